What follows belongs to an exercise in optimizing a design on an open flow for small area and a short achievable clock period; a production flow would make more cautious choices.
Function was checked by simulation only, so behaviour that the tests miss may differ from the original.
The runs stand in the order in which they began. Some may have run side by side, so a run need not build on the results above it, and the first need not be the original design.
Not every run is shown, and edits may drop behaviour that the tests do not exercise.

==> design/flow/design.v <==
module TGR#(
    parameter    PLATFORM = "xilinx"
)(
input			clk,
input			rst_n,
input           test_stop,
input           lau_update_finish,
(*mark_debug="TRUE"*)input	 [11:0] in_tgr_pkt_len,
(*mark_debug="TRUE"*)input         in_tgr_slot_shift, 
(*mark_debug="TRUE"*)input	 [15:0] in_tgr_tb_size,        
(*mark_debug="TRUE"*)input   [15:0] in_tgr_tb_rate,        
input	        in_tgr_selected,    
output	reg     out_tgr_req
);
wire [15:0] pkt_len;
assign pkt_len = {4'b0,in_tgr_pkt_len+12'd4};
(*mark_debug="TRUE"*)reg  [15:0] RT;         
(*mark_debug="TRUE"*)reg  [15:0] CT;         
always@(posedge clk or negedge rst_n) begin
    if(rst_n == 1'b0) begin
        CT <= 16'd0;	
    end
    else begin
		if(in_tgr_selected == 1'b1)begin
		    CT <= pkt_len;
		end
		else begin
		    CT <= 16'd0;
		end
    end
end 
(*mark_debug="TRUE"*)reg [3:0] tb_state;
localparam INIT_S = 4'd0,
           TB_UPDATA_S = 4'd1;
reg slot_shift_slave;
always@(negedge clk or negedge rst_n) begin
    if(rst_n == 1'b0) begin
        RT <= 16'd0;
        slot_shift_slave <= 1'b0;
        tb_state <= INIT_S;
    end
	else begin
	    case(tb_state)
	        INIT_S:begin
	            if(lau_update_finish == 1'b1)begin
	                RT <= in_tgr_tb_rate;
	                tb_state <= TB_UPDATA_S;
	            end
	            else begin
	                RT <= 16'd0;
	                tb_state <= INIT_S;
	            end   
	        end
	        TB_UPDATA_S:begin
	           if(test_stop == 1'b0)begin
	               tb_state <= TB_UPDATA_S;
	               if(slot_shift_slave != in_tgr_slot_shift) begin
	                   slot_shift_slave <= in_tgr_slot_shift;
	                   if(RT + in_tgr_tb_rate - CT <= in_tgr_tb_size)begin
	                       RT <= RT + in_tgr_tb_rate - CT;
	                   end
	                   else begin
	                       RT <= in_tgr_tb_size;
	                   end
	                end
	                else begin
	                    RT <= RT - CT;
	                end
                end
                else begin
                    RT <= 16'd0;
                    tb_state <= INIT_S;
                end
            end
            default:begin
                tb_state <= INIT_S;
            end
            endcase
        end
end
always@(posedge clk or negedge rst_n) begin
    if(rst_n == 1'b0) begin
        out_tgr_req <= 1'b0;
    end
    else begin
	    if(RT >= pkt_len)begin
		    out_tgr_req <= 1'b1;
		end
		else begin
		    out_tgr_req <= 1'b0;
		end
    end     
end        
endmodule
module GCM#(
    parameter    PLATFORM = "xilinx"
)(
input			clk,
input			rst_n,
input           lau_update_finish,
input	        in_gcm_test_start,       
input	        test_stop,       
(*mark_debug="TRUE"*)input     [3:0]  slot_shift_cnt, 
input              gcl_ram_rd,
input	        in_gcm_req_1,    
input	        in_gcm_req_2, 
input	        in_gcm_req_3, 
input	        in_gcm_req_4,
input	        in_gcm_req_5, 
input	        in_gcm_req_6, 
input	        in_gcm_req_7, 
input	        in_gcm_req_8,   
output	reg             out_gcm_gcl_rd,   
output	reg      [4:0]  out_gcm_gcl_addr,    
(*mark_debug="TRUE"*)input	 [127:0]in_gcm_gc,
(*mark_debug="TRUE"*)output	reg      [7:0]  out_gcm_valid
);
(*mark_debug="TRUE"*)wire [7:0] req;
assign req = {in_gcm_req_8,in_gcm_req_7,in_gcm_req_6,in_gcm_req_5,in_gcm_req_4,in_gcm_req_3,in_gcm_req_2,in_gcm_req_1};
(*mark_debug="TRUE"*)reg [3:0] gcm_state; 
localparam INIT_S = 4'd0,
           IDLE_S = 4'd1,
           WAIT1_S = 4'd2,
		   WAIT2_S = 4'd3,
		   READ_S = 4'd4,
		   SLOT_FINISH_S = 4'd5;
always@(posedge clk or negedge rst_n) begin
    if(rst_n == 1'b0) begin
        out_gcm_gcl_rd <= 1'b0;  
		out_gcm_gcl_addr <= 5'd0;
		gcm_state <= INIT_S;
    end
    else begin
	    case(gcm_state)
	        INIT_S:begin
			    if(lau_update_finish == 1'b1)begin 
			        out_gcm_gcl_rd <= 1'b1;
				    gcm_state <= WAIT1_S; 
				end
				else begin
				    out_gcm_gcl_rd <= 1'b0;
				    gcm_state <= INIT_S; 
				end
			end
            IDLE_S:begin
			    if(test_stop == 1'b0)begin
			        if(gcl_ram_rd == 1'b1)begin
					    out_gcm_gcl_rd <= 1'b1;  
				        gcm_state <= WAIT1_S;    
				    end
				    else begin
					    out_gcm_gcl_rd <= 1'b0;
				        gcm_state <= IDLE_S; 
				    end
				end
				else begin
				    out_gcm_gcl_rd <= 1'b0;
				    out_gcm_gcl_addr <= 5'd0;
				    gcm_state <= INIT_S; 
				end
			end
            WAIT1_S:begin
			    gcm_state <= WAIT2_S;    
		    end
            WAIT2_S:begin
			    gcm_state <= READ_S;    
		    end
			READ_S:begin
			    out_gcm_gcl_rd <= 1'b0;
			    out_gcm_gcl_addr <= out_gcm_gcl_addr + 5'd1;
			    gcm_state <= IDLE_S;    
		    end
	    endcase
    end     
end 
always@(posedge clk or negedge rst_n) begin
    if(rst_n == 1'b0) begin
        out_gcm_valid <= 8'b0;  
    end
    else begin
	    if(in_gcm_test_start == 1'b0)begin
		    out_gcm_valid <= 8'b0;
		end
		else begin
	        case(slot_shift_cnt) 
                4'b0000: out_gcm_valid <= in_gcm_gc[7:0]     & req;
                4'b0001: out_gcm_valid <= in_gcm_gc[15:8]    & req;	
                4'b0010: out_gcm_valid <= in_gcm_gc[23:16]   & req;	
                4'b0011: out_gcm_valid <= in_gcm_gc[31:24]   & req;	
                4'b0100: out_gcm_valid <= in_gcm_gc[39:32]   & req;	
                4'b0101: out_gcm_valid <= in_gcm_gc[47:40]   & req;	
                4'b0110: out_gcm_valid <= in_gcm_gc[55:48]   & req;	
                4'b0111: out_gcm_valid <= in_gcm_gc[63:56]   & req;	
                4'b1000: out_gcm_valid <= in_gcm_gc[71:64]   & req;	
                4'b1001: out_gcm_valid <= in_gcm_gc[79:72]   & req;	
                4'b1010: out_gcm_valid <= in_gcm_gc[87:80]   & req;	
                4'b1011: out_gcm_valid <= in_gcm_gc[95:88]   & req;	
                4'b1100: out_gcm_valid <= in_gcm_gc[103:96]  & req;	
                4'b1101: out_gcm_valid <= in_gcm_gc[111:104] & req;	
                4'b1110: out_gcm_valid <= in_gcm_gc[119:112] & req;	
                4'b1111: out_gcm_valid <= in_gcm_gc[127:120] & req;
                default: out_gcm_valid <= 8'b0;	
            endcase
        end		
    end     
end       
endmodule
module TSM#(
    parameter    PLATFORM = "xilinx"
)(
input	   clk,
input      rst_n,
input      [7:0] in_tsm_valid,
(*mark_debug="TRUE"*)input    in_tsm_outport_free,
input    in_tsm_test_start,
(*mark_debug="TRUE"*)input     [7:0] in_tsm_fifo_usedw,  
(*mark_debug="TRUE"*)output	reg [7:0]  out_tsm_selected
);
(*mark_debug="TRUE"*)reg [1:0] tsm_state;
reg       init_flag;   
localparam IDLE_S = 2'd0,
           UDO_FIFO_FREE_S = 2'd1,
           PRIORITY_SCHEDULE_S = 2'd2;
always@(posedge clk or negedge rst_n) begin
    if(rst_n == 1'b0) begin
        out_tsm_selected <= 8'b0; 
		init_flag <= 1'b1;
		tsm_state <= IDLE_S;
    end
    else begin
	    case(tsm_state)
            IDLE_S:begin
			    if(init_flag || in_tsm_outport_free)begin
				    tsm_state <= UDO_FIFO_FREE_S;    
				end
				else begin
				    tsm_state <= IDLE_S; 
				end
			end
			UDO_FIFO_FREE_S:begin
	            if(in_tsm_fifo_usedw <= 8'd5)begin
		            tsm_state <= PRIORITY_SCHEDULE_S; 
		        end
		        else begin			
			        tsm_state <= UDO_FIFO_FREE_S; 
			    end
			end
            PRIORITY_SCHEDULE_S:begin
			    if(|out_tsm_selected)begin
				    out_tsm_selected <= 8'b0;
					init_flag <= 1'b0;
					tsm_state <= IDLE_S;
                end					
                else begin
				    tsm_state <= PRIORITY_SCHEDULE_S;	
	                casex(in_tsm_valid)
		                8'bxxxx_xxx1:out_tsm_selected <= 8'b0000_0001;
		                8'bxxxx_xx10:out_tsm_selected <= 8'b0000_0010;
                        8'bxxxx_x100:out_tsm_selected <= 8'b0000_0100;
                        8'bxxxx_1000:out_tsm_selected <= 8'b0000_1000;
			            8'bxxx1_0000:out_tsm_selected <= 8'b0001_0000;
			            8'bxx10_0000:out_tsm_selected <= 8'b0010_0000;
			            8'bx100_0000:out_tsm_selected <= 8'b0100_0000;
			            8'b1000_0000:out_tsm_selected <= 8'b1000_0000;
		                default:out_tsm_selected <= 8'b0;
		            endcase                 				
				end
		    end
	    endcase
    end     
end 
endmodule 
module DRM#(
    parameter    PLATFORM = "xilinx"
)(
input			clk,
input			rst_n,
input           in_drm_addr_shift,
input    [7:0]  in_drm_selected,
output	reg         out_drm_pkt_hdr_rd,
output	reg  [5:0]  out_drm_pkt_hdr_addr,
input	     [127:0]in_drm_pkt_hdr,
output	reg  [127:0]out_drm_pkt_hdr,
output	reg         out_drm_pkt_hdr_wr
);
(*mark_debug="TRUE"*)reg [2:0] drm_state;
localparam IDLE_S = 3'd0,
           WAIT1_S = 3'd1,
		   WAIT2_S = 3'd2,
		   READ_DATA1_S = 3'd3,
           READ_DATA2_S = 3'd4,
		   READ_DATA3_S = 3'd5,
		   READ_DATA4_S = 3'd6;
always@(posedge clk or negedge rst_n) begin
    if(rst_n == 1'b0) begin
        out_drm_pkt_hdr_rd <= 1'b0;
		out_drm_pkt_hdr_addr <= 6'd0;
		out_drm_pkt_hdr <= 128'b0;
		out_drm_pkt_hdr_wr <= 1'b0;
		drm_state <= IDLE_S;
    end
    else begin
	    case(drm_state)
            IDLE_S:begin
		        out_drm_pkt_hdr <= 128'b0;
		        out_drm_pkt_hdr_wr <= 1'b0;
			    if(in_drm_selected != 8'd0)begin
				    drm_state <= WAIT1_S; 
                    out_drm_pkt_hdr_rd <= 1'b1;
		            case(in_drm_selected)
		                8'b0000_0001:out_drm_pkt_hdr_addr <= {in_drm_addr_shift,5'd0};
		                8'b0000_0010:out_drm_pkt_hdr_addr <= {in_drm_addr_shift,5'd4};
                        8'b0000_0100:out_drm_pkt_hdr_addr <= {in_drm_addr_shift,5'd8};
                        8'b0000_1000:out_drm_pkt_hdr_addr <= {in_drm_addr_shift,5'd12};
		                8'b0001_0000:out_drm_pkt_hdr_addr <= {in_drm_addr_shift,5'd16};
		                8'b0010_0000:out_drm_pkt_hdr_addr <= {in_drm_addr_shift,5'd20};
		                8'b0100_0000:out_drm_pkt_hdr_addr <= {in_drm_addr_shift,5'd24};
		                8'b1000_0000:out_drm_pkt_hdr_addr <= {in_drm_addr_shift,5'd28};					
		                default:out_drm_pkt_hdr_addr <= 6'd0;	
		            endcase 					  
				end
				else begin
                    out_drm_pkt_hdr_rd <= 1'b0;
		            out_drm_pkt_hdr_addr <= 6'd0;
				    drm_state <= IDLE_S; 
				end
			end
			WAIT1_S:begin
			    out_drm_pkt_hdr_addr <= out_drm_pkt_hdr_addr + 6'd1;
		        drm_state <= WAIT2_S;
		    end
			WAIT2_S:begin
			    out_drm_pkt_hdr_addr <= out_drm_pkt_hdr_addr + 6'd1;
		        drm_state <= READ_DATA1_S;
		    end
            READ_DATA1_S:begin
		        out_drm_pkt_hdr <= in_drm_pkt_hdr;
		        out_drm_pkt_hdr_wr <= 1'b1;			
			    out_drm_pkt_hdr_addr <= out_drm_pkt_hdr_addr + 6'd1;
		        drm_state <= READ_DATA2_S;
			end
            READ_DATA2_S:begin		        		        
		        out_drm_pkt_hdr <= in_drm_pkt_hdr;
		        out_drm_pkt_hdr_wr <= 1'b1;			
	            out_drm_pkt_hdr_addr <= out_drm_pkt_hdr_addr + 6'd1;
		        drm_state <= READ_DATA3_S;
			end
            READ_DATA3_S:begin
                out_drm_pkt_hdr_rd <= 1'b0;
		        out_drm_pkt_hdr_addr <= 6'd0;
		        out_drm_pkt_hdr <= in_drm_pkt_hdr;
		        out_drm_pkt_hdr_wr <= 1'b1;			
		        drm_state <= READ_DATA4_S;
			end
            READ_DATA4_S:begin
		        out_drm_pkt_hdr <= in_drm_pkt_hdr;
		        out_drm_pkt_hdr_wr <= 1'b1;			
		        drm_state <= IDLE_S;
			end
	    endcase
    end     
end 
endmodule 
module PHE#(
    parameter    PLATFORM = "xilinx"
)(
input		clk,
input		rst_n,
input       cnt_rst,
input    in_phe_test_start,
input    [47:0] timestamp,
input    [3:0]  slot_shift_cnt, 
(*mark_debug="TRUE"*)input    [8:0]  slot_ID,
input    [11:0] in_phe_pkt_1_len,
input    [11:0] in_phe_pkt_2_len,
input    [11:0] in_phe_pkt_3_len,
input    [11:0] in_phe_pkt_4_len,
input    [11:0] in_phe_pkt_5_len,
input    [11:0] in_phe_pkt_6_len,
input    [11:0] in_phe_pkt_7_len,
input    [11:0] in_phe_pkt_8_len,
output	reg  [31:0] out_phe_pkt_1_cnt,
output	reg  [31:0] out_phe_pkt_2_cnt,
output	reg  [31:0] out_phe_pkt_3_cnt,
output	reg  [31:0] out_phe_pkt_4_cnt,
output	reg  [31:0] out_phe_pkt_5_cnt,
output	reg  [31:0] out_phe_pkt_6_cnt,
output	reg  [31:0] out_phe_pkt_7_cnt,
output	reg  [31:0] out_phe_pkt_8_cnt,
input   [7:0]  in_phe_selected,
input    [127:0]in_phe_pkt_hdr,
input           in_phe_pkt_hdr_wr,
output	reg  [133:0]out_phe_data,
output	reg         out_phe_data_wr,
output	reg         out_phe_data_valid,
output	reg         out_phe_data_valid_wr
);
reg [127:0] reg_ph_data_1;
reg reg_ph_data_1_wr;
reg [127:0] reg_ph_data_2;
reg reg_ph_data_2_wr;
always@(posedge clk or negedge rst_n) begin
    if(rst_n == 1'b0) begin
        reg_ph_data_1 <= 128'b0;
		reg_ph_data_1_wr <= 1'b0;
        reg_ph_data_2 <= 128'b0;
		reg_ph_data_2_wr <= 1'b0;
    end
    else begin
        reg_ph_data_1 <= in_phe_pkt_hdr;
		reg_ph_data_1_wr <= in_phe_pkt_hdr_wr;
        reg_ph_data_2 <= reg_ph_data_1;
		reg_ph_data_2_wr <= reg_ph_data_1_wr;
	end
end
reg [11:0] reg_selected_pkt_len;
reg [31:0] reg_selected_pkt_seq;
always@(posedge clk or negedge rst_n) begin
    if(rst_n == 1'b0) begin
        reg_selected_pkt_len <= 12'b0;
        reg_selected_pkt_seq <= 32'd0;
        out_phe_pkt_1_cnt <= 32'd0; 
        out_phe_pkt_2_cnt <= 32'd0; 
        out_phe_pkt_3_cnt <= 32'd0; 
        out_phe_pkt_4_cnt <= 32'd0; 
        out_phe_pkt_5_cnt <= 32'd0; 
        out_phe_pkt_6_cnt <= 32'd0; 
        out_phe_pkt_7_cnt <= 32'd0; 
        out_phe_pkt_8_cnt <= 32'd0; 
    end
	else begin
	    if(cnt_rst == 1'b0)begin
		    case(in_phe_selected)
		        8'b0000_0001:begin
		            reg_selected_pkt_len <= in_phe_pkt_1_len;
		            out_phe_pkt_1_cnt <= out_phe_pkt_1_cnt + 32'd1; 
		            reg_selected_pkt_seq <= out_phe_pkt_1_cnt + 32'd1; 
		        end
		        8'b0000_0010:begin 
		            reg_selected_pkt_len <= in_phe_pkt_2_len;
		            out_phe_pkt_2_cnt <= out_phe_pkt_2_cnt + 32'd1; 
		            reg_selected_pkt_seq <= out_phe_pkt_2_cnt + 32'd1; 
		        end
                8'b0000_0100:begin 
                    reg_selected_pkt_len <= in_phe_pkt_3_len;
                    out_phe_pkt_3_cnt <= out_phe_pkt_3_cnt + 32'd1; 
                    reg_selected_pkt_seq <= out_phe_pkt_3_cnt + 32'd1; 
                end
                8'b0000_1000:begin 
                    reg_selected_pkt_len <= in_phe_pkt_4_len;
                    out_phe_pkt_4_cnt <= out_phe_pkt_4_cnt + 32'd1;
                    reg_selected_pkt_seq <= out_phe_pkt_4_cnt + 32'd1;  
                end
		        8'b0001_0000:begin 
		            reg_selected_pkt_len <= in_phe_pkt_5_len;
		            out_phe_pkt_5_cnt <= out_phe_pkt_5_cnt + 32'd1; 
		            reg_selected_pkt_seq <= out_phe_pkt_5_cnt + 32'd1; 
		        end
		        8'b0010_0000:begin 
		            reg_selected_pkt_len <= in_phe_pkt_6_len;
		            out_phe_pkt_6_cnt <= out_phe_pkt_6_cnt + 32'd1; 
		            reg_selected_pkt_seq <= out_phe_pkt_6_cnt + 32'd1; 
		        end
		        8'b0100_0000:begin 
		            reg_selected_pkt_len <= in_phe_pkt_7_len;
		            out_phe_pkt_7_cnt <= out_phe_pkt_7_cnt + 32'd1;
		            reg_selected_pkt_seq <= out_phe_pkt_7_cnt + 32'd1; 
		        end 
		        8'b1000_0000:begin 
		            reg_selected_pkt_len <= in_phe_pkt_8_len;
		            out_phe_pkt_8_cnt <= out_phe_pkt_8_cnt + 32'd1; 
		            reg_selected_pkt_seq <= out_phe_pkt_8_cnt + 32'd1; 
		        end	
		        default:begin
		            reg_selected_pkt_len <= reg_selected_pkt_len;
		            out_phe_pkt_1_cnt <= out_phe_pkt_1_cnt;
		            out_phe_pkt_2_cnt <= out_phe_pkt_2_cnt;
		            out_phe_pkt_3_cnt <= out_phe_pkt_3_cnt;
		            out_phe_pkt_4_cnt <= out_phe_pkt_4_cnt;
		            out_phe_pkt_5_cnt <= out_phe_pkt_5_cnt;
		            out_phe_pkt_6_cnt <= out_phe_pkt_6_cnt;
		            out_phe_pkt_7_cnt <= out_phe_pkt_7_cnt;
		            out_phe_pkt_8_cnt <= out_phe_pkt_8_cnt;
		            reg_selected_pkt_seq <= reg_selected_pkt_seq; 
		        end	
		    endcase
		end
		else begin
            reg_selected_pkt_len <= 12'b0;
            reg_selected_pkt_seq <= 32'd0;
            out_phe_pkt_1_cnt <= 32'd0; 
            out_phe_pkt_2_cnt <= 32'd0; 
            out_phe_pkt_3_cnt <= 32'd0; 
            out_phe_pkt_4_cnt <= 32'd0; 
            out_phe_pkt_5_cnt <= 32'd0; 
            out_phe_pkt_6_cnt <= 32'd0; 
            out_phe_pkt_7_cnt <= 32'd0; 
            out_phe_pkt_8_cnt <= 32'd0; 	
		end
	end
end
reg [11:0] reg_remain_pkt_len;
(*mark_debug="TRUE"*)reg [2:0] phe_state;
localparam IDLE_S = 3'd0,
           GENERATE_MD1_S = 3'd1,
		   MODIFY_DATA1_S = 3'd2,
		   MODIFY_DATA2_S = 3'd3,
           MODIFY_DATA3_S = 3'd4,
		   MODIFY_DATA4_S = 3'd5,
		   ADD_SEQ_S = 3'd6,
		   PKT_EXTENSION_S = 3'd7;
always@(posedge clk or negedge rst_n) begin
    if(rst_n == 1'b0) begin
        out_phe_data <= 134'b0;
		out_phe_data_wr <= 1'b0;
		out_phe_data_valid <= 1'b0;
		out_phe_data_valid_wr <= 1'b0;
		reg_remain_pkt_len <= 12'd0;
		phe_state <= IDLE_S;
    end
    else begin
	    case(phe_state)
            IDLE_S:begin
		        out_phe_data_valid <= 1'b0;
		        out_phe_data_valid_wr <= 1'b0;
				reg_remain_pkt_len <= reg_selected_pkt_len;
			    if(in_phe_pkt_hdr_wr == 1'b1)begin
				    out_phe_data <= {2'b01,4'd0,20'd0,reg_selected_pkt_len + 12'd32,96'd0};
				    out_phe_data_wr <= 1'b1;
				    phe_state <= GENERATE_MD1_S;   
				end
				else begin
                    out_phe_data <= 134'b0;
		            out_phe_data_wr <= 1'b0;
				    phe_state <= IDLE_S; 
				end
			end
			GENERATE_MD1_S:begin
				out_phe_data <= {2'b11,4'd0,128'd0};
				out_phe_data_wr <= 1'b1;
				phe_state <= MODIFY_DATA1_S;  
		    end
			MODIFY_DATA1_S:begin
				out_phe_data <= {2'b11,4'd0,reg_ph_data_2};
				out_phe_data_wr <= 1'b1;
				reg_remain_pkt_len <= reg_remain_pkt_len - 12'd16;
				phe_state <= MODIFY_DATA2_S; 
		    end
			MODIFY_DATA2_S:begin
				out_phe_data <= {2'b11,4'd0,reg_ph_data_2};
				out_phe_data_wr <= 1'b1;
				reg_remain_pkt_len <= reg_remain_pkt_len - 12'd16;
				phe_state <= MODIFY_DATA3_S; 
		    end
			MODIFY_DATA3_S:begin
				out_phe_data <= {2'b11,4'd0,reg_ph_data_2};
				out_phe_data_wr <= 1'b1;
				reg_remain_pkt_len <= reg_remain_pkt_len - 12'd16;
				phe_state <= MODIFY_DATA4_S; 
		    end
			MODIFY_DATA4_S:begin
				out_phe_data_wr <= 1'b1;
			    if(reg_remain_pkt_len <= 12'd16)begin
				    out_phe_data[133:48] <= {2'b10,4'd0 - reg_remain_pkt_len[3:0],reg_ph_data_2[127:48]};
				    out_phe_data[47:0] <= timestamp;          
					out_phe_data_valid <= 1'b1;
		            out_phe_data_valid_wr <= 1'b1;					
				    phe_state <= IDLE_S; 
				end
				else begin
					out_phe_data[133:48] <= {2'b11,4'd0,reg_ph_data_2[127:48]};
				    out_phe_data[47:0] <= timestamp;          
					reg_remain_pkt_len <= reg_remain_pkt_len - 12'd16;
				    phe_state <= ADD_SEQ_S; 				
				end
		    end
		    ADD_SEQ_S:begin
		        if(reg_remain_pkt_len <= 12'd16)begin
				    out_phe_data <= {2'b10,4'd0 - reg_remain_pkt_len[3:0],reg_selected_pkt_seq,76'd0,slot_shift_cnt,7'b0,slot_ID};
				    out_phe_data_wr <= 1'b1;
					out_phe_data_valid <= 1'b1;
		            out_phe_data_valid_wr <= 1'b1;
		            phe_state <= IDLE_S;
				end
				else begin
				    out_phe_data <= {2'b11,4'd0,reg_selected_pkt_seq,76'd0,slot_shift_cnt,7'b0,slot_ID};
				    out_phe_data_wr <= 1'b1;
                    reg_remain_pkt_len <= reg_remain_pkt_len - 12'd16;  
		            phe_state <= PKT_EXTENSION_S;				    
				end		    
		    end
            PKT_EXTENSION_S:begin
		        if(reg_remain_pkt_len <= 12'd16)begin
				    out_phe_data <= {2'b10,4'd0 - reg_remain_pkt_len[3:0],128'b0};
				    out_phe_data_wr <= 1'b1;
					out_phe_data_valid <= 1'b1;
		            out_phe_data_valid_wr <= 1'b1;
		            phe_state <= IDLE_S;
				end
				else begin
				    out_phe_data <= {2'b11,4'd0,128'd0};
				    out_phe_data_wr <= 1'b1;
                    reg_remain_pkt_len <= reg_remain_pkt_len - 12'd16;  
		            phe_state <= PKT_EXTENSION_S;				    
				end
			end
	    endcase
    end     
end 
endmodule 
module PGM#(
    parameter    PLATFORM = "xilinx"
)(
input			clk,
input			rst_n,
input           cnt_rst,
input           lau_update_finish,
input     [47:0] timestamp,
input            in_pgm_addr_shift,
input            in_pgm_slot_shift, 
input	         in_pgm_test_start,       
input            test_stop, 
input     [11:0] in_pgm_pkt_1_len,
input     [11:0] in_pgm_pkt_2_len,
input     [11:0] in_pgm_pkt_3_len,
input     [11:0] in_pgm_pkt_4_len,
input     [11:0] in_pgm_pkt_5_len,
input     [11:0] in_pgm_pkt_6_len,
input     [11:0] in_pgm_pkt_7_len,
input     [11:0] in_pgm_pkt_8_len,
input	  [15:0] in_pgm_tb_1_size, 
input     [15:0] in_pgm_tb_1_rate,
input	  [15:0] in_pgm_tb_2_size, 
input     [15:0] in_pgm_tb_2_rate,
input	  [15:0] in_pgm_tb_3_size, 
input     [15:0] in_pgm_tb_3_rate,
input	  [15:0] in_pgm_tb_4_size, 
input     [15:0] in_pgm_tb_4_rate,
input	  [15:0] in_pgm_tb_5_size, 
input     [15:0] in_pgm_tb_5_rate,
input	  [15:0] in_pgm_tb_6_size, 
input     [15:0] in_pgm_tb_6_rate,
input	  [15:0] in_pgm_tb_7_size, 
input     [15:0] in_pgm_tb_7_rate,
input	  [15:0] in_pgm_tb_8_size, 
input     [15:0] in_pgm_tb_8_rate,
input            gcl_ram_rd,
input     [3:0]  slot_shift_cnt, 
input     [8:0]  slot_ID,
output     [31:0] out_pgm_pkt_1_cnt,
output     [31:0] out_pgm_pkt_2_cnt,
output     [31:0] out_pgm_pkt_3_cnt,
output     [31:0] out_pgm_pkt_4_cnt,
output     [31:0] out_pgm_pkt_5_cnt,
output     [31:0] out_pgm_pkt_6_cnt,
output     [31:0] out_pgm_pkt_7_cnt,
output     [31:0] out_pgm_pkt_8_cnt,
input     [7:0]  in_pgm_fifo_usedw, 
output           out_pgm_gcl_rd,   
output    [4:0]  out_pgm_gcl_addr,    
input	  [127:0]in_pgm_gc,         
output	         out_pgm_pkt_hdr_rd,
output	  [5:0]  out_pgm_pkt_hdr_addr,
input	  [127:0]in_pgm_pkt_hdr,
(*mark_debug="TRUE"*)output	   [133:0]out_pgm_data,
(*mark_debug="TRUE"*)output	          out_pgm_data_wr,
(*mark_debug="TRUE"*)output	          out_pgm_data_valid,
(*mark_debug="TRUE"*)output	          out_pgm_data_valid_wr
);
wire [7:0]	tsm_selected;  
wire        tgr2gcm_req_1;
wire        tgr2gcm_req_2;
wire        tgr2gcm_req_3;
wire        tgr2gcm_req_4;
wire        tgr2gcm_req_5;
wire        tgr2gcm_req_6;
wire        tgr2gcm_req_7;
wire        tgr2gcm_req_8;
wire [7:0]  gcm2tsm_valid;
wire [127:0]drm2phe_pkt_hdr;
wire        drm2phe_pkt_hdr_wr;
TGR TGR_1_inst(
.clk(clk),
.rst_n(rst_n), 
.test_stop(test_stop),
.lau_update_finish(lau_update_finish),
.in_tgr_pkt_len(in_pgm_pkt_1_len),
.in_tgr_slot_shift(in_pgm_slot_shift),
.in_tgr_tb_size(in_pgm_tb_1_size),
.in_tgr_tb_rate(in_pgm_tb_1_rate),   
.in_tgr_selected(tsm_selected[0]),
.out_tgr_req(tgr2gcm_req_1)
);
TGR TGR_2_inst(
.clk(clk),
.rst_n(rst_n), 
.test_stop(test_stop),
.lau_update_finish(lau_update_finish),
.in_tgr_pkt_len(in_pgm_pkt_2_len),
.in_tgr_slot_shift(in_pgm_slot_shift),
.in_tgr_tb_size(in_pgm_tb_2_size),
.in_tgr_tb_rate(in_pgm_tb_2_rate),   
.in_tgr_selected(tsm_selected[1]),
.out_tgr_req(tgr2gcm_req_2)
);
TGR TGR_3_inst(
.clk(clk),
.rst_n(rst_n), 
.test_stop(test_stop),
.lau_update_finish(lau_update_finish),
.in_tgr_pkt_len(in_pgm_pkt_3_len),
.in_tgr_slot_shift(in_pgm_slot_shift),
.in_tgr_tb_size(in_pgm_tb_3_size),
.in_tgr_tb_rate(in_pgm_tb_3_rate),   
.in_tgr_selected(tsm_selected[2]),
.out_tgr_req(tgr2gcm_req_3)
);
TGR TGR_4_inst(
.clk(clk),
.rst_n(rst_n), 
.test_stop(test_stop),
.lau_update_finish(lau_update_finish),
.in_tgr_pkt_len(in_pgm_pkt_4_len),
.in_tgr_slot_shift(in_pgm_slot_shift),
.in_tgr_tb_size(in_pgm_tb_4_size),
.in_tgr_tb_rate(in_pgm_tb_4_rate),   
.in_tgr_selected(tsm_selected[3]),
.out_tgr_req(tgr2gcm_req_4)
);
TGR TGR_5_inst(
.clk(clk),
.rst_n(rst_n), 
.test_stop(test_stop),
.lau_update_finish(lau_update_finish),
.in_tgr_pkt_len(in_pgm_pkt_5_len),
.in_tgr_slot_shift(in_pgm_slot_shift),
.in_tgr_tb_size(in_pgm_tb_5_size),
.in_tgr_tb_rate(in_pgm_tb_5_rate),   
.in_tgr_selected(tsm_selected[4]),
.out_tgr_req(tgr2gcm_req_5)
);
TGR TGR_6_inst(
.clk(clk),
.rst_n(rst_n), 
.test_stop(test_stop),
.lau_update_finish(lau_update_finish),
.in_tgr_pkt_len(in_pgm_pkt_6_len),
.in_tgr_slot_shift(in_pgm_slot_shift),
.in_tgr_tb_size(in_pgm_tb_6_size),
.in_tgr_tb_rate(in_pgm_tb_6_rate),   
.in_tgr_selected(tsm_selected[5]),
.out_tgr_req(tgr2gcm_req_6)
);
TGR TGR_7_inst(
.clk(clk),
.rst_n(rst_n), 
.test_stop(test_stop),
.lau_update_finish(lau_update_finish),
.in_tgr_pkt_len(in_pgm_pkt_7_len),
.in_tgr_slot_shift(in_pgm_slot_shift),
.in_tgr_tb_size(in_pgm_tb_7_size),
.in_tgr_tb_rate(in_pgm_tb_7_rate),   
.in_tgr_selected(tsm_selected[6]),
.out_tgr_req(tgr2gcm_req_7)
);
TGR TGR_8_inst(
.clk(clk),
.rst_n(rst_n), 
.test_stop(test_stop),
.lau_update_finish(lau_update_finish),
.in_tgr_pkt_len(in_pgm_pkt_8_len),
.in_tgr_slot_shift(in_pgm_slot_shift),
.in_tgr_tb_size(in_pgm_tb_8_size),
.in_tgr_tb_rate(in_pgm_tb_8_rate),   
.in_tgr_selected(tsm_selected[7]),
.out_tgr_req(tgr2gcm_req_8)
);
GCM GCM_inst(
.clk(clk),
.rst_n(rst_n),
.lau_update_finish(lau_update_finish),
.test_stop(test_stop),  
.in_gcm_test_start(in_pgm_test_start),  
.slot_shift_cnt(slot_shift_cnt),
.gcl_ram_rd(gcl_ram_rd),
.in_gcm_req_1(tgr2gcm_req_1),
.in_gcm_req_2(tgr2gcm_req_2),  
.in_gcm_req_3(tgr2gcm_req_3),
.in_gcm_req_4(tgr2gcm_req_4),
.in_gcm_req_5(tgr2gcm_req_5),
.in_gcm_req_6(tgr2gcm_req_6),
.in_gcm_req_7(tgr2gcm_req_7),
.in_gcm_req_8(tgr2gcm_req_8),
.out_gcm_gcl_rd(out_pgm_gcl_rd),
.out_gcm_gcl_addr(out_pgm_gcl_addr),
.in_gcm_gc(in_pgm_gc),
.out_gcm_valid(gcm2tsm_valid)
);
TSM TSM_inst(
.clk(clk),
.rst_n(rst_n),
.in_tsm_test_start(in_pgm_test_start),
.in_tsm_valid(gcm2tsm_valid),
.in_tsm_outport_free(out_pgm_data_valid),       
.in_tsm_fifo_usedw(in_pgm_fifo_usedw),
.out_tsm_selected(tsm_selected)
);
DRM DRM_inst(
.clk(clk),
.rst_n(rst_n),
.in_drm_addr_shift(in_pgm_addr_shift),
.in_drm_selected(tsm_selected),  
.out_drm_pkt_hdr_rd(out_pgm_pkt_hdr_rd),
.out_drm_pkt_hdr_addr(out_pgm_pkt_hdr_addr),
.in_drm_pkt_hdr(in_pgm_pkt_hdr),     
.out_drm_pkt_hdr(drm2phe_pkt_hdr),
.out_drm_pkt_hdr_wr(drm2phe_pkt_hdr_wr)
);
PHE PHE_inst(
.clk(clk),
.rst_n(rst_n),
.cnt_rst(cnt_rst),
.in_phe_test_start(in_pgm_test_start),
.timestamp(timestamp),
.slot_shift_cnt(slot_shift_cnt),
.slot_ID(slot_ID),
.in_phe_pkt_1_len(in_pgm_pkt_1_len),
.in_phe_pkt_2_len(in_pgm_pkt_2_len),
.in_phe_pkt_3_len(in_pgm_pkt_3_len),
.in_phe_pkt_4_len(in_pgm_pkt_4_len),
.in_phe_pkt_5_len(in_pgm_pkt_5_len),
.in_phe_pkt_6_len(in_pgm_pkt_6_len),
.in_phe_pkt_7_len(in_pgm_pkt_7_len),
.in_phe_pkt_8_len(in_pgm_pkt_8_len),
.out_phe_pkt_1_cnt(out_pgm_pkt_1_cnt),
.out_phe_pkt_2_cnt(out_pgm_pkt_2_cnt),
.out_phe_pkt_3_cnt(out_pgm_pkt_3_cnt),
.out_phe_pkt_4_cnt(out_pgm_pkt_4_cnt),
.out_phe_pkt_5_cnt(out_pgm_pkt_5_cnt),
.out_phe_pkt_6_cnt(out_pgm_pkt_6_cnt),
.out_phe_pkt_7_cnt(out_pgm_pkt_7_cnt),
.out_phe_pkt_8_cnt(out_pgm_pkt_8_cnt),
.in_phe_selected(tsm_selected),
.in_phe_pkt_hdr(drm2phe_pkt_hdr),
.in_phe_pkt_hdr_wr(drm2phe_pkt_hdr_wr),
.out_phe_data(out_pgm_data),
.out_phe_data_wr(out_pgm_data_wr),
.out_phe_data_valid(out_pgm_data_valid),
.out_phe_data_valid_wr(out_pgm_data_valid_wr)
);
endmodule
==> design/flow/run.sh <==
#!/bin/bash
# synth_recipe.tcl (not shown) runs the flow's synth.tcl, then flattens the netlist and writes it again
# the make line also repeats each setting of config.mk as NAME=value (left out here)
make -C /OpenROAD-flow-scripts/flow DESIGN_CONFIG=/design/flow/config.mk WORK_HOME=/design/flow/orfs CLKGATE_MAP_FILE= SYNTH_SCRIPT=/design/flow/synth_recipe.tcl finish
==> design/flow/config.mk <==
export PLATFORM = sky130hd
export DESIGN_NAME = PGM
export DESIGN_NICKNAME = PGM
export VERILOG_FILES = /design/flow/design.v
export SDC_FILE = /design/flow/constraint.sdc
export NUM_CORES = 4
export LEC_CHECK = 0
export CAP_MARGIN = 20
export CORE_MARGIN = 2
export CORE_UTILIZATION = 40
export SLEW_MARGIN = 20
==> design/flow/constraint.sdc <==
create_clock -name core_clock -period 18.0 [get_ports {clk}]
set_input_delay 3.6000 -clock core_clock [delete_from_list [all_inputs] [get_ports {clk}]]
set_output_delay 3.6000 -clock core_clock [all_outputs]
set_load 0.01 [all_outputs]
==> results of run 1 <==
cells in the mapped netlist, types with 14 or more instances:
cell                         n
sky130_fd_sc_hd__a22oi_1    59
sky130_fd_sc_hd__a21oi_1   402
sky130_fd_sc_hd__fa_1      104
sky130_fd_sc_hd__o221ai_1   18
sky130_fd_sc_hd__o211ai_1   81
sky130_fd_sc_hd__o31ai_1    19
sky130_fd_sc_hd__a221oi_1   56
sky130_fd_sc_hd__or3_1     104
sky130_fd_sc_hd__a21o_1    118
sky130_fd_sc_hd__and4_1     26
sky130_fd_sc_hd__o21a_1     34
sky130_fd_sc_hd__and2_1     47
sky130_fd_sc_hd__nor2b_1    61
sky130_fd_sc_hd__o21bai_1   26
sky130_fd_sc_hd__nor4_1     28
sky130_fd_sc_hd__inv_1     786
sky130_fd_sc_hd__buf_2      47
sky130_fd_sc_hd__a31oi_1    85
sky130_fd_sc_hd__ha_1      493
sky130_fd_sc_hd__nor2_1    610
sky130_fd_sc_hd__mux2_2     19
sky130_fd_sc_hd__o21ai_0   332
sky130_fd_sc_hd__a32o_1     20
sky130_fd_sc_hd__or2_2      24
sky130_fd_sc_hd__o22ai_1    68
sky130_fd_sc_hd__dfrtp_1   977
sky130_fd_sc_hd__nand4_1   113
sky130_fd_sc_hd__a211o_1    20
sky130_fd_sc_hd__dfrtn_1   144
sky130_fd_sc_hd__nand2b_1   35
sky130_fd_sc_hd__and3_1    149
sky130_fd_sc_hd__nand2_1   608
sky130_fd_sc_hd__a22o_1    196
sky130_fd_sc_hd__nand3_1   272
sky130_fd_sc_hd__xnor2_1   367
sky130_fd_sc_hd__buf_1      14
sky130_fd_sc_hd__xor2_1    326
sky130_fd_sc_hd__mux2i_1    77
sky130_fd_sc_hd__nor3_1    132
sky130_fd_sc_hd__clkbuf_1  241
sky130_fd_sc_hd__a211oi_1   60
flip-flops by register name (all words and copies together), names as in the netlist, 32 cells and up:
signal                         flops
PHE_inst.out_phe_data            134
DRM_inst.out_drm_pkt_hdr         128
PHE_inst.reg_ph_data_1           128
PHE_inst.reg_ph_data_2           128
PHE_inst.out_phe_pkt_1_cnt        32
PHE_inst.out_phe_pkt_2_cnt        32
PHE_inst.out_phe_pkt_3_cnt        32
PHE_inst.out_phe_pkt_4_cnt        32
PHE_inst.out_phe_pkt_5_cnt        32
PHE_inst.out_phe_pkt_6_cnt        32
PHE_inst.out_phe_pkt_7_cnt        32
PHE_inst.out_phe_pkt_8_cnt        32
PHE_inst.reg_selected_pkt_seq     32
worst min path at each step:
stage                     depth (start not counted)  slack [ns]                          end                         from
after floorplan                                   0        0.33    PHE_inst.reg_ph_data_2[0]    PHE_inst.reg_ph_data_1[0]
final                                             0        0.34   PHE_inst.reg_ph_data_2[53]   PHE_inst.reg_ph_data_1[53]
after CTS                                         0        0.34   PHE_inst.reg_ph_data_2[51]   PHE_inst.reg_ph_data_1[51]
after detailed placement                          0        0.33  PHE_inst.reg_ph_data_2[106]  PHE_inst.reg_ph_data_1[106]
after global routing                              0        0.35   PHE_inst.reg_ph_data_2[81]   PHE_inst.reg_ph_data_1[81]
after global placement                            0        0.33   PHE_inst.reg_ph_data_2[62]   PHE_inst.reg_ph_data_1[62]
routing by layer:
metal	track usage, %	wire (microns)
met2	54.36	144300
met4	20.75	20700
met1	39.66	117600
met3	6.580	19700
met5	0	93
cell families (layout without fill, tap and decap cells):
kind of cell    after synthesis  in the layout  synth area share, %
fa+ha+maj                   597            597                11.77
other cells                   0             48                    0
mux                          97             97                1.436
xor+xnor                    693            693                8.656
buf+inv                    1095           2280                5.958
simple gates               2269           2269                15.59
compound gates             1728           1728                16.55
flops                      1122           1122                40.04
area by class of cell:
type                            count  area, sq um
Antenna cell                       48        120.1
Clock buffer                      198         4018
Clock inverter                     51        918.4
Fill cell                       16180        84850
Inverter                          788         2958
Multi-Input combinational cell   5384        38000
Sequential cell                  1122        28080
Tap cell                         2325         2909
Timing Repair Buffer             1243        12160
worst max-delay path, stage by stage:
cell                              delay, ns
sky130_fd_sc_hd__clkdlybuf4s50_1       0.66
sky130_fd_sc_hd__inv_1                 0.12
sky130_fd_sc_hd__fa_1                  0.54
sky130_fd_sc_hd__inv_1                 0.04
sky130_fd_sc_hd__ha_1                  0.29
sky130_fd_sc_hd__a211o_1               0.34
sky130_fd_sc_hd__a2111oi_4             0.35
sky130_fd_sc_hd__nor3_1                0.18
sky130_fd_sc_hd__o311ai_1              0.33
sky130_fd_sc_hd__a21boi_1              0.17
sky130_fd_sc_hd__or3_1                 0.35
sky130_fd_sc_hd__and2_1                0.17
sky130_fd_sc_hd__ha_1                  0.28
sky130_fd_sc_hd__nand4_1               0.16
sky130_fd_sc_hd__nor4_2                0.36
sky130_fd_sc_hd__nor3_1                0.09
sky130_fd_sc_hd__o31ai_1               0.11
sky130_fd_sc_hd__o21a_1                0.23
sky130_fd_sc_hd__buf_12                0.17
sky130_fd_sc_hd__mux2i_1               0.20
sky130_fd_sc_hd__nand2_1               0.07
sky130_fd_sc_hd__a32o_1                0.28
metrics by stage:
step | cells | utilization, %
2_1_floorplan | 7601 | -
3_3_place_gp | 10860 | 48.30
3_5_place_dp | 10860 | 48.30
4_1_cts | 11110 | 51.14
5_1_grt | 11150 | 51.23
6_report | 11160 | 51.24
what timing repair did:
| item | CTS | global route |
|---|---|---|
| hold endpoints to repair | 0 | 0 |
| endpoints found under the setup margin | 0 | 16 |
| gates resized for setup | 0 | 4 |
| setup buffers | 0 | 0 |
==> implementation parameters, run 1 <==
Parameter                              Value

Synth
  Most used flip-flop cell after synthesis    sky130_fd_sc_hd__dfrtp_1
  Yosys synthesis warning count    5
  Proportion of synthesized chip area in sequential cells    40.04%
  Largest cells by area after synthesis    sky130_fd_sc_hd__dfrtp_1 (35%), sky130_fd_sc_hd__ha_1 (8.8%), sky130_fd_sc_hd__dfrtn_1 (5.1%)
  Nets in the synthesized netlist    8884
  Yosys top cell by area    sky130_fd_sc_hd__dfrtp_1
  Flip-flop and latch count after synthesis    1122
  Cells after Synth    7601
  Netlist area before placement    around 70000 sq um
  Mean post-synth cell area    about 9.2 sq um
  Share of the synthesized area in the top cell type    a little over a third
  Post-synthesis async set-or-reset flop share    between 90% and 100%
  Number of distinct library cell variants in the gate-level netlist after synthesis    96
  EDFF count, synth    0

Timing
  Accumulated negative setup slack    0 ns
  Relative slew slack    between 10% and 20%
  Count of endpoints failing setup in the final report    0
  Worst Slack Setup Final    0.4221 ns
  Max-slew violations    0
  Unrepaired setup endpoints after global routing    no
  Hold slack    between 0.3 and 0.4 ns
  Worst-Margin Slew    1.204 ns
  Clock tree skew after final layout    0.1075 ns
  Number of hold-slack violations in the final timing report    0

Detailed routing
  Total wirelength of the detailed-routed design    302400 microns
  1st-pass router iterations    6
  Number of violations reported at the end of detailed-routing iteration 0    between 5000 and 6000
  Avg WL per Cell    27.10 microns
  Remaining design rule violation count    0
  Antenna Nets Post-Route    0
  Via density per instance    5.620
  Vias post-DR    62710

Clock tree
  Clock insertion delay at the later pin of the skew report    approximately 0.80 ns
  Number of CTS-inserted buffers    roughly 140
  Clk pin slew, worst setup/hold paths    0.06 ns
  H-Tree Depth    4
  CTS root buffer    sky130_fd_sc_hd__clkbuf_16
  Post-CTS Hold Buffers    0
  Buffer depth of the longest clock path    3
  CTS tree    yes
  Sinks on Clock Net    1122

Placed design
  Global placer's final weighted congestion    1.088
  Placed Area    84050 sq um
  Placed wire-length estimate    239200 microns
  Dpl ws    -0.5468 ns
  Number of port buffers    1090

Floorplanning
  Chip Width    422.7 microns
  Boundary Pins    approximately 1100
  Starting utilization of the core area    40.30%
  Standard-cell row count    roughly 150
  Placeable core region    174000 sq um
  Die Y    between 400 and 500 microns
  Die area    178700 sq um

Job
  Max_cap viols    0

Global routing
  Maximum number of pins on one net before global-route repair    192
  GRT Util Overall    33.07%
  Wire length of the first global-routing pass    432100 microns
  Vias in the first global route    between 60000 and 70000
  Global-route congestion overflow total    0
  Antenna violations before repair    73

Critical path
  Endpoint of the worst setup timing path    TGR_4_inst.RT[0]
  Type of origin of the critical path    input pin
  Worst reg2reg startpoint    TGR_4_inst.CT[1]
  Startpoint-to-endpoint class of the critical path    in -> reg
  R2R setup slack    3.46 ns
  Setup crit end kind    register
  Arrival time of data at the critical path endpoint    9.12 ns
  Required time of the critical path    9.54 ns
  R2R Path End    TGR_4_inst.RT[0]
  R2R cell count    20
  Peak fanout along the critical path    19
  Worst setup path startpoint    in_pgm_tb_4_rate[2]

Worst hold path
  Class of the tightest hold or removal check    reg -> reg

Layout
  Commonest cells after routing, fill and taps aside    sky130_fd_sc_hd__clkdlybuf4s50_1 (1082), sky130_fd_sc_hd__dfrtp_1 (977), sky130_fd_sc_hd__inv_1 (786), sky130_fd_sc_hd__nand2_1 (608), sky130_fd_sc_hd__nor2_1 (604)
  Final instance area    approximately 89000 sq um
  Area grow syn2layout    27.16%
  Layout cell share with drive strength beyond 1    5.611%
  Layout net count    9957
  Leading cell type in the layout, fill and taps excluded    sky130_fd_sc_hd__clkdlybuf4s50_1

Outcome
  Result of the run    finished clean
Power of run 1 is not shown: the default activity estimate is doubtful for this run.
==> inputs of run 2 (changes only) <==
==> design/flow/design.v (replaced) <==
module PGM#(
    parameter    PLATFORM = "xilinx"
)(
input			clk,
input			rst_n,
input           cnt_rst,
input           lau_update_finish,
input     [47:0] timestamp,
input            in_pgm_addr_shift,
input            in_pgm_slot_shift, 
input	         in_pgm_test_start,       
input            test_stop, 
input     [11:0] in_pgm_pkt_1_len,
input     [11:0] in_pgm_pkt_2_len,
input     [11:0] in_pgm_pkt_3_len,
input     [11:0] in_pgm_pkt_4_len,
input     [11:0] in_pgm_pkt_5_len,
input     [11:0] in_pgm_pkt_6_len,
input     [11:0] in_pgm_pkt_7_len,
input     [11:0] in_pgm_pkt_8_len,
input	  [15:0] in_pgm_tb_1_size, 
input     [15:0] in_pgm_tb_1_rate,
input	  [15:0] in_pgm_tb_2_size, 
input     [15:0] in_pgm_tb_2_rate,
input	  [15:0] in_pgm_tb_3_size, 
input     [15:0] in_pgm_tb_3_rate,
input	  [15:0] in_pgm_tb_4_size, 
input     [15:0] in_pgm_tb_4_rate,
input	  [15:0] in_pgm_tb_5_size, 
input     [15:0] in_pgm_tb_5_rate,
input	  [15:0] in_pgm_tb_6_size, 
input     [15:0] in_pgm_tb_6_rate,
input	  [15:0] in_pgm_tb_7_size, 
input     [15:0] in_pgm_tb_7_rate,
input	  [15:0] in_pgm_tb_8_size, 
input     [15:0] in_pgm_tb_8_rate,
input            gcl_ram_rd,
input     [3:0]  slot_shift_cnt, 
input     [8:0]  slot_ID,
output     [31:0] out_pgm_pkt_1_cnt,
output     [31:0] out_pgm_pkt_2_cnt,
output     [31:0] out_pgm_pkt_3_cnt,
output     [31:0] out_pgm_pkt_4_cnt,
output     [31:0] out_pgm_pkt_5_cnt,
output     [31:0] out_pgm_pkt_6_cnt,
output     [31:0] out_pgm_pkt_7_cnt,
output     [31:0] out_pgm_pkt_8_cnt,
input     [7:0]  in_pgm_fifo_usedw, 
output           out_pgm_gcl_rd,   
output    [4:0]  out_pgm_gcl_addr,    
input	  [127:0]in_pgm_gc,         
output	         out_pgm_pkt_hdr_rd,
output	  [5:0]  out_pgm_pkt_hdr_addr,
input	  [127:0]in_pgm_pkt_hdr,
output	   [133:0]out_pgm_data,
output	          out_pgm_data_wr,
output	          out_pgm_data_valid,
output	          out_pgm_data_valid_wr
);
localparam S_R    = 4'd0,    
           S_UDO  = 4'd1,    
           S_PRIO = 4'd2,    
           S_SEL  = 4'd3,    
           S_P1   = 4'd4,    
           S_P2   = 4'd5,
           S_P3   = 4'd6,
           S_P4   = 4'd7,    
           S_P5   = 4'd8,    
           S_P6   = 4'd9,    
           S_P7   = 4'd10,   
           S_P8   = 4'd11,   
           S_P9   = 4'd12,   
           S_AS   = 4'd13,   
           S_EXT  = 4'd14,   
           S_E    = 4'd15;   
wire [11:0] len [0:7];
wire [15:0] tbs [0:7];
wire [15:0] tbr [0:7];
assign len[0] = in_pgm_pkt_1_len; assign tbs[0] = in_pgm_tb_1_size; assign tbr[0] = in_pgm_tb_1_rate;
assign len[1] = in_pgm_pkt_2_len; assign tbs[1] = in_pgm_tb_2_size; assign tbr[1] = in_pgm_tb_2_rate;
assign len[2] = in_pgm_pkt_3_len; assign tbs[2] = in_pgm_tb_3_size; assign tbr[2] = in_pgm_tb_3_rate;
assign len[3] = in_pgm_pkt_4_len; assign tbs[3] = in_pgm_tb_4_size; assign tbr[3] = in_pgm_tb_4_rate;
assign len[4] = in_pgm_pkt_5_len; assign tbs[4] = in_pgm_tb_5_size; assign tbr[4] = in_pgm_tb_5_rate;
assign len[5] = in_pgm_pkt_6_len; assign tbs[5] = in_pgm_tb_6_size; assign tbr[5] = in_pgm_tb_6_rate;
assign len[6] = in_pgm_pkt_7_len; assign tbs[6] = in_pgm_tb_7_size; assign tbr[6] = in_pgm_tb_7_rate;
assign len[7] = in_pgm_pkt_8_len; assign tbs[7] = in_pgm_tb_8_size; assign tbr[7] = in_pgm_tb_8_rate;
reg  [3:0]  st;
reg  [2:0]  idx;         
reg         shift_r;     
reg         gv;          
reg  [2:0]  gidx;        
reg  [11:0] L;           
reg         Z;           
reg  [7:0]  R8;          
reg  [3:0]  N;           
reg  [127:0] hA, hB, hC;   
reg  [127:0] D;          
reg  [31:0] cnt [0:7];
wire [11:0] SLe  = Z ? 12'd0 : L;
wire        last = (R8 == 8'd0) || (R8 == 8'd1 && N == 4'd0);
wire [31:0] seq  = cnt[idx];
wire [31:0] inc  = seq + 32'd1;
always @(posedge clk or negedge rst_n) begin
    if (!rst_n) st <= S_R;
    else case (st)
        S_R:    st <= S_UDO;
        S_UDO:  if (in_pgm_fifo_usedw <= 8'd5) st <= S_PRIO;
        S_PRIO: if (gv) st <= S_SEL;
        S_P9, S_AS, S_EXT:
                st <= last ? S_E : (st == S_EXT ? S_EXT : st + 4'd1);
        S_E:    st <= S_UDO;
        default: st <= st + 4'd1;
    endcase
end
always @(posedge clk) begin
    if (st == S_PRIO && gv) idx <= gidx;
    if (st == S_SEL) begin
        shift_r <= in_pgm_addr_shift;
        L <= len[idx];
    end
    if (st == S_P4) begin
        R8 <= SLe[11:4];
        N  <= SLe[3:0];
    end
    else if (st == S_P6 || st == S_P7 || st == S_P8 ||
             ((st == S_P9 || st == S_AS || st == S_EXT) && !last))
        R8 <= R8 - 8'd1;
    hA <= in_pgm_pkt_hdr;
    hB <= hA;
    hC <= hB;
end
always @(posedge clk or negedge rst_n) begin
    if (!rst_n) Z <= 1'b1;
    else if (cnt_rst) Z <= 1'b1;
    else if (st == S_SEL) Z <= 1'b0;
end
genvar gk;
generate for (gk = 0; gk < 8; gk = gk + 1) begin : g_cnt
    always @(posedge clk or negedge rst_n) begin
        if (!rst_n) cnt[gk] <= 32'd0;
        else if (cnt_rst) cnt[gk] <= 32'd0;
        else if (st == S_SEL && idx == gk) cnt[gk] <= inc;
    end
end endgenerate
assign out_pgm_pkt_1_cnt = cnt[0];
assign out_pgm_pkt_2_cnt = cnt[1];
assign out_pgm_pkt_3_cnt = cnt[2];
assign out_pgm_pkt_4_cnt = cnt[3];
assign out_pgm_pkt_5_cnt = cnt[4];
assign out_pgm_pkt_6_cnt = cnt[5];
assign out_pgm_pkt_7_cnt = cnt[6];
assign out_pgm_pkt_8_cnt = cnt[7];
always @(posedge clk or negedge rst_n) begin
    if (!rst_n) D <= 128'd0;
    else case (st)
        S_P4:  D <= {20'd0, SLe + 12'd32, 96'd0};
        S_P6, S_P7, S_P8: D <= hC;
        S_P9:  D <= {hC[127:48], timestamp};
        S_AS:  D <= {seq, 76'd0, slot_shift_cnt, 7'b0, slot_ID};
        default: D <= 128'd0;
    endcase
end
assign out_pgm_data[127:0]   = D;
assign out_pgm_data[133]     = st[3] && st != S_P5;
assign out_pgm_data[132]     = st[3] && st != S_E;
assign out_pgm_data[131:128] = (st == S_E) ? 4'd0 - N : 4'd0;
assign out_pgm_data_wr       = st[3];
assign out_pgm_data_valid    = (st == S_E);
assign out_pgm_data_valid_wr = (st == S_E);
assign out_pgm_pkt_hdr_rd   = (st[3:2] == 2'b01) || (st == S_P5);
assign out_pgm_pkt_hdr_addr = (st[3:2] == 2'b01) ? {shift_r, idx, st[1:0]} :
                              (st == S_P5) ? {{shift_r, idx} + 4'd1, 2'b00} : 6'd0;
localparam G_INIT = 3'b000, G_IDLE = 3'b001, G_W1 = 3'b100, G_W2 = 3'b101, G_RD = 3'b110;
reg [2:0] gst;
reg [4:0] gaddr;
always @(posedge clk or negedge rst_n) begin
    if (!rst_n) begin
        gst <= G_INIT;
        gaddr <= 5'd0;
    end
    else case (gst)
        G_INIT: if (lau_update_finish) gst <= G_W1;
        G_IDLE: if (test_stop) begin gst <= G_INIT; gaddr <= 5'd0; end
                else if (gcl_ram_rd) gst <= G_W1;
        G_W1:   gst <= G_W2;
        G_W2:   gst <= G_RD;
        G_RD:   begin gst <= G_IDLE; gaddr <= gaddr + 5'd1; end
        default: gst <= gst;
    endcase
end
assign out_pgm_gcl_rd   = gst[2];
assign out_pgm_gcl_addr = gaddr;
reg  [7:0] req;
wire [7:0] gbyte = in_pgm_gc[slot_shift_cnt*8 +: 8];
wire [7:0] gval  = gbyte & req;
always @(posedge clk) begin
    gv <= in_pgm_test_start && (gval != 8'd0);
    casez (gval)
        8'b???????1: gidx <= 3'd0;
        8'b??????10: gidx <= 3'd1;
        8'b?????100: gidx <= 3'd2;
        8'b????1000: gidx <= 3'd3;
        8'b???10000: gidx <= 3'd4;
        8'b??100000: gidx <= 3'd5;
        8'b?1000000: gidx <= 3'd6;
        default:     gidx <= 3'd7;
    endcase
end
reg upd;      
reg slave;    
always @(posedge clk or negedge rst_n) begin
    if (!rst_n) begin
        upd <= 1'b0;
        slave <= 1'b0;
    end
    else if (!upd) upd <= lau_update_finish;
    else if (test_stop) upd <= 1'b0;
    else slave <= in_pgm_slot_shift;
end
wire        shift = slave ^ in_pgm_slot_shift;
wire        ct_on = (st == S_P1);
wire [15:0] ctv   = {4'd0, L + 12'd4};
genvar gi;
generate for (gi = 0; gi < 8; gi = gi + 1) begin : g_tb
    reg  [15:0] RT;
    wire [15:0] ct = (ct_on && idx == gi) ? ctv : 16'd0;
    wire [15:0] t1 = RT - ct;
    wire [15:0] s  = t1 + tbr[gi];
    reg  [15:0] rn;
    always @(*) begin
        if (!upd)           rn = lau_update_finish ? tbr[gi] : 16'd0;
        else if (test_stop) rn = 16'd0;
        else if (shift)     rn = (s <= tbs[gi]) ? s : tbs[gi];
        else                rn = t1;
    end
    always @(posedge clk) begin
        RT <= rn;
        req[gi] <= rn >= {4'd0, len[gi] + 12'd4};
    end
end endgenerate
endmodule
==> run 2 against run 1 <==
Net effect: still clean; synthesized cell count is 26% lower; final cell count is 23% lower; via count shrank 22%; count of clock-buffer cells in the layout decreased by 47; die area is 24% lower.
==> implementation parameters, run 2 <==
Parameter                              Value

Global routing
  GRT Util Overall    34.99% (was 33.07%)
  Wire length of the first global-routing pass    342300 microns (was 432100 microns)
  Maximum number of pins on one net before global-route repair    101 (was 192)
  Vias in the first global route    47270 (was 61660)
  Antenna violations before repair    115 (was 73)
  Global-route congestion overflow total    0 (unchanged)

Critical path
  Required time of the critical path    18.38 ns (was 9.54 ns)
  Startpoint-to-endpoint class of the critical path    reg -> reg (was in -> reg)
  Type of origin of the critical path    register (was input pin)
  Longest individual stage delay on the worst path    0.72 ns (was 0.66 ns)
  Arrival time of data at the critical path endpoint    11.51 ns (was 9.12 ns)
  Setup crit end kind    register (unchanged)
  Worst-path cell with the longest stage delay    sky130_fd_sc_hd__ha_2 (was sky130_fd_sc_hd__clkdlybuf4s50_1)
  Peak fanout along the critical path    46 (was 19)

Floorplanning
  Standard-cell row count    133 (was 153)
  Placeable core region    131300 sq um (was 174000 sq um)
  Chip Width    367.6 microns (was 422.7 microns)
  Boundary Pins    1092 (unchanged)
  Die area    135100 sq um (was 178700 sq um)
  Starting utilization of the core area    40.27% (was 40.30%)
  Die Y    367.6 microns (was 422.7 microns)

Detailed routing
  Number of violations reported at the end of detailed-routing iteration 0    5020 (was 5268)
  Vias post-DR    49080 (was 62710)
  Avg WL per Cell    28.59 microns (was 27.10 microns)
  Total wirelength of the detailed-routed design    244500 microns (was 302400 microns)
  1st-pass router iterations    8 (was 6)
  Antenna Nets Post-Route    0 (unchanged)
  Remaining design rule violation count    0 (unchanged)
  Via density per instance    5.737 (was 5.620)

Outcome
  Result of the run    finished clean (unchanged)

Layout
  Number of fill cells in the layout    11850 (was 16180)
  Layout cell share with drive strength beyond 1    6.097% (was 5.611%)
  Area taken by flip-flops and latches    21320 sq um (was 28080 sq um)
  Area grow syn2layout    31.38% (was 27.16%)
  Register containing the most flip-flops in the final layout    cnt (was PHE_inst.out_phe_data)
  Largest register FFs    256 (was 134)
  Footprint of the multi-input gates    29570 sq um (was 38000 sq um)
  Layout net count    7846 (was 9957)
  Commonest cells after routing, fill and taps aside    sky130_fd_sc_hd__clkdlybuf4s50_1 (1087), sky130_fd_sc_hd__dfxtp_1 (524), sky130_fd_sc_hd__nor2_1 (505), sky130_fd_sc_hd__nand2_1 (489), sky130_fd_sc_hd__ha_1 (488) (was sky130_fd_sc_hd__clkdlybuf4s50_1 (1082), sky130_fd_sc_hd__dfrtp_1 (977), sky130_fd_sc_hd__inv_1 (786), sky130_fd_sc_hd__nand2_1 (608), sky130_fd_sc_hd__nor2_1 (604))
  Leading cell type in the layout, fill and taps excluded    sky130_fd_sc_hd__clkdlybuf4s50_1 (unchanged)

Synth
  Number of distinct library cell variants in the gate-level netlist after synthesis    96 (unchanged)
  Yosys top cell by area    sky130_fd_sc_hd__dfxtp_1 (was sky130_fd_sc_hd__dfrtp_1)
  Share of the synthesized area in the top cell type    19.84% (was 34.87%)
  Nets in the synthesized netlist    6851 (was 8884)
  Post-synthesis async set-or-reset flop share    41.96% (was 100.0%)
  EDFF count, synth    28 (was 0)
  Mean post-synth cell area    9.349 sq um (was 9.225 sq um)
  Largest cells by area after synthesis    sky130_fd_sc_hd__dfxtp_1 (20%), sky130_fd_sc_hd__dfrtp_1 (19%), sky130_fd_sc_hd__ha_1 (12%) (was sky130_fd_sc_hd__dfrtp_1 (35%), sky130_fd_sc_hd__ha_1 (8.8%), sky130_fd_sc_hd__dfrtn_1 (5.1%))
  Cells after Synth    5656 (was 7601)
  Most used standard cell by instance count after synthesis    sky130_fd_sc_hd__dfxtp_1 (was sky130_fd_sc_hd__dfrtp_1)
  Netlist area before placement    52880 sq um (was 70120 sq um)
  Proportion of synthesized chip area in sequential cells    40.31% (was 40.04%)
  Synth cell count leaders    sky130_fd_sc_hd__dfxtp_1 (524), sky130_fd_sc_hd__nor2_1 (511), sky130_fd_sc_hd__ha_1 (493) (was sky130_fd_sc_hd__dfrtp_1 (977), sky130_fd_sc_hd__inv_1 (786), sky130_fd_sc_hd__nor2_1 (610))
  Flip-flop and latch count after synthesis    951 (was 1122)
  Yosys synthesis warning count    2 (was 5)
  Most used flip-flop cell after synthesis    sky130_fd_sc_hd__dfxtp_1 (was sky130_fd_sc_hd__dfrtp_1)

Timing
  Post-layout min period    about 11 ns
  Max-slew violations    0 (unchanged)
  Unrepaired setup endpoints after global routing    no (unchanged)
  Ratio of final minimum period to clock period    61.84%
  Hold slack    0.2645 ns (was 0.3432 ns)
  Count of endpoints failing setup in the final report    0 (unchanged)
  Highest clock frequency the design can meet    89.84 MHz
  Relative slew slack    24.23% (was 19.74%)
  Accumulated negative setup slack    0 ns (unchanged)
  Number of hold-slack violations in the final timing report    0 (unchanged)
  Clock tree skew after final layout    0.08841 ns (was 0.1075 ns)
  Worst-Margin Slew    1.133 ns (was 1.204 ns)

Placed design
  Global placer's final weighted congestion    0.9801 (was 1.088)
  Placed wire-length estimate    191800 microns (was 239200 microns)
  Number of port buffers    1090 (unchanged)

Clock tree
  Number of CTS-inserted buffers    102 (was 135)
  Post-CTS Hold Buffers    0 (unchanged)
  CTS tree    yes (unchanged)
  H-Tree Depth    3 (was 4)
  Clock insertion delay at the later pin of the skew report    0.73 ns (was 0.80 ns)
  Clk pin slew, worst setup/hold paths    0.06 ns (about the same)
  Number of gates resized after cts    0 (unchanged)
  Post CTS Setup Buffer Count    0 (unchanged)
  Buffer depth of the longest clock path    3 (unchanged)
  Sinks on Clock Net    951 (was 1122)
  CTS root buffer    sky130_fd_sc_hd__clkbuf_16 (unchanged)

Worst hold path
  Class of the tightest hold or removal check    reg -> reg (unchanged)

Job
  Max_cap viols    0 (unchanged)
[run 2: changes by cell type in the layout (fill, tap and decap cells not counted), sizes merged, moves of 92 or more]
cell	before	now
nor2	610	511
inv	788	315
xnor2	367	194
buf	160	68
dfrtn	144	0
xor2	326	117
nand2	608	491
dfxtp	0	524
a22o	196	90
dfrtp	977	398
a211oi	60	221
and3	149	48
nand3	273	139
[run 2: through the flow]
| step | area [sq um] | util, % | setup slack [ns] | cells |
|---|---|---|---|---|
| floorplan | 52880 | - | 8.210 | 5656 |
| CTS | 69300 | 52.78 | 7.060 | 8495 |
| global placement | 65670 | 50.01 | 6.929 | 8301 |
| detailed placement | 65670 | 50.01 | 6.890 | 8301 |
| global route | 69400 | 52.86 | 6.255 | 8523 |
| finish | 69480 | 52.91 | 6.870 | 8554 |
[run 2: worst max-delay path: cells and delay by family (launching register included)]
| kind | cells | cell delay [ns] |
|---|---|---|
| AO/OA/AOI/OAI | 15 | 4.16 |
| XOR/XNOR | 2 | 0.36 |
| adder cells (fa/ha/maj) | 5 | 2.04 |
| buffers and inverters | 1 | 0.61 |
| flip-flops | 1 | 0.34 |
| multiplexers | 1 | 0.33 |
| AND/OR/NAND/NOR | 12 | 2.99 |
[run 2: final timing paths]
kind                       slack [ns]         end     from  cells after the start
setup reg to reg                 6.87      req[7]   idx[2]                     36
max in group asynchronous       12.86  cnt[3][26]    rst_n                      3
setup / recovery                 6.87      req[7]   idx[2]                     36
hold / removal                   0.26     hB[103]  hA[103]                      0
min in group asynchronous        2.91   cnt[1][3]    rst_n                      1
hold reg to reg                  0.26     hB[103]  hA[103]                      0
[run 2: cells by family (layout without fill, tap and decap cells)]
kind of cell / after synthesis / after routing / share of synthesized area (%)
and+or+nand+nor: 1648 / 1648 / 14.50
AOI/OAI and AO/OA: 1509 / 1509 / 19.59
DFF: 951 / 951 / 40.31
buffers and inverters: 577 / 1662 / 4.155
adders and majority gates: 509 / 509 / 12.27
xor gates and xnor gates: 312 / 312 / 5.272
muxes: 150 / 150 / 3.897
other: 0 / 58 / 0
[run 2: layer usage]
| metal | global-route usage (%) | routed length [microns] | share of wire, % | vias up |
|---|---|---|---|---|
| met3 | 13.61 | 29160 | 12 | 564 |
| met1 | 42.46 | 94290 | 39 | 23550 |
| met2 | 53.93 | 107400 | 44 | 2358 |
| met4 | 17.35 | 13140 | 5.4 | 88 |
| met5 | 0 | 540 | 0.22 | - |
| li1 | - | - | - | 22520 |
[run 2: cell type report]
cell class | count | area share (%)
Timing Repair Buffer | 1155 | 16.46
Clock buffer | 151 | 4.549
Tap cell | 1755 | 3.161
Clock inverter | 43 | 0.6862
Inverter | 313 | 1.691
Multi-Input combinational cell | 4128 | 42.57
Antenna cell | 58 | 0.2089
Sequential cell | 951 | 30.68
Power of run 2 is not shown: the default activity estimate is doubtful for this run.
==> inputs of run 3 (changes only) <==
--- a/design/flow/design.v
+++ b/design/flow/design.v
@@ -190,7 +190,7 @@
 end
 assign out_pgm_gcl_rd   = gst[2];
 assign out_pgm_gcl_addr = gaddr;
-reg  [7:0] req;
+wire [7:0] req;
 wire [7:0] gbyte = in_pgm_gc[slot_shift_cnt*8 +: 8];
 wire [7:0] gval  = gbyte & req;
 always @(posedge clk) begin
@@ -223,19 +223,23 @@
 genvar gi;
 generate for (gi = 0; gi < 8; gi = gi + 1) begin : g_tb
     reg  [15:0] RT;
+    reg  [11:0] pl;
     wire [15:0] ct = (ct_on && idx == gi) ? ctv : 16'd0;
     wire [15:0] t1 = RT - ct;
-    wire [15:0] s  = t1 + tbr[gi];
+    wire [16:0] u  = {1'b0, t1} + {1'b0, tbr[gi]};
+    wire [17:0] w  = {2'b0, tbs[gi]} - {2'b0, t1} - {2'b0, tbr[gi]};
+    wire        le = u[16] ? !(w[17] && !w[16]) : !w[17];
     reg  [15:0] rn;
     always @(*) begin
         if (!upd)           rn = lau_update_finish ? tbr[gi] : 16'd0;
         else if (test_stop) rn = 16'd0;
-        else if (shift)     rn = (s <= tbs[gi]) ? s : tbs[gi];
+        else if (shift)     rn = le ? u[15:0] : tbs[gi];
         else                rn = t1;
     end
     always @(posedge clk) begin
         RT <= rn;
-        req[gi] <= rn >= {4'd0, len[gi] + 12'd4};
-    end
+        pl <= len[gi] + 12'd4;
+    end
+    assign req[gi] = RT >= {4'd0, pl};
 end endgenerate
 endmodule
==> design/flow/flow/run.sh (new file) <==
#!/bin/bash
set -euo pipefail
HERE=$(cd "$(dirname "$0")" && pwd)
MARGIN=$(cat "$HERE/margin.txt")
KNOBS=(BUFFER_PORTS_ARGS="-buffer_cell sky130_fd_sc_hd__buf_1" SETUP_SLACK_MARGIN=$MARGIN)
if [[ -f "$HERE/knobs.txt" ]]; then
  while read -r kv; do [[ -n "$kv" ]] && KNOBS+=("$kv"); done < "$HERE/knobs.txt"
fi
bash standard.sh "${KNOBS[@]}" synth > synth.log 2>&1
bash standard.sh "${KNOBS[@]}" floorplan > floorplan.log 2>&1
bash standard.sh "${KNOBS[@]}" place > place.log 2>&1
bash standard.sh "${KNOBS[@]}" cts > cts.log 2>&1
bash standard.sh "${KNOBS[@]}" route > route.log 2>&1
bash standard.sh "${KNOBS[@]}" finish > finish.log 2>&1
==> design/flow/flow/margin.txt (new file) <==
11
==> design/flow/standard.sh (new file) <==
#!/bin/bash
# synth_recipe.tcl (not shown) runs the flow's synth.tcl, then flattens the netlist and writes it again
# the make line also repeats each setting of config.mk as NAME=value (left out here)
make -C /OpenROAD-flow-scripts/flow DESIGN_CONFIG=/design/flow/config.mk WORK_HOME=/design/flow/orfs CLKGATE_MAP_FILE= SYNTH_SCRIPT=/design/flow/synth_recipe.tcl "${@:-finish}"
--- a/design/flow/config.mk
+++ b/design/flow/config.mk
@@ -5,7 +5,8 @@
 export SDC_FILE = /design/flow/constraint.sdc
 export NUM_CORES = 4
 export LEC_CHECK = 0
+export ABC_CLOCK_PERIOD_IN_PS = 2500
 export CAP_MARGIN = 20
 export CORE_MARGIN = 2
-export CORE_UTILIZATION = 40
+export CORE_UTILIZATION = 60
 export SLEW_MARGIN = 20
removed: design/flow/run.sh
==> run 3 against run 2 <==
Net effect: hold slack better by 0.052 ns; worst setup slack better by 4.1 ns; synthesized cell count is 12% higher; critical path type is now in -> reg; non-clock buffer count is 133 higher.
==> implementation parameters, run 3 <==
Parameter                              Value

Global routing
  Antenna violations before repair    119 (was 115)
  Maximum number of pins on one net before global-route repair    134 (was 101)
  Global-route congestion overflow total    0 (unchanged)
  GRT Util Overall    49.12% (was 34.99%)
  Wire length of the first global-routing pass    361100 microns (was 342300 microns)
  Vias in the first global route    52290 (was 47270)

Synth
  Synth cell count leaders    sky130_fd_sc_hd__dfxtp_1 (612), sky130_fd_sc_hd__ha_1 (609), sky130_fd_sc_hd__nor2_1 (575) (was sky130_fd_sc_hd__dfxtp_1 (524), sky130_fd_sc_hd__nor2_1 (511), sky130_fd_sc_hd__ha_1 (493))
  Largest cells by area after synthesis    sky130_fd_sc_hd__dfxtp_1 (21%), sky130_fd_sc_hd__dfrtp_1 (17%), sky130_fd_sc_hd__ha_1 (13%) (was sky130_fd_sc_hd__dfxtp_1 (20%), sky130_fd_sc_hd__dfrtp_1 (19%), sky130_fd_sc_hd__ha_1 (12%))
  Mean post-synth cell area    9.291 sq um (was 9.349 sq um)
  Synthesized-area fraction occupied by xor and xnor cells    5.898% (was 5.272%)
  Share of cell area taken by muxes after synthesis    3.666% (was 3.897%)
  Combinational family with the most area after synthesis    compound AO/OA/AOI/OAI gates (unchanged)
  Most used flip-flop cell after synthesis    sky130_fd_sc_hd__dfxtp_1 (unchanged)
  Area fraction in and, or, nand and nor cells after synthesis    13.96% (was 14.50%)
  Netlist area before placement    58980 sq um (was 52880 sq um)
  EDFF count, synth    28 (unchanged)
  Cells after Synth    6348 (was 5656)
  Post-synthesis async set-or-reset flop share    38.40% (was 41.96%)
  Yosys synthesis warning count    2 (unchanged)
  Fraction of the mapped netlist area in compound gates    18.57% (was 19.59%)
  Most used standard cell by instance count after synthesis    sky130_fd_sc_hd__dfxtp_1 (unchanged)
  Yosys top cell by area    sky130_fd_sc_hd__dfxtp_1 (unchanged)
  Share of the synthesized area in the top cell type    20.77% (was 19.84%)
  Area share of fa/ha/maj cells after synthesis    13.85% (was 12.27%)
  Proportion of synthesized chip area in sequential cells    39.13% (was 40.31%)
  Number of distinct library cell variants in the gate-level netlist after synthesis    94 (was 96)
  Flip-flop and latch count after synthesis    1039 (was 951)
  Nets in the synthesized netlist    7667 (was 6851)

Detailed routing
  1st-pass router iterations    12 (was 8)
  Vias post-DR    58010 (was 49080)
  Top layer reached by signal wires    met5 (unchanged)
  Remaining design rule violation count    0 (unchanged)
  WL met1    90910 microns (was 94290 microns)
  Met2 wire length    103400 microns (was 107400 microns)
  WL met3    45820 microns (was 29160 microns)
  Number of violations reported at the end of detailed-routing iteration 0    8164 (was 5020)
  Avg WL per Cell    29.16 microns (was 28.59 microns)
  Via density per instance    6.451 (was 5.737)
  Total wirelength of the detailed-routed design    262200 microns (was 244500 microns)
  Antenna Nets Post-Route    0 (unchanged)

Timing
  Number of hold-slack violations in the final timing report    0 (unchanged)
  Unrepaired setup endpoints after global routing    yes (was no)
  Max-slew violations    0 (unchanged)
  Highest clock frequency the design can meet    141.8 MHz (was 89.84 MHz)
  Ratio of final minimum period to clock period    39.17% (was 61.84%)
  Accumulated negative setup slack    0 ns (unchanged)
  Post-layout min period    7.050 ns (was 11.13 ns)
  Clock tree skew after final layout    0.04330 ns (was 0.08841 ns)
  Count of endpoints failing setup in the final report    0 (unchanged)
  Worst-Margin Slew    1.263 ns (was 1.133 ns)
  Relative slew slack    14.92% (was 24.23%)

Layout
  Register containing the most flip-flops in the final layout    cnt (unchanged)
  Largest register FFs    256 (unchanged)
  Layout cell share with drive strength beyond 1    11.71% (was 6.097%)
  Leading cell type in the layout, fill and taps excluded    sky130_fd_sc_hd__buf_1 (was sky130_fd_sc_hd__clkdlybuf4s50_1)
  Area grow syn2layout    22.17% (was 31.38%)
  Number of fill cells in the layout    7323 (was 11850)
  Commonest cells after routing, fill and taps aside    sky130_fd_sc_hd__buf_1 (1071), sky130_fd_sc_hd__dfxtp_1 (612), sky130_fd_sc_hd__ha_1 (567), sky130_fd_sc_hd__nor2_1 (549), sky130_fd_sc_hd__inv_1 (508) (was sky130_fd_sc_hd__clkdlybuf4s50_1 (1087), sky130_fd_sc_hd__dfxtp_1 (524), sky130_fd_sc_hd__nor2_1 (505), sky130_fd_sc_hd__nand2_1 (489), sky130_fd_sc_hd__ha_1 (488))
  Layout net count    8834 (was 7846)

Floorplanning
  Boundary Pins    1092 (unchanged)
  Placeable core region    97840 sq um (was 131300 sq um)
  Die Y    317.5 microns (was 367.6 microns)
  Chip Width    317.5 microns (was 367.6 microns)
  Standard-cell row count    115 (was 133)
  Die area    100800 sq um (was 135100 sq um)
  Starting utilization of the core area    60.28% (was 40.27%)

Critical path
  Crit-path most repeated cell    sky130_fd_sc_hd__a21o_1
  Arrival time of data at the critical path endpoint    7.66 ns (was 11.51 ns)
  Required time of the critical path    18.61 ns (was 18.38 ns)
  Startpoint-to-endpoint class of the critical path    in -> reg (was reg -> reg)
  Critical path, cell by cell    buf_1 -> inv_1 -> ha_2 -> fa_1 -> nor2b_1 -> o31ai_1 -> nand2_1 -> a21o_1 -> xor2_1 -> ha_1 -> a21o_1 -> a2111oi_2 -> o41ai_4 -> maj3_2 -> nor2_1 -> a21oi_1 -> a221o_1
  R2R Path End    g_tb[1].RT[2] (was req[7])
  Longest individual stage delay on the worst path    0.68 ns (was 0.72 ns)
  Type of origin of the critical path    input pin (was register)
  Worst reg2reg startpoint    idx[0] (was idx[2])
  R2R cell count    38 (was 36)
  R2R setup slack    11.06 ns (was 6.87 ns)
  Peak fanout along the critical path    7 (was 46)
  Worst-path cell with the longest stage delay    sky130_fd_sc_hd__a2111oi_2 (was sky130_fd_sc_hd__ha_2)
  Setup crit end kind    register (unchanged)

Worst hold path
  Destination of the worst hold path    hB[3] (was hB[103])
  Min-Delay Path Depth    0 (unchanged)
  Class of the tightest hold or removal check    reg -> reg (unchanged)
  Launch point of the worst hold path    hA[3] (was hA[103])

Placed design
  Placed wire-length estimate    197900 microns (was 191800 microns)
  Global placer's final weighted congestion    1.068 (was 0.9801)
  Number of port buffers    1090 (unchanged)

Clock tree
  Clock insertion delay at the later pin of the skew report    0.74 ns (was 0.73 ns)
  H-Tree Depth    3 (unchanged)
  Number of CTS-inserted buffers    106 (was 102)
  CTS root buffer    sky130_fd_sc_hd__clkbuf_16 (unchanged)
  Sinks on Clock Net    1039 (was 951)
  CTS tree    yes (unchanged)
  Clk pin slew, worst setup/hold paths    0.07 ns (was 0.06 ns)
  Buffer depth of the longest clock path    3 (unchanged)

Job
  Max_cap viols    0 (unchanged)

Outcome
  Result of the run    finished clean (unchanged)
-- run 3: cell types whose count changed after synthesis, sizes merged, moves of 34 or more --
cell	change
inv	+205
ha	+116
xnor2	+91
dfxtp	+88
nor2	+66
a211oi	-63
nor3	+60
o221ai	+42
nor2b	+34
-- run 3: area by class of cell --
class                   instances  area, sq um  area share (%)
diodes                         95        237.7          0.3299
clock buffers                 152         3162           4.388
clock inverters                50        623.1          0.8647
inverters                     518         1972           2.737
multi-input cells            4562        35330           49.03
flip-flops and latches       1039        23080           32.03
well taps                    1287         1610           2.235
repair buffers               1288         6045           8.389
-- run 3: critical path, delay by kind of cell --
kind / cells / cell delay [ns]
adders and majority gates: 4 / 1.24
AOI/OAI and AO/OA: 7 / 2.14
and+or+nand+nor: 3 / 0.35
buffers and inverters: 2 / 0.16
xor gates and xnor gates: 1 / 0.15
-- run 3: metal layers --
metal  vias to the layer above  track usage [%]
li1                      25160                -
met1                     27480            59.11
met2                      4290            67.02
met3                      1030            26.02
met4                        46            34.12
met5                         -                0
-- run 3: worst max path at each step --
stage	slack [ns]	to	from	cells after the start
2_1_floorplan	10.66	g_tb[7].RT[13]	in_pgm_tb_8_size[1]	21
3_3_place_gp	9.11	g_tb[2].RT[14]	idx[0]	36
3_5_place_dp	9.02	g_tb[2].RT[14]	idx[0]	36
4_1_cts	10.99	g_tb[4].RT[1]	idx[1]	32
5_1_grt	10.84	g_tb[7].RT[3]	idx[0]	36
6_report	10.95	g_tb[5].RT[15]	in_pgm_tb_6_size[0]	17
-- run 3: metrics by stage --
stage | hold slack, ns | worst slack, ns | std cells | cell area (sq um) | util [%]
floorplan | 0.3096 | 10.66 | 6348 | 59300 | -
global placement | 0.3097 | 9.113 | 8528 | 64460 | 65.88
detailed placement | 0.3121 | 9.017 | 8528 | 64480 | 65.90
CTS | 0.3189 | 10.99 | 8795 | 69360 | 70.89
global route | 0.3226 | 10.84 | 8947 | 71950 | 73.53
finish | 0.3167 | 10.95 | 8991 | 72060 | 73.64
-- run 3: logic make-up (layout without fill, tap and decap cells) --
kind of cell,after synthesis,after routing
AOI/OAI and AO/OA,1570,1573
xor gates and xnor gates,395,395
adders and majority gates,640,652
buffers and inverters,764,2008
DFF,1039,1039
muxes,161,161
other,0,95
and+or+nand+nor,1779,1781
-- run 3: timing repair --
item                                    in CTS  in global routing
gates cloned                                11                 11
pin swaps                                   40                181
endpoints found under the setup margin     152                156
gates resized for setup                    115                386
hold buffers                                 0                  0
setup buffers                               54                 89
Power of run 3 is not shown: the default activity estimate is doubtful for this run.
==> inputs of run 4 (changes only) <==
==> design/flow/flow/margin.txt (replaced) <==
12.5
--- a/design/flow/config.mk
+++ b/design/flow/config.mk
@@ -5,7 +5,7 @@
 export SDC_FILE = /design/flow/constraint.sdc
 export NUM_CORES = 4
 export LEC_CHECK = 0
-export ABC_CLOCK_PERIOD_IN_PS = 2500
+export ABC_CLOCK_PERIOD_IN_PS = 2000
 export CAP_MARGIN = 20
 export CORE_MARGIN = 2
 export CORE_UTILIZATION = 60
==> run 4 against run 3 <==
Net effect: still clean; sequential share of layout area shrank 0.93 points; hold slack lost 0.0065 ns; worst setup slack got worse by 0.0026 ns; first-iteration DRC count grew 8.0%; synthesized area did not move; global-route usage grew 2.9 points; core utilization is 2.2 points higher; clock skew is 0.028 ns higher; die area unchanged.
==> implementation parameters, run 4 <==
Parameter                              Value

Outcome
  Result of the run    finished clean (unchanged)

Detailed routing
  1st-pass router iterations    14 (was 12)
  Number of violations reported at the end of detailed-routing iteration 0    8821 (was 8164)
  Vias post-DR    59860 (was 58010)
  Antenna Nets Post-Route    0 (unchanged)
  Remaining design rule violation count    0 (unchanged)
  Avg WL per Cell    30.31 microns (was 29.16 microns)
  Via density per instance    6.588 (was 6.451)
  Total wirelength of the detailed-routed design    275400 microns (was 262200 microns)

Timing
  Worst-Margin Slew    1.286 ns (was 1.263 ns)
  Ratio of final minimum period to clock period    39.18% (was 39.17%)
  Unrepaired setup endpoints after global routing    yes (unchanged)
  Count of endpoints failing setup in the final report    0 (unchanged)
  Max-slew violations    0 (unchanged)
  Clock tree skew after final layout    0.07127 ns (was 0.04330 ns)
  Number of hold-slack violations in the final timing report    0 (unchanged)
  Relative slew slack    14.18% (was 14.92%)
  Accumulated negative setup slack    0 ns (unchanged)
  Hold slack    0.3102 ns (was 0.3167 ns)
  Post-layout min period    7.052 ns (was 7.050 ns)
  Highest clock frequency the design can meet    141.8 MHz (about the same)

Layout
  Layout cell share with drive strength beyond 1    14.92% (was 11.71%)
  Layout net count    8929 (was 8834)
  Commonest cells after routing, fill and taps aside    sky130_fd_sc_hd__buf_1 (1056), sky130_fd_sc_hd__dfxtp_1 (612), sky130_fd_sc_hd__ha_1 (557), sky130_fd_sc_hd__nor2_1 (526), sky130_fd_sc_hd__inv_1 (498) (was sky130_fd_sc_hd__buf_1 (1071), sky130_fd_sc_hd__dfxtp_1 (612), sky130_fd_sc_hd__ha_1 (567), sky130_fd_sc_hd__nor2_1 (549), sky130_fd_sc_hd__inv_1 (508))
  Register containing the most flip-flops in the final layout    cnt (unchanged)
  Area grow syn2layout    25.84% (was 22.17%)
  Number of fill cells in the layout    6791 (was 7323)
  Leading cell type in the layout, fill and taps excluded    sky130_fd_sc_hd__buf_1 (unchanged)
  Largest register FFs    256 (unchanged)
  Finished Layout Cells    9086 (was 8991)
  Fraction of the core area covered by cells at the end of the flow    75.85% (was 73.64%)

Synth
  Most used standard cell by instance count after synthesis    sky130_fd_sc_hd__dfxtp_1 (unchanged)
  Netlist area before placement    58980 sq um (unchanged)
  Cells after Synth    6348 (unchanged)
  Nets in the synthesized netlist    7667 (unchanged)
  Number of distinct library cell variants in the gate-level netlist after synthesis    94 (unchanged)
  Yosys top cell by area    sky130_fd_sc_hd__dfxtp_1 (unchanged)
  Mean post-synth cell area    9.291 sq um (unchanged)
  Post-synthesis async set-or-reset flop share    38.40% (unchanged)
  EDFF count, synth    28 (unchanged)
  Share of the synthesized area in the top cell type    20.77% (unchanged)
  Most used flip-flop cell after synthesis    sky130_fd_sc_hd__dfxtp_1 (unchanged)
  Flip-flop and latch count after synthesis    1039 (unchanged)
  Largest cells by area after synthesis    sky130_fd_sc_hd__dfxtp_1 (21%), sky130_fd_sc_hd__dfrtp_1 (17%), sky130_fd_sc_hd__ha_1 (13%) (unchanged)
  Yosys synthesis warning count    2 (unchanged)
  Synth cell count leaders    sky130_fd_sc_hd__dfxtp_1 (612), sky130_fd_sc_hd__ha_1 (609), sky130_fd_sc_hd__nor2_1 (575) (unchanged)
  Proportion of synthesized chip area in sequential cells    39.13% (unchanged)

Clock tree
  Clk pin slew, worst setup/hold paths    0.07 ns (about the same)
  H-Tree Depth    3 (unchanged)
  Clock insertion delay at the later pin of the skew report    0.75 ns (was 0.74 ns)
  CTS root buffer    sky130_fd_sc_hd__clkbuf_16 (unchanged)
  CTS tree    yes (unchanged)
  Sinks on Clock Net    1039 (unchanged)
  Buffer depth of the longest clock path    3 (unchanged)
  Number of CTS-inserted buffers    105 (was 106)

Critical path
  Family with the most delay on the worst path    buffers and inverters (was compound AO/OA/AOI/OAI gates)
  Setup crit end kind    register (unchanged)
  Crit-path most repeated cell    sky130_fd_sc_hd__buf_4 (was sky130_fd_sc_hd__a21o_1)
  Longest individual stage delay on the worst path    0.40 ns (was 0.68 ns)
  Peak fanout along the critical path    5 (was 7)
  Buf+Inv Stages, Crit Path    13 (was 2)
  Worst-path cell with the longest stage delay    sky130_fd_sc_hd__maj3_4 (was sky130_fd_sc_hd__a2111oi_2)
  Type of origin of the critical path    input pin (unchanged)
  Arrival time of data at the critical path endpoint    7.69 ns (was 7.66 ns)
  Startpoint-to-endpoint class of the critical path    in -> reg (unchanged)
  Required time of the critical path    18.63 ns (was 18.61 ns)

Floorplanning
  Placeable core region    97840 sq um (unchanged)
  Die Y    317.5 microns (unchanged)
  Die area    100800 sq um (unchanged)
  Starting utilization of the core area    60.28% (unchanged)
  Boundary Pins    1092 (unchanged)
  Chip Width    317.5 microns (unchanged)
  Standard-cell row count    115 (unchanged)

Placed design
  Placed wire-length estimate    201400 microns (was 197900 microns)
  Number of port buffers    1090 (unchanged)
  Global placer's final weighted congestion    1.066 (was 1.068)
  Cell total after placement    8527 (was 8528)

Job
  Max_cap viols    0 (unchanged)

Global routing
  Maximum number of pins on one net before global-route repair    97 (was 134)
  Antenna violations before repair    102 (was 119)
  Wire length of the first global-routing pass    382600 microns (was 361100 microns)
  GRT Util Overall    51.99% (was 49.12%)
  Vias in the first global route    55460 (was 52290)
  Global-route congestion overflow total    0 (unchanged)

Worst hold path
  Class of the tightest hold or removal check    reg -> reg (unchanged)
==> run 4: cell counts after synthesis <==
Identical to the previous run, type by type.
==> run 4: path summary, 6_finish.rpt <==
path	from	endpoint	slack, ns	depth (start not counted)
setup / recovery	in_pgm_tb_8_size[1]	g_tb[7].RT[3]	10.95	30
max in group asynchronous	rst_n	D[32]	12.80	4
hold / removal	hB[98]	hC[98]	0.31	0
min in group asynchronous	rst_n	D[57]	2.89	1
hold reg to reg	hB[98]	hC[98]	0.31	0
setup reg to reg	idx[0]	g_tb[2].RT[14]	10.97	33
==> run 4: layer usage <==
metal / vias up / global-route usage, % / routed length (microns)
li1: 25360 / - / -
met1: 28440 / 62.43 / 93540
met2: 4692 / 71.83 / 108800
met3: 1319 / 26.51 / 48490
met4: 46 / 36.23 / 24270
met5: - / 0.2837 / 296
==> run 4: layout make-up <==
type | instances | area (sq um) | area share [%]
antenna | 97 | 242.7 | 0.3271
clock buffer | 147 | 3070 | 4.137
clock inverter | 52 | 735.7 | 0.9913
inverter | 518 | 2029 | 2.734
multi-input combinational | 4561 | 36140 | 48.69
sequential | 1039 | 23080 | 31.10
tap | 1287 | 1610 | 2.170
timing repair buffer | 1385 | 7310 | 9.849
==> run 4: worst reg2reg max path: cells and delay by family, from the launching register on <==
| family | cells | cell delay (ns) |
|---|---|---|
| compound gates | 11 | 2.76 |
| xor+xnor | 2 | 0.31 |
| fa+ha+maj | 5 | 1.54 |
| buf+inv | 5 | 0.62 |
| flops | 1 | 0.41 |
| mux | 1 | 0.18 |
| simple gates | 9 | 1.05 |
==> run 4: kinds of logic (layout without fill, tap and decap cells) <==
logic type | after synthesis | count (layout) | synth area share, %
other | 0 | 97 | 0
buffers and inverters | 764 | 2102 | 4.924
multiplexers | 161 | 161 | 3.666
flip-flops | 1039 | 1039 | 39.13
AO/OA/AOI/OAI | 1570 | 1573 | 18.57
adder cells (fa/ha/maj) | 640 | 652 | 13.85
XOR/XNOR | 395 | 395 | 5.898
AND/OR/NAND/NOR | 1779 | 1780 | 13.96
==> run 4: repair_timing <==
action,CTS,global route
resized for setup,460,266
cloned,25,3
hold buffers,0,0
hold endpoints to repair,0,0
pin swaps,203,121
endpoints found under the setup margin,471,380
setup buffers,178,56
==> run 4: metrics by stage <==
stage | worst slack [ns] | instance area, sq um
after global routing | 10.80 | 74080
after floorplan | 10.66 | 59810
after detailed placement | 9.119 | 64810
after CTS | 11.03 | 72330
final | 10.95 | 74220
after global placement | 9.246 | 64810
Power of run 4 is not shown: the default activity estimate is doubtful for this run.
==> inputs of run 5 (changes only) <==
--- a/design/flow/design.v
+++ b/design/flow/design.v
@@ -220,22 +220,24 @@
 wire        shift = slave ^ in_pgm_slot_shift;
 wire        ct_on = (st == S_P1);
 wire [15:0] ctv   = {4'd0, L + 12'd4};
+wire [15:0] rt_all [0:7];
+wire [15:0] rt_deb = rt_all[idx] - ctv;
 genvar gi;
 generate for (gi = 0; gi < 8; gi = gi + 1) begin : g_tb
     reg  [15:0] RT;
     reg  [11:0] pl;
-    wire [15:0] ct = (ct_on && idx == gi) ? ctv : 16'd0;
-    wire [15:0] t1 = RT - ct;
-    wire [16:0] u  = {1'b0, t1} + {1'b0, tbr[gi]};
-    wire [17:0] w  = {2'b0, tbs[gi]} - {2'b0, t1} - {2'b0, tbr[gi]};
-    wire        le = u[16] ? !(w[17] && !w[16]) : !w[17];
-    reg  [15:0] rn;
+    assign rt_all[gi] = RT;
+    wire [15:0] t1 = (ct_on && idx == gi) ? rt_deb : RT;
+    wire [15:0] s  = t1 + tbr[gi];
+    wire        le = s <= tbs[gi];
+    reg  [15:0] alt;
     always @(*) begin
-        if (!upd)           rn = lau_update_finish ? tbr[gi] : 16'd0;
-        else if (test_stop) rn = 16'd0;
-        else if (shift)     rn = le ? u[15:0] : tbs[gi];
-        else                rn = t1;
-    end
+        if (!upd)           alt = lau_update_finish ? tbr[gi] : 16'd0;
+        else if (test_stop) alt = 16'd0;
+        else if (shift)     alt = tbs[gi];
+        else                alt = t1;
+    end
+    wire [15:0] rn = (upd && !test_stop && shift && le) ? s : alt;
     always @(posedge clk) begin
         RT <= rn;
         pl <= len[gi] + 12'd4;
==> design/flow/flow/margin.txt (replaced) <==
11.5
==> design/flow/config.mk (replaced) <==
export PLATFORM = sky130hd
export DESIGN_NAME = PGM
export DESIGN_NICKNAME = PGM
export VERILOG_FILES = /design/flow/design.v
export SDC_FILE = /design/flow/constraint.sdc
export NUM_CORES = 4
export LEC_CHECK = 0
export CAP_MARGIN = 20
export CORE_MARGIN = 2
export CORE_UTILIZATION = 65
export CTS_BUF_LIST = sky130_fd_sc_hd__clkbuf_8
export CTS_CLUSTER_DIAMETER = 100
export CTS_CLUSTER_SIZE = 30
export SLEW_MARGIN = 20
==> run 5 against run 4 <==
Net effect: the flow now stops in I/O pin placement; synthesized cell count decreased by 18%; synthesized area decreased by 13%.
==> implementation parameters, run 5 <==
Parameter                              Value

Synth
  Synth cell count leaders    sky130_fd_sc_hd__dfxtp_1 (612), sky130_fd_sc_hd__nor2_1 (479), sky130_fd_sc_hd__nand2_1 (413) (was sky130_fd_sc_hd__dfxtp_1 (612), sky130_fd_sc_hd__ha_1 (609), sky130_fd_sc_hd__nor2_1 (575))
  Cells after Synth    5236 (was 6348)
  Yosys synthesis warning count    2 (unchanged)
  Share of the synthesized area in the top cell type    23.96% (was 20.77%)
  Mean post-synth cell area    9.766 sq um (was 9.291 sq um)
  Nets in the synthesized netlist    6320 (was 7667)
  EDFF count, synth    28 (unchanged)
  Most used flip-flop cell after synthesis    sky130_fd_sc_hd__dfxtp_1 (unchanged)
  Number of distinct library cell variants in the gate-level netlist after synthesis    88 (was 94)
  Yosys top cell by area    sky130_fd_sc_hd__dfxtp_1 (unchanged)
  Netlist area before placement    51130 sq um (was 58980 sq um)
  Post-synthesis async set-or-reset flop share    38.40% (unchanged)
  Proportion of synthesized chip area in sequential cells    45.13% (was 39.13%)
  Most used standard cell by instance count after synthesis    sky130_fd_sc_hd__dfxtp_1 (unchanged)
  Largest cells by area after synthesis    sky130_fd_sc_hd__dfxtp_1 (24%), sky130_fd_sc_hd__dfrtp_1 (19%), sky130_fd_sc_hd__ha_1 (9.5%) (was sky130_fd_sc_hd__dfxtp_1 (21%), sky130_fd_sc_hd__dfrtp_1 (17%), sky130_fd_sc_hd__ha_1 (13%))
  Flip-flop and latch count after synthesis    1039 (unchanged)

Outcome
  Result of the run    aborted with a tool error (was finished clean)
  Err    [ERROR PPL-0024] Number of IO pins (1092) exceeds maximum number of available positions (1024). Increase the die perimeter from 1137.90um to 1485.12um.
  Last flow stage reached    I/O pin placement

Floorplanning
  Starting utilization of the core area    65.79% (was 60.28%)
  Standard-cell row count    102 (was 115)
  Chip Width    284.5 microns (was 317.5 microns)
  Die Y    284.5 microns (was 317.5 microns)
run 5: cell families after synthesis:
kind of cell,count (synthesis),synth area share [%]
simple gates,1421,12.88
compound gates,1373,19.29
buf+inv,617,4.590
flops,1039,45.13
fa+ha+maj,398,9.871
xor+xnor,237,4.103
mux,151,4.130
==> inputs of run 6 (changes only) <==
--- a/design/flow/design.v
+++ b/design/flow/design.v
@@ -228,8 +228,12 @@
     reg  [11:0] pl;
     assign rt_all[gi] = RT;
     wire [15:0] t1 = (ct_on && idx == gi) ? rt_deb : RT;
-    wire [15:0] s  = t1 + tbr[gi];
-    wire        le = s <= tbs[gi];
+    wire [16:0] u  = {1'b0, t1} + {1'b0, tbr[gi]};
+    wire [15:0] ps = tbs[gi] ^ ~t1 ^ ~tbr[gi];
+    wire [15:0] pc = (tbs[gi] & ~t1) | (tbs[gi] & ~tbr[gi]) | (~t1 & ~tbr[gi]);
+    wire [15:0] y  = {pc[14:0], 1'b1};
+    wire        c  = y >= ~ps;
+    wire        le = u[16] ? (pc[15] | c) : (pc[15] & c);
     reg  [15:0] alt;
     always @(*) begin
         if (!upd)           alt = lau_update_finish ? tbr[gi] : 16'd0;
@@ -237,7 +241,7 @@
         else if (shift)     alt = tbs[gi];
         else                alt = t1;
     end
-    wire [15:0] rn = (upd && !test_stop && shift && le) ? s : alt;
+    wire [15:0] rn = (upd && !test_stop && shift && le) ? u[15:0] : alt;
     always @(posedge clk) begin
         RT <= rn;
         pl <= len[gi] + 12'd4;
--- a/design/flow/config.mk
+++ b/design/flow/config.mk
@@ -8,7 +8,4 @@
 export CAP_MARGIN = 20
 export CORE_MARGIN = 2
 export CORE_UTILIZATION = 65
-export CTS_BUF_LIST = sky130_fd_sc_hd__clkbuf_8
-export CTS_CLUSTER_DIAMETER = 100
-export CTS_CLUSTER_SIZE = 30
 export SLEW_MARGIN = 20
==> run 6 against run 5 <==
Net effect: the run again fails in I/O pin placement; synthesized cell count rose by 8.4%; synthesized area increased by 9.1%.
==> implementation parameters, run 6 <==
Parameter                              Value

Floorplanning
  Die Y    297.0 microns (was 284.5 microns)
  Chip Width    297.0 microns (was 284.5 microns)
  Starting utilization of the core area    65.55% (was 65.79%)
  Standard-cell row count    107 (was 102)

Synth
  Nets in the synthesized netlist    6912 (was 6320)
  Share of the synthesized area in the top cell type    21.95% (was 23.96%)
  Proportion of synthesized chip area in sequential cells    41.35% (was 45.13%)
  Number of distinct library cell variants in the gate-level netlist after synthesis    94 (was 88)
  Mean post-synth cell area    9.833 sq um (was 9.766 sq um)
  EDFF count, synth    28 (unchanged)
  Flip-flop and latch count after synthesis    1039 (unchanged)
  Cells after Synth    5676 (was 5236)
  Largest cells by area after synthesis    sky130_fd_sc_hd__dfxtp_1 (22%), sky130_fd_sc_hd__dfrtp_1 (18%), sky130_fd_sc_hd__ha_1 (10%) (was sky130_fd_sc_hd__dfxtp_1 (24%), sky130_fd_sc_hd__dfrtp_1 (19%), sky130_fd_sc_hd__ha_1 (9.5%))
  Synth cell count leaders    sky130_fd_sc_hd__dfxtp_1 (612), sky130_fd_sc_hd__inv_1 (477), sky130_fd_sc_hd__ha_1 (461) (was sky130_fd_sc_hd__dfxtp_1 (612), sky130_fd_sc_hd__nor2_1 (479), sky130_fd_sc_hd__nand2_1 (413))
  Post-synthesis async set-or-reset flop share    38.40% (unchanged)
  Yosys synthesis warning count    2 (unchanged)
  Most used flip-flop cell after synthesis    sky130_fd_sc_hd__dfxtp_1 (unchanged)
  Netlist area before placement    55810 sq um (was 51130 sq um)
  Most used standard cell by instance count after synthesis    sky130_fd_sc_hd__dfxtp_1 (unchanged)
  Yosys top cell by area    sky130_fd_sc_hd__dfxtp_1 (unchanged)

Outcome
  Result of the run    aborted with a tool error (unchanged)
  Err    [ERROR PPL-0024] Number of IO pins (1092) exceeds maximum number of available positions (1072). Increase the die perimeter from 1188.10um to 1485.12um. (was [ERROR PPL-0024] Number of IO pins (1092) exceeds maximum number of available positions (1024). Increase the die perimeter from 1137.90um to 1485.12um.)
  Last flow stage reached    I/O pin placement (unchanged)
[run 6: kinds of logic after synthesis]
kind of cell               synth area share [%]
AOI/OAI and AO/OA                         18.19
and+or+nand+nor                           11.52
DFF                                       41.35
buffers and inverters                     5.226
adders and majority gates                 13.69
xor gates and xnor gates                  5.197
muxes                                     4.827
==> inputs of run 7 (changes only) <==
--- a/design/flow/config.mk
+++ b/design/flow/config.mk
@@ -6,6 +6,6 @@
 export NUM_CORES = 4
 export LEC_CHECK = 0
 export CAP_MARGIN = 20
-export CORE_MARGIN = 2
-export CORE_UTILIZATION = 65
+export CORE_AREA = 5 5 315 315
+export DIE_AREA = 0 0 320 320
 export SLEW_MARGIN = 20
==> run 7 against run 6 <==
Net effect: the run now finishes clean; synthesized cell count is the same; synthesized area is the same.
==> implementation parameters, run 7 <==
Parameter                              Value

Clock tree
  H-Tree Depth    3
  CTS tree    yes
  Number of CTS-inserted buffers    105
  CTS root buffer    sky130_fd_sc_hd__clkbuf_16
  Buffer depth of the longest clock path    3
  Clk pin slew, worst setup/hold paths    0.07 ns
  Clock insertion delay at the later pin of the skew report    about 0.73 ns
  Sinks on Clock Net    1039
  Post-CTS Hold Buffers    0

Floorplanning
  Die Y    320 microns (was 297.0 microns)
  Chip Width    320 microns (was 297.0 microns)
  Die area    102400 sq um
  Boundary Pins    1092
  Starting utilization of the core area    58.65% (was 65.55%)
  Standard-cell row count    113 (was 107)
  Placeable core region    95150 sq um

Global routing
  GR met2 Demand/Resource    69.20%
  Wire length of the first global-routing pass    348300 microns
  Global-route congestion overflow total    0
  Vias in the first global route    approximately 50000
  Met1 Track Usage GR    a little over half
  Most utilized layer in the global route result    met2
  GRT Util Overall    47.00%
  Maximum number of pins on one net before global-route repair    187
  Antenna violations before repair    154
  Met3 Track Usage GR    17.45%

Synth
  Share of the synthesized area in the top cell type    21.95% (unchanged)
  Netlist area before placement    55810 sq um (unchanged)
  Proportion of synthesized chip area in sequential cells    41.35% (unchanged)
  Mean post-synth cell area    9.833 sq um (unchanged)
  Yosys synthesis warning count    2 (unchanged)
  Most used standard cell by instance count after synthesis    sky130_fd_sc_hd__dfxtp_1 (unchanged)
  Flip-flop and latch count after synthesis    1039 (unchanged)
  Largest cells by area after synthesis    sky130_fd_sc_hd__dfxtp_1 (22%), sky130_fd_sc_hd__dfrtp_1 (18%), sky130_fd_sc_hd__ha_1 (10%) (unchanged)
  Cells after Synth    5676 (unchanged)
  Yosys top cell by area    sky130_fd_sc_hd__dfxtp_1 (unchanged)
  Number of distinct library cell variants in the gate-level netlist after synthesis    94 (unchanged)
  EDFF count, synth    28 (unchanged)
  Synth cell count leaders    sky130_fd_sc_hd__dfxtp_1 (612), sky130_fd_sc_hd__inv_1 (477), sky130_fd_sc_hd__ha_1 (461) (unchanged)
  Post-synthesis async set-or-reset flop share    38.40% (unchanged)
  Most used flip-flop cell after synthesis    sky130_fd_sc_hd__dfxtp_1 (unchanged)
  Nets in the synthesized netlist    6912 (unchanged)

Detailed routing
  Total wirelength of the detailed-routed design    roughly 250000 microns
  1st-pass router iterations    14
  Avg WL per Cell    between 30 and 40 microns
  Vias post-DR    52690
  Remaining design rule violation count    0
  Via density per instance    6.363
  Antenna Nets Post-Route    0
  Number of violations reported at the end of detailed-routing iteration 0    roughly 8700

Critical path
  Worst setup path startpoint    idx[1]
  Longest individual stage delay on the worst path    0.70 ns
  Peak fanout along the critical path    7
  Required time of the critical path    18.65 ns
  Startpoint-to-endpoint class of the critical path    reg -> reg
  Arrival time of data at the critical path endpoint    7.57 ns
  Setup crit end kind    register
  Worst reg2reg startpoint    idx[1]
  Worst-path cell with the longest stage delay    sky130_fd_sc_hd__a222oi_1
  Type of origin of the critical path    register

Timing
  Clock tree skew after final layout    0.04442 ns
  Accumulated negative setup slack    0 ns
  Unrepaired setup endpoints after global routing    yes
  Count of endpoints failing setup in the final report    0
  Post-layout min period    6.919 ns
  Ratio of final minimum period to clock period    around two fifths
  Max-slew violations    0
  Highest clock frequency the design can meet    144.5 MHz
  Worst Slack Setup Final    11.08 ns
  Number of hold-slack violations in the final timing report    0
  Worst-Margin Slew    1.285 ns
  Relative slew slack    14.04%

Job
  Max_cap viols    0

Worst hold path
  Launch point of the worst hold path    hB[68]
  Class of the tightest hold or removal check    reg -> reg

Layout
  Largest register FFs    256
  Register containing the most flip-flops in the final layout    cnt
  Commonest cells after routing, fill and taps aside    sky130_fd_sc_hd__buf_1 (1086), sky130_fd_sc_hd__dfxtp_1 (612), sky130_fd_sc_hd__inv_1 (457), sky130_fd_sc_hd__ha_1 (438), sky130_fd_sc_hd__nor2_1 (421)
  Leading cell type in the layout, fill and taps excluded    sky130_fd_sc_hd__buf_1
  Layout net count    8025
  Layout cell share with drive strength beyond 1    11.05%
  Fraction of the core area covered by cells at the end of the flow    around 70%
  Number of fill cells in the layout    7358
  Finished Layout Cells    8281
  Area grow syn2layout    21.73%

Placed design
  Placed wire-length estimate    about 190000 microns
  Dpl ws    9.814 ns
  Cell total after placement    7818
  Number of port buffers    1090
  Global placer's final weighted congestion    1.036

Outcome
  Result of the run    finished clean (was aborted with a tool error)
run 7: path summary, 6_finish.rpt:
kind,cells after the start,slack (ns),endpoint
worst max register to register,28,11.08,g_tb[5].RT[4]
worst min register to register,0,0.32,hC[68]
min in group asynchronous,1,2.88,gaddr[3]
worst min-delay path,0,0.32,hC[68]
worst max-delay path,28,11.08,g_tb[5].RT[4]
max in group asynchronous,4,12.28,D[20]
run 7: metal layers:
| layer | up-vias | part of all wire, % |
|---|---|---|
| li1 | 22630 | - |
| met1 | 25090 | 33 |
| met2 | 3903 | 42 |
| met3 | 1030 | 14 |
| met4 | 30 | 11 |
| met5 | - | 0.062 |
run 7: critical path: cells and delay by family, from the launching register on:
kind / cells / cell delay (ns)
multiplexers: 1 / 0.21
adder cells (fa/ha/maj): 4 / 1.18
AND/OR/NAND/NOR: 2 / 0.28
flip-flops: 1 / 0.50
buffers and inverters: 6 / 0.96
XOR/XNOR: 1 / 0.20
AO/OA/AOI/OAI: 14 / 3.49
run 7: cell families (layout without fill, tap and decap cells):
logic type,after synthesis,after routing,synth area share [%]
AOI/OAI and AO/OA,1417,1419,18.19
xor gates and xnor gates,320,320,5.197
adders and majority gates,559,559,13.69
buffers and inverters,750,1950,5.226
DFF,1039,1039,41.35
muxes,211,211,4.827
other,0,137,0
and+or+nand+nor,1380,1381,11.52
run 7: repair_timing:
action,4_1_cts,5_1_grt
endpoints found under the setup margin,133,129
setup buffers,91,23
pin swaps,57,36
cloned,11,4
gates resized for setup,162,130
run 7: cell type report:
| cell class | instances | area [sq um] | share of cell area (%) |
|---|---|---|---|
| tap | 1265 | 1583 | 2.330 |
| clock buffer | 157 | 3093 | 4.553 |
| inverter | 478 | 1794 | 2.641 |
| antenna | 137 | 342.8 | 0.5046 |
| timing repair buffer | 1275 | 6217 | 9.151 |
| clock inverter | 40 | 584.3 | 0.8601 |
| sequential | 1039 | 23080 | 33.97 |
| multi-input combinational | 3890 | 31240 | 45.99 |
run 7: through the flow:
stage          hold slack, ns  instance area, sq um
3_3_place_gp           0.3099                 61340
6_report               0.3238                 67940
4_1_cts                0.3208                 66780
5_1_grt                0.3245                 67840
3_5_place_dp           0.3121                 61340
2_1_floorplan          0.3096                 56400
Power of run 7 is not shown: the default activity estimate is doubtful for this run.
==> inputs of run 8 (changes only) <==
--- a/design/flow/design.v
+++ b/design/flow/design.v
@@ -86,7 +86,6 @@
 assign len[7] = in_pgm_pkt_8_len; assign tbs[7] = in_pgm_tb_8_size; assign tbr[7] = in_pgm_tb_8_rate;
 reg  [3:0]  st;
 reg  [2:0]  idx;         
-reg         shift_r;     
 reg         gv;          
 reg  [2:0]  gidx;        
 reg  [11:0] L;           
@@ -100,24 +99,60 @@
 wire        last = (R8 == 8'd0) || (R8 == 8'd1 && N == 4'd0);
 wire [31:0] seq  = cnt[idx];
 wire [31:0] inc  = seq + 32'd1;
-always @(posedge clk or negedge rst_n) begin
-    if (!rst_n) st <= S_R;
-    else case (st)
-        S_R:    st <= S_UDO;
-        S_UDO:  if (in_pgm_fifo_usedw <= 8'd5) st <= S_PRIO;
-        S_PRIO: if (gv) st <= S_SEL;
+function [16:0] ks16;
+    input [15:0] a, b;
+    input        cin;
+    reg   [15:0] g, p, G, P;
+    integer i, d;
+    begin
+        g = a & b;
+        p = a ^ b;
+        G = g;
+        P = p;
+        G[0] = g[0] | (p[0] & cin);
+        for (d = 1; d < 16; d = d * 2)
+            for (i = 15; i >= d; i = i - 1) begin
+                G[i] = G[i] | (P[i] & G[i-d]);
+                P[i] = P[i] & P[i-d];
+            end
+        ks16 = {G[15], p ^ {G[14:0], cin}};
+    end
+endfunction
+reg  [3:0] nst;
+always @(*) begin
+    case (st)
+        S_R:    nst = S_UDO;
+        S_UDO:  nst = (in_pgm_fifo_usedw <= 8'd5) ? S_PRIO : S_UDO;
+        S_PRIO: nst = gv ? S_SEL : S_PRIO;
         S_P9, S_AS, S_EXT:
-                st <= last ? S_E : (st == S_EXT ? S_EXT : st + 4'd1);
-        S_E:    st <= S_UDO;
-        default: st <= st + 4'd1;
-    endcase
+                nst = last ? S_E : (st == S_EXT ? S_EXT : st + 4'd1);
+        S_E:    nst = S_UDO;
+        default: nst = st + 4'd1;
+    endcase
+end
+reg       o133, o132, vld, hrd;
+reg [3:0] nib;
+reg [5:0] haddr;
+always @(posedge clk or negedge rst_n) begin
+    if (!rst_n) begin
+        st <= S_R;
+        o133 <= 1'b0; o132 <= 1'b0; vld <= 1'b0; nib <= 4'd0;
+        hrd <= 1'b0; haddr <= 6'd0;
+    end
+    else begin
+        st   <= nst;
+        o133 <= nst[3] && nst != S_P5;
+        o132 <= nst[3] && nst != S_E;
+        vld  <= (nst == S_E);
+        nib  <= (nst == S_E) ? 4'd0 - N : 4'd0;
+        hrd  <= (st == S_SEL) || (st[3:2] == 2'b01);
+        haddr <= (st == S_SEL) ? {in_pgm_addr_shift, idx, 2'b00} :
+                 (st[3:2] == 2'b01) ? haddr + 6'd1 : 6'd0;
+    end
 end
 always @(posedge clk) begin
     if (st == S_PRIO && gv) idx <= gidx;
-    if (st == S_SEL) begin
-        shift_r <= in_pgm_addr_shift;
-        L <= len[idx];
-    end
+    if (st == S_SEL) L <= len[idx];
     if (st == S_P4) begin
         R8 <= SLe[11:4];
         N  <= SLe[3:0];
@@ -161,15 +196,14 @@
     endcase
 end
 assign out_pgm_data[127:0]   = D;
-assign out_pgm_data[133]     = st[3] && st != S_P5;
-assign out_pgm_data[132]     = st[3] && st != S_E;
-assign out_pgm_data[131:128] = (st == S_E) ? 4'd0 - N : 4'd0;
+assign out_pgm_data[133]     = o133;
+assign out_pgm_data[132]     = o132;
+assign out_pgm_data[131:128] = nib;
 assign out_pgm_data_wr       = st[3];
-assign out_pgm_data_valid    = (st == S_E);
-assign out_pgm_data_valid_wr = (st == S_E);
-assign out_pgm_pkt_hdr_rd   = (st[3:2] == 2'b01) || (st == S_P5);
-assign out_pgm_pkt_hdr_addr = (st[3:2] == 2'b01) ? {shift_r, idx, st[1:0]} :
-                              (st == S_P5) ? {{shift_r, idx} + 4'd1, 2'b00} : 6'd0;
+assign out_pgm_data_valid    = vld;
+assign out_pgm_data_valid_wr = vld;
+assign out_pgm_pkt_hdr_rd    = hrd;
+assign out_pgm_pkt_hdr_addr  = haddr;
 localparam G_INIT = 3'b000, G_IDLE = 3'b001, G_W1 = 3'b100, G_W2 = 3'b101, G_RD = 3'b110;
 reg [2:0] gst;
 reg [4:0] gaddr;
@@ -218,21 +252,22 @@
     else slave <= in_pgm_slot_shift;
 end
 wire        shift = slave ^ in_pgm_slot_shift;
+reg  [15:0] nct;
+always @(posedge clk) if (st == S_SEL) nct <= 16'd0 - {4'd0, len[idx] + 12'd4};
 wire        ct_on = (st == S_P1);
-wire [15:0] ctv   = {4'd0, L + 12'd4};
-wire [15:0] rt_all [0:7];
-wire [15:0] rt_deb = rt_all[idx] - ctv;
 genvar gi;
 generate for (gi = 0; gi < 8; gi = gi + 1) begin : g_tb
     reg  [15:0] RT;
     reg  [11:0] pl;
-    assign rt_all[gi] = RT;
-    wire [15:0] t1 = (ct_on && idx == gi) ? rt_deb : RT;
-    wire [16:0] u  = {1'b0, t1} + {1'b0, tbr[gi]};
+    wire [15:0] cg = (ct_on && idx == gi) ? nct : 16'd0;
+    wire [16:0] tk = ks16(RT, cg, 1'b0);
+    wire [15:0] t1 = tk[15:0];
+    wire [16:0] u  = ks16(t1, tbr[gi], 1'b0);
     wire [15:0] ps = tbs[gi] ^ ~t1 ^ ~tbr[gi];
     wire [15:0] pc = (tbs[gi] & ~t1) | (tbs[gi] & ~tbr[gi]) | (~t1 & ~tbr[gi]);
     wire [15:0] y  = {pc[14:0], 1'b1};
-    wire        c  = y >= ~ps;
+    wire [16:0] yk = ks16(y, ps, 1'b1);    
+    wire        c  = yk[16];
     wire        le = u[16] ? (pc[15] | c) : (pc[15] & c);
     reg  [15:0] alt;
     always @(*) begin
==> design/flow/flow/margin.txt (replaced) <==
12.7
==> run 8 against run 7 <==
Net effect: critical path type unchanged; still clean on timing, DRC and antenna; hold slack worse by 0.0028 ns; critical endpoint is now g_tb[7].RT[14]; clock skew about the same; via count up 9.6%.
==> implementation parameters, run 8 <==
Parameter                              Value

Outcome
  Result of the run    finished clean (unchanged)

Floorplanning
  Die Y    320 microns (unchanged)
  Standard-cell row count    113 (unchanged)
  Placeable core region    95150 sq um (unchanged)
  Starting utilization of the core area    63.39% (was 58.65%)
  Die area    102400 sq um (unchanged)
  Chip Width    320 microns (unchanged)
  Boundary Pins    1092 (unchanged)

Synth
  Synth cell count leaders    sky130_fd_sc_hd__dfxtp_1 (612), sky130_fd_sc_hd__ha_1 (558), sky130_fd_sc_hd__nor2_1 (508) (was sky130_fd_sc_hd__dfxtp_1 (612), sky130_fd_sc_hd__inv_1 (477), sky130_fd_sc_hd__ha_1 (461))
  Number of distinct library cell variants in the gate-level netlist after synthesis    102 (was 94)
  Proportion of synthesized chip area in sequential cells    39.39% (was 41.35%)
  Share of the synthesized area in the top cell type    20.31% (was 21.95%)
  Most used standard cell by instance count after synthesis    sky130_fd_sc_hd__dfxtp_1 (unchanged)
  Most used flip-flop cell after synthesis    sky130_fd_sc_hd__dfxtp_1 (unchanged)
  Flip-flop and latch count after synthesis    1064 (was 1039)
  Yosys synthesis warning count    2 (unchanged)
  Mean post-synth cell area    9.897 sq um (was 9.833 sq um)
  Netlist area before placement    60320 sq um (was 55810 sq um)
  EDFF count, synth    39 (was 28)
  Yosys top cell by area    sky130_fd_sc_hd__dfxtp_1 (unchanged)
  Post-synthesis async set-or-reset flop share    38.82% (was 38.40%)
  Largest cells by area after synthesis    sky130_fd_sc_hd__dfxtp_1 (20%), sky130_fd_sc_hd__dfrtp_1 (17%), sky130_fd_sc_hd__ha_1 (12%) (was sky130_fd_sc_hd__dfxtp_1 (22%), sky130_fd_sc_hd__dfrtp_1 (18%), sky130_fd_sc_hd__ha_1 (10%))
  Cells after Synth    6095 (was 5676)
  Nets in the synthesized netlist    7427 (was 6912)

Detailed routing
  Antenna Nets Post-Route    0 (unchanged)
  Vias post-DR    57730 (was 52690)
  Number of violations reported at the end of detailed-routing iteration 0    8529 (was 8714)
  1st-pass router iterations    9 (was 14)
  Via density per instance    6.560 (was 6.363)
  Total wirelength of the detailed-routed design    267600 microns (was 254900 microns)
  Remaining design rule violation count    0 (unchanged)
  Avg WL per Cell    30.41 microns (was 30.78 microns)

Timing
  Count of endpoints failing setup in the final report    0 (unchanged)
  Max-slew violations    0 (unchanged)
  Ratio of final minimum period to clock period    32.26% (was 38.44%)
  Worst-Margin Slew    1.182 ns (was 1.285 ns)
  Post-layout min period    5.807 ns (was 6.919 ns)
  Relative slew slack    21.01% (was 14.04%)
  Clock tree skew after final layout    0.04454 ns (was 0.04442 ns)
  Unrepaired setup endpoints after global routing    yes (unchanged)
  Accumulated negative setup slack    0 ns (unchanged)
  Number of hold-slack violations in the final timing report    0 (unchanged)
  Highest clock frequency the design can meet    172.2 MHz (was 144.5 MHz)

Placed design
  Global placer's final weighted congestion    1.055 (was 1.036)
  Number of port buffers    1090 (unchanged)
  Placed Area    65750 sq um (was 61340 sq um)
  Placed wire-length estimate    197400 microns (was 191000 microns)

Clock tree
  Clock insertion delay at the later pin of the skew report    0.74 ns (was 0.73 ns)
  Buffer depth of the longest clock path    3 (unchanged)
  CTS root buffer    sky130_fd_sc_hd__clkbuf_16 (unchanged)
  Number of CTS-inserted buffers    107 (was 105)
  Clk pin slew, worst setup/hold paths    0.07 ns (about the same)
  Sinks on Clock Net    1064 (was 1039)
  CTS tree    yes (unchanged)
  Post-CTS Hold Buffers    0 (unchanged)
  H-Tree Depth    3 (unchanged)

Worst hold path
  Class of the tightest hold or removal check    reg -> reg (unchanged)

Layout
  Area grow syn2layout    24.46% (was 21.73%)
  Register containing the most flip-flops in the final layout    cnt (unchanged)
  Layout net count    8682 (was 8025)
  Commonest cells after routing, fill and taps aside    sky130_fd_sc_hd__buf_1 (983), sky130_fd_sc_hd__dfxtp_1 (612), sky130_fd_sc_hd__ha_1 (513), sky130_fd_sc_hd__nor2_1 (474), sky130_fd_sc_hd__inv_1 (465) (was sky130_fd_sc_hd__buf_1 (1086), sky130_fd_sc_hd__dfxtp_1 (612), sky130_fd_sc_hd__inv_1 (457), sky130_fd_sc_hd__ha_1 (438), sky130_fd_sc_hd__nor2_1 (421))
  Number of fill cells in the layout    6124 (was 7358)
  Largest register FFs    256 (unchanged)
  Final instance area    75070 sq um (was 67940 sq um)
  Leading cell type in the layout, fill and taps excluded    sky130_fd_sc_hd__buf_1 (unchanged)
  Layout cell share with drive strength beyond 1    15.55% (was 11.05%)

Critical path
  Setup crit end kind    register (unchanged)
  Worst setup path startpoint    st[0] (was idx[1])
  R2R Path End    g_tb[7].RT[14] (was g_tb[5].RT[4])
  Type of origin of the critical path    register (unchanged)
  Endpoint of the worst setup timing path    g_tb[7].RT[14] (was g_tb[5].RT[4])
  Worst reg2reg startpoint    st[0] (was idx[1])
  R2R cell count    27 (was 28)
  Startpoint-to-endpoint class of the critical path    reg -> reg (unchanged)
  R2R setup slack    12.19 ns (was 11.08 ns)
  Peak fanout along the critical path    4 (was 7)
  Arrival time of data at the critical path endpoint    6.41 ns (was 7.57 ns)
  Required time of the critical path    18.60 ns (was 18.65 ns)

Global routing
  Met3 Track Usage GR    24.02% (was 17.45%)
  Global-route congestion overflow total    0 (unchanged)
  Maximum number of pins on one net before global-route repair    170 (was 187)
  Vias in the first global route    53500 (was 48910)
  Most utilized layer in the global route result    met2 (unchanged)
  GRT Util Overall    48.56% (was 47.00%)
  Wire length of the first global-routing pass    367700 microns (was 348300 microns)
  Met1 Track Usage GR    57.53% (was 54.22%)
  GR met2 Demand/Resource    69.45% (was 69.20%)
  Antenna violations before repair    103 (was 154)

Job
  Max_cap viols    0 (unchanged)
==> run 8: repair_timing <==
item / CTS / global route
gates resized for setup: 429 / 286
gates cloned: 14 / 1
endpoints found under the setup margin: 302 / 262
pin swaps: 141 / 171
setup buffers: 149 / 86
endpoints found under the hold margin: 0 / 0
==> run 8: worst max-delay path: stages (launching register included) <==
cell and delay, ns:
sky130_fd_sc_hd__dfrtp_1 0.40, sky130_fd_sc_hd__inv_2 0.09, sky130_fd_sc_hd__ha_4 0.19, sky130_fd_sc_hd__nand4b_1 0.12
sky130_fd_sc_hd__buf_6 0.16, sky130_fd_sc_hd__buf_6 0.12, sky130_fd_sc_hd__nor2_4 0.23, sky130_fd_sc_hd__and2_4 0.22
sky130_fd_sc_hd__ha_4 0.20, sky130_fd_sc_hd__a211o_1 0.29, sky130_fd_sc_hd__a2111o_1 0.47, sky130_fd_sc_hd__nand3_2 0.10
sky130_fd_sc_hd__nand4_1 0.08, sky130_fd_sc_hd__o211ai_1 0.17, sky130_fd_sc_hd__o21ai_2 0.14, sky130_fd_sc_hd__mux2i_2 0.25
sky130_fd_sc_hd__nor2_2 0.09, sky130_fd_sc_hd__fa_1 0.56, sky130_fd_sc_hd__inv_2 0.05, sky130_fd_sc_hd__ha_4 0.26
sky130_fd_sc_hd__nand4_1 0.07, sky130_fd_sc_hd__nor2_1 0.09, sky130_fd_sc_hd__nor2_1 0.05, sky130_fd_sc_hd__o31a_1 0.29
sky130_fd_sc_hd__maj3_2 0.34, sky130_fd_sc_hd__nor2_4 0.20, sky130_fd_sc_hd__buf_12 0.16, sky130_fd_sc_hd__mux2_4 0.29
==> run 8: layer usage <==
layer  wire length [microns]  part of all wire, %  vias up
met5                     415                 0.16        -
met4                   24680                  9.2       56
met3                   43570                   16     1245
met2                  109800                   41     4356
met1                   89060                   33    27680
li1                        -                    -    24390
==> run 8: worst min-delay path by stage <==
stage | cells after the start | slack, ns | end | start
after floorplan | 0 | 0.31 | hB[0] | hA[0]
after global placement | 0 | 0.31 | hC[88] | hB[88]
after detailed placement | 0 | 0.31 | hB[118] | hA[118]
after CTS | 0 | 0.32 | hC[101] | hB[101]
after global routing | 0 | 0.32 | hC[105] | hB[105]
final | 0 | 0.32 | hB[65] | hA[65]
==> run 8: metrics by stage <==
stage          std cells  util (%)  setup WS, ns  hold slack [ns]
2_1_floorplan       6095         -         11.84           0.3096
3_3_place_gp        8255     69.09         10.12           0.3096
3_5_place_dp        8255     69.10         10.06           0.3121
4_1_cts             8622     76.52         12.29           0.3208
5_1_grt             8742     78.74         12.05           0.3238
6_report            8800     78.90         12.19           0.3210
==> run 8: logic make-up (layout without fill, tap and decap cells) <==
logic type,count (synthesis),count (layout),share of synthesized area [%]
flops,1064,1064,39.39
simple gates,1572,1572,12.83
mux,239,239,5.240
compound gates,1399,1401,16.63
xor+xnor,428,428,6.351
other cells,0,90,0
buf+inv,737,2085,4.901
fa+ha+maj,656,656,14.66
==> run 8: cell type report <==
| class | instances | area, sq um | area share [%] |
|---|---|---|---|
| Clock inverter | 52 | 591.8 | 0.7883 |
| Clock buffer | 152 | 3177 | 4.232 |
| Antenna cell | 90 | 225.2 | 0.3000 |
| Tap cell | 1265 | 1583 | 2.108 |
| Timing Repair Buffer | 1384 | 7366 | 9.812 |
| Multi-Input combinational cell | 4296 | 36450 | 48.55 |
| Sequential cell | 1064 | 23760 | 31.65 |
| Inverter | 497 | 1914 | 2.550 |
Power of run 8 is not shown: the default activity estimate is doubtful for this run.
==> inputs of run 9 (changes only) <==
--- a/design/flow/design.v
+++ b/design/flow/design.v
@@ -252,16 +252,29 @@
     else slave <= in_pgm_slot_shift;
 end
 wire        shift = slave ^ in_pgm_slot_shift;
-reg  [15:0] nct;
-always @(posedge clk) if (st == S_SEL) nct <= 16'd0 - {4'd0, len[idx] + 12'd4};
+reg  [7:0]  sel1;        
+reg  [15:0] nct;         
+always @(posedge clk) begin
+    if (st == S_PRIO && gv) sel1 <= 8'd1 << gidx;
+    if (st == S_SEL) nct <= 16'd0 - {4'd0, len[idx] + 12'd4};
+end
 wire        ct_on = (st == S_P1);
+wire [15:0] rt_all [0:7];
+reg  [15:0] rt_sel;
+integer si;
+always @(*) begin
+    rt_sel = 16'd0;
+    for (si = 0; si < 8; si = si + 1)
+        rt_sel = rt_sel | (rt_all[si] & {16{sel1[si]}});
+end
+wire [16:0] rt_dbk = ks16(rt_sel, nct, 1'b0);
+wire [15:0] rt_deb = rt_dbk[15:0];
 genvar gi;
 generate for (gi = 0; gi < 8; gi = gi + 1) begin : g_tb
     reg  [15:0] RT;
     reg  [11:0] pl;
-    wire [15:0] cg = (ct_on && idx == gi) ? nct : 16'd0;
-    wire [16:0] tk = ks16(RT, cg, 1'b0);
-    wire [15:0] t1 = tk[15:0];
+    assign rt_all[gi] = RT;
+    wire [15:0] t1 = (ct_on && sel1[gi]) ? rt_deb : RT;
     wire [16:0] u  = ks16(t1, tbr[gi], 1'b0);
     wire [15:0] ps = tbs[gi] ^ ~t1 ^ ~tbr[gi];
     wire [15:0] pc = (tbs[gi] & ~t1) | (tbs[gi] & ~tbr[gi]) | (~t1 & ~tbr[gi]);
==> run 9 against run 8 <==
Net effect: global-route usage increased by 3.1 points; count of clock-buffer cells in the layout is 2 lower; via count decreased by 5.1%; first-iteration DRC count rose by 6.5%; flip-flop and latch count rose by 8; synthesized area down 5.2%; final cell count is 4.8% lower; wire length is 3.9% higher; critical path type is now in -> reg; critical endpoint is now g_tb[6].RT[15].
==> implementation parameters, run 9 <==
Parameter                              Value

Global routing
  Vias in the first global route    51410 (was 53500)
  Global-route congestion overflow total    0 (unchanged)
  Wire length of the first global-routing pass    378800 microns (was 367700 microns)
  Antenna violations before repair    147 (was 103)
  GRT Util Overall    51.63% (was 48.56%)
  Maximum number of pins on one net before global-route repair    115 (was 170)

Synth
  Most used standard cell by instance count after synthesis    sky130_fd_sc_hd__dfxtp_1 (unchanged)
  Share of cell area taken by muxes after synthesis    5.637% (was 5.240%)
  Fraction of the mapped netlist area in compound gates    17.36% (was 16.63%)
  Most used flip-flop cell after synthesis    sky130_fd_sc_hd__dfxtp_1 (unchanged)
  Number of distinct library cell variants in the gate-level netlist after synthesis    115 (was 102)
  Synthesized-area fraction occupied by xor and xnor cells    5.263% (was 6.351%)
  Cells after Synth    5701 (was 6095)
  Post-synthesis async set-or-reset flop share    38.53% (was 38.82%)
  EDFF count, synth    47 (was 39)
  Combinational family with the most area after synthesis    compound AO/OA/AOI/OAI gates (unchanged)
  Yosys synthesis warning count    2 (unchanged)
  Area fraction in and, or, nand and nor cells after synthesis    11.52% (was 12.83%)
  Flip-flop and latch count after synthesis    1072 (was 1064)
  Proportion of synthesized chip area in sequential cells    41.97% (was 39.39%)
  Synth cell count leaders    sky130_fd_sc_hd__dfxtp_1 (612), sky130_fd_sc_hd__inv_1 (483), sky130_fd_sc_hd__ha_1 (454) (was sky130_fd_sc_hd__dfxtp_1 (612), sky130_fd_sc_hd__ha_1 (558), sky130_fd_sc_hd__nor2_1 (508))
  Yosys top cell by area    sky130_fd_sc_hd__dfxtp_1 (unchanged)
  Mean post-synth cell area    10.03 sq um (was 9.897 sq um)
  Nets in the synthesized netlist    6922 (was 7427)
  Area share of fa/ha/maj cells after synthesis    12.98% (was 14.66%)
  Share of the synthesized area in the top cell type    21.43% (was 20.31%)
  Netlist area before placement    57180 sq um (was 60320 sq um)
  Largest cells by area after synthesis    sky130_fd_sc_hd__dfxtp_1 (21%), sky130_fd_sc_hd__dfrtp_1 (18%), sky130_fd_sc_hd__ha_1 (9.9%) (was sky130_fd_sc_hd__dfxtp_1 (20%), sky130_fd_sc_hd__dfrtp_1 (17%), sky130_fd_sc_hd__ha_1 (12%))

Placed design
  Number of port buffers    1090 (unchanged)
  Placed wire-length estimate    214200 microns (was 197400 microns)
  Global placer's final weighted congestion    1.106 (was 1.055)

Layout
  Layout cell share with drive strength beyond 1    15.52% (was 15.55%)
  Register containing the most flip-flops in the final layout    cnt (unchanged)
  Leading cell type in the layout, fill and taps excluded    sky130_fd_sc_hd__buf_1 (unchanged)
  Largest register FFs    256 (unchanged)
  Layout net count    8128 (was 8682)
  Area grow syn2layout    24.32% (was 24.46%)
  Number of fill cells in the layout    6616 (was 6124)
  Area taken by flip-flops and latches    24000 sq um (was 23760 sq um)
  Commonest cells after routing, fill and taps aside    sky130_fd_sc_hd__buf_1 (972), sky130_fd_sc_hd__dfxtp_1 (611), sky130_fd_sc_hd__inv_1 (438), sky130_fd_sc_hd__nor2_1 (417), sky130_fd_sc_hd__dfrtp_1 (411) (was sky130_fd_sc_hd__buf_1 (983), sky130_fd_sc_hd__dfxtp_1 (612), sky130_fd_sc_hd__ha_1 (513), sky130_fd_sc_hd__nor2_1 (474), sky130_fd_sc_hd__inv_1 (465))
  Footprint of the multi-input gates    32320 sq um (was 36450 sq um)

Clock tree
  Clock insertion delay at the later pin of the skew report    0.74 ns (about the same)
  Sinks on Clock Net    1072 (was 1064)
  Post-CTS Hold Buffers    0 (unchanged)
  CTS tree    yes (unchanged)
  Number of CTS-inserted buffers    109 (was 107)
  Buffer depth of the longest clock path    3 (unchanged)
  CTS root buffer    sky130_fd_sc_hd__clkbuf_16 (unchanged)
  Clk pin slew, worst setup/hold paths    0.06 ns (was 0.07 ns)
  H-Tree Depth    3 (unchanged)

Job
  Max_cap viols    0 (unchanged)

Detailed routing
  Total wirelength of the detailed-routed design    278100 microns (was 267600 microns)
  1st-pass router iterations    10 (was 9)
  Remaining design rule violation count    0 (unchanged)
  Avg WL per Cell    33.20 microns (was 30.41 microns)
  Vias post-DR    54760 (was 57730)
  Via density per instance    6.537 (was 6.560)
  Antenna Nets Post-Route    0 (unchanged)
  Number of violations reported at the end of detailed-routing iteration 0    9086 (was 8529)

Timing
  Clock tree skew after final layout    0.04105 ns (was 0.04454 ns)
  Accumulated negative setup slack    0 ns (unchanged)
  Relative slew slack    20.12% (was 21.01%)
  Ratio of final minimum period to clock period    32.11% (was 32.26%)
  Max-slew violations    0 (unchanged)
  Number of hold-slack violations in the final timing report    0 (unchanged)
  Unrepaired setup endpoints after global routing    yes (unchanged)
  Count of endpoints failing setup in the final report    0 (unchanged)
  Highest clock frequency the design can meet    173.0 MHz (was 172.2 MHz)
  Post-layout min period    5.780 ns (was 5.807 ns)
  Worst-Margin Slew    1.195 ns (was 1.182 ns)

Critical path
  Family with the most delay on the worst path    compound AO/OA/AOI/OAI gates (was adder cells)
  Longest individual stage delay on the worst path    0.58 ns (was 0.56 ns)
  Startpoint-to-endpoint class of the critical path    in -> reg (was reg -> reg)
  Setup crit end kind    register (unchanged)
  Required time of the critical path    18.62 ns (was 18.60 ns)
  Arrival time of data at the critical path endpoint    6.40 ns (was 6.41 ns)
  Worst-path cell with the longest stage delay    sky130_fd_sc_hd__fa_1 (unchanged)
  Buf+Inv Stages, Crit Path    2 (was 5)
  Peak fanout along the critical path    6 (was 4)
  Critical path, cell by cell    buf_8 -> fa_1 -> inv_2 -> ha_4 -> and4_1 -> o211ai_1 -> o221ai_1 -> o21ai_1 -> a31oi_1 -> o221a_4 -> o21ai_4 -> o311a_1 -> a31oi_1
  Type of origin of the critical path    input pin (was register)
  Crit-path most repeated cell    sky130_fd_sc_hd__a31oi_1 (was sky130_fd_sc_hd__ha_4)

Floorplanning
  Placeable core region    95150 sq um (unchanged)
  Standard-cell row count    113 (unchanged)
  Die Y    320 microns (unchanged)
  Die area    102400 sq um (unchanged)
  Boundary Pins    1092 (unchanged)
  Chip Width    320 microns (unchanged)
  Starting utilization of the core area    60.09% (was 63.39%)

Worst hold path
  Class of the tightest hold or removal check    reg -> reg (unchanged)

Outcome
  Result of the run    finished clean (unchanged)
[run 9: cell types whose count changed after synthesis, sizes merged, moves of 49 or more]
cell,delta
and2,-109
o21ai,+109
ha,-104
xnor2,-83
a22oi,+74
nor2,-70
a21oi,-68
nor3,-49
[run 9: area by class of cell]
| class | instances | area share (%) |
|---|---|---|
| diodes | 109 | 0.3837 |
| inverters | 486 | 2.607 |
| multi-input cells | 3882 | 45.47 |
| flip-flops and latches | 1072 | 33.77 |
| clock inverters | 58 | 0.8625 |
| well taps | 1265 | 2.227 |
| repair buffers | 1356 | 10.10 |
| clock buffers | 150 | 4.587 |
[run 9: cell families after synthesis]
family | after synthesis
AO/OA/AOI/OAI | 1403
AND/OR/NAND/NOR | 1342
flip-flops | 1072
buffers and inverters | 749
adder cells (fa/ha/maj) | 547
XOR/XNOR | 335
multiplexers | 253
[run 9: path summary, 6_finish.rpt]
check / start / to / slack, ns / depth (start not counted)
max in group asynchronous: rst_n / cnt[5][25] / 13.05 / 4
setup reg to reg: g_tb[1].RT[0] / g_tb[4].RT[14] / 12.31 / 24
hold / removal: hA[104] / hB[104] / 0.32 / 0
hold reg to reg: hA[104] / hB[104] / 0.32 / 0
setup / recovery: in_pgm_tb_7_rate[7] / g_tb[6].RT[15] / 12.22 / 13
min in group asynchronous: rst_n / D[8] / 2.94 / 1
[run 9: what timing repair did]
item	in CTS	in global routing
pin swaps	132	131
endpoints found under the hold margin	0	0
gates cloned	8	0
setup buffers	117	56
resized for setup	375	275
endpoints found under the setup margin	296	332
[run 9: per-stage QoR]
step / area, sq um / utilization (%) / instances / hold WS, ns / setup WS, ns
6_report: 71080 / 74.70 / 8378 / 0.3194 / 12.22
5_1_grt: 70910 / 74.52 / 8310 / 0.3175 / 12.18
4_1_cts: 69350 / 72.89 / 8213 / 0.3104 / 12.26
3_5_place_dp: 62930 / 66.14 / 7880 / 0.3121 / 10.84
3_3_place_gp: 62930 / 66.14 / 7880 / 0.3095 / 10.91
2_1_floorplan: 57750 / - / 5701 / 0.3096 / 11.79
[run 9: worst reg2reg max path, delay by kind of cell (launching register included)]
kind,cells,cell delay (ns)
buffers and inverters,5,0.79
multiplexers,1,0.30
AO/OA/AOI/OAI,7,1.27
AND/OR/NAND/NOR,5,0.63
adder cells (fa/ha/maj),5,1.68
flip-flops,1,0.56
XOR/XNOR,1,0.32
[run 9: routing by layer]
layer | up-vias | wire (microns) | global-route usage [%] | part of all wire [%]
li1 | 22960 | - | - | -
met5 | - | 744 | 1.667 | 0.27
met2 | 4208 | 109600 | 70.90 | 39
met4 | 74 | 25960 | 35.98 | 9.3
met1 | 26320 | 90600 | 59.92 | 33
met3 | 1208 | 51180 | 30.40 | 18
Power of run 9 is not shown: the default activity estimate is doubtful for this run.
==> inputs of run 10 (changes only) <==
--- a/design/flow/config.mk
+++ b/design/flow/config.mk
@@ -7,5 +7,7 @@
 export LEC_CHECK = 0
 export CAP_MARGIN = 20
 export CORE_AREA = 5 5 315 315
+export CTS_CLUSTER_DIAMETER = 60
+export CTS_CLUSTER_SIZE = 24
 export DIE_AREA = 0 0 320 320
 export SLEW_MARGIN = 20
==> run 10 against run 9 <==
Net effect: synthesized area is the same; critical path depth grew 10; final area shrank 0.54%; largest cell class unchanged; final cell count shrank 0.25%; flip-flop and latch count is the same; die area is the same; sequential share of layout area grew 0.18 points; still clean; highest routed layer unchanged.
==> implementation parameters, run 10 <==
Parameter                              Value

Global routing
  Antenna violations before repair    153 (was 147)
  Wire length of the first global-routing pass    375600 microns (was 378800 microns)
  Vias in the first global route    50850 (was 51410)
  GRT Util Overall    51.33% (was 51.63%)
  Maximum number of pins on one net before global-route repair    115 (unchanged)
  Global-route congestion overflow total    0 (unchanged)

Synth
  Yosys top cell by area    sky130_fd_sc_hd__dfxtp_1 (unchanged)
  Yosys synthesis warning count    2 (unchanged)
  Flip-flop and latch count after synthesis    1072 (unchanged)
  Largest cells by area after synthesis    sky130_fd_sc_hd__dfxtp_1 (21%), sky130_fd_sc_hd__dfrtp_1 (18%), sky130_fd_sc_hd__ha_1 (9.9%) (unchanged)
  Most used standard cell by instance count after synthesis    sky130_fd_sc_hd__dfxtp_1 (unchanged)
  Cells after Synth    5701 (unchanged)
  EDFF count, synth    47 (unchanged)
  Mean post-synth cell area    10.03 sq um (unchanged)
  Share of the synthesized area in the top cell type    21.43% (unchanged)
  Nets in the synthesized netlist    6922 (unchanged)
  Synth cell count leaders    sky130_fd_sc_hd__dfxtp_1 (612), sky130_fd_sc_hd__inv_1 (483), sky130_fd_sc_hd__ha_1 (454) (unchanged)
  Post-synthesis async set-or-reset flop share    38.53% (unchanged)
  Netlist area before placement    57180 sq um (unchanged)
  Number of distinct library cell variants in the gate-level netlist after synthesis    115 (unchanged)
  Most used flip-flop cell after synthesis    sky130_fd_sc_hd__dfxtp_1 (unchanged)
  Proportion of synthesized chip area in sequential cells    41.97% (unchanged)

Placed design
  Global placer's final weighted congestion    1.106 (unchanged)
  Placed wire-length estimate    214200 microns (unchanged)
  Number of port buffers    1090 (unchanged)

Critical path
  Longest individual stage delay on the worst path    0.80 ns (was 0.58 ns)
  Setup crit end kind    register (unchanged)
  Buf+Inv Stages, Crit Path    7 (was 2)
  Worst-path cell with the longest stage delay    sky130_fd_sc_hd__xor2_2 (was sky130_fd_sc_hd__fa_1)
  R2R cell count    23 (was 24)
  Peak fanout along the critical path    6 (unchanged)
  Number of cells on the critical path    23 (was 13)
  Startpoint-to-endpoint class of the critical path    reg -> reg (was in -> reg)
  Type of origin of the critical path    register (was input pin)
  Required time of the critical path    18.56 ns (was 18.62 ns)
  Critical path, cell by cell    buf_6 -> buf_6 -> a22oi_2 -> nand4_1 -> ha_2 -> inv_2 -> fa_2 -> xor2_2 -> buf_4 -> o21ai_0 -> inv_1 -> ha_4 -> nor2b_2 -> o31a_1 -> o41ai_4 -> o21ai_2 -> or4b_4 -> a31oi_4 -> maj3_2 -> nor2_4 -> buf_12 -> buf_12 -> mux2i_1 (was buf_8 -> fa_1 -> inv_2 -> ha_4 -> and4_1 -> o211ai_1 -> o221ai_1 -> o21ai_1 -> a31oi_1 -> o221a_4 -> o21ai_4 -> o311a_1 -> a31oi_1)
  Family with the most delay on the worst path    compound AO/OA/AOI/OAI gates (unchanged)
  Arrival time of data at the critical path endpoint    6.38 ns (was 6.40 ns)

Timing
  Highest clock frequency the design can meet    171.6 MHz (was 173.0 MHz)
  Accumulated negative setup slack    0 ns (unchanged)
  Unrepaired setup endpoints after global routing    yes (unchanged)
  Post-layout min period    5.827 ns (was 5.780 ns)
  Worst-Margin Slew    1.218 ns (was 1.195 ns)
  Ratio of final minimum period to clock period    32.37% (was 32.11%)
  Clock tree skew after final layout    0.06584 ns (was 0.04105 ns)
  Number of hold-slack violations in the final timing report    0 (unchanged)
  Count of endpoints failing setup in the final report    0 (unchanged)
  Relative slew slack    18.77% (was 20.12%)
  Max-slew violations    0 (unchanged)

Detailed routing
  Via density per instance    6.505 (was 6.537)
  1st-pass router iterations    11 (was 10)
  Total wirelength of the detailed-routed design    276900 microns (was 278100 microns)
  Avg WL per Cell    33.14 microns (was 33.20 microns)
  Number of violations reported at the end of detailed-routing iteration 0    8521 (was 9086)
  Vias post-DR    54360 (was 54760)
  Antenna Nets Post-Route    0 (unchanged)
  Remaining design rule violation count    0 (unchanged)

Clock tree
  CTS tree    yes (unchanged)
  Number of CTS-inserted buffers    88 (was 109)
  CTS root buffer    sky130_fd_sc_hd__clkbuf_16 (unchanged)
  Clk pin slew, worst setup/hold paths    0.09 ns (was 0.06 ns)
  Post-CTS Hold Buffers    0 (unchanged)
  Sinks on Clock Net    1072 (unchanged)
  Buffer depth of the longest clock path    3 (unchanged)
  H-Tree Depth    3 (unchanged)
  Clock insertion delay at the later pin of the skew report    0.75 ns (was 0.74 ns)

Floorplanning
  Boundary Pins    1092 (unchanged)
  Placeable core region    95150 sq um (unchanged)
  Die area    102400 sq um (unchanged)
  Standard-cell row count    113 (unchanged)
  Die Y    320 microns (unchanged)
  Starting utilization of the core area    60.09% (unchanged)
  Chip Width    320 microns (unchanged)

Layout
  Layout net count    8118 (was 8128)
  Largest register FFs    256 (unchanged)
  Register containing the most flip-flops in the final layout    cnt (unchanged)
  Area grow syn2layout    23.65% (was 24.32%)
  Number of fill cells in the layout    6735 (was 6616)
  Commonest cells after routing, fill and taps aside    sky130_fd_sc_hd__buf_1 (964), sky130_fd_sc_hd__dfxtp_1 (612), sky130_fd_sc_hd__inv_1 (436), sky130_fd_sc_hd__nor2_1 (414), sky130_fd_sc_hd__dfrtp_1 (411) (was sky130_fd_sc_hd__buf_1 (972), sky130_fd_sc_hd__dfxtp_1 (611), sky130_fd_sc_hd__inv_1 (438), sky130_fd_sc_hd__nor2_1 (417), sky130_fd_sc_hd__dfrtp_1 (411))
  Leading cell type in the layout, fill and taps excluded    sky130_fd_sc_hd__buf_1 (unchanged)
  Layout cell share with drive strength beyond 1    15.47% (was 15.52%)

Worst hold path
  Class of the tightest hold or removal check    reg -> reg (unchanged)
  Min-Delay Path Depth    0 (unchanged)

Outcome
  Result of the run    finished clean (unchanged)

Job
  Max_cap viols    0 (unchanged)
==> run 10: per-stage QoR <==
stage                     hold slack [ns]  std cells  setup WS (ns)  utilization, %  instance area [sq um]
after floorplan                    0.3096       5701          11.79               -                  57750
after global placement             0.3095       7880          10.91           66.14                  62930
after detailed placement           0.3121       7880          10.84           66.14                  62930
after CTS                          0.3265       8188          12.21           72.43                  68920
after global routing               0.3320       8290          12.06           74.12                  70530
final                              0.3233       8357          12.17           74.30                  70700
==> run 10: final cells by class <==
| cell class | instances | area, sq um | share of cell area (%) |
|---|---|---|---|
| clock buffers | 109 | 2375 | 3.359 |
| inverters | 486 | 1846 | 2.610 |
| well taps | 1265 | 1583 | 2.239 |
| multi-input cells | 3881 | 32440 | 45.88 |
| clock inverters | 57 | 815.8 | 1.154 |
| repair buffers | 1368 | 7345 | 10.39 |
| diodes | 119 | 297.8 | 0.4212 |
| flip-flops and latches | 1072 | 24000 | 33.95 |
==> run 10: kinds of logic (layout without fill, tap and decap cells) <==
group	count (synthesis)	count (layout)	share of synthesized area [%]
AO/OA/AOI/OAI	1403	1404	17.36
XOR/XNOR	335	335	5.263
adder cells (fa/ha/maj)	547	547	12.98
buffers and inverters	749	2020	5.267
flip-flops	1072	1072	41.97
multiplexers	253	253	5.637
other	0	119	0
AND/OR/NAND/NOR	1342	1342	11.52
==> run 10: worst paths after layout <==
check / slack (ns) / endpoint / from
setup / recovery: 12.17 / g_tb[0].RT[8] / sel1[2]
hold / removal: 0.32 / hC[67] / hB[67]
setup reg to reg: 12.17 / g_tb[0].RT[8] / sel1[2]
hold reg to reg: 0.32 / hC[67] / hB[67]
max in group asynchronous: 13.05 / cnt[6][15] / rst_n
min in group asynchronous: 2.96 / D[89] / rst_n
==> run 10: per-layer routing <==
| layer | vias up | share of wire [%] | track usage, % |
|---|---|---|---|
| li1 | 22890 | - | - |
| met1 | 26150 | 33 | 59.39 |
| met2 | 4051 | 39 | 69.44 |
| met3 | 1207 | 19 | 31.17 |
| met4 | 70 | 9.7 | 37.18 |
| met5 | - | 0.17 | 0 |
==> run 10: what timing repair did <==
action,CTS,global route
resized for setup,420,281
buffers inserted,136,50
cloned,6,0
pin swaps,119,123
setup endpoints to repair,296,338
endpoints found under the hold margin,0,0
Power of run 10 is not shown: the default activity estimate is doubtful for this run.
==> inputs of run 11 (changes only) <==
==> design/flow/flow/margin.txt (replaced) <==
12.2
--- a/design/flow/config.mk
+++ b/design/flow/config.mk
@@ -7,7 +7,5 @@
 export LEC_CHECK = 0
 export CAP_MARGIN = 20
 export CORE_AREA = 5 5 315 315
-export CTS_CLUSTER_DIAMETER = 60
-export CTS_CLUSTER_SIZE = 24
 export DIE_AREA = 0 0 320 320
 export SLEW_MARGIN = 20
==> run 11 against run 10 <==
Net effect: critical endpoint is now nct[11]; final area fell by 2.1%; register-to-register slack got worse by 0.02 ns; global-route usage fell by 3.8 points; highest routed layer unchanged; critical path type is now in -> reg; first-iteration DRC count fell by 6.0%; clock skew fell by 0.029 ns; non-clock buffer count fell by 85; still clean on timing, DRC and antenna; die area did not move.
==> implementation parameters, run 11 <==
Parameter                              Value

Synth
  Yosys top cell by area    sky130_fd_sc_hd__dfxtp_1 (unchanged)
  Flip-flop and latch count after synthesis    1072 (unchanged)
  Cells after Synth    5701 (unchanged)
  Netlist area before placement    57180 sq um (unchanged)
  Mean post-synth cell area    10.03 sq um (unchanged)
  Share of the synthesized area in the top cell type    21.43% (unchanged)
  Yosys synthesis warning count    2 (unchanged)
  EDFF count, synth    47 (unchanged)
  Number of distinct library cell variants in the gate-level netlist after synthesis    115 (unchanged)
  Proportion of synthesized chip area in sequential cells    41.97% (unchanged)
  Largest cells by area after synthesis    sky130_fd_sc_hd__dfxtp_1 (21%), sky130_fd_sc_hd__dfrtp_1 (18%), sky130_fd_sc_hd__ha_1 (9.9%) (unchanged)
  Most used flip-flop cell after synthesis    sky130_fd_sc_hd__dfxtp_1 (unchanged)
  Most used standard cell by instance count after synthesis    sky130_fd_sc_hd__dfxtp_1 (unchanged)
  Nets in the synthesized netlist    6922 (unchanged)
  Synth cell count leaders    sky130_fd_sc_hd__dfxtp_1 (612), sky130_fd_sc_hd__inv_1 (483), sky130_fd_sc_hd__ha_1 (454) (unchanged)
  Post-synthesis async set-or-reset flop share    38.53% (unchanged)

Global routing
  Global-route congestion overflow total    0 (unchanged)
  Antenna violations before repair    116 (was 153)
  Wire length of the first global-routing pass    354000 microns (was 375600 microns)
  GRT Util Overall    47.50% (was 51.33%)
  Maximum number of pins on one net before global-route repair    178 (was 115)
  Vias in the first global route    49620 (was 50850)

Critical path
  Startpoint-to-endpoint class of the critical path    in -> reg (was reg -> reg)
  Setup crit end kind    register (unchanged)
  Arrival time of data at the critical path endpoint    6.45 ns (was 6.38 ns)
  Worst reg2reg startpoint    sel1[7] (was sel1[2])
  Type of origin of the critical path    input pin (was register)
  Required time of the critical path    18.57 ns (was 18.56 ns)
  R2R cell count    22 (was 23)
  R2R setup slack    12.15 ns (was 12.17 ns)
  Peak fanout along the critical path    5 (was 6)
  R2R Path End    g_tb[1].RT[14] (was g_tb[0].RT[8])

Timing
  Clock tree skew after final layout    0.03647 ns (was 0.06584 ns)
  Highest clock frequency the design can meet    170.2 MHz (was 171.6 MHz)
  Count of endpoints failing setup in the final report    0 (unchanged)
  Worst Slack Setup Final    12.13 ns (was 12.17 ns)
  Max-slew violations    0 (unchanged)
  Post-layout min period    5.875 ns (was 5.827 ns)
  Number of hold-slack violations in the final timing report    0 (unchanged)
  Unrepaired setup endpoints after global routing    yes (unchanged)
  Relative slew slack    16.93% (was 18.77%)
  Worst-Margin Slew    1.241 ns (was 1.218 ns)
  Accumulated negative setup slack    0 ns (unchanged)
  Ratio of final minimum period to clock period    32.64% (was 32.37%)

Layout
  Final instance area    69210 sq um (was 70700 sq um)
  Layout cell share with drive strength beyond 1    11.91% (was 15.47%)
  Layout net count    8053 (was 8118)
  Commonest cells after routing, fill and taps aside    sky130_fd_sc_hd__buf_1 (1039), sky130_fd_sc_hd__dfxtp_1 (612), sky130_fd_sc_hd__inv_1 (461), sky130_fd_sc_hd__ha_1 (424), sky130_fd_sc_hd__nor2_1 (423) (was sky130_fd_sc_hd__buf_1 (964), sky130_fd_sc_hd__dfxtp_1 (612), sky130_fd_sc_hd__inv_1 (436), sky130_fd_sc_hd__nor2_1 (414), sky130_fd_sc_hd__dfrtp_1 (411))
  Register containing the most flip-flops in the final layout    cnt (unchanged)
  Leading cell type in the layout, fill and taps excluded    sky130_fd_sc_hd__buf_1 (unchanged)
  Area grow syn2layout    21.04% (was 23.65%)
  Largest register FFs    256 (unchanged)

Clock tree
  Number of CTS-inserted buffers    106 (was 88)
  Sinks on Clock Net    1072 (unchanged)
  Post-CTS Hold Buffers    0 (unchanged)
  Clk pin slew, worst setup/hold paths    0.06 ns (was 0.09 ns)
  H-Tree Depth    3 (unchanged)
  Clock insertion delay at the later pin of the skew report    0.75 ns (about the same)
  CTS tree    yes (unchanged)
  CTS root buffer    sky130_fd_sc_hd__clkbuf_16 (unchanged)
  Buffer depth of the longest clock path    3 (unchanged)

Worst hold path
  Min-Delay Path Depth    0 (unchanged)
  Destination of the worst hold path    hC[16] (was hC[67])
  Class of the tightest hold or removal check    reg -> reg (unchanged)
  Launch point of the worst hold path    hB[16] (was hB[67])

Detailed routing
  Via density per instance    6.411 (was 6.505)
  WL met3    36870 microns (was 51500 microns)
  Avg WL per Cell    30.96 microns (was 33.14 microns)
  Met2 wire length    106100 microns (was 107700 microns)
  WL met1    91770 microns (was 90460 microns)
  Number of violations reported at the end of detailed-routing iteration 0    8014 (was 8521)
  Vias post-DR    53120 (was 54360)
  Remaining design rule violation count    0 (unchanged)
  1st-pass router iterations    7 (was 11)
  Total wirelength of the detailed-routed design    256500 microns (was 276900 microns)
  Top layer reached by signal wires    met5 (unchanged)
  Antenna Nets Post-Route    0 (unchanged)

Floorplanning
  Placeable core region    95150 sq um (unchanged)
  Starting utilization of the core area    60.09% (unchanged)
  Die Y    320 microns (unchanged)
  Standard-cell row count    113 (unchanged)
  Chip Width    320 microns (unchanged)
  Die area    102400 sq um (unchanged)
  Boundary Pins    1092 (unchanged)

Outcome
  Result of the run    finished clean (unchanged)

Job
  Max_cap viols    0 (unchanged)

Placed design
  Dpl ws    10.74 ns (was 10.84 ns)
  Placed wire-length estimate    197500 microns (was 214200 microns)
  Number of port buffers    1090 (unchanged)
  Global placer's final weighted congestion    1.065 (was 1.106)
  Placed Area    62800 sq um (was 62930 sq um)
==> run 11: cell counts after synthesis <==
No cell type changed its count.
==> run 11: worst max-delay path, stage by stage <==
cell                       delay, ns
sky130_fd_sc_hd__buf_1          0.14
sky130_fd_sc_hd__mux2i_1        0.54
sky130_fd_sc_hd__o22ai_1        0.19
sky130_fd_sc_hd__o32ai_2        0.57
sky130_fd_sc_hd__a21oi_1        0.08
sky130_fd_sc_hd__a311o_1        0.42
sky130_fd_sc_hd__a211oi_4       0.31
sky130_fd_sc_hd__nand2_1        0.12
sky130_fd_sc_hd__mux2_4         0.32
sky130_fd_sc_hd__a22oi_2        0.14
==> run 11: cells by family after synthesis <==
| family | share of synthesized area [%] |
|---|---|
| adder cells (fa/ha/maj) | 12.98 |
| multiplexers | 5.637 |
| flip-flops | 41.97 |
| buffers and inverters | 5.267 |
| AO/OA/AOI/OAI | 17.36 |
| AND/OR/NAND/NOR | 11.52 |
| XOR/XNOR | 5.263 |
==> run 11: metal layers <==
metal	global-route usage (%)	up-vias
li1	-	22750
met2	67.79	3839
met4	30.68	50
met3	18.74	976
met1	60.08	25510
met5	0	-
==> run 11: timing repair <==
item | in CTS | in global routing
endpoints found under the setup margin | 210 | 343
buffers inserted | 70 | 40
cloned | 4 | 4
pin swaps | 33 | 92
resized for setup | 75 | 257
==> run 11: layout make-up <==
type                       instances  area (sq um)
antenna                           94         235.2
sequential                      1072         24000
clock buffer                     147          3024
fill                            7110         25940
timing repair buffer            1283          6062
clock inverter                    55         688.2
tap                             1265          1583
inverter                         486          1828
multi-input combinational       3883         31790
==> run 11: worst max-delay path by stage <==
stage                                   start        endpoint  cells after the start
after floorplan           in_pgm_tb_2_rate[3]  g_tb[1].RT[10]                     11
after global placement                sel1[7]  g_tb[1].RT[14]                     25
after detailed placement  in_pgm_tb_2_rate[4]  g_tb[1].RT[14]                     11
after CTS                 in_pgm_tb_2_rate[0]  g_tb[1].RT[14]                     14
after global routing                  sel1[4]  g_tb[5].RT[12]                     24
final                     in_pgm_pkt_8_len[8]         nct[11]                     10
==> run 11: metrics by stage <==
stage | instances | hold WS [ns] | util [%]
floorplan | 5701 | 0.3096 | -
global placement | 7868 | 0.3095 | 65.99
detailed placement | 7869 | 0.3121 | 66.00
CTS | 8145 | 0.3233 | 71.04
global route | 8235 | 0.3221 | 72.60
finish | 8285 | 0.3205 | 72.73
Power of run 11 is not shown: the default activity estimate is doubtful for this run.
==> inputs of run 12 (changes only) <==
--- a/design/flow/design.v
+++ b/design/flow/design.v
@@ -99,23 +99,21 @@
 wire        last = (R8 == 8'd0) || (R8 == 8'd1 && N == 4'd0);
 wire [31:0] seq  = cnt[idx];
 wire [31:0] inc  = seq + 32'd1;
-function [16:0] ks16;
+function kc16;
     input [15:0] a, b;
     input        cin;
-    reg   [15:0] g, p, G, P;
+    reg   [15:0] G, T;
     integer i, d;
     begin
-        g = a & b;
-        p = a ^ b;
-        G = g;
-        P = p;
-        G[0] = g[0] | (p[0] & cin);
+        G = a & b;
+        T = a | b;
+        G[0] = G[0] | (T[0] & cin);
         for (d = 1; d < 16; d = d * 2)
             for (i = 15; i >= d; i = i - 1) begin
-                G[i] = G[i] | (P[i] & G[i-d]);
-                P[i] = P[i] & P[i-d];
+                G[i] = G[i] | (T[i] & G[i-d]);
+                T[i] = T[i] & T[i-d];
             end
-        ks16 = {G[15], p ^ {G[14:0], cin}};
+        kc16 = G[15];
     end
 endfunction
 reg  [3:0] nst;
@@ -267,20 +265,18 @@
     for (si = 0; si < 8; si = si + 1)
         rt_sel = rt_sel | (rt_all[si] & {16{sel1[si]}});
 end
-wire [16:0] rt_dbk = ks16(rt_sel, nct, 1'b0);
-wire [15:0] rt_deb = rt_dbk[15:0];
+wire [15:0] rt_deb = rt_sel + nct;
 genvar gi;
 generate for (gi = 0; gi < 8; gi = gi + 1) begin : g_tb
     reg  [15:0] RT;
     reg  [11:0] pl;
     assign rt_all[gi] = RT;
     wire [15:0] t1 = (ct_on && sel1[gi]) ? rt_deb : RT;
-    wire [16:0] u  = ks16(t1, tbr[gi], 1'b0);
+    wire [16:0] u  = {1'b0, t1} + {1'b0, tbr[gi]};
     wire [15:0] ps = tbs[gi] ^ ~t1 ^ ~tbr[gi];
     wire [15:0] pc = (tbs[gi] & ~t1) | (tbs[gi] & ~tbr[gi]) | (~t1 & ~tbr[gi]);
     wire [15:0] y  = {pc[14:0], 1'b1};
-    wire [16:0] yk = ks16(y, ps, 1'b1);    
-    wire        c  = yk[16];
+    wire        c  = kc16(y, ps, 1'b1);    
     wire        le = u[16] ? (pc[15] | c) : (pc[15] & c);
     reg  [15:0] alt;
     always @(*) begin
@@ -294,6 +290,6 @@
         RT <= rn;
         pl <= len[gi] + 12'd4;
     end
-    assign req[gi] = RT >= {4'd0, pl};
+    assign req[gi] = kc16(RT, ~{4'd0, pl}, 1'b1);    
 end endgenerate
 endmodule
==> design/flow/flow/margin.txt (replaced) <==
12.7
--- a/design/flow/config.mk
+++ b/design/flow/config.mk
@@ -9,3 +9,4 @@
 export CORE_AREA = 5 5 315 315
 export DIE_AREA = 0 0 320 320
 export SLEW_MARGIN = 20
+export TNS_END_PERCENT = 20
==> run 12 against run 11 <==
Net effect: via count shrank 1.3%; fmax shrank 11%; flip-flop and latch count is the same; non-clock buffer count grew 56.
==> implementation parameters, run 12 <==
Parameter                              Value

Synth
  Largest cells by area after synthesis    sky130_fd_sc_hd__dfxtp_1 (22%), sky130_fd_sc_hd__dfrtp_1 (19%), sky130_fd_sc_hd__ha_1 (5.6%) (was sky130_fd_sc_hd__dfxtp_1 (21%), sky130_fd_sc_hd__dfrtp_1 (18%), sky130_fd_sc_hd__ha_1 (9.9%))
  Area fraction in and, or, nand and nor cells after synthesis    11.25% (was 11.52%)
  Proportion of synthesized chip area in sequential cells    43.38% (was 41.97%)
  Flip-flop and latch count after synthesis    1072 (unchanged)
  Share of the synthesized area in the top cell type    22.14% (was 21.43%)
  Mean post-synth cell area    9.982 sq um (was 10.03 sq um)
  Post-synthesis async set-or-reset flop share    38.53% (unchanged)
  Number of distinct library cell variants in the gate-level netlist after synthesis    118 (was 115)
  Combinational family with the most area after synthesis    compound AO/OA/AOI/OAI gates (unchanged)
  Most used standard cell by instance count after synthesis    sky130_fd_sc_hd__dfxtp_1 (unchanged)
  Yosys top cell by area    sky130_fd_sc_hd__dfxtp_1 (unchanged)
  Most used flip-flop cell after synthesis    sky130_fd_sc_hd__dfxtp_1 (unchanged)
  Area share of fa/ha/maj cells after synthesis    10.18% (was 12.98%)
  Fraction of the mapped netlist area in compound gates    19.20% (was 17.36%)
  Netlist area before placement    55330 sq um (was 57180 sq um)
  Cells after Synth    5543 (was 5701)
  Nets in the synthesized netlist    6556 (was 6922)
  Yosys synthesis warning count    2 (unchanged)
  Synth cell count leaders    sky130_fd_sc_hd__dfxtp_1 (612), sky130_fd_sc_hd__nand2_1 (514), sky130_fd_sc_hd__inv_1 (470) (was sky130_fd_sc_hd__dfxtp_1 (612), sky130_fd_sc_hd__inv_1 (483), sky130_fd_sc_hd__ha_1 (454))
  Synthesized-area fraction occupied by xor and xnor cells    5.093% (was 5.263%)
  EDFF count, synth    47 (unchanged)
  Share of cell area taken by muxes after synthesis    5.699% (was 5.637%)

Layout
  Layout cell share with drive strength beyond 1    13.72% (was 11.91%)
  Commonest cells after routing, fill and taps aside    sky130_fd_sc_hd__buf_1 (1013), sky130_fd_sc_hd__dfxtp_1 (612), sky130_fd_sc_hd__nand2_1 (511), sky130_fd_sc_hd__inv_1 (451), sky130_fd_sc_hd__dfrtp_1 (412) (was sky130_fd_sc_hd__buf_1 (1039), sky130_fd_sc_hd__dfxtp_1 (612), sky130_fd_sc_hd__inv_1 (461), sky130_fd_sc_hd__ha_1 (424), sky130_fd_sc_hd__nor2_1 (423))
  Area grow syn2layout    23.35% (was 21.04%)
  Footprint of the multi-input gates    29950 sq um (was 31790 sq um)
  Area taken by flip-flops and latches    24000 sq um (unchanged)
  Number of fill cells in the layout    7204 (was 7110)
  Leading cell type in the layout, fill and taps excluded    sky130_fd_sc_hd__buf_1 (unchanged)
  Register containing the most flip-flops in the final layout    cnt (unchanged)
  Largest register FFs    256 (unchanged)
  Layout net count    7744 (was 8053)

Detailed routing
  1st-pass router iterations    10 (was 7)
  Remaining design rule violation count    0 (unchanged)
  Total wirelength of the detailed-routed design    251300 microns (was 256500 microns)
  Number of violations reported at the end of detailed-routing iteration 0    7484 (was 8014)
  Vias post-DR    52440 (was 53120)
  Antenna Nets Post-Route    0 (unchanged)
  Avg WL per Cell    30.75 microns (was 30.96 microns)
  Via density per instance    6.417 (was 6.411)

Critical path
  Required time of the critical path    18.59 ns (was 18.57 ns)
  Setup crit end kind    register (unchanged)
  Startpoint-to-endpoint class of the critical path    in -> reg (unchanged)
  Type of origin of the critical path    input pin (unchanged)
  R2R cell count    26 (was 22)
  Arrival time of data at the critical path endpoint    7.16 ns (was 6.45 ns)
  Peak fanout along the critical path    6 (was 5)

Clock tree
  Clk pin slew, worst setup/hold paths    0.06 ns (about the same)
  Sinks on Clock Net    1072 (unchanged)
  Post-CTS Hold Buffers    0 (unchanged)
  Clock insertion delay at the later pin of the skew report    0.72 ns (was 0.75 ns)
  Number of CTS-inserted buffers    109 (was 106)
  CTS root buffer    sky130_fd_sc_hd__clkbuf_16 (unchanged)
  Buffer depth of the longest clock path    3 (unchanged)
  CTS tree    yes (unchanged)
  H-Tree Depth    3 (unchanged)

Timing
  Unrepaired setup endpoints after global routing    yes (unchanged)
  Highest clock frequency the design can meet    152.2 MHz (was 170.2 MHz)
  Relative slew slack    19.40% (was 16.93%)
  Count of endpoints failing setup in the final report    0 (unchanged)
  Clock tree skew after final layout    0.04428 ns (was 0.03647 ns)
  Accumulated negative setup slack    0 ns (unchanged)
  Worst-Margin Slew    1.199 ns (was 1.241 ns)
  Number of hold-slack violations in the final timing report    0 (unchanged)
  Max-slew violations    0 (unchanged)
  Post-layout min period    6.569 ns (was 5.875 ns)
  Ratio of final minimum period to clock period    36.49% (was 32.64%)

Floorplanning
  Die Y    320 microns (unchanged)
  Placeable core region    95150 sq um (unchanged)
  Boundary Pins    1092 (unchanged)
  Chip Width    320 microns (unchanged)
  Standard-cell row count    113 (unchanged)
  Starting utilization of the core area    58.15% (was 60.09%)
  Die area    102400 sq um (unchanged)

Worst hold path
  Min-Delay Path Depth    0 (unchanged)
  Class of the tightest hold or removal check    reg -> reg (unchanged)

Placed design
  Placed wire-length estimate    190200 microns (was 197500 microns)
  Global placer's final weighted congestion    1.045 (was 1.065)
  Number of port buffers    1090 (unchanged)

Global routing
  Maximum number of pins on one net before global-route repair    203 (was 178)
  Antenna violations before repair    101 (was 116)
  Vias in the first global route    49060 (was 49620)
  Global-route congestion overflow total    0 (unchanged)
  Wire length of the first global-routing pass    349000 microns (was 354000 microns)
  GRT Util Overall    46.48% (was 47.50%)

Job
  Max_cap viols    0 (unchanged)

Outcome
  Result of the run    finished clean (unchanged)
-- run 12: layout make-up --
class	count	area share, %
antenna	79	0.2897
clock buffer	162	4.816
clock inverter	45	0.9130
inverter	474	2.642
multi-input combinational	3735	43.89
sequential	1072	35.16
tap	1265	2.319
timing repair buffer	1339	9.971
-- run 12: layer usage --
metal / share of wire [%] / GRT usage, % / vias up / wire [microns]
met5: 0.20 / 0 / - / 514
met4: 7.5 / 28.18 / 46 / 18770
met3: 15 / 19.79 / 899 / 37610
met2: 42 / 66.79 / 3855 / 104900
met1: 36 / 58.24 / 25260 / 89450
li1: - / - / 22370 / -
-- run 12: worst max-delay path, stage by stage --
cell                        delay, ns
sky130_fd_sc_hd__buf_6           0.10
sky130_fd_sc_hd__fa_1            0.59
sky130_fd_sc_hd__nor2b_2         0.07
sky130_fd_sc_hd__a21o_1          0.21
sky130_fd_sc_hd__a2111oi_4       0.45
sky130_fd_sc_hd__nor3_2          0.10
sky130_fd_sc_hd__a311oi_4        0.37
sky130_fd_sc_hd__o21ai_1         0.10
sky130_fd_sc_hd__a222oi_1        0.25
sky130_fd_sc_hd__nand3_1         0.13
sky130_fd_sc_hd__o2111ai_2       0.10
sky130_fd_sc_hd__a21oi_2         0.09
sky130_fd_sc_hd__maj3_2          0.40
sky130_fd_sc_hd__nand2b_4        0.25
sky130_fd_sc_hd__mux2_4          0.34
-- run 12: cell families after synthesis --
family | after synthesis
buffers and inverters | 738
adders and majority gates | 418
DFF | 1072
xor gates and xnor gates | 320
and+or+nand+nor | 1313
muxes | 242
AOI/OAI and AO/OA | 1440
-- run 12: per-stage QoR --
stage | setup WS [ns] | instances | cell area (sq um) | hold WS, ns | util, %
final | 11.43 | 8171 | 68250 | 0.2976 | 71.73
after global routing | 11.29 | 8135 | 68160 | 0.3174 | 71.63
after CTS | 11.46 | 8047 | 66780 | 0.3119 | 70.18
after detailed placement | 10.07 | 7717 | 60830 | 0.3121 | 63.93
after global placement | 10.11 | 7717 | 60820 | 0.3098 | 63.92
after floorplan | 11.19 | 5543 | 55460 | 0.3096 | -
-- run 12: path summary, 6_finish.rpt --
kind,slack (ns),endpoint,from
setup / recovery,11.43,g_tb[1].RT[13],in_pgm_tb_2_size[5]
max in group asynchronous,13.11,cnt[5][28],rst_n
hold / removal,0.30,hC[40],hB[40]
setup reg to reg,11.50,g_tb[1].RT[13],sel1[1]
hold reg to reg,0.30,hC[40],hB[40]
min in group asynchronous,2.81,D[31],rst_n
-- run 12: repair_timing --
| action | in CTS | in global routing |
|---|---|---|
| endpoints found under the setup margin | 344 | 519 |
| pin swaps | 113 | 88 |
| buffers inserted | 119 | 42 |
| cloned | 4 | 2 |
| gates resized for setup | 258 | 258 |
Power of run 12 is not shown: the default activity estimate is doubtful for this run.
==> inputs of run 13 (changes only) <==
--- a/design/flow/design.v
+++ b/design/flow/design.v
@@ -99,6 +99,25 @@
 wire        last = (R8 == 8'd0) || (R8 == 8'd1 && N == 4'd0);
 wire [31:0] seq  = cnt[idx];
 wire [31:0] inc  = seq + 32'd1;
+function [16:0] ks16;
+    input [15:0] a, b;
+    input        cin;
+    reg   [15:0] g, p, G, P;
+    integer i, d;
+    begin
+        g = a & b;
+        p = a ^ b;
+        G = g;
+        P = p;
+        G[0] = g[0] | (p[0] & cin);
+        for (d = 1; d < 16; d = d * 2)
+            for (i = 15; i >= d; i = i - 1) begin
+                G[i] = G[i] | (P[i] & G[i-d]);
+                P[i] = P[i] & P[i-d];
+            end
+        ks16 = {G[15], p ^ {G[14:0], cin}};
+    end
+endfunction
 function kc16;
     input [15:0] a, b;
     input        cin;
@@ -272,11 +291,12 @@
     reg  [11:0] pl;
     assign rt_all[gi] = RT;
     wire [15:0] t1 = (ct_on && sel1[gi]) ? rt_deb : RT;
-    wire [16:0] u  = {1'b0, t1} + {1'b0, tbr[gi]};
+    wire [16:0] u  = ks16(t1, tbr[gi], 1'b0);
     wire [15:0] ps = tbs[gi] ^ ~t1 ^ ~tbr[gi];
     wire [15:0] pc = (tbs[gi] & ~t1) | (tbs[gi] & ~tbr[gi]) | (~t1 & ~tbr[gi]);
     wire [15:0] y  = {pc[14:0], 1'b1};
-    wire        c  = kc16(y, ps, 1'b1);    
+    wire [16:0] yk = ks16(y, ps, 1'b1);    
+    wire        c  = yk[16];
     wire        le = u[16] ? (pc[15] | c) : (pc[15] & c);
     reg  [15:0] alt;
     always @(*) begin
--- a/design/flow/config.mk
+++ b/design/flow/config.mk
@@ -9,4 +9,3 @@
 export CORE_AREA = 5 5 315 315
 export DIE_AREA = 0 0 320 320
 export SLEW_MARGIN = 20
-export TNS_END_PERCENT = 20
==> run 13 against run 12 <==
Net effect: hold slack gained 0.020 ns; critical path type is now reg -> reg; highest routed layer unchanged; first-iteration DRC count grew 35%; die area is the same.
==> implementation parameters, run 13 <==
Parameter                              Value

Detailed routing
  Total wirelength of the detailed-routed design    286000 microns (was 251300 microns)
  Remaining design rule violation count    0 (unchanged)
  Via density per instance    6.694 (was 6.417)
  Antenna Nets Post-Route    0 (unchanged)
  Vias post-DR    55860 (was 52440)
  Avg WL per Cell    34.28 microns (was 30.75 microns)
  Number of violations reported at the end of detailed-routing iteration 0    10130 (was 7484)
  1st-pass router iterations    13 (was 10)

Placed design
  Dpl ws    10.94 ns (was 10.07 ns)
  Global placer's final weighted congestion    1.061 (was 1.045)
  Placed wire-length estimate    213400 microns (was 190200 microns)
  Number of port buffers    1090 (unchanged)

Timing
  Relative slew slack    15.02% (was 19.40%)
  Worst-Margin Slew    1.258 ns (was 1.199 ns)
  Max-slew violations    0 (unchanged)
  Ratio of final minimum period to clock period    32.39% (was 36.49%)
  Highest clock frequency the design can meet    171.5 MHz (was 152.2 MHz)
  Accumulated negative setup slack    0 ns (unchanged)
  Number of hold-slack violations in the final timing report    0 (unchanged)
  Post-layout min period    5.831 ns (was 6.569 ns)
  Count of endpoints failing setup in the final report    0 (unchanged)
  Clock tree skew after final layout    0.04287 ns (was 0.04428 ns)
  Worst Slack Setup Final    12.17 ns (was 11.43 ns)
  Unrepaired setup endpoints after global routing    yes (unchanged)
  Hold slack    0.3179 ns (was 0.2976 ns)

Floorplanning
  Die area    102400 sq um (unchanged)
  Die Y    320 microns (unchanged)
  Placeable core region    95150 sq um (unchanged)
  Chip Width    320 microns (unchanged)
  Boundary Pins    1092 (unchanged)
  Starting utilization of the core area    59.14% (was 58.15%)
  Standard-cell row count    113 (unchanged)

Synth
  Proportion of synthesized chip area in sequential cells    42.65% (was 43.38%)
  Number of distinct library cell variants in the gate-level netlist after synthesis    107 (was 118)
  Largest cells by area after synthesis    sky130_fd_sc_hd__dfxtp_1 (22%), sky130_fd_sc_hd__dfrtp_1 (18%), sky130_fd_sc_hd__ha_1 (8.0%) (was sky130_fd_sc_hd__dfxtp_1 (22%), sky130_fd_sc_hd__dfrtp_1 (19%), sky130_fd_sc_hd__ha_1 (5.6%))
  Flip-flop and latch count after synthesis    1072 (unchanged)
  Synthesized-area fraction occupied by xor and xnor cells    5.194% (was 5.093%)
  Post-synthesis async set-or-reset flop share    38.53% (unchanged)
  Netlist area before placement    56270 sq um (was 55330 sq um)
  Area fraction in and, or, nand and nor cells after synthesis    12.78% (was 11.25%)
  Yosys synthesis warning count    2 (unchanged)
  Fraction of the mapped netlist area in compound gates    17.11% (was 19.20%)
  Share of the synthesized area in the top cell type    21.77% (was 22.14%)
  Most used standard cell by instance count after synthesis    sky130_fd_sc_hd__dfxtp_1 (unchanged)
  Combinational family with the most area after synthesis    compound AO/OA/AOI/OAI gates (unchanged)
  Nets in the synthesized netlist    6800 (was 6556)
  Area share of fa/ha/maj cells after synthesis    11.54% (was 10.18%)
  Yosys top cell by area    sky130_fd_sc_hd__dfxtp_1 (unchanged)
  Mean post-synth cell area    9.916 sq um (was 9.982 sq um)
  Cells after Synth    5675 (was 5543)
  Share of cell area taken by muxes after synthesis    5.577% (was 5.699%)
  Most used flip-flop cell after synthesis    sky130_fd_sc_hd__dfxtp_1 (unchanged)
  EDFF count, synth    47 (unchanged)
  Synth cell count leaders    sky130_fd_sc_hd__dfxtp_1 (612), sky130_fd_sc_hd__nor2_1 (467), sky130_fd_sc_hd__inv_1 (423) (was sky130_fd_sc_hd__dfxtp_1 (612), sky130_fd_sc_hd__nand2_1 (514), sky130_fd_sc_hd__inv_1 (470))

Clock tree
  CTS tree    yes (unchanged)
  Post-CTS Hold Buffers    0 (unchanged)
  Sinks on Clock Net    1072 (unchanged)
  CTS root buffer    sky130_fd_sc_hd__clkbuf_16 (unchanged)
  Clk pin slew, worst setup/hold paths    0.07 ns (was 0.06 ns)
  Number of CTS-inserted buffers    108 (was 109)
  Clock insertion delay at the later pin of the skew report    0.73 ns (was 0.72 ns)
  H-Tree Depth    3 (unchanged)
  Buffer depth of the longest clock path    3 (unchanged)

Critical path
  Worst setup path startpoint    sel1[5] (was in_pgm_tb_2_size[5])
  Startpoint-to-endpoint class of the critical path    reg -> reg (was in -> reg)
  Required time of the critical path    18.63 ns (was 18.59 ns)
  Type of origin of the critical path    register (was input pin)
  Longest individual stage delay on the worst path    0.56 ns (was 0.59 ns)
  Peak fanout along the critical path    9 (was 6)
  Arrival time of data at the critical path endpoint    6.46 ns (was 7.16 ns)
  R2R cell count    23 (was 26)
  R2R Path End    g_tb[0].RT[14] (was g_tb[1].RT[13])
  Setup crit end kind    register (unchanged)
  Worst reg2reg startpoint    sel1[5] (was sel1[1])
  Critical path, cell by cell    buf_6 -> a22oi_2 -> nand4_1 -> ha_4 -> o211ai_1 -> a21oi_4 -> nor4_4 -> o31a_1 -> buf_4 -> o311a_4 -> buf_12 -> o21ai_2 -> nand2_1 -> a21o_1 -> ha_1 -> o21ai_0 -> o21bai_1 -> a21o_1 -> a221o_1 -> maj3_2 -> and2_4 -> buf_12 -> mux2i_1 (was buf_6 -> fa_1 -> nor2b_2 -> a21o_1 -> a2111oi_4 -> nor3_2 -> a311oi_4 -> o21ai_1 -> a222oi_1 -> nand3_1 -> o2111ai_2 -> a21oi_2 -> maj3_2 -> nand2b_4 -> mux2_4)
  Worst-path cell with the longest stage delay    sky130_fd_sc_hd__edfxtp_1 (was sky130_fd_sc_hd__fa_1)
  Endpoint of the worst setup timing path    g_tb[0].RT[14] (was g_tb[1].RT[13])
  R2R setup slack    12.17 ns (was 11.50 ns)

Worst hold path
  Class of the tightest hold or removal check    reg -> reg (unchanged)

Global routing
  Maximum number of pins on one net before global-route repair    114 (was 203)
  GRT Util Overall    52.76% (was 46.48%)
  Vias in the first global route    52590 (was 49060)
  Antenna violations before repair    136 (was 101)
  Global-route congestion overflow total    0 (unchanged)
  Wire length of the first global-routing pass    389300 microns (was 349000 microns)

Layout
  Layout cell share with drive strength beyond 1    15.56% (was 13.72%)
  Commonest cells after routing, fill and taps aside    sky130_fd_sc_hd__buf_1 (961), sky130_fd_sc_hd__dfxtp_1 (612), sky130_fd_sc_hd__nor2_1 (454), sky130_fd_sc_hd__dfrtp_1 (412), sky130_fd_sc_hd__inv_1 (383) (was sky130_fd_sc_hd__buf_1 (1013), sky130_fd_sc_hd__dfxtp_1 (612), sky130_fd_sc_hd__nand2_1 (511), sky130_fd_sc_hd__inv_1 (451), sky130_fd_sc_hd__dfrtp_1 (412))
  Number of fill cells in the layout    6531 (was 7204)
  Largest register FFs    256 (unchanged)
  Layout net count    8011 (was 7744)
  Area grow syn2layout    24.90% (was 23.35%)
  Leading cell type in the layout, fill and taps excluded    sky130_fd_sc_hd__buf_1 (unchanged)
  Register containing the most flip-flops in the final layout    cnt (unchanged)

Outcome
  Result of the run    finished clean (unchanged)

Job
  Max_cap viols    0 (unchanged)
## run 13: cell families (layout without fill, tap and decap cells)
logic type,Yosys count,count (layout)
muxes,252,252
DFF,1072,1072
xor gates and xnor gates,332,332
buffers and inverters,698,2001
adders and majority gates,478,478
other,0,99
AOI/OAI and AO/OA,1357,1357
and+or+nand+nor,1486,1489
## run 13: per-layer routing
metal	routed length, microns	vias to the layer above	share of wire [%]	track usage [%]
li1	-	22870	-	-
met1	92110	26860	32	61.83
met2	115200	4729	40	74.01
met3	51910	1344	18	28.53
met4	26520	58	9.3	36.39
met5	338	-	0.12	0
## run 13: worst max-delay path: cells and delay by family, from the launching register on
kind / cells / cell delay [ns]
AOI/OAI and AO/OA: 11 / 2.58
adders and majority gates: 3 / 1.04
buffers and inverters: 4 / 0.68
DFF: 1 / 0.56
muxes: 1 / 0.18
and+or+nand+nor: 4 / 0.64
## run 13: final cells by class
class	count	area, sq um	share of cell area [%]
Multi-Input combinational cell	3908	31630	45.01
Sequential cell	1072	24000	34.15
Timing Repair Buffer	1370	7330	10.43
Clock buffer	139	3047	4.335
Inverter	426	1639	2.332
Tap cell	1265	1583	2.252
Clock inverter	66	803.3	1.143
Antenna cell	99	247.7	0.3525
## run 13: worst min path at each step
| stage | from | end | depth (start not counted) |
|---|---|---|---|
| final | hB[34] | hC[34] | 0 |
| after global routing | hB[91] | hC[91] | 0 |
| after CTS | hB[86] | hC[86] | 0 |
| after detailed placement | hA[118] | hB[118] | 0 |
| after global placement | hB[64] | hC[64] | 0 |
| after floorplan | hA[0] | hB[0] | 0 |
## run 13: timing repair
item	in CTS	in global routing
setup endpoints to repair	429	340
resized for setup	488	148
setup buffers	171	34
gates cloned	10	2
pin swaps	150	72
## run 13: through the flow
step / cells / util [%] / instance area (sq um)
after floorplan: 5675 / - / 56870
after global placement: 7823 / 64.98 / 61830
after detailed placement: 7823 / 64.98 / 61830
after CTS: 8209 / 72.71 / 69190
after global routing: 8291 / 73.72 / 70150
final: 8345 / 73.86 / 70280
Power of run 13 is not shown: the default activity estimate is doubtful for this run.
==> inputs of run 14 (changes only) <==
==> design/flow/flow/margin.txt (replaced) <==
12.5
--- a/design/flow/config.mk
+++ b/design/flow/config.mk
@@ -5,7 +5,7 @@
 export SDC_FILE = /design/flow/constraint.sdc
 export NUM_CORES = 4
 export LEC_CHECK = 0
-export CAP_MARGIN = 20
+export CAP_MARGIN = 30
 export CORE_AREA = 5 5 315 315
 export DIE_AREA = 0 0 320 320
 export SLEW_MARGIN = 20
==> run 14 against run 13 <==
Net effect: still clean; non-clock buffer count fell by 32; die area did not move; hold slack barely moved; wire length fell by 2.7%; synthesized area did not move; clock skew rose by 0.015 ns; fmax rose by 0.54%; first-iteration DRC count fell by 9.1%; worst setup slack improved by 0.032 ns.
==> implementation parameters, run 14 <==
Parameter                              Value

Placed design
  Placed Area    62020 sq um (was 61830 sq um)
  Number of port buffers    1090 (unchanged)
  Placed wire-length estimate    212700 microns (was 213400 microns)
  Cell total after placement    7843 (was 7823)
  Global placer's final weighted congestion    1.071 (was 1.061)

Critical path
  Required time of the critical path    18.60 ns (was 18.63 ns)
  Startpoint-to-endpoint class of the critical path    in -> reg (was reg -> reg)
  Worst setup path startpoint    in_pgm_tb_4_rate[0] (was sel1[5])
  Type of origin of the critical path    input pin (was register)
  R2R cell count    23 (unchanged)
  Arrival time of data at the critical path endpoint    6.40 ns (was 6.46 ns)
  Setup crit end kind    register (unchanged)
  Peak fanout along the critical path    5 (was 9)
  Worst reg2reg startpoint    sel1[3] (was sel1[5])

Floorplanning
  Die Y    320 microns (unchanged)
  Standard-cell row count    113 (unchanged)
  Boundary Pins    1092 (unchanged)
  Placeable core region    95150 sq um (unchanged)
  Starting utilization of the core area    59.14% (unchanged)
  Chip Width    320 microns (unchanged)
  Die area    102400 sq um (unchanged)

Global routing
  Wire length of the first global-routing pass    380200 microns (was 389300 microns)
  Met1 Track Usage GR    61.70% (was 61.83%)
  Global-route congestion overflow total    0 (unchanged)
  Vias in the first global route    51290 (was 52590)
  Most utilized layer in the global route result    met2 (unchanged)
  GR met2 Demand/Resource    70.97% (was 74.01%)
  Met3 Track Usage GR    26.65% (was 28.53%)
  Maximum number of pins on one net before global-route repair    112 (was 114)
  GRT Util Overall    51.57% (was 52.76%)
  Antenna violations before repair    138 (was 136)

Synth
  Yosys synthesis warning count    2 (unchanged)
  EDFF count, synth    47 (unchanged)
  Share of the synthesized area in the top cell type    21.77% (unchanged)
  Cells after Synth    5675 (unchanged)
  Yosys top cell by area    sky130_fd_sc_hd__dfxtp_1 (unchanged)
  Nets in the synthesized netlist    6800 (unchanged)
  Number of distinct library cell variants in the gate-level netlist after synthesis    107 (unchanged)
  Proportion of synthesized chip area in sequential cells    42.65% (unchanged)
  Flip-flop and latch count after synthesis    1072 (unchanged)
  Largest cells by area after synthesis    sky130_fd_sc_hd__dfxtp_1 (22%), sky130_fd_sc_hd__dfrtp_1 (18%), sky130_fd_sc_hd__ha_1 (8.0%) (unchanged)
  Netlist area before placement    56270 sq um (unchanged)
  Most used flip-flop cell after synthesis    sky130_fd_sc_hd__dfxtp_1 (unchanged)
  Most used standard cell by instance count after synthesis    sky130_fd_sc_hd__dfxtp_1 (unchanged)
  Synth cell count leaders    sky130_fd_sc_hd__dfxtp_1 (612), sky130_fd_sc_hd__nor2_1 (467), sky130_fd_sc_hd__inv_1 (423) (unchanged)
  Mean post-synth cell area    9.916 sq um (unchanged)
  Post-synthesis async set-or-reset flop share    38.53% (unchanged)

Job
  Max_cap viols    0 (unchanged)

Timing
  Max-slew violations    0 (unchanged)
  Worst-Margin Slew    1.048 ns (was 1.258 ns)
  Relative slew slack    29.84% (was 15.02%)
  Accumulated negative setup slack    0 ns (unchanged)
  Post-layout min period    5.799 ns (was 5.831 ns)
  Number of hold-slack violations in the final timing report    0 (unchanged)
  Count of endpoints failing setup in the final report    0 (unchanged)
  Ratio of final minimum period to clock period    32.22% (was 32.39%)
  Unrepaired setup endpoints after global routing    yes (unchanged)
  Clock tree skew after final layout    0.05792 ns (was 0.04287 ns)
  Highest clock frequency the design can meet    172.4 MHz (was 171.5 MHz)

Clock tree
  CTS root buffer    sky130_fd_sc_hd__clkbuf_16 (unchanged)
  Sinks on Clock Net    1072 (unchanged)
  Number of CTS-inserted buffers    108 (unchanged)
  H-Tree Depth    3 (unchanged)
  Post-CTS Hold Buffers    0 (unchanged)
  Clk pin slew, worst setup/hold paths    0.07 ns (about the same)
  Buffer depth of the longest clock path    3 (unchanged)
  CTS tree    yes (unchanged)
  Clock insertion delay at the later pin of the skew report    0.74 ns (was 0.73 ns)

Detailed routing
  Antenna Nets Post-Route    0 (unchanged)
  Via density per instance    6.575 (was 6.694)
  Number of violations reported at the end of detailed-routing iteration 0    9203 (was 10130)
  Total wirelength of the detailed-routed design    278300 microns (was 286000 microns)
  Remaining design rule violation count    0 (unchanged)
  Avg WL per Cell    33.48 microns (was 34.28 microns)
  Vias post-DR    54650 (was 55860)
  1st-pass router iterations    14 (was 13)

Outcome
  Result of the run    finished clean (unchanged)

Layout
  Fraction of the core area covered by cells at the end of the flow    72.86% (was 73.86%)
  Commonest cells after routing, fill and taps aside    sky130_fd_sc_hd__buf_1 (1003), sky130_fd_sc_hd__dfxtp_1 (610), sky130_fd_sc_hd__nor2_1 (455), sky130_fd_sc_hd__dfrtp_1 (412), sky130_fd_sc_hd__inv_1 (395) (was sky130_fd_sc_hd__buf_1 (961), sky130_fd_sc_hd__dfxtp_1 (612), sky130_fd_sc_hd__nor2_1 (454), sky130_fd_sc_hd__dfrtp_1 (412), sky130_fd_sc_hd__inv_1 (383))
  Finished Layout Cells    8312 (was 8345)
  Largest register FFs    256 (unchanged)
  Layout cell share with drive strength beyond 1    13.57% (was 15.56%)
  Register containing the most flip-flops in the final layout    cnt (unchanged)
  Layout net count    7977 (was 8011)
  Leading cell type in the layout, fill and taps excluded    sky130_fd_sc_hd__buf_1 (unchanged)
  Area grow syn2layout    23.20% (was 24.90%)
  Final instance area    69330 sq um (was 70280 sq um)

Worst hold path
  Min-Delay Path Depth    0 (unchanged)
  Launch point of the worst hold path    hB[107] (was hB[34])
  Class of the tightest hold or removal check    reg -> reg (unchanged)
## run 14: metal layers
metal / up-vias / wire [microns]
li1: 22760 / -
met1: 26320 / 92310
met2: 4425 / 111100
met3: 1088 / 48610
met4: 58 / 25780
met5: - / 418
## run 14: critical path, stage by stage
cell and delay (ns):
sky130_fd_sc_hd__buf_8 0.08, sky130_fd_sc_hd__ha_4 0.12, sky130_fd_sc_hd__inv_2 0.04, sky130_fd_sc_hd__fa_2 0.36, sky130_fd_sc_hd__nor2b_4 0.13, sky130_fd_sc_hd__o31a_1 0.20, sky130_fd_sc_hd__o211ai_1 0.16, sky130_fd_sc_hd__o31a_1 0.38
sky130_fd_sc_hd__o2bb2ai_2 0.15, sky130_fd_sc_hd__o21a_1 0.18, sky130_fd_sc_hd__maj3_2 0.34, sky130_fd_sc_hd__nor2_4 0.18, sky130_fd_sc_hd__buf_6 0.13, sky130_fd_sc_hd__buf_12 0.11, sky130_fd_sc_hd__mux2i_1 0.23
## run 14: cell families after synthesis
family	Yosys count	share of synthesized area, %
adders and majority gates	478	11.54
muxes	252	5.577
and+or+nand+nor	1486	12.78
AOI/OAI and AO/OA	1357	17.11
DFF	1072	42.65
xor gates and xnor gates	332	5.194
buffers and inverters	698	5.156
## run 14: cell type report
cell class | instances | area [sq um]
antenna | 100 | 250.2
sequential | 1072 | 24000
tap | 1265 | 1583
inverter | 426 | 1629
clock inverter | 48 | 558.0
fill | 6761 | 25820
multi-input combinational | 3906 | 31220
timing repair buffer | 1338 | 6834
clock buffer | 157 | 3257
## run 14: final timing paths
kind                            endpoint  slack [ns]
min in group asynchronous          D[65]        2.86
min                              hC[107]        0.32
max                        g_tb[3].RT[9]       12.20
max in group asynchronous      cnt[3][3]       12.82
max reg2reg                g_tb[3].RT[9]       12.22
min reg2reg                      hC[107]        0.32
## run 14: through the flow
step / hold WS, ns / setup WS, ns
after floorplan: 0.3096 / 11.79
after global placement: 0.3095 / 10.46
after detailed placement: 0.3121 / 10.48
after CTS: 0.3128 / 12.30
after global routing: 0.3196 / 12.14
final: 0.3180 / 12.20
## run 14: repair_timing
action                                  in CTS  in global routing
endpoints found under the setup margin     384                297
setup buffers                              112                 42
cloned                                       5                  2
resized for setup                          297                181
pin swaps                                  115                 80
Power of run 14 is not shown: the default activity estimate is doubtful for this run.

==> re-timing with driven ports <==
In the flow no input, the clock included, has a driving cell. The finished layouts below were timed again as built, in two steps. Step 1, drivers: a clkbuf_16 drives clk and a buf_2 each remaining input, both assumed. Step 2 adds t to the input delays and takes it off the output delays; t is the mean of the earliest and latest rising clock arrival at the registers after step 1. Input paths then give back, and output paths get back, about the clock's delay inside the block. Slacks: no drivers / after step 1 / after step 2; pairs: no drivers / after step 1.
| run | t, ns | setup slack, ns | pins driven straight from the clock port |
|---|---|---|---|
| run 2 | 0.769 | 6.870 / 6.870 / 6.774 | 1 |
| run 3 | 0.799 | 10.950 / 10.879 / 10.080 | 1 |
| run 4 | 0.791 | 10.948 / 10.927 / 10.136 | 1 |
| run 7 | 0.793 | 11.081 / 11.081 / 10.934 | 1 |
| run 8 | 0.787 | 12.193 / 12.152 / 11.365 | 1 |
| run 9 | 0.809 | 12.220 / 12.155 / 11.346 | 1 |
| run 10 | 0.796 | 12.173 / 12.131 / 11.335 | 1 |
| run 11 | 0.795 | 12.125 / 12.126 / 11.331 | 1 |
| run 12 | 0.772 | 11.431 / 11.371 / 10.599 | 1 |
| run 13 | 0.803 | 12.169 / 12.169 / 11.434 | 1 |
| run 14 | 0.789 | 12.201 / 12.202 / 11.413 | 1 |
After both steps every run listed still meets setup and hold. For run 9, which loses most, drivers alone change the setup slack by -0.065 ns; drivers and shift together by -0.874 ns.
